Context: an optimization exercise on an open-source flow, tuned for small area, a short achievable clock period and few clock cycles per item. The choices shown serve that exercise and are no tape-out recipe.
RTL that was checked went through simulation tests only; none was proved equivalent to the original.
Runs are listed by start time; runs that overlapped did not see each other's results, and the first one shown may already differ from the original design.
Some runs may be left out. An edit can pass the tests and still lose a function that they never use.
No functional check of the RTL was part of runs 4 to 11 and 14 to 16.
Power figures rest on the tool's default switching activity, not on a simulated workload.

==> flow/design.v <==
`timescale 1ns / 1ps
module divider#(
  parameter WIDTH    = 32,
  parameter CACHING  =  0,  
  parameter INIT_VLD =  0  
)(
  input clk, 
  input rst, 
  input start, 
  input      [WIDTH-1:0] dividend, 
  input      [WIDTH-1:0] divisor, 
  output reg [WIDTH-1:0] quotient, 
  output     [WIDTH-1:0] remainder, 
  output reg zeroErr, 
  output valid
);
  localparam IDLE = 0,
             PREP = 1,
             CALC = 2;
  reg [1:0] state;
  reg [WIDTH-1:0] dividendOp; 
  reg [WIDTH  :0] divisorOp; 
  localparam C_WIDTH = $clog2(WIDTH)+1;
  reg [C_WIDTH-1:0] shiftCounter;
  always@(posedge clk) begin
    if(state == IDLE) begin
      shiftCounter <= 0;
    end case(state)
      PREP: shiftCounter <= shiftCounter+1;
      CALC: shiftCounter <= shiftCounter-1;
    endcase
  end
  wire zeroDivide = divisor == 0;
  wire useCache;  
  wire startCalculation = !zeroDivide && start && !(CACHING && useCache);
  wire subtract  = {1'b0,dividendOp} >= divisorOp && state == CALC;
  wire stopShift = dividendOp < (divisorOp<<1);
  generate  
    if(INIT_VLD) begin
      assign valid = state == IDLE && !start;
    end else begin
      reg valid_en;
      assign valid = valid_en && !start && state == IDLE;
      always@(posedge clk) begin
        if(rst) begin
          valid_en <= 0;
        end else begin
          valid_en <= valid_en || start;
        end
      end
    end
  endgenerate
  always@(posedge clk) begin
    if(rst) begin
      zeroErr <= 0;
    end else begin
      zeroErr <= start && state == IDLE ? zeroDivide : zeroErr;
    end
  end
  always@(posedge clk) begin
    if(startCalculation) begin
      divisorOp <= divisor;
    end else case(state)
      PREP: divisorOp <= divisorOp<<1;
      CALC: divisorOp <= divisorOp>>1;
    endcase
  end
  always@(posedge clk) begin
    if(startCalculation) begin
      dividendOp <= dividend;
    end else begin
      dividendOp <= subtract ? dividendOp-divisorOp : dividendOp; 
    end
  end
  always@(posedge clk) begin
    if(state == PREP) begin
      quotient <= 0;
    end else begin
      quotient <= state == CALC ? (quotient<<1) | subtract : quotient;
    end
  end
  assign remainder = dividendOp;
  always@(posedge clk) begin
    if(rst) begin
      state <= IDLE;
    end else case(state)
      IDLE: state <=  startCalculation ? PREP : state;
      PREP: state <=         stopShift ? CALC : state;
      CALC: state <= shiftCounter == 0 ? IDLE : state;
    endcase
  end
  generate  
    if(CACHING) begin
      reg [WIDTH-1:0] dividend_cached, divisor_cached;
      assign useCache = (dividend == dividend_cached) && (divisor == divisor_cached);
      always@(posedge clk) begin
        if (rst) begin
          dividend_cached <= 0;
          divisor_cached  <= 0;
        end else begin
          dividend_cached <= startCalculation && state == IDLE ? dividend : dividend_cached;
          divisor_cached  <= startCalculation && state == IDLE ? divisor  :  divisor_cached;
        end
      end
    end
  endgenerate
endmodule
==> flow/run.sh <==
#!/bin/bash
# synth_recipe.tcl (not shown) runs the flow's synth.tcl, then flattens the netlist and writes it again
# the make line also repeats each setting of config.mk as NAME=value (left out here)
make -C /OpenROAD-flow-scripts/flow DESIGN_CONFIG=/design/flow/config.mk WORK_HOME=/design/flow/orfs CLKGATE_MAP_FILE= SYNTH_SCRIPT=/design/flow/synth_recipe.tcl finish
==> flow/config.mk <==
export PLATFORM = sky130hd
export DESIGN_NAME = divider
export DESIGN_NICKNAME = divider
export VERILOG_FILES = /design/flow/design.v
export SDC_FILE = /design/flow/constraint.sdc
export NUM_CORES = 4
export LEC_CHECK = 0
export CAP_MARGIN = 20
export CORE_MARGIN = 2
export CORE_UTILIZATION = 40
export SLEW_MARGIN = 20
==> flow/constraint.sdc <==
create_clock -name core_clock -period 5.0 [get_ports {clk}]
set_input_delay 1.0000 -clock core_clock [delete_from_list [all_inputs] [get_ports {clk}]]
set_output_delay 1.0000 -clock core_clock [all_outputs]
set_load 0.01 [all_outputs]
==> flow_metrics.tcl, run 1 <==
set metrics [dict create \
    status "complete, no violations" \
    dp_cells 1110 \
    critical_path_arrival_ns 3.44 \
    power.static_leakage_uw 0.00379 \
    seq_power_share_pct 28.3 \
    timing.final.crit_period_ns 3.39 \
    timing_worst_setup_path_type "reg -> reg" \
    placedInstanceArea_um2 8820 \
    clock_skew_ns 0.00917 \
    cp-end-kind "register" \
    initialDrtViolationCount 259 \
    final_area_um2 9140 \
    synthFlopType "edfxtp_1" \
    hold_buffers 0 \
    p_clk_share_pct 13.3 \
    final_core_utilization_pct 51.0 \
    tns_ns 0 \
    tritoncts "done" \
    globalRoute.totalOverflow 0 \
    syn_inst 774 \
    synth-seq-area-share_pct 39.2 \
    mappedNetlistArea_um2 7250 \
    fin_nets 1032 \
    initial_utilization_pct 40.5 \
    layout-drive-gt1-share_pct 4.57 \
    hold_ws_ns 0.475 \
    post_cts_buffers 0 \
    switching_share_pct 43.2 \
    core_area_um2 17900 \
    sw_pwr_uw 2320 \
    clock_tree.buffer_depth 2 \
    critPathRequiredTime_ns 5.06 \
    via_per_inst 5.36 \
    cellInternalPower_uw 3050 \
    htreeDepth 3 \
    instances_no_fill 1127 \
    ios 133 \
    drt_first_pass_iters 5 \
    max_clock_freq_ghz 0.295 \
    comb_power_share_pct 58.3 \
    maxSlewHeadroom_pct 49.9 \
    period_share_pct 67.8 \
    final.fill_count 1709 \
    detail_route.drc_violations 0 \
    cts_made_buffers 9 \
    setup-violations-final 0 \
    maximum_number_of_pins_on_one_net_before_global_route_repair 57 \
    synth-edff-count 70 \
    cellPowerDensity_nw_per_um2 588 \
    hpwlAfterDp_um 14900 \
    timing.final.hold_violations 0 \
    floorplan.die.height_um 139 \
    finalMaxSlewViolations 0 \
    globalRouteTotalUtil_pct 20.0 \
    numClockSinks 107 \
    synth-warning-count 2 \
    worst_slew_pin_slew_ns 0.751 \
    chipWidth_um 139 \
    peakVddDrop_mv 0.260 \
    post_synth_num_cell_types 63 \
    max_cap_violations 0 \
    setup.worst_path.start_class "register" \
    synth_nets 913 \
    postSynthRegisterBits 107 \
    postCtsResizedCells 0 \
    first_global_vias 5863 \
    clk_pin_slew_ns 0.08 \
    worstSkewPairLatency_ns 0.35 \
    cts_root_buf "clkbuf_16" \
    ys_async_sr_fraction_pct 0 \
    dr_total_vias 6046 \
    area_delta_synth_final_pct 25.9 \
    detailed_route_wire_length_um 19700 \
    portBuffers 132 \
    crit_path_max_fanout 21 \
    syn-mean-instance-area_um2 9.37 \
    final_antenna_diode_count 0 \
    row_count 49 \
    post_drt_wl_per_cell_um 17.4 \
    die-area_um2 19200 \
    grt_first_pass_wirelength_um 30900 \
    setup_repair_after_global_routing_missed_its_margin "false" \
    antenna_violations_before_repair 0 \
    min-delay-path-class "reg -> reg" \
    gpl.final_weighted_congestion 0.867 \
    ant_nets_after_route 0 \
]
cells in the mapped netlist (2+ instances only):
library cell | instances | area [µm²]
a211oi_2 | 3 | 37.5
dfxtp_1 | 37 | 741
buf_1 | 3 | 11.3
or3_1 | 4 | 25.0
mux2i_1 | 63 | 631
a31o_2 | 3 | 26.3
nor4_1 | 12 | 75.1
and4_1 | 3 | 26.3
nand2_1 | 43 | 161
o21ai_0 | 22 | 110
a31oi_1 | 7 | 43.8
and3_1 | 7 | 43.8
o2111ai_1 | 3 | 26.3
nand3b_1 | 2 | 15.0
ha_1 | 70 | 876
nand3_1 | 9 | 45.0
edfxtp_1 | 70 | 2100
xnor2_1 | 12 | 105
or2_2 | 4 | 25.0
o21bai_1 | 2 | 15.0
fa_1 | 2 | 40.0
o21a_1 | 2 | 15.0
nor2_1 | 105 | 394
a211o_1 | 2 | 17.5
nor3_1 | 6 | 30.0
inv_1 | 49 | 184
buf_2 | 4 | 20.0
a211oi_1 | 5 | 37.5
clkbuf_1 | 23 | 86.3
o31ai_1 | 4 | 30.0
o211ai_1 | 4 | 30.0
xor2_1 | 14 | 123
and2_1 | 7 | 43.8
nor2b_1 | 8 | 50.1
nand4_1 | 13 | 81.3
a21oi_1 | 84 | 420
nand2b_1 | 6 | 37.5
a21o_1 | 32 | 240
sequential cells by signal (all words and copies together) (netlist names):
register	count
divisorOp	33
genblk1.valid_en	1
state	2
quotient	32
shiftCounter	6
dividendOp	32
zeroErr	1
worst paths after layout:
path / startpoint / to / slack (ns) / cells past startpoint
setup / recovery: divisorOp[1] / dividendOp[18] / 1.61 / 11
hold / removal: genblk1.valid_en / genblk1.valid_en / 0.48 / 2
setup reg to reg: divisorOp[1] / dividendOp[18] / 1.61 / 11
hold reg to reg: genblk1.valid_en / genblk1.valid_en / 0.48 / 2
cell usage in the layout (no fill, tap or decap), drive strengths merged, types with 13 or more instances in the layout:
master / n
a21o: 32
a21oi: 85
clkdlybuf4s50: 132
dfxtp: 37
edfxtp: 70
ha: 70
inv: 52
mux2i: 63
nand2: 43
nand4: 13
nor2: 105
o21ai: 23
xor2: 14
per-layer routing:
metal  vias to the layer above  global-route usage (%)  part of all wire [%]
met5                         -                       0                     0
met4                         0                    5.21                   1.2
met3                        17                    3.80                   5.2
met2                       159                    31.7                    45
met1                      2816                    28.1                    49
li1                       3054                       -                     -
stage by stage:
stage	worst slack (ns)	total power (µW)
6_report	1.61	5370
2_1_floorplan	0.205	3700
3_3_place_gp	1.35	4640
5_1_grt	1.40	5790
4_1_cts	1.31	5390
3_5_place_dp	1.32	4650
power groups by stage:
| stage | registers [µW] | logic (µW) | clock network [µW] |
|---|---|---|---|
| final | 1520 | 3130 | 715 |
| after global routing | 1550 | 3470 | 760 |
| after CTS | 1530 | 3130 | 733 |
| after detailed placement | 1540 | 3110 | 0 |
| after global placement | 1540 | 3100 | 0 |
| after floorplan | 1500 | 2210 | 0 |
area by class of cell:
type                       instances  area (µm²)  share of cell area [%]
timing repair buffer             139        1390                    15.3
sequential                       107        2840                    31.1
multi-input combinational        587        4140                    45.3
clock inverter                     4        27.5                   0.301
clock buffer                      12         258                    2.82
inverter                          49         184                    2.01
tap                              229         287                    3.14
worst max-delay path, cell delays in order (launching register included):
cell and delay, ns:
edfxtp_1 0.43, inv_1 0.12, ha_1 0.31, nor2b_1 0.16, o2111ai_1 0.14, a21oi_1 0.25, o21bai_1 0.17, a31oi_2 0.41
a31o_1 0.28, a21oi_1 0.12, o21ai_4 0.45, buf_16 0.24
cell families after synthesis:
group                      synth area share, %
adders and majority gates                 12.6
AOI/OAI and AO/OA                         17.0
DFF                                       39.2
and+or+nand+nor                           15.0
muxes                                     8.85
buffers and inverters                     4.23
xor gates and xnor gates                  3.14
Testbench counts, summed over its fixed seeds: cycles 50,286, items 3,200.
==> run 2, diff against run 1 <==
==> flow/design.v (replaced) <==
`timescale 1ns / 1ps
module divider#(
  parameter WIDTH    = 32,
  parameter CACHING  =  0,
  parameter INIT_VLD =  0
)(
  input clk,
  input rst,
  input start,
  input      [WIDTH-1:0] dividend,
  input      [WIDTH-1:0] divisor,
  output reg [WIDTH-1:0] quotient,
  output     [WIDTH-1:0] remainder,
  output reg zeroErr,
  output valid
);
  reg [31:0] rem;
  reg [31:0] dsr;
  reg [4:0]  cnt;
  reg        busy;
  reg        vld;
  wire [5:0] za;
  wire [5:0] zb;
  divider_lzc32 u_lza (.x(dividend), .z(za));
  divider_lzc32 u_lzb (.x(divisor), .z(zb));
  wire [6:0] sdiff = {1'b0, zb} - {1'b0, za};    
  wire       shorter = sdiff[6];                  
  wire       zeroDivide = zb[5];
  wire       quick = shorter | zeroDivide;
  wire [4:0] s = sdiff[4:0];
  wire [32:0] diff = {1'b0, rem} - {1'b0, dsr};
  wire        ge = ~diff[32];
  wire        last = cnt == 5'd0;
  assign remainder = rem;
  assign valid = vld;
  always @(posedge clk) begin
    if (rst) begin
      busy <= 1'b0;
      vld  <= 1'b0;
    end else if (start) begin
      busy <= ~quick;
      vld  <= quick;
    end else if (busy && last) begin
      busy <= 1'b0;
      vld  <= 1'b1;
    end
  end
  always @(posedge clk) begin
    if (start) begin
      rem      <= dividend;
      quotient <= 32'd0;
      dsr      <= divisor << s;
      cnt      <= s;
      zeroErr  <= zeroDivide;
    end else begin
      if (busy) begin
        if (ge) rem <= diff[31:0];
        quotient <= {quotient[30:0], ge};
      end
      dsr <= dsr >> 1;
      cnt <= cnt - 5'd1;
    end
  end
endmodule
module divider_lzc32 (
  input  [31:0] x,
  output [5:0]  z
);
  wire [15:0] v0;
  wire [15:0] z0;
  wire [7:0]  v1;
  wire [15:0] z1;
  wire [3:0]  v2;
  wire [11:0] z2;
  wire [1:0]  v3;
  wire [7:0]  z3;
  genvar i;
  generate
    for (i = 0; i < 16; i = i + 1) begin : l0
      assign v0[i] = x[2*i+1] | x[2*i];
      assign z0[i] = ~x[2*i+1];
    end
    for (i = 0; i < 8; i = i + 1) begin : l1
      assign v1[i] = v0[2*i+1] | v0[2*i];
      assign z1[2*i+1:2*i] = v0[2*i+1] ? {1'b0, z0[2*i+1]} : {1'b1, z0[2*i]};
    end
    for (i = 0; i < 4; i = i + 1) begin : l2
      assign v2[i] = v1[2*i+1] | v1[2*i];
      assign z2[3*i+2:3*i] = v1[2*i+1] ? {1'b0, z1[4*i+3:4*i+2]} : {1'b1, z1[4*i+1:4*i]};
    end
    for (i = 0; i < 2; i = i + 1) begin : l3
      assign v3[i] = v2[2*i+1] | v2[2*i];
      assign z3[4*i+3:4*i] = v2[2*i+1] ? {1'b0, z2[6*i+5:6*i+3]} : {1'b1, z2[6*i+2:6*i]};
    end
  endgenerate
  wire [4:0] z4 = v3[1] ? {1'b0, z3[7:4]} : {1'b1, z3[3:0]};
  assign z = (v3[1] | v3[0]) ? {1'b0, z4} : 6'd32;
endmodule
==> flow_metrics.tcl, run 2 <==
set metrics [dict create \
    depth_of_the_worst_register_to_register_path 16 \
    drt_first_pass_iters 6 \
    period_share_pct 94.2 \
    min-delay-path-class "reg -> reg" \
    ios 133 \
    gpl.final_weighted_congestion 0.920 \
    final_core_utilization_pct 56.4 \
    hold_ws_ns 0.475 \
    detailed_route_wire_length_um 22600 \
    synth_top_area_share_pct 19.1 \
    timing.final.hold_violations 0 \
    syn-mean-instance-area_um2 8.82 \
    layout-drive-gt1-share_pct 17.3 \
    globalRouteTotalUtil_pct 22.9 \
    synth_top_cells_by_count "nand2_1 (84), nor2_1 (77), dfxtp_1 (71), inv_1 (63), a21oi_1 (61)" \
    cp_slowest_stage_delay_ns 0.54 \
    hold_buffers 0 \
    final_antenna_diode_count 0 \
    dr_total_vias 7207 \
    post_cts_buffers 0 \
    globalRoute.totalOverflow 0 \
    power.static_leakage_uw 0.00422 \
    numClockSinks 104 \
    crit_path_max_fanout 10 \
    peakVddDrop_mv 0.198 \
    antenna_violations_before_repair 0 \
    largestRegisters "dsr x32, quotient x32, rem x32" \
    syn_inst 846 \
    portBuffers 132 \
    worst_hold_path.endpoint "cnt[0]" \
    post_drt_wl_per_cell_um 17.2 \
    final_common_cell "clkdlybuf4s50_1" \
    max_clock_freq_ghz 0.212 \
    detail_route.drc_violations 0 \
    cp_cell_sequence "clkdlybuf4s50_1, nor4_1, o31ai_1, a21oi_1, o31ai_1, o211ai_1, inv_1, ha_1, inv_1, fa_1, xnor2_2, buf_4, mux2i_1, nor2_1, or3_1" \
    area_delta_synth_final_pct 37.2 \
    setup_repair_after_global_routing_missed_its_margin "false" \
    reg2reg_slack_ns 0.97 \
    grt_first_pass_wirelength_um 36200 \
    critPathRequiredTime_ns 5.24 \
    postCtsResizedCells 0 \
    mappedNetlistArea_um2 7460 \
    setup.worst_path.start_class "input port" \
    postSynthRegisterBits 104 \
    synth-edff-count 33 \
    timing.final.crit_period_ns 4.71 \
    worstSkewPairLatency_ns 0.36 \
    synthFlopType "dfxtp_1" \
    synth_nets 955 \
    cts_root_buf "clkbuf_16" \
    clock_tree.buffer_depth 2 \
    die-area_um2 19800 \
    crit_path_top_delay_cell "clkdlybuf4s50_1" \
    synth-warning-count 1 \
    cts_made_buffers 9 \
    hpwlAfterDp_um 18200 \
    maxSlewHeadroom_pct 34.1 \
    rr_startpoint "rem[0]" \
    core_area_um2 18100 \
    clk_pin_slew_ns 0.08 \
    path_buf_inv 4 \
    r2r_end "rem[17]" \
    worst_slew_pin_slew_ns 0.989 \
    synth-seq-area-share_pct 32.3 \
    tritoncts "done" \
    fin_nets 1191 \
    ys_async_sr_fraction_pct 0 \
    htreeDepth 3 \
    post_synth_num_cell_types 56 \
    via_per_inst 5.48 \
    min-delay-start "cnt[0]" \
    floorplan.die.height_um 141 \
    clock_skew_ns 0.00976 \
    hold_depth 1 \
    initialDrtViolationCount 316 \
    row_count 49 \
    first_global_vias 6821 \
    finalMaxSlewViolations 0 \
    maximum_number_of_pins_on_one_net_before_global_route_repair 72 \
    synthDominantAreaCellType "dfxtp_1" \
    worst_path_dominant_cell_family "buffers and inverters" \
    chipWidth_um 141 \
    max_cap_violations 0 \
    timing_worst_setup_path_type "in -> reg" \
    layout.cells.most_common_list "clkdlybuf4s50_1 (131), buf_4 (128), nand2_1 (84), nor2_1 (77), dfxtp_1 (70)" \
    initial_utilization_pct 41.1 \
    synth_area_leaders "dfxtp_1 (19%), edfxtp_1 (13%), mux4_2 (8.2%)" \
    cp-end-kind "register" \
    setup-violations-final 0 \
    critical_path_arrival_ns 4.95 \
    post-synth-top-count-cell "nand2_1" \
    ant_nets_after_route 0 \
    status "complete, no violations" \
    cellPowerDensity_nw_per_um2 445 \
]
==> run 2: changes by cell type in the layout (fill, tap and decap cells not counted), moves of 13 or more <==
cell | previous run | this run
buf_4 | 6 | 128
edfxtp_1 | 70 | 33
inv_1 | 49 | 63
o21ai_0 | 20 | 58
ha_1 | 69 | 40
nor3_1 | 6 | 21
dfxtp_1 | 37 | 70
a21oi_1 | 84 | 61
a21o_1 | 32 | 19
mux4_2 | 0 | 27
nand2_1 | 43 | 84
nor2_1 | 105 | 77
==> run 2: per-layer routing <==
layer  wire (µm)  up-vias  global-route usage [%]  part of all wire (%)
li1            -     3600                       -                     -
met1       10500     3366                    31.3                    46
met4         482        0                    7.16                   2.1
met2       10600      209                    38.7                    47
met5           0        -                       0                     0
met3        1040       32                    2.11                   4.6
==> run 2: cells by family (layout without fill, tap and decap cells) <==
| kind of cell | after synthesis | after routing | share of synthesized area [%] |
|---|---|---|---|
| simple gates | 245 | 245 | 14.8 |
| compound gates | 238 | 238 | 20.5 |
| flops | 104 | 104 | 32.3 |
| buf+inv | 101 | 342 | 5.30 |
| mux | 84 | 84 | 16.0 |
| fa+ha+maj | 42 | 42 | 7.24 |
| xor+xnor | 32 | 32 | 3.76 |
==> run 2: how the worst max path moves through the flow <==
stage,from,endpoint,slack [ns],cells after the start
after detailed placement,divisor[2],dsr[26],-0.06,22
after global routing,dividend[22],dsr[25],0.04,14
final,dividend[2],dsr[25],0.29,15
after CTS,dividend[23],dsr[28],0.28,14
after global placement,divisor[2],dsr[28],-0.03,15
after floorplan,divisor[6],dsr[18],0.46,13
==> run 2: stage by stage <==
stage                     setup WS (ns)  setup TNS, ns  instances  area (µm²)  power [µW]
after floorplan                   0.457              0        846        7460        2940
after global placement          -0.0321        -0.0949       1300        9950        3870
after detailed placement        -0.0601         -0.214       1300        9950        3880
after CTS                         0.275              0       1316       10200        4570
after global routing             0.0446              0       1316       10200        4880
final                             0.292              0       1316       10200        4560
==> run 2: report_power, final <==
| group | internal (µW) | switching (µW) | leakage [µW] |
|---|---|---|---|
| clock network | 346 | 337 | 0.000141 |
| logic | 1260 | 1350 | 0.00317 |
| registers | 1130 | 137 | 0.000912 |
| total | 2730 | 1820 | 0.00422 |
==> run 2: layout make-up <==
type | count | area, µm²
Clock buffer | 10 | 229
Clock inverter | 6 | 47.5
Fill cell | 1736 | 7910
Inverter | 64 | 240
Multi-Input combinational cell | 641 | 4690
Sequential cell | 104 | 2410
Tap cell | 229 | 287
Timing Repair Buffer | 262 | 2330
Testbench counts for the RTL of run 2, summed over its fixed seeds: cycles 24,253, items 3,200.
==> run 3, diff against run 2 <==
==> flow/flow/run.sh (new file) <==
#!/bin/bash
set -euo pipefail
bash standard.sh "BUFFER_PORTS_ARGS=-buffer_cell sky130_fd_sc_hd__buf_1" finish > make_finish.log 2>&1
==> flow/standard.sh (new file) <==
#!/bin/bash
# synth_recipe.tcl (not shown) runs the flow's synth.tcl, then flattens the netlist and writes it again
# the make line also repeats each setting of config.mk as NAME=value (left out here)
make -C /OpenROAD-flow-scripts/flow DESIGN_CONFIG=/design/flow/config.mk WORK_HOME=/design/flow/orfs CLKGATE_MAP_FILE= SYNTH_SCRIPT=/design/flow/synth_recipe.tcl "${@:-finish}"
removed: flow/run.sh
==> flow_metrics.tcl, run 3 <==
set metrics [dict create \
    dp_cells 1210 \
    detail_route.drc_violations 0 \
    first_global_vias 6516 \
    postSynthRegisterBits 104 \
    maxUsedRoutingLayer "met4" \
    largestRegisters "dsr x32, quotient x32, rem x32" \
    gpl.final_weighted_congestion 0.956 \
    globalRouteTotalUtil_pct 22.1 \
    ios 133 \
    synth_area_leaders "dfxtp_1 (19%), edfxtp_1 (13%), mux4_2 (8.2%)" \
    post_cts_buffers 0 \
    worstSkewPairLatency_ns 0.36 \
    row_count 49 \
    period_share_pct 96.5 \
    layout.cells.most_common_list "buf_1 (131), nand2_1 (84), nor2_1 (77), dfxtp_1 (70), inv_1 (63)" \
    tritoncts "done" \
    totalPowerFinal_uw 4320 \
    postCtsResizedCells 0 \
    ant_nets_after_route 0 \
    critPathRequiredTime_ns 5.29 \
    min-delay-path-class "reg -> reg" \
    cp_cell_sequence "buf_1, nor2_1, nand4_1, nor4_1, o21ai_0, a211oi_1, o311ai_0, buf_4, fa_1, buf_4, xnor2_2, buf_4, o31ai_1, o21ai_0, o21ai_0" \
    clk_pin_slew_ns 0.08 \
    timing_worst_setup_path_type "in -> reg" \
    dr_total_vias 7011 \
    final_common_cell "buf_1" \
    synthFlopType "dfxtp_1" \
    numClockSinks 104 \
    synth_top_cells_by_count "nand2_1 (84), nor2_1 (77), dfxtp_1 (71), inv_1 (63), a21oi_1 (61)" \
    synth_nets 955 \
    power.static_leakage_uw 0.00345 \
    via_per_inst 5.72 \
    detailed_route_wire_length_um 21800 \
    initialDrtViolationCount 623 \
    synth-seq-area-share_pct 32.3 \
    max_clock_freq_ghz 0.207 \
    htreeDepth 3 \
    area_delta_synth_final_pct 17.1 \
    worst_slew_pin_slew_ns 0.968 \
    timing.final.hold_violations 0 \
    post_synth_num_cell_types 56 \
    maxSlewHeadroom_pct 35.5 \
    clock_tree.buffer_depth 2 \
    met3_length_um 1290 \
    portBuffers 132 \
    syn_inst 846 \
    timing.final.crit_period_ns 4.83 \
    synth-edff-count 33 \
    max_cap_violations 0 \
    post-synth-top-count-cell "nand2_1" \
    finalMaxSlewViolations 0 \
    die-area_um2 19800 \
    clock_skew_ns 0.00673 \
    setup-violations-final 0 \
    globalRoute.totalOverflow 0 \
    cts_made_buffers 9 \
    grt_first_pass_wirelength_um 34700 \
    antenna_violations_before_repair 0 \
    crit_path_top_delay_cell "o31ai_1" \
    setup_repair_after_global_routing_missed_its_margin "false" \
    cp-end-kind "register" \
    synthDominantAreaCellType "dfxtp_1" \
    met1_routed_wirelength_after_detailed_routing_um 10200 \
    final_core_utilization_pct 48.1 \
    layout-drive-gt1-share_pct 9.73 \
    core_area_um2 18100 \
    synth_top_area_share_pct 19.1 \
    cellPowerDensity_nw_per_um2 494 \
    peakVddDrop_mv 0.176 \
    floorplan.die.height_um 141 \
    hpwlAfterDp_um 17300 \
    crit_path_max_fanout 11 \
    placedInstanceArea_um2 8430 \
    final_area_um2 8730 \
    fin_nets 1101 \
    synth-warning-count 1 \
    ys_async_sr_fraction_pct 0 \
    post_drt_wl_per_cell_um 17.7 \
    syn-mean-instance-area_um2 8.82 \
    instances_no_fill 1226 \
    mappedNetlistArea_um2 7460 \
    chipWidth_um 141 \
    setup.worst_path.start_class "input port" \
    critical_path_arrival_ns 5.12 \
    cts_root_buf "clkbuf_16" \
    tns_ns 0 \
    drt_first_pass_iters 7 \
    final_antenna_diode_count 0 \
    met2WireLength_um 9770 \
    maximum_number_of_pins_on_one_net_before_global_route_repair 74 \
    initial_utilization_pct 41.1 \
    status "complete, no violations" \
    cp_slowest_stage_delay_ns 0.65 \
    hold_buffers 0 \
]
==> run 3: worst paths after layout <==
path	from	depth (start not counted)	slack (ns)	end
hold / removal	cnt[0]	1	0.47	cnt[0]
setup / recovery	dividend[23]	15	0.17	dsr[28]
setup reg to reg	rem[0]	16	0.91	rem[15]
hold reg to reg	cnt[0]	1	0.47	cnt[0]
==> run 3: metrics by stage <==
stage | setup slack, ns | hold slack (ns)
finish | 0.174 | 0.470
global route | 0.00681 | 0.519
CTS | 0.282 | 0.475
detailed placement | -0.0714 | 0.462
global placement | -0.147 | 0.456
floorplan | 0.457 | 0.435
==> run 3: metal layers <==
metal / GRT usage [%] / vias to the layer above
met1: 31.4 / 3285
li1: - / 3420
met4: 7.68 / 0
met5: 0 / -
met3: 2.79 / 44
met2: 35.1 / 262
==> run 3: layout make-up <==
| type | count | area, µm² |
|---|---|---|
| Inverter | 64 | 240 |
| Timing Repair Buffer | 172 | 812 |
| Tap cell | 229 | 287 |
| Sequential cell | 104 | 2410 |
| Clock inverter | 7 | 81.3 |
| Fill cell | 1801 | 9410 |
| Multi-Input combinational cell | 641 | 4680 |
| Clock buffer | 9 | 225 |
==> run 3: logic make-up (layout without fill, tap and decap cells) <==
group	Yosys count	count (layout)	share of synthesized area, %
flip-flops	104	104	32.3
AND/OR/NAND/NOR	245	245	14.8
adder cells (fa/ha/maj)	42	42	7.24
buffers and inverters	101	252	5.30
AO/OA/AOI/OAI	238	238	20.5
XOR/XNOR	32	32	3.76
multiplexers	84	84	16.0
==> run 3: worst max-delay path: cells and delay by family <==
family / cells / cell delay (ns)
AO/OA/AOI/OAI: 6 / 1.84
XOR/XNOR: 1 / 0.26
AND/OR/NAND/NOR: 3 / 0.86
adder cells (fa/ha/maj): 1 / 0.43
buffers and inverters: 4 / 0.73
==> run 3: report_power, final <==
group	total (µW)	internal (µW)	switching (µW)
logic	2330	994	1330
clock network	726	359	367
registers	1260	1130	137
==> run 4, diff against run 3 <==
--- a/flow/design.v
+++ b/flow/design.v
@@ -17,6 +17,7 @@
   reg [31:0] rem;
   reg [31:0] dsr;
   reg [4:0]  cnt;
+  reg        align;
   reg        busy;
   reg        vld;
   wire [5:0] za;
@@ -27,7 +28,6 @@
   wire       shorter = sdiff[6];                  
   wire       zeroDivide = zb[5];
   wire       quick = shorter | zeroDivide;
-  wire [4:0] s = sdiff[4:0];
   wire [32:0] diff = {1'b0, rem} - {1'b0, dsr};
   wire        ge = ~diff[32];
   wire        last = cnt == 5'd0;
@@ -35,11 +35,16 @@
   assign valid = vld;
   always @(posedge clk) begin
     if (rst) begin
-      busy <= 1'b0;
-      vld  <= 1'b0;
+      align <= 1'b0;
+      busy  <= 1'b0;
+      vld   <= 1'b0;
     end else if (start) begin
-      busy <= ~quick;
-      vld  <= quick;
+      align <= ~quick;
+      busy  <= 1'b0;
+      vld   <= quick;
+    end else if (align) begin
+      align <= 1'b0;
+      busy  <= 1'b1;
     end else if (busy && last) begin
       busy <= 1'b0;
       vld  <= 1'b1;
@@ -49,9 +54,11 @@
     if (start) begin
       rem      <= dividend;
       quotient <= 32'd0;
-      dsr      <= divisor << s;
-      cnt      <= s;
+      dsr      <= divisor;
+      cnt      <= sdiff[4:0];
       zeroErr  <= zeroDivide;
+    end else if (align) begin
+      dsr      <= dsr << cnt;
     end else begin
       if (busy) begin
         if (ge) rem <= diff[31:0];
--- a/flow/config.mk
+++ b/flow/config.mk
@@ -5,7 +5,9 @@
 export SDC_FILE = /design/flow/constraint.sdc
 export NUM_CORES = 4
 export LEC_CHECK = 0
+export ABC_CLOCK_PERIOD_IN_PS = 2000
 export CAP_MARGIN = 20
 export CORE_MARGIN = 2
 export CORE_UTILIZATION = 40
+export SETUP_SLACK_MARGIN = 2.8
 export SLEW_MARGIN = 20
==> flow_metrics.tcl, run 4 <==
set metrics [dict create \
    setup-violations-final 0 \
    setup.worst_path.start_class "input port" \
    setup_repair_after_global_routing_missed_its_margin "true" \
    peakVddDrop_mv 0.238 \
    synth_area_leaders "dfxtp_1 (15%), edfxtp_1 (14%), nand2_1 (7.7%)" \
    antenna_violations_before_repair 0 \
    instances_no_fill 1514 \
    via_per_inst 5.84 \
    detailed_route_wire_length_um 30600 \
    drt_first_pass_iters 5 \
    clock_skew_ns 0.0145 \
    initial_utilization_pct 40.3 \
    htreeDepth 3 \
    floorplan.die.height_um 149 \
    synth-warning-count 1 \
    syn-mean-instance-area_um2 8.19 \
    layout-drive-gt1-share_pct 34.9 \
    syn_inst 1025 \
    power.static_leakage_uw 0.00447 \
    initialDrtViolationCount 779 \
    grt_first_pass_wirelength_um 45200 \
    detail_route.drc_violations 0 \
    tns_ns 0 \
    critPathRequiredTime_ns 5.09 \
    timing.final.crit_period_ns 3.32 \
    cp_cell_sequence "buf_6, nor2_4, o31ai_4, a211oi_2, nor3_2, nor4_2, o41ai_2, buf_4, a2111o_1, ha_1, a21o_1, a21oi_2, xor2_1, a21oi_1" \
    cellPowerDensity_nw_per_um2 414 \
    dr_total_vias 8838 \
    synth-seq-area-share_pct 29.8 \
    timing_worst_setup_path_type "in -> reg" \
    critical_path_arrival_ns 3.41 \
    maxSlewHeadroom_pct 33.9 \
    first_global_vias 8158 \
    numClockSinks 105 \
    post_synth_num_cell_types 74 \
    cts_root_buf "clkbuf_16" \
    timing.final.hold_violations 0 \
    die-area_um2 22200 \
    tritoncts "done" \
    cts_made_buffers 9 \
    area_delta_synth_final_pct 43.0 \
    layout.cells.most_common_list "nand2_1 (159), buf_1 (118), buf_4 (82), nor2_1 (72), a21oi_1 (63)" \
    placedInstanceArea_um2 9350 \
    gpl.final_weighted_congestion 0.915 \
    synth_top_area_share_pct 15.5 \
    max_cap_violations 0 \
    postSynthRegisterBits 105 \
    worstSkewPairLatency_ns 0.37 \
    ys_async_sr_fraction_pct 0 \
    final_core_utilization_pct 57.7 \
    ant_nets_after_route 0 \
    mappedNetlistArea_um2 8400 \
    clock_tree.buffer_depth 2 \
    crit_path_max_fanout 4 \
    largestRegisters "dsr x32, quotient x32, rem x32" \
    synth-edff-count 40 \
    ios 133 \
    row_count 53 \
    synthDominantAreaCellType "dfxtp_1" \
    synth_top_cells_by_count "nand2_1 (172), a21oi_1 (99), nor2_1 (87), o21ai_0 (84), dfxtp_1 (65)" \
    min-delay-path-class "reg -> reg" \
    cp_slowest_stage_delay_ns 0.36 \
    period_share_pct 66.4 \
    clk_pin_slew_ns 0.08 \
    chipWidth_um 149 \
    globalRouteTotalUtil_pct 26.2 \
    worst_slew_pin_slew_ns 0.990 \
    crit_path_top_delay_cell "a2111o_1" \
    cp-end-kind "register" \
    post-synth-top-count-cell "nand2_1" \
    globalRoute.totalOverflow 0 \
    hpwlAfterDp_um 20300 \
    final_antenna_diode_count 0 \
    synth_nets 1134 \
    dp_cells 1385 \
    portBuffers 132 \
    maximum_number_of_pins_on_one_net_before_global_route_repair 88 \
    finalMaxSlewViolations 0 \
    hold_buffers 0 \
    hold_ws_ns 0.468 \
    post_drt_wl_per_cell_um 20.2 \
    core_area_um2 20800 \
    final_common_cell "nand2_1" \
    synthFlopType "dfxtp_1" \
    fin_nets 1343 \
    final_area_um2 12000 \
    status "complete, no violations" \
    max_clock_freq_ghz 0.301 \
]
-- run 4: cell type report --
cell class,instances,area (µm²)
Inverter,58,223
Fill cell,1827,8810
Tap cell,275,344
Timing Repair Buffer,254,1750
Sequential cell,105,2580
Multi-Input combinational cell,806,6820
Clock buffer,9,225
Clock inverter,7,70.1
-- run 4: cells by family (layout without fill, tap and decap cells) --
kind of cell	Yosys count	after routing	synth area share [%]
simple gates	349	350	18.0
fa+ha+maj	42	42	6.44
xor+xnor	30	30	3.13
buf+inv	115	328	6.03
mux	66	66	12.6
flops	105	105	29.8
compound gates	318	318	24.0
-- run 4: worst max-delay path, delay by kind of cell --
kind,cells,cell delay [ns]
xor gates and xnor gates,1,0.15
buffers and inverters,2,0.27
adders and majority gates,1,0.28
AOI/OAI and AO/OA,7,1.26
and+or+nand+nor,3,0.43
-- run 4: through the flow --
step / total power [µW] / setup WS [ns]
floorplan: 2750 / 1.79
global placement: 3220 / 1.05
detailed placement: 3220 / 1.04
CTS: 4590 / 1.66
global route: 5210 / 1.60
finish: 4970 / 1.68
-- run 4: where the power goes --
part	leakage (µW)	total, µW	internal (µW)	switching (µW)
Combinational	0.00338	3070	1440	1640
Clock	0.000147	739	355	385
Sequential	0.000945	1160	1030	128
Total	0.00447	4970	2830	2150
-- run 4: per-layer routing --
metal  up-vias  global-route usage (%)  part of all wire [%]
met2       350                    43.6                    49
met3        60                    4.37                   6.3
li1       4157                       -                     -
met5         -                       0                     0
met1      4271                    34.7                    42
met4         0                    8.43                   3.1
-- run 4: path summary, 6_finish.rpt --
check / from / to / slack (ns) / depth (start not counted)
max reg2reg: rem[0] / rem[14] / 2.16 / 13
min reg2reg: quotient[31] / quotient[31] / 0.47 / 2
max: dividend[3] / cnt[3] / 1.68 / 14
min: quotient[31] / quotient[31] / 0.47 / 2
-- run 4: repair_timing --
item,in CTS,in global routing
gates resized for setup,242,135
cloned,4,1
buffers inserted,72,36
endpoints found under the setup margin,129,98
pin swaps,68,62
==> run 5, diff against run 4 <==
==> flow/config.mk (replaced) <==
export PLATFORM = sky130hd
export DESIGN_NAME = divider
export DESIGN_NICKNAME = divider
export VERILOG_FILES = /design/flow/design.v
export SDC_FILE = /design/flow/constraint.sdc
export NUM_CORES = 4
export LEC_CHECK = 0
export ABC_CLOCK_PERIOD_IN_PS = 2500
export CAP_MARGIN = 20
export CORE_MARGIN = 2
export CORE_UTILIZATION = 40
export SETUP_SLACK_MARGIN = 2.3
export SLEW_MARGIN = 20
==> flow_metrics.tcl, run 5 <==
set metrics [dict create \
    finalMaxSlewViolations 0 \
    antenna_violations_before_repair 0 \
    mappedNetlistArea_um2 8400 \
    grt_first_pass_wirelength_um 42100 \
    setup-violations-final 0 \
    layout.cells.most_common_list "nand2_1 (168), buf_1 (123), a21oi_1 (86), nor2_1 (79), o21ai_0 (75)" \
    max_cap_violations 0 \
    clock_skew_ns 0.0138 \
    core_area_um2 20800 \
    tns_ns 0 \
    ios 133 \
    place_ws_ns 1.13 \
    gpl.final_weighted_congestion 0.909 \
    tritoncts "done" \
    crit_path_max_fanout 4 \
    period_share_pct 62.8 \
    timing.final.crit_period_ns 3.14 \
    clock_tree.buffer_depth 2 \
    first_global_vias 7700 \
    fin_nets 1266 \
    cts_root_buf "clkbuf_16" \
    portBuffers 132 \
    layout-drive-gt1-share_pct 20.0 \
    worstSkewPairLatency_ns 0.36 \
    final_common_cell "nand2_1" \
    critPathRequiredTime_ns 5.09 \
    clk_pin_slew_ns 0.08 \
    hpwlAfterDp_um 20400 \
    floorplan.die.height_um 149 \
    die-area_um2 22200 \
    cp-end-kind "register" \
    final_core_utilization_pct 49.6 \
    synthDominantAreaCellType "dfxtp_1" \
    htreeDepth 3 \
    globalRoute.totalOverflow 0 \
    post-synth-top-count-cell "nand2_1" \
    syn_inst 1025 \
    setup_repair_after_global_routing_missed_its_margin "true" \
    final_antenna_diode_count 0 \
    synthFlopType "dfxtp_1" \
    largestRegisters "dsr x32, quotient x32, rem x32" \
    syn-mean-instance-area_um2 8.19 \
    area_delta_synth_final_pct 23.1 \
    ys_async_sr_fraction_pct 0 \
    cts_made_buffers 9 \
    synth-seq-area-share_pct 29.8 \
    synth_top_cells_by_count "nand2_1 (172), a21oi_1 (99), nor2_1 (87), o21ai_0 (84), dfxtp_1 (65)" \
    drt_first_pass_iters 5 \
    synth_top_area_share_pct 15.5 \
    timing.final.hold_violations 0 \
    initialDrtViolationCount 761 \
    detailed_route_wire_length_um 27700 \
    power.static_leakage_uw 0.00381 \
    synth_nets 1134 \
    post_drt_wl_per_cell_um 19.3 \
    globalRouteTotalUtil_pct 24.4 \
    maxSlewHeadroom_pct 54.3 \
    detail_route.drc_violations 0 \
    min-delay-path-class "reg -> reg" \
    status "complete, no violations" \
    timing_worst_setup_path_type "in -> reg" \
    ant_nets_after_route 0 \
    dr_total_vias 8237 \
    synth_area_leaders "dfxtp_1 (15%), edfxtp_1 (14%), nand2_1 (7.7%)" \
    synth-warning-count 1 \
    worst_slew_pin_slew_ns 0.686 \
    numClockSinks 105 \
    initial_utilization_pct 40.3 \
    chipWidth_um 149 \
    critical_path_arrival_ns 3.24 \
    postSynthRegisterBits 105 \
    post_synth_num_cell_types 74 \
    synth-edff-count 40 \
    maximum_number_of_pins_on_one_net_before_global_route_repair 78 \
    max_clock_freq_ghz 0.318 \
    cellPowerDensity_nw_per_um2 403 \
    via_per_inst 5.73 \
    setup.worst_path.start_class "input port" \
    peakVddDrop_mv 0.197 \
    row_count 53 \
    final.setup.worst_slack_ns 1.86 \
]
[run 5: path summary, 6_finish.rpt]
check,depth (start not counted),endpoint,slack (ns),startpoint
worst max-delay path,11,cnt[2],1.86,dividend[3]
worst min-delay path,2,quotient[31],0.46,quotient[31]
worst max register to register,12,rem[5],2.20,rem[0]
worst min register to register,2,quotient[31],0.46,quotient[31]
[run 5: cell families (layout without fill, tap and decap cells)]
logic type	count (synthesis)	after routing	share of synthesized area [%]
AO/OA/AOI/OAI	318	318	24.0
buffers and inverters	115	250	6.03
XOR/XNOR	30	30	3.13
multiplexers	66	66	12.6
adder cells (fa/ha/maj)	42	42	6.44
flip-flops	105	105	29.8
AND/OR/NAND/NOR	349	351	18.0
[run 5: critical path, stage by stage]
cell       delay, ns
buf_2           0.13
nor4_1          0.43
nand4_1         0.30
nor3_2          0.40
a2111oi_4       0.10
fa_2            0.38
buf_4           0.15
buf_6           0.10
xnor2_1         0.12
nand2_1         0.06
o21ai_1         0.06
[run 5: routing by layer]
metal  track usage, %  share of wire [%]
met5                0                  0
met4             6.33                1.5
met3             3.27                5.1
met2             40.9                 49
met1             33.3                 44
[run 5: power by group]
group	internal [µW]	switching (µW)
Clock	360	388
Sequential	1030	130
Combinational	968	1290
Total	2360	1810
[run 5: per-stage QoR]
step / hold slack (ns) / instances / instance area [µm²] / power (µW)
after global routing: 0.489 / 1437 / 10300 / 4430
after floorplan: 0.481 / 1025 / 8540 / 2650
final: 0.464 / 1437 / 10300 / 4170
after CTS: 0.463 / 1423 / 9890 / 3990
after detailed placement: 0.451 / 1386 / 9180 / 3120
after global placement: 0.444 / 1386 / 9180 / 3130
[run 5: timing repair]
action	CTS	global route
resized for setup	59	84
endpoints found under the setup margin	51	60
gates cloned	2	0
hold buffers	0	0
pin swaps	27	34
setup buffers	19	14
[run 5: final cells by class]
type                       instances  area, µm²
clock buffer                       9        225
timing repair buffer             176        927
multi-input combinational        807       6010
tap                              275        344
sequential                       105       2530
clock inverter                     7       81.3
inverter                          58        218
fill                            2047      10500
==> run 6, diff against run 5 <==
--- a/flow/design.v
+++ b/flow/design.v
@@ -17,6 +17,7 @@
   reg [31:0] rem;
   reg [31:0] dsr;
   reg [4:0]  cnt;
+  reg [4:0]  zbr;
   reg        align;
   reg        busy;
   reg        vld;
@@ -24,10 +25,12 @@
   wire [5:0] zb;
   divider_lzc32 u_lza (.x(dividend), .z(za));
   divider_lzc32 u_lzb (.x(divisor), .z(zb));
-  wire [6:0] sdiff = {1'b0, zb} - {1'b0, za};    
-  wire       shorter = sdiff[6];                  
-  wire       zeroDivide = zb[5];
+  wire [31:0] sa;                                 
+  divider_smear32 u_sa (.x(dividend), .s(sa));
+  wire       zeroDivide = ~|divisor;
+  wire       shorter = |(divisor & ~sa);          
   wire       quick = shorter | zeroDivide;
+  wire [4:0] s = zbr - cnt;                       
   wire [32:0] diff = {1'b0, rem} - {1'b0, dsr};
   wire        ge = ~diff[32];
   wire        last = cnt == 5'd0;
@@ -55,10 +58,12 @@
       rem      <= dividend;
       quotient <= 32'd0;
       dsr      <= divisor;
-      cnt      <= sdiff[4:0];
+      cnt      <= za[4:0];
+      zbr      <= zb[4:0];
       zeroErr  <= zeroDivide;
     end else if (align) begin
-      dsr      <= dsr << cnt;
+      dsr      <= dsr << s;
+      cnt      <= s;
     end else begin
       if (busy) begin
         if (ge) rem <= diff[31:0];
@@ -103,3 +108,14 @@
   wire [4:0] z4 = v3[1] ? {1'b0, z3[7:4]} : {1'b1, z3[3:0]};
   assign z = (v3[1] | v3[0]) ? {1'b0, z4} : 6'd32;
 endmodule
+module divider_smear32 (
+  input  [31:0] x,
+  output [31:0] s
+);
+  wire [31:0] p0 = x;
+  wire [31:0] p1 = p0 | {1'b0, p0[31:1]};
+  wire [31:0] p2 = p1 | {2'b0, p1[31:2]};
+  wire [31:0] p3 = p2 | {4'b0, p2[31:4]};
+  wire [31:0] p4 = p3 | {8'b0, p3[31:8]};
+  assign s = p4 | {16'b0, p4[31:16]};
+endmodule
==> flow_metrics.tcl, run 6 <==
set metrics [dict create \
    synth_top_cells_by_count "nand2_1 (189), a21oi_1 (106), nor2_1 (95), o21ai_0 (83), dfxtp_1 (70)" \
    ant_nets_after_route 0 \
    met3_usage_pct 3.36 \
    synth_top_area_share_pct 16.4 \
    finalMaxSlewViolations 0 \
    tritoncts "done" \
    post-synth-top-count-cell "nand2_1" \
    largestRegisters "dsr x32, quotient x32, rem x32" \
    cp-end-kind "register" \
    hold_buffers 0 \
    setup.worst_path.start_class "register" \
    cts_made_buffers 9 \
    synth_nets 1194 \
    rr_startpoint "rem[0]" \
    crit_path_max_fanout 8 \
    period_share_pct 61.1 \
    detail_route.drc_violations 0 \
    final.fill_count 1937 \
    row_count 53 \
    min-delay-start "quotient[31]" \
    portBuffers 132 \
    grt.met2_usage_pct 43.5 \
    layout-drive-gt1-share_pct 26.5 \
    clk_pin_slew_ns 0.08 \
    synth-edff-count 40 \
    synthDominantAreaCellType "dfxtp_1" \
    dr_total_vias 9250 \
    clock_tree.buffer_depth 2 \
    clock_skew_ns 0.0105 \
    postSynthRegisterBits 110 \
    first_global_vias 8608 \
    status "complete, no violations" \
    tns_ns 0 \
    critPathCapture "rem[22]" \
    grt.met1_usage_pct 40.2 \
    layout.cells.most_common_list "nand2_1 (180), buf_1 (102), a21oi_1 (90), nor2_1 (84), buf_4 (66)" \
    critPathRequiredTime_ns 5.09 \
    final_common_cell "nand2_1" \
    post_synth_num_cell_types 76 \
    setup_repair_after_global_routing_missed_its_margin "true" \
    fin_nets 1376 \
    synthFlopType "dfxtp_1" \
    via_per_inst 5.97 \
    core_area_um2 21000 \
    max_clock_freq_ghz 0.327 \
    synth_area_leaders "dfxtp_1 (16%), edfxtp_1 (14%), nand2_1 (8.3%)" \
    max_cap_violations 0 \
    hpwlAfterDp_um 22900 \
    grt_first_pass_wirelength_um 48800 \
    power.static_leakage_uw 0.00439 \
    instances_no_fill 1549 \
    maximum_number_of_pins_on_one_net_before_global_route_repair 68 \
    syn_inst 1087 \
    detailed_route_wire_length_um 32300 \
    maxSlewHeadroom_pct 37.4 \
    final_antenna_diode_count 0 \
    worstSkewPairLatency_ns 0.37 \
    mappedNetlistArea_um2 8560 \
    ios 133 \
    chipWidth_um 150 \
    floorplan.die.height_um 150 \
    timing_worst_setup_path_type "reg -> reg" \
    syn-mean-instance-area_um2 7.87 \
    initialDrtViolationCount 963 \
    worst_slew_pin_slew_ns 0.938 \
    timing.final.crit_period_ns 3.06 \
    post_drt_wl_per_cell_um 20.9 \
    cellPowerDensity_nw_per_um2 467 \
    die-area_um2 22600 \
    final_core_utilization_pct 54.2 \
    globalRouteTotalUtil_pct 28.2 \
    worstSetupStartpoint "rem[0]" \
    drt_first_pass_iters 8 \
    antenna_violations_before_repair 0 \
    synth-warning-count 1 \
    htreeDepth 3 \
    cts_root_buf "clkbuf_16" \
    initial_utilization_pct 40.7 \
    setup-violations-final 0 \
    numClockSinks 110 \
    timing.final.hold_violations 0 \
    globalRoute.totalOverflow 0 \
    reg2reg_slack_ns 1.94 \
    r2r_end "rem[22]" \
    ys_async_sr_fraction_pct 0 \
    depth_of_the_worst_register_to_register_path 14 \
    synth-seq-area-share_pct 30.4 \
    peakVddDrop_mv 0.237 \
    area_delta_synth_final_pct 33.1 \
    grt_most_used_layer "met2" \
    gpl.final_weighted_congestion 0.989 \
    dp_cells 1453 \
    critical_path_arrival_ns 3.15 \
    min-delay-path-class "reg -> reg" \
]
run 6: cell count changes after synthesis, moves of 7 or more:
cell,previous run,this run
nor2_1,87,95
nand3_1,8,18
clkbuf_1,31,41
mux2i_1,20,38
inv_1,57,65
nor3_1,23,14
mux2_2,15,5
nand2_1,172,189
a21oi_1,99,106
a311oi_1,1,10
a21o_1,18,33
run 6: how the worst min path moves through the flow:
stage	to	slack [ns]	depth (start not counted)
2_1_floorplan	quotient[31]	0.48	2
3_3_place_gp	quotient[31]	0.44	2
3_5_place_dp	quotient[31]	0.45	2
4_1_cts	quotient[31]	0.46	2
5_1_grt	quotient[29]	0.48	2
6_report	quotient[31]	0.46	2
run 6: layout make-up:
| type | instances | area, µm² | area share [%] |
|---|---|---|---|
| repair buffers | 225 | 1460 | 12.8 |
| inverters | 65 | 244 | 2.14 |
| well taps | 275 | 344 | 3.02 |
| clock inverters | 6 | 52.6 | 0.461 |
| multi-input cells | 858 | 6430 | 56.4 |
| clock buffers | 10 | 229 | 2.01 |
| flip-flops and latches | 110 | 2640 | 23.2 |
run 6: worst max-delay path: stages, from the launching register on:
cell       delay [ns]
edfxtp_1         0.36
inv_1            0.05
ha_2             0.19
fa_2             0.38
nor2b_4          0.16
o2111ai_4        0.14
a21oi_2          0.21
a211oi_4         0.06
buf_6            0.13
a221oi_4         0.28
a41oi_2          0.17
buf_4            0.19
a21oi_4          0.17
buf_12           0.15
buf_16           0.13
run 6: logic make-up after synthesis:
group | count (synthesis) | share of synthesized area (%)
adder cells (fa/ha/maj) | 40 | 6.02
AND/OR/NAND/NOR | 382 | 19.8
flip-flops | 110 | 30.4
multiplexers | 58 | 9.05
AO/OA/AOI/OAI | 340 | 25.2
XOR/XNOR | 37 | 3.87
buffers and inverters | 120 | 5.64
run 6: through the flow:
stage          area, µm²  hold slack (ns)  worst slack (ns)  total power, µW
5_1_grt            11400            0.484              1.88             5570
3_5_place_dp        9320            0.448              1.39             3450
2_1_floorplan       8620            0.481              2.03             2860
6_report           11400            0.461              1.94             5320
4_1_cts            10700            0.460              2.00             4760
3_3_place_gp        9320            0.442              1.50             3450
run 6: power breakdown:
group / internal, µW / switching [µW]
Combinational: 1530 / 1850
Clock: 349 / 388
Sequential: 1090 / 122
Total: 2960 / 2360
run 6: metal layers:
layer  share of wire (%)  vias up
li1                    -     4308
met1                  43     4401
met2                  45      476
met3                 8.5       65
met4                 3.1        0
met5                   0        -
run 6: repair_timing:
item | CTS | global route
pin swaps | 40 | 61
cloned | 3 | 0
setup buffers | 51 | 26
setup endpoints to repair | 86 | 86
resized for setup | 138 | 161
==> run 7, diff against run 6 <==
--- a/flow/design.v
+++ b/flow/design.v
@@ -31,9 +31,13 @@
   wire       shorter = |(divisor & ~sa);          
   wire       quick = shorter | zeroDivide;
   wire [4:0] s = zbr - cnt;                       
-  wire [32:0] diff = {1'b0, rem} - {1'b0, dsr};
-  wire        ge = ~diff[32];
-  wire        last = cnt == 5'd0;
+  wire [32:0] diff1 = {1'b0, rem} - {1'b0, dsr};
+  wire [32:0] diff2 = {1'b0, rem} - {2'b0, dsr[31:1]};
+  wire        ge1 = ~diff1[32];
+  wire        ge2 = ~diff2[32];
+  wire        k0 = cnt == 5'd0;
+  wire        two = ~ge1 & ~k0;
+  wire        last = k0 | (cnt == 5'd1 & ~ge1);
   assign remainder = rem;
   assign valid = vld;
   always @(posedge clk) begin
@@ -66,11 +70,22 @@
       cnt      <= s;
     end else begin
       if (busy) begin
-        if (ge) rem <= diff[31:0];
-        quotient <= {quotient[30:0], ge};
+        if (ge1)
+          rem <= diff1[31:0];
+        else if (two && ge2)
+          rem <= diff2[31:0];
+        if (two)
+          quotient <= {quotient[29:0], 1'b0, ge2};
+        else
+          quotient <= {quotient[30:0], ge1};
       end
-      dsr <= dsr >> 1;
-      cnt <= cnt - 5'd1;
+      if (two) begin
+        dsr <= dsr >> 2;
+        cnt <= cnt - 5'd2;
+      end else begin
+        dsr <= dsr >> 1;
+        cnt <= cnt - 5'd1;
+      end
     end
   end
 endmodule
==> flow_metrics.tcl, run 7 <==
set metrics [dict create \
    worstSkewPairLatency_ns 0.39 \
    final_common_cell "buf_1" \
    cts_root_buf "clkbuf_16" \
    clk_pin_slew_ns 0.10 \
    largestRegisters "dsr x32, quotient x32, rem x32" \
    chipWidth_um 171 \
    detail_route.drc_violations 0 \
    setup.worst_path.start_class "register" \
    period_share_pct 65.0 \
    r2r_end "rem[26]" \
    rr_startpoint "rem[2]" \
    tritoncts "done" \
    cts_made_buffers 9 \
    timing.final.hold_violations 0 \
    post-synth-top-count-cell "nand2_1" \
    critical_path_arrival_ns 3.36 \
    tns_ns 0 \
    finalMaxSlewViolations 0 \
    clock_skew_ns 0.0185 \
    ant_nets_after_route 0 \
    initialDrtViolationCount 1427 \
    mappedNetlistArea_um2 11100 \
    reg2reg_slack_ns 1.75 \
    setup_repair_after_global_routing_missed_its_margin "true" \
    synth_nets 1589 \
    worst_slew_pin_slew_ns 1.08 \
    via_per_inst 6.29 \
    core_area_um2 27600 \
    syn_inst 1448 \
    area_delta_synth_final_pct 36.5 \
    post_synth_num_cell_types 77 \
    portBuffers 132 \
    synth_top_cells_by_count "nand2_1 (160), a21oi_1 (151), nor2_1 (135), o21ai_0 (80), inv_1 (77)" \
    maximum_number_of_pins_on_one_net_before_global_route_repair 65 \
    syn-mean-instance-area_um2 7.67 \
    globalRoute.totalOverflow 0 \
    hpwlAfterDp_um 32200 \
    timing_worst_setup_path_type "reg -> reg" \
    htreeDepth 3 \
    synth-warning-count 1 \
    fin_nets 1766 \
    final.fill_count 2530 \
    drt_first_pass_iters 5 \
    synthFlopType "dfxtp_1" \
    synth_top_area_share_pct 12.4 \
    cp-end-kind "register" \
    post_drt_wl_per_cell_um 23.4 \
    detailed_route_wire_length_um 47000 \
    final_antenna_diode_count 0 \
    crit_path_max_fanout 4 \
    dr_total_vias 12625 \
    first_global_vias 11402 \
    worst_hold_path.endpoint "quotient[6]" \
    max_clock_freq_ghz 0.308 \
    synthDominantAreaCellType "dfxtp_1" \
    globalRouteTotalUtil_pct 30.1 \
    register_area_um2 2640 \
    hold_depth 2 \
    row_count 61 \
    min-delay-start "quotient[4]" \
    initial_utilization_pct 40.3 \
    ios 133 \
    antenna_violations_before_repair 1 \
    min-delay-path-class "reg -> reg" \
    floorplan.die.height_um 171 \
    critPathRequiredTime_ns 5.11 \
    setup-violations-final 0 \
    hold_buffers 0 \
    die-area_um2 29100 \
    numClockSinks 110 \
    max_cap_violations 0 \
    multi_input_area_um2 9580 \
    layout.cells.most_common_list "buf_1 (129), nand2_1 (127), nor2_1 (121), a21oi_1 (102), inv_1 (66)" \
    synth_area_leaders "dfxtp_1 (12%), edfxtp_1 (11%), ha_1 (8.0%)" \
    depth_of_the_worst_register_to_register_path 11 \
    ys_async_sr_fraction_pct 0 \
    synth-seq-area-share_pct 23.5 \
    gpl.final_weighted_congestion 0.972 \
    timing.final.crit_period_ns 3.25 \
    layout-drive-gt1-share_pct 28.8 \
    status "complete, no violations" \
    clock_tree.buffer_depth 2 \
    grt_first_pass_wirelength_um 66800 \
    synth-edff-count 41 \
    postSynthRegisterBits 110 \
    maxSlewHeadroom_pct 27.7 \
]
==> run 7: cell count changes after synthesis, sizes merged, moves of 25 or more <==
cell	previous run	this run
a211oi	8	36
a21oi	107	152
a311oi	10	35
ha	38	71
nand2	189	163
nor2	95	136
nor3	14	55
==> run 7: metrics by stage <==
| stage | setup WS, ns | hold WS, ns | instances | cell area, µm² | util [%] |
|---|---|---|---|---|---|
| after floorplan | 1.80 | 0.483 | 1448 | 11400 | - |
| after global placement | 1.04 | 0.486 | 1883 | 12000 | 43.4 |
| after detailed placement | 1.03 | 0.494 | 1883 | 12000 | 43.4 |
| after CTS | 1.83 | 0.499 | 1956 | 13500 | 49.0 |
| after global routing | 1.69 | 0.533 | 2008 | 15200 | 55.0 |
| final | 1.75 | 0.503 | 2008 | 15200 | 55.0 |
==> run 7: what timing repair did <==
item / CTS / global route
setup buffers: 46 / 43
pin swaps: 40 / 119
gates resized for setup: 162 / 264
endpoints found under the setup margin: 140 / 142
gates cloned: 11 / 9
==> run 7: cell type report <==
type | instances | area share [%]
Multi-Input combinational cell | 1179 | 63.1
Sequential cell | 110 | 17.4
Timing Repair Buffer | 248 | 12.2
Tap cell | 378 | 3.12
Inverter | 77 | 1.96
Clock buffer | 9 | 1.49
Clock inverter | 7 | 0.668
==> run 7: worst max-delay path by stage <==
stage / endpoint / slack (ns) / cells past startpoint / startpoint
6_report: rem[26] / 1.75 / 11 / rem[2]
5_1_grt: rem[26] / 1.69 / 13 / rem[0]
3_3_place_gp: quotient[11] / 1.04 / 11 / dsr[27]
4_1_cts: vld / 1.83 / 14 / rem[0]
3_5_place_dp: quotient[5] / 1.03 / 11 / dsr[25]
2_1_floorplan: rem[0] / 1.80 / 14 / rem[0]
==> run 7: worst max-delay path, stage by stage, from the launching register on <==
cell,delay [ns]
edfxtp_1,0.46
ha_1,0.37
and2b_1,0.19
o31a_1,0.34
buf_6,0.15
o2111a_1,0.27
o211ai_1,0.32
a31o_2,0.26
o21ai_0,0.10
a21oi_1,0.20
xor2_1,0.22
a221oi_2,0.08
==> run 7: kinds of logic (layout without fill, tap and decap cells) <==
logic type | count (synthesis) | after routing | synth area share [%]
XOR/XNOR | 58 | 58 | 4.57
AND/OR/NAND/NOR | 472 | 482 | 19.3
AO/OA/AOI/OAI | 502 | 502 | 29.9
adder cells (fa/ha/maj) | 74 | 74 | 8.53
multiplexers | 63 | 63 | 7.68
flip-flops | 110 | 110 | 23.5
buffers and inverters | 169 | 341 | 6.56
==> run 7: per-layer routing <==
metal  global-route usage, %  share of wire (%)  routed length (µm)  vias to the layer above
li1                        -                  -                   -                     5773
met1                    40.4                 42               19600                     6129
met2                    48.1                 45               21400                      623
met3                    6.13                9.1                4290                       98
met4                    10.7                3.8                1770                        2
met5                       0              0.021                  10                        -
Power of run 7 is not shown: the default activity estimate is doubtful for this run.
==> run 8, diff against run 7 <==
--- a/flow/design.v
+++ b/flow/design.v
@@ -14,78 +14,83 @@
   output reg zeroErr,
   output valid
 );
-  reg [31:0] rem;
+  reg [32:0] rem;       
   reg [31:0] dsr;
   reg [4:0]  cnt;
   reg [4:0]  zbr;
   reg        align;
   reg        busy;
+  reg        fix;
   reg        vld;
-  wire [5:0] za;
-  wire [5:0] zb;
+  wire [5:0]  za;
+  wire [5:0]  zb;
   divider_lzc32 u_lza (.x(dividend), .z(za));
   divider_lzc32 u_lzb (.x(divisor), .z(zb));
   wire [31:0] sa;                                 
   divider_smear32 u_sa (.x(dividend), .s(sa));
-  wire       zeroDivide = ~|divisor;
-  wire       shorter = |(divisor & ~sa);          
-  wire       quick = shorter | zeroDivide;
-  wire [4:0] s = zbr - cnt;                       
-  wire [32:0] diff1 = {1'b0, rem} - {1'b0, dsr};
-  wire [32:0] diff2 = {1'b0, rem} - {2'b0, dsr[31:1]};
-  wire        ge1 = ~diff1[32];
-  wire        ge2 = ~diff2[32];
-  wire        k0 = cnt == 5'd0;
-  wire        two = ~ge1 & ~k0;
-  wire        last = k0 | (cnt == 5'd1 & ~ge1);
-  assign remainder = rem;
+  wire        zeroDivide = ~|divisor;
+  wire        shorter = |(divisor & ~sa);         
+  wire        quick = shorter | zeroDivide;
+  wire [4:0]  s;
+  wire [5:0]  bw;
+  wire [31:0] sh [0:5];
+  assign bw[0] = 1'b0;
+  assign sh[0] = dsr;
+  genvar i;
+  generate
+    for (i = 0; i < 5; i = i + 1) begin : al
+      assign s[i]    = zbr[i] ^ cnt[i] ^ bw[i];
+      assign bw[i+1] = (~zbr[i] & cnt[i]) | (~(zbr[i] ^ cnt[i]) & bw[i]);
+      assign sh[i+1] = s[i] ? (sh[i] << (1 << i)) : sh[i];
+    end
+  endgenerate
+  wire        neg = rem[32];
+  wire [32:0] sum = rem + ({1'b0, dsr} ^ {33{~neg}}) + {32'd0, ~neg};
+  wire        last = cnt == 5'd0;
+  assign remainder = rem[31:0];
   assign valid = vld;
   always @(posedge clk) begin
     if (rst) begin
       align <= 1'b0;
       busy  <= 1'b0;
+      fix   <= 1'b0;
       vld   <= 1'b0;
     end else if (start) begin
       align <= ~quick;
       busy  <= 1'b0;
+      fix   <= 1'b0;
       vld   <= quick;
     end else if (align) begin
       align <= 1'b0;
       busy  <= 1'b1;
     end else if (busy && last) begin
-      busy <= 1'b0;
-      vld  <= 1'b1;
+      busy  <= 1'b0;
+      fix   <= sum[32];
+      vld   <= ~sum[32];
+    end else if (fix) begin
+      fix   <= 1'b0;
+      vld   <= 1'b1;
     end
   end
   always @(posedge clk) begin
     if (start) begin
-      rem      <= dividend;
+      rem      <= {1'b0, dividend};
       quotient <= 32'd0;
       dsr      <= divisor;
       cnt      <= za[4:0];
       zbr      <= zb[4:0];
       zeroErr  <= zeroDivide;
     end else if (align) begin
-      dsr      <= dsr << s;
+      dsr      <= sh[5];
       cnt      <= s;
     end else begin
-      if (busy) begin
-        if (ge1)
-          rem <= diff1[31:0];
-        else if (two && ge2)
-          rem <= diff2[31:0];
-        if (two)
-          quotient <= {quotient[29:0], 1'b0, ge2};
-        else
-          quotient <= {quotient[30:0], ge1};
-      end
-      if (two) begin
-        dsr <= dsr >> 2;
-        cnt <= cnt - 5'd2;
-      end else begin
+      if (busy || fix)
+        rem <= sum;
+      if (busy)
+        quotient <= {quotient[30:0], ~sum[32]};
+      if (!last)
         dsr <= dsr >> 1;
-        cnt <= cnt - 5'd1;
-      end
+      cnt <= cnt - 5'd1;
     end
   end
 endmodule
==> flow/config.mk (replaced) <==
export PLATFORM = sky130hd
export DESIGN_NAME = divider
export DESIGN_NICKNAME = divider
export VERILOG_FILES = /design/flow/design.v
export SDC_FILE = /design/flow/constraint.sdc
export NUM_CORES = 4
export LEC_CHECK = 0
export CAP_MARGIN = 20
export CORE_MARGIN = 2
export CORE_UTILIZATION = 50
export SETUP_SLACK_MARGIN = 2.5
export SLEW_MARGIN = 20
==> flow_metrics.tcl, run 8 <==
set metrics [dict create \
    postSynthRegisterBits 112 \
    timing.final.hold_violations 0 \
    timing.final.crit_period_ns 3.06 \
    timing_worst_setup_path_type "reg -> reg" \
    worstSkewPairLatency_ns 0.37 \
    chipWidth_um 139 \
    synth-seq-area-share_pct 32.4 \
    portBuffers 132 \
    gpl.final_weighted_congestion 0.934 \
    syn_inst 1080 \
    via_per_inst 6.32 \
    synthDominantAreaCellType "edfxtp_1" \
    cp_slowest_stage_delay_ns 0.59 \
    htreeDepth 3 \
    max_cap_violations 0 \
    final.setup.worst_slack_ns 1.94 \
    setup-violations-final 0 \
    detail_route.drc_violations 0 \
    globalRoute.totalOverflow 0 \
    tns_ns 0 \
    post-synth-top-count-cell "nand2_1" \
    tritoncts "done" \
    largestRegisters "rem x33, dsr x32, quotient x32" \
    period_share_pct 61.3 \
    min-delay-path-class "reg -> reg" \
    syn-mean-instance-area_um2 8.40 \
    ant_nets_after_route 0 \
    cts_made_buffers 9 \
    drt_first_pass_iters 5 \
    critPathRequiredTime_ns 5.10 \
    synth-edff-count 70 \
    power.static_leakage_uw 0.00462 \
    clk_pin_slew_ns 0.09 \
    largest_register_ff_count 33 \
    worst_path_dominant_cell_family "multiplexers" \
    initial_utilization_pct 50.7 \
    numClockSinks 112 \
    ys_async_sr_fraction_pct 0 \
    cp-end-kind "register" \
    finalMaxSlewViolations 0 \
    synthFlopType "edfxtp_1" \
    first_global_vias 8934 \
    post_synth_num_cell_types 76 \
    worst_path_most_repeated_cell "mux2_4" \
    globalRouteTotalUtil_pct 33.6 \
    max_clock_freq_ghz 0.326 \
    layout.cells.most_common_list "nand2_1 (156), buf_1 (115), a21oi_1 (94), buf_4 (88), edfxtp_1 (70)" \
    maximum_number_of_pins_on_one_net_before_global_route_repair 80 \
    synth_top_area_share_pct 23.2 \
    cellPowerDensity_nw_per_um2 561 \
    grt.met2_usage_pct 55.2 \
    grt_most_used_layer "met2" \
    hold_depth 2 \
    worst_slew_pin_slew_ns 0.868 \
    cts_root_buf "clkbuf_16" \
    cp_num_cells 11 \
    synth_top_cells_by_count "nand2_1 (166), a21oi_1 (108), o21ai_0 (89), nor2_1 (77), edfxtp_1 (70)" \
    floorplan.die.height_um 139 \
    clock_tree.buffer_depth 2 \
    die-area_um2 19200 \
    synth_nets 1185 \
    antenna_violations_before_repair 0 \
    critical_path_arrival_ns 3.16 \
    crit_path_top_delay_cell "fa_2" \
    initialDrtViolationCount 878 \
    setup.worst_path.start_class "register" \
    detailed_route_wire_length_um 33800 \
    clock_skew_ns 0.0144 \
    synth-warning-count 1 \
    ios 133 \
    peakVddDrop_mv 0.316 \
    dr_total_vias 9618 \
    depth_of_the_worst_register_to_register_path 11 \
    hpwlAfterDp_um 23000 \
    totalPowerFinal_uw 6920 \
    path_buf_inv 2 \
    core_area_um2 17900 \
    post_drt_wl_per_cell_um 22.2 \
    final_antenna_diode_count 0 \
    final_common_cell "nand2_1" \
    mappedNetlistArea_um2 9070 \
    layout-drive-gt1-share_pct 28.6 \
    maxSlewHeadroom_pct 42.1 \
    fin_nets 1393 \
    status "complete, no violations" \
    met3_usage_pct 5.52 \
    place_ws_ns 1.27 \
    grt.met1_usage_pct 45.2 \
    area_delta_synth_final_pct 36.2 \
    synth_area_leaders "edfxtp_1 (23%), dfxtp_1 (9.3%), nand2_1 (6.9%)" \
    cp_cell_sequence "inv_2, ha_4, fa_2, buf_6, mux2_4, nor2_4, a21oi_2, mux4_2, mux2_4, a211oi_2, a21oi_1" \
    setup_repair_after_global_routing_missed_its_margin "true" \
    row_count 49 \
    top_register "rem" \
    crit_path_max_fanout 4 \
    grt_first_pass_wirelength_um 50800 \
]
run 8: logic make-up after synthesis:
| logic type | after synthesis | synth area share, % |
|---|---|---|
| compound gates | 333 | 23.5 |
| buf+inv | 98 | 4.17 |
| xor+xnor | 60 | 5.79 |
| flops | 112 | 32.4 |
| fa+ha+maj | 38 | 5.57 |
| mux | 55 | 8.44 |
| simple gates | 384 | 20.1 |
run 8: worst paths after layout:
check,from,endpoint,slack (ns)
setup reg to reg,zbr[0],dsr[26],1.94
hold / removal,quotient[31],quotient[31],0.46
hold reg to reg,quotient[31],quotient[31],0.46
setup / recovery,zbr[0],dsr[26],1.94
run 8: cell type report:
type,count,area [µm²]
repair inverters,2,12.5
inverters,41,158
repair buffers,252,1640
multi-input cells,870,7020
fillers,1451,5550
clock inverters,6,60.1
clock buffers,10,229
well taps,229,287
flip-flops and latches,112,2950
run 8: routing by layer:
layer  vias to the layer above  share of wire [%]  wire length (µm)
met2                       520                 47             15800
li1                       4406                  -                 -
met3                        99                8.4              2840
met5                         -                  0                 0
met1                      4593                 41             13800
met4                         0                4.0              1340
run 8: worst min-delay path: cells and delay by family (launching register included):
family | cells | cell delay (ns)
AO/OA/AOI/OAI | 1 | 0.05
AND/OR/NAND/NOR | 1 | 0.05
flip-flops | 1 | 0.32
run 8: where the power goes:
group | internal [µW] | total (µW) | switching, µW
logic | 2240 | 4680 | 2440
clock network | 353 | 757 | 404
registers | 1240 | 1480 | 245
total | 3830 | 6920 | 3090
run 8: per-stage QoR:
stage	instance area, µm²	utilization [%]	cells	hold slack, ns
6_report	12300	69.0	1522	0.464
3_3_place_gp	9880	55.2	1394	0.444
2_1_floorplan	9340	-	1080	0.454
4_1_cts	11700	65.4	1494	0.464
5_1_grt	12300	69.0	1522	0.489
3_5_place_dp	9880	55.2	1394	0.451
run 8: repair_timing:
action | in CTS | in global routing
hold buffers | 0 | 0
pin swaps | 80 | 67
hold endpoints to repair | 0 | 0
setup buffers | 83 | 27
gates cloned | 1 | 1
endpoints found under the setup margin | 71 | 99
gates resized for setup | 180 | 101
==> run 9, diff against run 8 <==
--- a/flow/config.mk
+++ b/flow/config.mk
@@ -8,5 +8,5 @@
 export CAP_MARGIN = 20
 export CORE_MARGIN = 2
 export CORE_UTILIZATION = 50
-export SETUP_SLACK_MARGIN = 2.5
+export SETUP_SLACK_MARGIN = 1.5
 export SLEW_MARGIN = 20
==> flow_metrics.tcl, run 9 <==
set metrics [dict create \
    ant_nets_after_route 0 \
    switching_share_pct 45.5 \
    synth_top_area_share_pct 23.2 \
    globalRoute.totalOverflow 0 \
    peakVddDrop_mv 0.252 \
    post_drt_wl_per_cell_um 21.3 \
    globalRouteTotalUtil_pct 30.9 \
    cellPowerDensity_nw_per_um2 530 \
    instances_no_fill 1420 \
    p_clk_share_pct 13.5 \
    clk_pin_slew_ns 0.08 \
    initialDrtViolationCount 803 \
    final_area_um2 10200 \
    grt_first_pass_wirelength_um 47000 \
    cellInternalPower_uw 2930 \
    clock_tree.buffer_depth 2 \
    grt.met1_usage_pct 42.6 \
    min-delay-path-class "reg -> reg" \
    floorplan.die.height_um 139 \
    first_global_vias 8387 \
    status "complete, no violations" \
    max_clock_freq_ghz 0.300 \
    tns_ns 0 \
    clock_skew_ns 0.00978 \
    portBuffers 132 \
    synth-seq-area-share_pct 32.4 \
    synth_top_cells_by_count "nand2_1 (166), a21oi_1 (108), o21ai_0 (89), nor2_1 (77), edfxtp_1 (70)" \
    synth_compound_gate_area_share_pct 23.5 \
    final_core_utilization_pct 56.7 \
    worstSkewPairLatency_ns 0.37 \
    fin_nets 1291 \
    finalMaxSlewViolations 0 \
    sw_pwr_uw 2450 \
    synth_xor_area_share_pct 5.79 \
    detail_route.drc_violations 0 \
    core_area_um2 17900 \
    critPathRequiredTime_ns 5.18 \
    setup-violations-final 0 \
    initial_utilization_pct 50.7 \
    hpwlAfterDp_um 22900 \
    timing_worst_setup_path_type "reg -> reg" \
    crit_path_top_delay_cell "fa_2" \
    synth_fa_ha_area_share_pct 5.57 \
    synth-edff-count 70 \
    chipWidth_um 139 \
    ys_async_sr_fraction_pct 0 \
    synth_area_leaders "edfxtp_1 (23%), dfxtp_1 (9.3%), nand2_1 (6.9%)" \
    synthDominantAreaCellType "edfxtp_1" \
    synthSimpleGateAreaFrac_pct 20.1 \
    die-area_um2 19200 \
    critical_path_arrival_ns 3.52 \
    layout-drive-gt1-share_pct 7.72 \
    final.fill_count 1728 \
    ios 133 \
    top_register "rem" \
    power.static_leakage_uw 0.00370 \
    largestRegisters "rem x33, dsr x32, quotient x32" \
    timing.final.crit_period_ns 3.34 \
    htreeDepth 3 \
    synthFlopType "edfxtp_1" \
    drt_first_pass_iters 8 \
    comb_power_share_pct 59.2 \
    largest_register_ff_count 33 \
    setup.worst_path.start_class "register" \
    detailed_route_wire_length_um 30200 \
    synth-warning-count 1 \
    cp_cell_sequence "inv_1, ha_2, fa_2, inv_1, fa_2, clkinvlp_4, buf_4, buf_4, o21a_1, a21oi_1, a22oi_1, o21ai_0" \
    dr_total_vias 8989 \
    cp_slowest_stage_delay_ns 0.82 \
    final_antenna_diode_count 0 \
    cts_root_buf "clkbuf_16" \
    crit_path_max_fanout 20 \
    mappedNetlistArea_um2 9070 \
    post_synth_mux_area_share_pct 8.44 \
    syn-mean-instance-area_um2 8.40 \
    gpl.final_weighted_congestion 0.980 \
    syn_inst 1080 \
    setup_repair_after_global_routing_missed_its_margin "false" \
    dp_cells 1398 \
    post-synth-top-count-cell "nand2_1" \
    synth_nets 1185 \
    antenna_violations_before_repair 0 \
    met3_usage_pct 5.21 \
    postSynthRegisterBits 112 \
    seq_power_share_pct 27.4 \
    final_common_cell "nand2_1" \
    numClockSinks 112 \
    totalPowerFinal_uw 5380 \
    multi_input_area_um2 5820 \
    cts_made_buffers 9 \
    placedInstanceArea_um2 9760 \
    via_per_inst 6.33 \
    worst_path_dominant_cell_family "adder cells" \
    path_buf_inv 5 \
    area_delta_synth_final_pct 12.0 \
    main_combinational_cell_family_by_area_after_synthesis "compound AO/OA/AOI/OAI gates" \
    max_cap_violations 0 \
    tritoncts "done" \
    worst_slew_pin_slew_ns 0.984 \
    timing.final.hold_violations 0 \
    maximum_number_of_pins_on_one_net_before_global_route_repair 59 \
    post_synth_num_cell_types 76 \
    grt.met2_usage_pct 48.4 \
    cp-end-kind "register" \
    register_area_um2 2950 \
    grt_most_used_layer "met2" \
    period_share_pct 66.8 \
    layout.cells.most_common_list "nand2_1 (166), buf_1 (131), a21oi_1 (108), o21ai_0 (87), nor2_1 (77)" \
    hold_buffers 0 \
    maxSlewHeadroom_pct 33.5 \
    row_count 49 \
]
==> run 9: cell counts after synthesis <==
No cell type changed its count.
==> run 9: what timing repair did <==
item,in CTS,in global routing
pin swaps,0,2
endpoints found under the setup margin,9,27
setup buffers,0,5
resized for setup,4,11
==> run 9: per-stage QoR <==
step | hold slack [ns] | worst slack [ns]
after global routing | 0.475 | 1.50
after global placement | 0.445 | 1.47
after CTS | 0.470 | 1.54
after detailed placement | 0.458 | 1.37
after floorplan | 0.454 | 1.81
final | 0.468 | 1.66
==> run 9: cell families after synthesis <==
logic type / after synthesis
xor+xnor: 60
simple gates: 384
compound gates: 333
mux: 55
buf+inv: 98
flops: 112
fa+ha+maj: 38
==> run 9: routing by layer <==
| layer | vias to the layer above | part of all wire [%] |
|---|---|---|
| met5 | - | 0 |
| met4 | 0 | 3.7 |
| met3 | 68 | 8.6 |
| met2 | 473 | 45 |
| met1 | 4260 | 43 |
| li1 | 4188 | - |
==> run 9: worst paths after layout <==
check	startpoint	to	cells after the start	slack (ns)
max reg2reg	zbr[0]	dsr[14]	12	1.66
max	zbr[0]	dsr[14]	12	1.66
min reg2reg	quotient[31]	quotient[31]	2	0.47
min	quotient[31]	quotient[31]	2	0.47
==> run 9: tightest hold or removal path: stages, from the launching register on <==
cell and delay [ns]:
dfxtp_1 0.32, nand2_1 0.05, a21oi_1 0.05
==> run 9: power groups by stage <==
stage,clock network (µW),registers (µW),logic [µW]
6_report,724,1470,3190
3_3_place_gp,0,1490,3040
3_5_place_dp,0,1490,3040
5_1_grt,766,1490,3490
2_1_floorplan,0,1420,2310
4_1_cts,733,1470,3070
==> run 9: final cells by class <==
class / count / share of cell area (%)
multi-input combinational: 870 / 57.3
clock inverter: 6 / 0.554
clock buffer: 10 / 2.25
timing repair buffer: 152 / 6.54
inverter: 41 / 1.55
tap: 229 / 2.82
sequential: 112 / 29.0
==> run 10, diff against run 9 <==
--- a/flow/design.v
+++ b/flow/design.v
@@ -39,8 +39,9 @@
   genvar i;
   generate
     for (i = 0; i < 5; i = i + 1) begin : al
-      assign s[i]    = zbr[i] ^ cnt[i] ^ bw[i];
-      assign bw[i+1] = (~zbr[i] & cnt[i]) | (~(zbr[i] ^ cnt[i]) & bw[i]);
+      wire eq = zbr[i] ~^ cnt[i];
+      assign s[i]    = eq ? bw[i] : ~bw[i];
+      assign bw[i+1] = eq ? bw[i] : cnt[i];
       assign sh[i+1] = s[i] ? (sh[i] << (1 << i)) : sh[i];
     end
   endgenerate
@@ -74,24 +75,27 @@
   end
   always @(posedge clk) begin
     if (start) begin
-      rem      <= {1'b0, dividend};
       quotient <= 32'd0;
-      dsr      <= divisor;
       cnt      <= za[4:0];
       zbr      <= zb[4:0];
       zeroErr  <= zeroDivide;
     end else if (align) begin
-      dsr      <= sh[5];
       cnt      <= s;
     end else begin
-      if (busy || fix)
-        rem <= sum;
       if (busy)
         quotient <= {quotient[30:0], ~sum[32]};
-      if (!last)
-        dsr <= dsr >> 1;
       cnt <= cnt - 5'd1;
     end
+  end
+  always @(posedge clk) begin
+    if (start)
+      rem <= {1'b0, dividend};
+    else if (busy || fix)
+      rem <= sum;
+  end
+  always @(posedge clk) begin
+    if (!(busy && last))
+      dsr <= start ? divisor : align ? sh[5] : dsr >> 1;
   end
 endmodule
 module divider_lzc32 (
--- a/flow/config.mk
+++ b/flow/config.mk
@@ -8,5 +8,5 @@
 export CAP_MARGIN = 20
 export CORE_MARGIN = 2
 export CORE_UTILIZATION = 50
-export SETUP_SLACK_MARGIN = 1.5
+export SETUP_SLACK_MARGIN = 2.0
 export SLEW_MARGIN = 20
==> flow_metrics.tcl, run 10 <==
set metrics [dict create \
    fin_nets 1351 \
    numClockSinks 112 \
    worstSetupStartpoint "rem[32]" \
    grt_first_pass_wirelength_um 48700 \
    globalRouteTotalUtil_pct 32.2 \
    post-synth-top-count-cell "nand2_1" \
    cellPowerDensity_nw_per_um2 466 \
    layout-drive-gt1-share_pct 14.0 \
    clock_tree.buffer_depth 2 \
    via_per_inst 6.19 \
    min-delay-path-class "reg -> reg" \
    setup_repair_after_global_routing_missed_its_margin "true" \
    synthFlopType "edfxtp_1" \
    dr_total_vias 9173 \
    cp_cell_sequence "buf_4, xnor2_4, ha_4, a21oi_4, o311ai_4, a211o_1, a21o_1, a32oi_4, o31ai_2, a31oi_2, nor4b_2, a211o_1" \
    synth-warning-count 1 \
    worst_path_most_repeated_cell "a211o_1" \
    core_area_um2 17900 \
    final_common_cell "nand2_1" \
    met3_usage_pct 6.91 \
    max_cap_violations 0 \
    crit_path_top_delay_cell "dfxtp_4" \
    post_synth_num_cell_types 82 \
    layout.cells.most_common_list "nand2_1 (171), buf_1 (131), a21oi_1 (112), nor2_1 (74), edfxtp_1 (70)" \
    status "complete, no violations" \
    clock_skew_ns 0.0119 \
    hpwlAfterDp_um 23100 \
    grt.met2_usage_pct 51.5 \
    cp_slowest_stage_delay_ns 0.41 \
    portBuffers 132 \
    mappedNetlistArea_um2 9110 \
    initialDrtViolationCount 744 \
    largestRegisters "rem x33, dsr x32, quotient x32" \
    min-delay-start "quotient[10]" \
    timing_worst_setup_path_type "reg -> reg" \
    globalRoute.totalOverflow 0 \
    postSynthRegisterBits 112 \
    ios 133 \
    clk_pin_slew_ns 0.09 \
    ys_async_sr_fraction_pct 0 \
    floorplan.die.height_um 139 \
    synth-seq-area-share_pct 32.3 \
    synth_top_cells_by_count "nand2_1 (173), a21oi_1 (122), nor2_1 (76), edfxtp_1 (70), o21ai_0 (66)" \
    final_core_utilization_pct 61.1 \
    timing.final.crit_period_ns 3.20 \
    maxSlewHeadroom_pct 43.8 \
    max_clock_freq_ghz 0.312 \
    area_delta_synth_final_pct 20.0 \
    setup-violations-final 0 \
    die-area_um2 19300 \
    critPathRequiredTime_ns 5.13 \
    cts_root_buf "clkbuf_16" \
    timing.final.hold_violations 0 \
    worst_slew_pin_slew_ns 0.835 \
    antenna_violations_before_repair 0 \
    first_global_vias 8633 \
    path_buf_inv 1 \
    synthDominantAreaCellType "edfxtp_1" \
    synth_nets 1195 \
    syn-mean-instance-area_um2 8.33 \
    cp-end-kind "register" \
    setup.worst_path.start_class "register" \
    detail_route.drc_violations 0 \
    grt.met1_usage_pct 42.5 \
    tritoncts "done" \
    detailed_route_wire_length_um 32500 \
    initial_utilization_pct 50.9 \
    synth_top_area_share_pct 23.1 \
    peakVddDrop_mv 0.279 \
    critical_path_arrival_ns 3.33 \
    period_share_pct 64.0 \
    final_area_um2 10900 \
    top_register "rem" \
    synth_area_leaders "edfxtp_1 (23%), dfxtp_1 (9.2%), nand2_1 (7.1%)" \
    worst_path_dominant_cell_family "compound AO/OA/AOI/OAI gates" \
    power.static_leakage_uw 0.00408 \
    maximum_number_of_pins_on_one_net_before_global_route_repair 77 \
    gpl.final_weighted_congestion 0.952 \
    syn_inst 1093 \
    post_drt_wl_per_cell_um 21.9 \
    drt_first_pass_iters 6 \
    tns_ns 0 \
    final.fill_count 1671 \
    worstSkewPairLatency_ns 0.38 \
    placedInstanceArea_um2 9750 \
    synth-edff-count 70 \
    htreeDepth 3 \
    hold_buffers 0 \
    rr_startpoint "rem[32]" \
    largest_register_ff_count 33 \
    row_count 49 \
    finalMaxSlewViolations 0 \
    ant_nets_after_route 0 \
    grt_most_used_layer "met2" \
    crit_path_max_fanout 9 \
    chipWidth_um 139 \
    cts_made_buffers 9 \
    final_antenna_diode_count 0 \
]
run 10: changes by cell type in the layout (fill, tap and decap cells not counted), moves of 6 or more:
cell / previous run / this run
a21oi_2: 1 / 12
and3_1: 26 / 4
buf_4: 17 / 60
mux2_2: 12 / 6
mux2i_1: 27 / 58
mux4_2: 16 / 4
nand3_1: 11 / 19
o21a_1: 12 / 2
o21ai_0: 87 / 62
o21ai_1: 3 / 9
o221ai_1: 9 / 3
or4_1: 10 / 4
xnor2_1: 51 / 43
xor2_1: 8 / 18
run 10: area by class of cell:
cell class | count | area [µm²] | share of cell area, %
clock buffer | 9 | 225 | 2.06
timing repair buffer | 199 | 1060 | 9.70
sequential | 112 | 2950 | 27.0
tap | 229 | 287 | 2.62
inverter | 36 | 135 | 1.24
clock inverter | 7 | 93.8 | 0.859
multi-input combinational | 891 | 6180 | 56.6
run 10: worst register-to-register path: stages, from the launching register on:
cell and delay (ns):
dfxtp_4 0.41, buf_4 0.18, xnor2_4 0.20, ha_4 0.25
a21oi_4 0.21, o311ai_4 0.15, a211o_1 0.36, a21o_1 0.25
a32oi_4 0.32, o31ai_2 0.12, a31oi_2 0.20, nor4b_2 0.08
a211o_1 0.24
run 10: cell families after synthesis:
| kind of cell | after synthesis | share of synthesized area, % |
|---|---|---|
| AO/OA/AOI/OAI | 334 | 23.2 |
| XOR/XNOR | 73 | 7.75 |
| adder cells (fa/ha/maj) | 37 | 5.17 |
| buffers and inverters | 93 | 4.34 |
| flip-flops | 112 | 32.3 |
| multiplexers | 71 | 8.44 |
| AND/OR/NAND/NOR | 373 | 18.8 |
run 10: path summary, 6_finish.rpt:
check                 end  slack, ns  depth (start not counted)
min reg2reg  quotient[11]       0.47                          2
max               rem[29]       1.80                         12
min          quotient[11]       0.47                          2
max reg2reg       rem[29]       1.80                         12
run 10: per-layer routing:
metal  share of wire [%]  wire length (µm)
met1                  42             13600
met2                  46             14800
met3                 8.8              2840
met4                 3.8              1240
met5                   0                 0
run 10: timing repair:
action / CTS / global route
endpoints found under the setup margin: 39 / 39
gates cloned: 2 / 2
pin swaps: 18 / 36
setup buffers: 24 / 29
resized for setup: 23 / 47
run 10: through the flow:
step                setup slack (ns)  total power, µW  std cells  hold WS (ns)
floorplan                       1.97             3170       1093         0.473
global placement                1.52             3790       1410         0.449
detailed placement              1.45             3790       1410         0.458
CTS                             1.88             4790       1452         0.471
global route                    1.68             5360       1483         0.485
finish                          1.80             5090       1483         0.470
run 10: where the power goes:
group          internal (µW)  total, µW  switching (µW)
clock                    375        819             445
sequential              1160       1310             154
combinational           1240       2960            1720
==> run 11, diff against run 10 <==
==> flow/flow/run.sh (replaced) <==
#!/bin/bash
set -euo pipefail
bash standard.sh "BUFFER_PORTS_ARGS=-buffer_cell sky130_fd_sc_hd__buf_1" "ADDER_MAP_FILE=" finish > make_finish.log 2>&1
==> flow_metrics.tcl, run 11 <==
set metrics [dict create \
    max_clock_freq_ghz 0.298 \
    htreeDepth 3 \
    die-area_um2 24000 \
    syn_inst 1524 \
    via_per_inst 6.24 \
    hpwlAfterDp_um 27000 \
    post-synth-top-count-cell "nand2_1" \
    hold_buffers 0 \
    cts_root_buf "clkbuf_16" \
    clock_skew_ns 0.0147 \
    clock_tree.buffer_depth 2 \
    instances_no_fill 1961 \
    cp-end-kind "register" \
    fin_nets 1738 \
    synthDominantAreaCellType "edfxtp_1" \
    worst_slew_pin_slew_ns 0.737 \
    final_antenna_diode_count 0 \
    timing.final.crit_period_ns 3.36 \
    detailed_route_wire_length_um 39600 \
    dp_cells 1841 \
    max_cap_violations 0 \
    mappedNetlistArea_um2 11400 \
    power.static_leakage_uw 0.00493 \
    synth-edff-count 70 \
    register_area_um2 2950 \
    antenna_violations_before_repair 2 \
    tritoncts "done" \
    synth_top_cells_by_count "nand2_1 (193), a21oi_1 (169), nor2_1 (147), o21ai_0 (110), xnor2_1 (81)" \
    cp_slowest_stage_delay_ns 0.48 \
    critical_path_arrival_ns 3.49 \
    numClockSinks 112 \
    tns_ns 0 \
    initialDrtViolationCount 1419 \
    critPathRequiredTime_ns 5.14 \
    final.fill_count 2111 \
    clk_pin_slew_ns 0.09 \
    synth-seq-area-share_pct 25.8 \
    synth_area_leaders "edfxtp_1 (18%), a21oi_1 (7.4%), dfxtp_1 (7.4%)" \
    reg2reg_slack_ns 1.64 \
    hold_ws_ns 0.469 \
    worst_path_most_repeated_cell "buf_6" \
    finalMaxSlewViolations 0 \
    final_common_cell "nand2_1" \
    synth-warning-count 1 \
    initial_utilization_pct 50.6 \
    chipWidth_um 155 \
    drt_first_pass_iters 5 \
    status "complete, no violations" \
    cts_made_buffers 9 \
    post_drt_wl_per_cell_um 20.2 \
    globalRoute.totalOverflow 0 \
    ys_async_sr_fraction_pct 0 \
    period_share_pct 67.1 \
    min-delay-path-class "reg -> reg" \
    layout.cells.most_common_list "nand2_1 (191), a21oi_1 (162), nor2_1 (144), buf_1 (132), o21ai_0 (104)" \
    syn-mean-instance-area_um2 7.47 \
    core_area_um2 22500 \
    detail_route.drc_violations 0 \
    timing_worst_setup_path_type "reg -> reg" \
    peakVddDrop_mv 0.212 \
    synth_top_area_share_pct 18.5 \
    row_count 55 \
    first_global_vias 11046 \
    post_synth_num_cell_types 96 \
    timing.final.hold_violations 0 \
    globalRouteTotalUtil_pct 32.0 \
    grt_first_pass_wirelength_um 61200 \
    dr_total_vias 12246 \
    crit_path_top_delay_cell "edfxtp_1" \
    setup-violations-final 0 \
    maxSlewHeadroom_pct 50.5 \
    top_register "rem" \
    synthFlopType "edfxtp_1" \
    ant_nets_after_route 0 \
    maximum_number_of_pins_on_one_net_before_global_route_repair 62 \
    place_ws_ns 1.19 \
    largest_register_ff_count 33 \
    area_delta_synth_final_pct 19.2 \
    floorplan.die.height_um 155 \
    portBuffers 132 \
    setup_repair_after_global_routing_missed_its_margin "true" \
    cellPowerDensity_nw_per_um2 436 \
    postSynthRegisterBits 112 \
    crit_path_max_fanout 4 \
    gpl.final_weighted_congestion 0.911 \
    largestRegisters "rem x33, dsr x32, quotient x32" \
    cp_cell_sequence "buf_6, or2b_1, a21oi_2, o41ai_4, a41oi_2, and2_4, o221ai_4, a211oi_4, nor4b_4, buf_6, nand3_2, a2bb2oi_2, nor3_2, a221o_1" \
    ios 133 \
    final.setup.worst_slack_ns 1.64 \
    worstSkewPairLatency_ns 0.38 \
    synth_nets 1591 \
    multi_input_area_um2 8150 \
    layout-drive-gt1-share_pct 16.2 \
    setup.worst_path.start_class "register" \
]
-- run 11: changes by cell type in the layout (fill, tap and decap cells not counted), moves of 17 or more --
cell and delta:
nand3_1 +17, nor2_1 +70, buf_4 +38, o21ai_0 +42, nor3_1 +17, inv_1 +22, ha_1 -28, xnor2_1 +29
a21oi_1 +50, nand2_1 +20
-- run 11: worst paths after layout --
kind                      from           end  cells past startpoint
setup / recovery        dsr[0]       rem[28]                     14
hold reg to reg   quotient[31]  quotient[31]                      2
setup reg to reg        dsr[0]       rem[28]                     14
hold / removal    quotient[31]  quotient[31]                      2
-- run 11: cell type report --
cell class | count | area share [%]
multi-input combinational | 1233 | 60.1
sequential | 112 | 21.7
timing repair buffer | 253 | 11.5
tap | 285 | 2.63
inverter | 62 | 1.73
clock buffer | 9 | 1.66
clock inverter | 7 | 0.710
-- run 11: critical path: cells and delay by family (launching register included) --
family / cells / cell delay [ns]
compound gates: 7 / 1.47
buf+inv: 2 / 0.32
flops: 1 / 0.48
simple gates: 5 / 0.84
-- run 11: power by group --
part | total (µW) | internal [µW] | switching (µW)
Combinational | 3640 | 1600 | 2040
Clock | 798 | 373 | 425
Sequential | 1480 | 1170 | 308
-- run 11: kinds of logic after synthesis --
family	Yosys count	share of synthesized area, %
compound gates	466	26.5
xor+xnor	108	8.37
fa+ha+maj	19	1.71
buf+inv	180	6.91
flops	112	25.8
mux	85	7.91
simple gates	554	22.7
-- run 11: routing by layer --
layer,GRT usage (%),wire length (µm),vias to the layer above
met5,0,13,-
met4,11.2,1100,2
met3,3.65,3180,73
met2,49.3,17800,552
met1,46.5,17500,5835
li1,-,-,5784
-- run 11: stage by stage --
stage,instance area (µm²),power [µW],utilization [%]
3_5_place_dp,11900,4510,52.8
2_1_floorplan,11400,3810,-
5_1_grt,13600,6310,60.3
6_report,13600,5920,60.3
3_3_place_gp,11900,4470,52.8
4_1_cts,13100,5670,58.2
-- run 11: timing repair --
action	in CTS	in global routing
pin swaps	37	22
gates cloned	2	1
buffers inserted	69	32
gates resized for setup	68	46
endpoints found under the setup margin	58	50
==> run 12, diff against run 11 <==
--- a/flow/design.v
+++ b/flow/design.v
@@ -14,13 +14,12 @@
   output reg zeroErr,
   output valid
 );
-  reg [32:0] rem;       
+  reg [31:0] rem;
   reg [31:0] dsr;
   reg [4:0]  cnt;
   reg [4:0]  zbr;
   reg        align;
   reg        busy;
-  reg        fix;
   reg        vld;
   wire [5:0]  za;
   wire [5:0]  zb;
@@ -45,57 +44,48 @@
       assign sh[i+1] = s[i] ? (sh[i] << (1 << i)) : sh[i];
     end
   endgenerate
-  wire        neg = rem[32];
-  wire [32:0] sum = rem + ({1'b0, dsr} ^ {33{~neg}}) + {32'd0, ~neg};
+  wire [32:0] diff = {1'b0, rem} - {1'b0, dsr};
+  wire        ge = ~diff[32];
   wire        last = cnt == 5'd0;
-  assign remainder = rem[31:0];
+  assign remainder = rem;
   assign valid = vld;
   always @(posedge clk) begin
     if (rst) begin
       align <= 1'b0;
       busy  <= 1'b0;
-      fix   <= 1'b0;
       vld   <= 1'b0;
     end else if (start) begin
       align <= ~quick;
       busy  <= 1'b0;
-      fix   <= 1'b0;
       vld   <= quick;
     end else if (align) begin
       align <= 1'b0;
       busy  <= 1'b1;
     end else if (busy && last) begin
       busy  <= 1'b0;
-      fix   <= sum[32];
-      vld   <= ~sum[32];
-    end else if (fix) begin
-      fix   <= 1'b0;
       vld   <= 1'b1;
     end
   end
   always @(posedge clk) begin
+    zbr <= zb[4:0];
+    cnt <= start ? za[4:0] : align ? s : cnt - 5'd1;
+  end
+  always @(posedge clk) begin
     if (start) begin
       quotient <= 32'd0;
-      cnt      <= za[4:0];
-      zbr      <= zb[4:0];
       zeroErr  <= zeroDivide;
-    end else if (align) begin
-      cnt      <= s;
-    end else begin
-      if (busy)
-        quotient <= {quotient[30:0], ~sum[32]};
-      cnt <= cnt - 5'd1;
+    end else if (busy) begin
+      quotient <= {quotient[30:0], ge};
     end
   end
   always @(posedge clk) begin
     if (start)
-      rem <= {1'b0, dividend};
-    else if (busy || fix)
-      rem <= sum;
+      rem <= dividend;
+    else if (busy && ge)
+      rem <= diff[31:0];
   end
   always @(posedge clk) begin
-    if (!(busy && last))
-      dsr <= start ? divisor : align ? sh[5] : dsr >> 1;
+    dsr <= start ? divisor : align ? sh[5] : dsr >> 1;
   end
 endmodule
 module divider_lzc32 (
==> flow/flow/run.sh (replaced) <==
#!/bin/bash
set -euo pipefail
bash standard.sh "BUFFER_PORTS_ARGS=-buffer_cell sky130_fd_sc_hd__buf_1" finish > make_finish.log 2>&1
--- a/flow/config.mk
+++ b/flow/config.mk
@@ -7,6 +7,6 @@
 export LEC_CHECK = 0
 export CAP_MARGIN = 20
 export CORE_MARGIN = 2
-export CORE_UTILIZATION = 50
-export SETUP_SLACK_MARGIN = 2.0
+export CORE_UTILIZATION = 60
+export SETUP_SLACK_MARGIN = 1.0
 export SLEW_MARGIN = 20
==> flow_metrics.tcl, run 12 <==
set metrics [dict create \
    status "complete, no violations" \
    floorplan.die.height_um 124 \
    period_share_pct 68.0 \
    drt_first_pass_iters 6 \
    critical_path_arrival_ns 3.42 \
    synth_nets 1213 \
    initialDrtViolationCount 1467 \
    final.setup.worst_slack_ns 1.60 \
    grt_first_pass_wirelength_um 44700 \
    syn-mean-instance-area_um2 7.76 \
    detailed_route_wire_length_um 29400 \
    timing.final.hold_violations 0 \
    synth_area_leaders "dfxtp_1 (17%), edfxtp_1 (12%), mux2i_1 (7.0%)" \
    worst_path_dominant_cell_family "compound AO/OA/AOI/OAI gates" \
    chipWidth_um 124 \
    row_count 43 \
    gpl.final_weighted_congestion 1.05 \
    final_common_cell "buf_1" \
    setup_repair_after_global_routing_missed_its_margin "false" \
    hold_buffers 0 \
    synth_top_cells_by_count "nor2_1 (123), a21oi_1 (115), nand2_1 (115), o21ai_0 (76), dfxtp_1 (75)" \
    synth-warning-count 1 \
    setup-violations-final 0 \
    min-delay-path-class "reg -> reg" \
    timing.final.crit_period_ns 3.40 \
    ys_async_sr_fraction_pct 0 \
    portBuffers 132 \
    fin_nets 1308 \
    peakVddDrop_mv 0.224 \
    cp-end-kind "register" \
    final_core_utilization_pct 67.9 \
    path_buf_inv 2 \
    worst_slew_pin_slew_ns 1.04 \
    synthDominantAreaCellType "dfxtp_1" \
    synthFlopType "dfxtp_1" \
    crit_path_max_fanout 32 \
    crit_path_top_delay_cell "buf_4" \
    place_ws_ns 1.66 \
    cp_slowest_stage_delay_ns 0.41 \
    core_area_um2 13900 \
    worstSkewPairLatency_ns 0.37 \
    ant_nets_after_route 0 \
    seq_power_share_pct 27.6 \
    post_drt_wl_per_cell_um 21.1 \
    clock_tree.buffer_depth 2 \
    critPathRequiredTime_ns 5.02 \
    dr_total_vias 9118 \
    synth-edff-count 35 \
    cp_cell_sequence "inv_1, ha_1, fa_1, nor2b_1, o21ai_1, a21oi_1, nand4_1, a21oi_1, o31ai_1, a21oi_1, a211o_1, buf_4" \
    comb_power_share_pct 54.5 \
    maximum_number_of_pins_on_one_net_before_global_route_repair 67 \
    cts_made_buffers 9 \
    tns_ns 0 \
    layout.cells.most_common_list "buf_1 (131), nor2_1 (123), nand2_1 (115), a21oi_1 (115), o21ai_0 (76)" \
    post_synth_num_cell_types 79 \
    cellInternalPower_uw 2240 \
    setup.worst_path.start_class "register" \
    mappedNetlistArea_um2 8610 \
    initial_utilization_pct 61.8 \
    area_delta_synth_final_pct 9.92 \
    first_global_vias 8061 \
    switching_share_pct 46.9 \
    postSynthRegisterBits 110 \
    globalRoute.totalOverflow 0 \
    timing_worst_setup_path_type "reg -> reg" \
    postCtsResizedCells 0 \
    htreeDepth 3 \
    globalRouteTotalUtil_pct 38.7 \
    numClockSinks 110 \
    largestRegisters "dsr x32, quotient x32, rem x32" \
    maxSlewHeadroom_pct 30.8 \
    sw_pwr_uw 1970 \
    clock_skew_ns 0.0108 \
    clk_pin_slew_ns 0.08 \
    final_antenna_diode_count 0 \
    cellPowerDensity_nw_per_um2 445 \
    max_cap_violations 0 \
    layout-drive-gt1-share_pct 4.38 \
    detail_route.drc_violations 0 \
    via_per_inst 6.56 \
    finalMaxSlewViolations 0 \
    cts_root_buf "clkbuf_16" \
    ios 133 \
    synth_top_area_share_pct 17.4 \
    power.static_leakage_uw 0.00369 \
    max_clock_freq_ghz 0.294 \
    hpwlAfterDp_um 22500 \
    syn_inst 1110 \
    p_clk_share_pct 17.9 \
    post-synth-top-count-cell "nor2_1" \
    post_cts_buffers 0 \
    worst_path_most_repeated_cell "a21oi_1" \
    synth-seq-area-share_pct 29.6 \
    tritoncts "done" \
    die-area_um2 15300 \
    antenna_violations_before_repair 0 \
]
## run 12: cell count changes in the layout (fill, tap and decap cells not counted), sizes merged, moves of 31 or more
cell,change
xnor2,-61
o21ai,-31
ha,+35
edfxtp,-35
dfxtp,+33
a21oi,-58
nand2,-77
buf,-108
## run 12: final timing paths
check | depth (start not counted) | slack, ns | to | startpoint
worst max-delay path | 12 | 1.60 | rem[7] | rem[0]
worst min register to register | 2 | 0.53 | quotient[11] | quotient[11]
worst max register to register | 12 | 1.60 | rem[7] | rem[0]
worst min-delay path | 2 | 0.53 | quotient[11] | quotient[11]
## run 12: worst register-to-register path, cell delays in order (launching register included)
cell and delay, ns:
edfxtp_1 0.35, inv_1 0.05, ha_1 0.21, fa_1 0.40, nor2b_1 0.14, o21ai_1 0.09, a21oi_1 0.33, nand4_1 0.27
a21oi_1 0.35, o31ai_1 0.16, a21oi_1 0.17, a211o_1 0.11, buf_4 0.41
## run 12: routing by layer
metal  share of wire [%]  global-route usage [%]
met3                  11                    8.33
met1                  41                    55.1
met5                   0                       0
met2                  44                    57.9
met4                 3.5                    13.8
## run 12: through the flow
step	total power (µW)	hold WS [ns]	cell area [µm²]	cells
3_3_place_gp	3370	0.484	9170	1374
6_report	4210	0.527	9470	1390
5_1_grt	4450	0.545	9470	1390
4_1_cts	4120	0.529	9470	1390
3_5_place_dp	3380	0.510	9170	1374
2_1_floorplan	2790	0.500	8610	1110
## run 12: logic make-up after synthesis
family / after synthesis / synth area share [%]
XOR/XNOR: 35 / 3.82
multiplexers: 71 / 9.20
flip-flops: 110 / 29.6
buffers and inverters: 128 / 6.02
AO/OA/AOI/OAI: 352 / 25.8
adder cells (fa/ha/maj): 37 / 5.45
AND/OR/NAND/NOR: 377 / 20.1
## run 12: area by class of cell
class                           instances  area, µm²
Clock buffer                            9        225
Timing Repair Buffer                  143        582
Inverter                               69        259
Tap cell                              180        225
Multi-Input combinational cell        872       5550
Sequential cell                       110       2550
Fill cell                            1265       4470
Clock inverter                          7       72.6
## run 12: power groups by stage
stage	Clock (µW)	Sequential (µW)	Combinational (µW)
2_1_floorplan	0	1170	1620
3_3_place_gp	0	1180	2190
3_5_place_dp	0	1180	2200
4_1_cts	750	1160	2220
5_1_grt	785	1170	2490
6_report	754	1160	2290
Testbench counts for the RTL of run 12, summed over its fixed seeds: cycles 25,920, items 3,200.
==> run 13, diff against run 12 <==
--- a/flow/config.mk
+++ b/flow/config.mk
@@ -8,5 +8,5 @@
 export CAP_MARGIN = 20
 export CORE_MARGIN = 2
 export CORE_UTILIZATION = 60
-export SETUP_SLACK_MARGIN = 1.0
+export SETUP_SLACK_MARGIN = 2.0
 export SLEW_MARGIN = 20
==> flow_metrics.tcl, run 13 <==
set metrics [dict create \
    status "complete, no violations" \
    maximum_number_of_pins_on_one_net_before_global_route_repair 70 \
    seq_power_share_pct 26.4 \
    numClockSinks 110 \
    clk_pin_slew_ns 0.07 \
    multi_input_area_um2 5840 \
    mappedNetlistArea_um2 8610 \
    final_core_utilization_pct 70.8 \
    crit_path_top_delay_cell "edfxtp_1" \
    final_common_cell "buf_1" \
    synth-seq-area-share_pct 29.6 \
    chipWidth_um 124 \
    worstSkewPairLatency_ns 0.37 \
    first_global_vias 8367 \
    gpl.final_weighted_congestion 1.00 \
    cp-end-kind "register" \
    max_cap_violations 0 \
    syn_inst 1110 \
    post-synth-top-count-cell "nor2_1" \
    synth_top_area_share_pct 17.4 \
    antenna_violations_before_repair 0 \
    worst_path_most_repeated_cell "a21oi_2" \
    timing.final.crit_period_ns 3.05 \
    post_synth_num_cell_types 79 \
    worst_path_dominant_cell_family "compound AO/OA/AOI/OAI gates" \
    critical_path_arrival_ns 3.10 \
    cellPowerDensity_nw_per_um2 449 \
    via_per_inst 6.75 \
    timing.final.hold_violations 0 \
    critPathRequiredTime_ns 5.06 \
    cp_cell_sequence "inv_2, ha_4, fa_2, nor2b_2, o21ai_2, a21oi_2, nand4_1, a21oi_2, o31ai_4, a21oi_2, buf_4, a211o_4" \
    depth_of_the_worst_register_to_register_path 12 \
    ys_async_sr_fraction_pct 0 \
    postSynthRegisterBits 110 \
    layout.cells.most_common_list "buf_1 (131), nor2_1 (123), nand2_1 (115), a21oi_1 (107), o21ai_0 (73)" \
    row_count 43 \
    synthDominantAreaCellType "dfxtp_1" \
    layout-drive-gt1-share_pct 8.80 \
    cellInternalPower_uw 2340 \
    core_area_um2 13900 \
    clock_tree.buffer_depth 2 \
    globalRouteTotalUtil_pct 40.4 \
    synthFlopType "dfxtp_1" \
    ant_nets_after_route 0 \
    initial_utilization_pct 61.8 \
    synth_top_cells_by_count "nor2_1 (123), a21oi_1 (115), nand2_1 (115), o21ai_0 (76), dfxtp_1 (75)" \
    synth_nets 1213 \
    die-area_um2 15300 \
    setup-violations-final 0 \
    crit_path_max_fanout 8 \
    power.static_leakage_uw 0.00381 \
    floorplan.die.height_um 124 \
    syn-mean-instance-area_um2 7.76 \
    largestRegisters "dsr x32, quotient x32, rem x32" \
    cts_root_buf "clkbuf_16" \
    period_share_pct 60.9 \
    register_area_um2 2560 \
    dr_total_vias 9496 \
    tns_ns 0 \
    post_drt_wl_per_cell_um 22.2 \
    setup_repair_after_global_routing_missed_its_margin "true" \
    final.fill_count 1225 \
    tritoncts "done" \
    globalRoute.totalOverflow 0 \
    detail_route.drc_violations 0 \
    synth-edff-count 35 \
    peakVddDrop_mv 0.281 \
    maxSlewHeadroom_pct 23.4 \
    grt_first_pass_wirelength_um 46700 \
    fin_nets 1325 \
    detailed_route_wire_length_um 31300 \
    synth-warning-count 1 \
    min-delay-path-class "reg -> reg" \
    final_antenna_diode_count 0 \
    path_buf_inv 2 \
    hpwlAfterDp_um 22300 \
    p_clk_share_pct 16.8 \
    synth_area_leaders "dfxtp_1 (17%), edfxtp_1 (12%), mux2i_1 (7.0%)" \
    finalMaxSlewViolations 0 \
    sw_pwr_uw 2090 \
    clock_skew_ns 0.0127 \
    switching_share_pct 47.2 \
    max_clock_freq_ghz 0.328 \
    comb_power_share_pct 56.8 \
    portBuffers 132 \
    ios 133 \
    initialDrtViolationCount 1408 \
    worst_slew_pin_slew_ns 1.15 \
    cp_num_cells 12 \
    cp_slowest_stage_delay_ns 0.37 \
    hold_depth 2 \
    cts_made_buffers 9 \
    area_delta_synth_final_pct 14.5 \
    setup.worst_path.start_class "register" \
    timing_worst_setup_path_type "reg -> reg" \
    drt_first_pass_iters 6 \
    htreeDepth 3 \
]
==> run 13: cell counts after synthesis <==
Identical to the previous run, type by type.
==> run 13: path summary, 6_finish.rpt <==
| check | slack [ns] | from | to |
|---|---|---|---|
| setup / recovery | 1.95 | rem[0] | rem[0] |
| hold / removal | 0.51 | quotient[0] | quotient[0] |
| hold reg to reg | 0.51 | quotient[0] | quotient[0] |
| setup reg to reg | 1.95 | rem[0] | rem[0] |
==> run 13: what timing repair did <==
action	CTS	global route
buffers inserted	10	4
pin swaps	12	16
hold buffers	0	0
cloned	4	1
setup endpoints to repair	40	62
hold endpoints to repair	0	0
gates resized for setup	18	37
==> run 13: through the flow <==
| step | setup slack, ns | hold slack, ns | instance area (µm²) | cells | total power (µW) |
|---|---|---|---|---|---|
| final | 1.95 | 0.512 | 9860 | 1407 | 4430 |
| after floorplan | 2.11 | 0.500 | 8610 | 1110 | 2790 |
| after global placement | 1.57 | 0.473 | 9150 | 1372 | 3380 |
| after detailed placement | 1.46 | 0.499 | 9150 | 1372 | 3390 |
| after CTS | 2.00 | 0.509 | 9670 | 1402 | 4210 |
| after global routing | 1.86 | 0.531 | 9860 | 1407 | 4630 |
==> run 13: area by class of cell <==
| type | count | share of cell area [%] |
|---|---|---|
| inverters | 69 | 2.63 |
| clock inverters | 6 | 0.431 |
| flip-flops and latches | 110 | 25.9 |
| well taps | 180 | 2.28 |
| multi-input cells | 877 | 59.2 |
| repair buffers | 155 | 7.02 |
| clock buffers | 10 | 2.54 |
==> run 13: cells by family after synthesis <==
group | Yosys count | synth area share, %
compound gates | 352 | 25.8
xor+xnor | 35 | 3.82
fa+ha+maj | 37 | 5.45
buf+inv | 128 | 6.02
flops | 110 | 29.6
mux | 71 | 9.20
simple gates | 377 | 20.1
==> run 13: worst min-delay path: cells and delay by family (launching register included) <==
kind             cells  cell delay, ns
flip-flops           1            0.33
AND/OR/NAND/NOR      1            0.08
AO/OA/AOI/OAI        1            0.06
==> run 13: layer usage <==
layer  vias to the layer above  GRT usage [%]  share of wire, %
li1                       4301              -                 -
met1                      4381           56.3                40
met2                       677           60.0                42
met3                       137           8.97                13
met4                         0           17.8               5.4
met5                         -              0                 0
==> run 13: power by group through the flow <==
stage               registers, µW  clock network [µW]  logic [µW]
CTS                          1160                 738        2310
global placement             1170                   0        2200
detailed placement           1180                   0        2210
finish                       1170                 742        2510
floorplan                    1170                   0        1620
global route                 1180                 766        2680
==> run 14, diff against run 13 <==
--- a/flow/design.v
+++ b/flow/design.v
@@ -44,8 +44,9 @@
       assign sh[i+1] = s[i] ? (sh[i] << (1 << i)) : sh[i];
     end
   endgenerate
-  wire [32:0] diff = {1'b0, rem} - {1'b0, dsr};
-  wire        ge = ~diff[32];
+  wire [32:0] diff;
+  wire        ge;
+  divider_sub33 u_sub (.a({1'b0, rem}), .b({1'b0, dsr}), .d(diff), .co(ge));
   wire        last = cnt == 5'd0;
   assign remainder = rem;
   assign valid = vld;
@@ -133,3 +134,43 @@
   wire [31:0] p4 = p3 | {8'b0, p3[31:8]};
   assign s = p4 | {16'b0, p4[31:16]};
 endmodule
+module divider_sub33 (
+  input  [32:0] a,
+  input  [32:0] b,
+  output [32:0] d,
+  output        co
+);
+  wire [32:0] p = a ^ ~b;
+  wire [32:0] g = a & ~b;
+  wire [32:0] G [0:9];
+  wire [32:0] P [0:9];
+  assign G[0] = {g[32:1], g[0] | p[0]};
+  assign P[0] = {p[32:1], 1'b0};
+  genvar l, i;
+  generate
+    for (l = 0; l < 5; l = l + 1) begin : up
+      for (i = 0; i < 33; i = i + 1) begin : b
+        if (i % (2 << l) == (2 << l) - 1) begin : n
+          assign G[l+1][i] = G[l][i] | (P[l][i] & G[l][i - (1 << l)]);
+          assign P[l+1][i] = P[l][i] & P[l][i - (1 << l)];
+        end else begin : w
+          assign G[l+1][i] = G[l][i];
+          assign P[l+1][i] = P[l][i];
+        end
+      end
+    end
+    for (l = 0; l < 4; l = l + 1) begin : dn
+      for (i = 0; i < 33; i = i + 1) begin : b
+        if (i % (16 >> l) == (8 >> l) - 1 && i >= 3 * (8 >> l) - 1) begin : n
+          assign G[l+6][i] = G[l+5][i] | (P[l+5][i] & G[l+5][i - (8 >> l)]);
+          assign P[l+6][i] = P[l+5][i] & P[l+5][i - (8 >> l)];
+        end else begin : w
+          assign G[l+6][i] = G[l+5][i];
+          assign P[l+6][i] = P[l+5][i];
+        end
+      end
+    end
+  endgenerate
+  assign d  = p ^ {G[9][31:0], 1'b1};
+  assign co = G[9][32];
+endmodule
==> flow_metrics.tcl, run 14 <==
set metrics [dict create \
    tns_ns 0 \
    globalRoute.totalOverflow 0 \
    cp-end-kind "register" \
    core_area_um2 13700 \
    initialDrtViolationCount 1139 \
    cellInternalPower_uw 2380 \
    status "complete, no violations" \
    post-synth-top-count-cell "nand2_1" \
    ios 133 \
    largestRegisters "dsr x32, quotient x32, rem x32" \
    synth_nets 1140 \
    clock_skew_ns 0.0117 \
    chipWidth_um 122 \
    htreeDepth 3 \
    timing.final.hold_violations 0 \
    synth-warning-count 2 \
    synth_top_cells_by_count "nand2_1 (126), nor2_1 (118), a21oi_1 (88), dfxtp_1 (75)" \
    drt_first_pass_iters 6 \
    peakVddDrop_mv 0.268 \
    worstSkewPairLatency_ns 0.38 \
    sw_pwr_uw 1900 \
    post_synth_num_cell_types 64 \
    clock_tree.buffer_depth 2 \
    fin_nets 1262 \
    hpwlAfterDp_um 20900 \
    maximum_number_of_pins_on_one_net_before_global_route_repair 82 \
    min-delay-path-class "reg -> reg" \
    setup-violations-final 0 \
    area_delta_synth_final_pct 17.5 \
    synth_area_leaders "dfxtp_1 (18%), edfxtp_1 (13%), mux2i_1 (7.1%)" \
    post_drt_wl_per_cell_um 21.0 \
    initial_utilization_pct 60.8 \
    final_core_utilization_pct 71.5 \
    critPathRequiredTime_ns 5.13 \
    cts_root_buf "clkbuf_16" \
    syn_inst 1023 \
    setup.worst_path.start_class "register" \
    detail_route.drc_violations 0 \
    layout.cells.most_common_list "buf_1 (131), nand2_1 (125), nor2_1 (116), a21oi_1 (78)" \
    row_count 43 \
    layout-drive-gt1-share_pct 14.0 \
    cellPowerDensity_nw_per_um2 436 \
    floorplan.die.height_um 122 \
    worst_slew_pin_slew_ns 0.976 \
    cts_made_buffers 9 \
    gpl.final_weighted_congestion 0.975 \
    switching_share_pct 44.4 \
    synthFlopType "dfxtp_1" \
    period_share_pct 63.8 \
    comb_power_share_pct 53.5 \
    finalMaxSlewViolations 0 \
    max_clock_freq_ghz 0.314 \
    first_global_vias 7781 \
    crit_path_max_fanout 3 \
    numClockSinks 110 \
    timing_worst_setup_path_type "reg -> reg" \
    maxSlewHeadroom_pct 34.9 \
    mappedNetlistArea_um2 8350 \
    globalRouteTotalUtil_pct 37.1 \
    die-area_um2 14900 \
    grt_first_pass_wirelength_um 42200 \
    portBuffers 132 \
    syn-mean-instance-area_um2 8.16 \
    power.static_leakage_uw 0.00372 \
    clk_pin_slew_ns 0.09 \
    dr_total_vias 8572 \
    postSynthRegisterBits 110 \
    tritoncts "done" \
    final_antenna_diode_count 0 \
    synth_top_area_share_pct 18.0 \
    ys_async_sr_fraction_pct 0 \
    max_cap_violations 0 \
    setup_repair_after_global_routing_missed_its_margin "true" \
    synth-edff-count 35 \
    final_common_cell "buf_1" \
    timing.final.crit_period_ns 3.19 \
    p_clk_share_pct 18.0 \
    critical_path_arrival_ns 3.32 \
    final_area_um2 9810 \
    hold_buffers 0 \
    detailed_route_wire_length_um 28000 \
    seq_power_share_pct 28.5 \
    antenna_violations_before_repair 0 \
    synth-seq-area-share_pct 30.6 \
    synthDominantAreaCellType "dfxtp_1" \
    placedInstanceArea_um2 8980 \
    ant_nets_after_route 0 \
    via_per_inst 6.45 \
]
## run 14: through the flow
stage	instances	power, µW	worst slack, ns	hold WS [ns]
final	1330	4280	1.81	0.501
after global routing	1330	4530	1.72	0.529
after CTS	1316	4080	1.82	0.506
after detailed placement	1294	3220	1.52	0.485
after global placement	1294	3190	1.54	0.477
after floorplan	1023	2660	2.02	0.531
## run 14: final cells by class
type / instances / area, µm²
fillers: 1161 / 3910
repair buffers: 163 / 747
clock buffers: 9 / 225
flip-flops and latches: 110 / 2580
inverters: 68 / 256
well taps: 180 / 225
clock inverters: 7 / 88.8
multi-input cells: 793 / 5680
## run 14: cells by family after synthesis
group	synth area share [%]
AOI/OAI and AO/OA	20.2
buffers and inverters	5.53
muxes	12.3
xor gates and xnor gates	3.49
DFF	30.6
adders and majority gates	8.93
and+or+nand+nor	18.9
## run 14: power by group through the flow
| stage | Clock, µW | Sequential [µW] | Combinational, µW |
|---|---|---|---|
| after CTS | 770 | 1210 | 2090 |
| final | 769 | 1220 | 2290 |
| after floorplan | 0 | 1210 | 1460 |
| after global placement | 0 | 1220 | 1970 |
| after detailed placement | 0 | 1230 | 1990 |
| after global routing | 808 | 1230 | 2490 |
## run 14: layer usage
layer  GRT usage, %  vias up  share of wire [%]
met5              0        -                  0
li1               -     3954                  -
met1           52.2     3987                 41
met3           7.40       71                 11
met4           16.8        0                4.2
met2           55.3      560                 45
## run 14: worst max-delay path, stage by stage, from the launching register on
cell,delay [ns]
edfxtp_1,0.37
inv_1,0.05
ha_2,0.18
fa_2,0.33
nand2b_4,0.16
a21oi_4,0.17
o2111ai_4,0.15
o21ai_4,0.25
and2_4,0.21
a21oi_2,0.06
o21a_1,0.20
o21a_1,0.18
fa_2,0.35
xnor2_1,0.13
nor2_1,0.09
nor2_1,0.05
## run 14: worst paths after layout
| path | from | endpoint | slack (ns) | cells after the start |
|---|---|---|---|---|
| max | rem[0] | rem[31] | 1.81 | 15 |
| min | quotient[31] | quotient[31] | 0.50 | 2 |
| max reg2reg | rem[0] | rem[31] | 1.81 | 15 |
| min reg2reg | quotient[31] | quotient[31] | 0.50 | 2 |
## run 14: timing repair
action / CTS / global route
pin swaps: 14 / 20
resized for setup: 39 / 54
endpoints found under the setup margin: 56 / 76
setup buffers: 6 / 14
==> run 15, diff against run 14 <==
--- a/flow/design.v
+++ b/flow/design.v
@@ -44,10 +44,15 @@
       assign sh[i+1] = s[i] ? (sh[i] << (1 << i)) : sh[i];
     end
   endgenerate
-  wire [32:0] diff;
-  wire        ge;
-  divider_sub33 u_sub (.a({1'b0, rem}), .b({1'b0, dsr}), .d(diff), .co(ge));
-  wire        last = cnt == 5'd0;
+  wire [32:0] diff1;
+  wire [32:0] diff2;
+  wire        ge1;
+  wire        ge2;
+  divider_sub33 u_sub1 (.a({1'b0, rem}), .b({1'b0, dsr}), .d(diff1), .co(ge1));
+  divider_sub33 u_sub2 (.a({1'b0, rem}), .b({2'b0, dsr[31:1]}), .d(diff2), .co(ge2));
+  wire        k0 = cnt == 5'd0;
+  wire        two = ~ge1 & ~k0;
+  wire        last = k0 | (cnt == 5'd1 & ~ge1);
   assign remainder = rem;
   assign valid = vld;
   always @(posedge clk) begin
@@ -69,24 +74,26 @@
   end
   always @(posedge clk) begin
     zbr <= zb[4:0];
-    cnt <= start ? za[4:0] : align ? s : cnt - 5'd1;
+    cnt <= start ? za[4:0] : align ? s : two ? cnt - 5'd2 : cnt - 5'd1;
   end
   always @(posedge clk) begin
     if (start) begin
       quotient <= 32'd0;
       zeroErr  <= zeroDivide;
     end else if (busy) begin
-      quotient <= {quotient[30:0], ge};
+      quotient <= two ? {quotient[29:0], 1'b0, ge2} : {quotient[30:0], ge1};
     end
   end
   always @(posedge clk) begin
     if (start)
       rem <= dividend;
-    else if (busy && ge)
-      rem <= diff[31:0];
+    else if (busy && ge1)
+      rem <= diff1[31:0];
+    else if (busy && two && ge2)
+      rem <= diff2[31:0];
   end
   always @(posedge clk) begin
-    dsr <= start ? divisor : align ? sh[5] : dsr >> 1;
+    dsr <= start ? divisor : align ? sh[5] : two ? dsr >> 2 : dsr >> 1;
   end
 endmodule
 module divider_lzc32 (
==> flow_metrics.tcl, run 15 <==
set metrics [dict create \
    numClockSinks 110 \
    drt_first_pass_iters 9 \
    final_antenna_diode_count 0 \
    gpl.final_weighted_congestion 1.08 \
    multi_input_area_um2 8450 \
    worst_slew_pin_slew_ns 0.936 \
    dr_total_vias 11783 \
    largestRegisters "dsr x32, quotient x32, rem x32" \
    final.fill_count 1173 \
    timing.final.crit_period_ns 3.43 \
    synth-edff-count 36 \
    crit_path_max_fanout 7 \
    cts_root_buf "clkbuf_16" \
    depth_of_the_worst_register_to_register_path 11 \
    met3_usage_pct 9.16 \
    cp-end-kind "register" \
    grt.met1_usage_pct 59.5 \
    layout.cells.most_common_list "buf_1 (131), nor2_1 (120), nand2_1 (111), mux2i_1 (91)" \
    ios 133 \
    post-synth-top-count-cell "nor2_1" \
    final_common_cell "buf_1" \
    critical_path_arrival_ns 3.55 \
    cp_slowest_stage_delay_ns 0.61 \
    setup_repair_after_global_routing_missed_its_margin "true" \
    max_cap_violations 0 \
    period_share_pct 68.5 \
    fin_nets 1609 \
    clock_skew_ns 0.0111 \
    htreeDepth 3 \
    detailed_route_wire_length_um 41600 \
    ys_async_sr_fraction_pct 0 \
    clk_pin_slew_ns 0.08 \
    area_delta_synth_final_pct 28.1 \
    floorplan.die.height_um 138 \
    worst_path_dominant_cell_family "compound AO/OA/AOI/OAI gates" \
    setup-violations-final 0 \
    synthFlopType "dfxtp_1" \
    min-delay-start "quotient[31]" \
    place_ws_ns 1.31 \
    hpwlAfterDp_um 26800 \
    synth_area_leaders "dfxtp_1 (14%), edfxtp_1 (10%), mux2i_1 (9.3%)" \
    hold_depth 2 \
    timing_worst_setup_path_type "reg -> reg" \
    syn-mean-instance-area_um2 8.45 \
    synthDominantAreaCellType "dfxtp_1" \
    rr_startpoint "dsr[29]" \
    mappedNetlistArea_um2 10700 \
    detail_route.drc_violations 0 \
    tns_ns 0 \
    first_global_vias 10593 \
    chipWidth_um 138 \
    worstSkewPairLatency_ns 0.37 \
    final.setup.worst_slack_ns 1.57 \
    via_per_inst 7.04 \
    synth_top_area_share_pct 13.8 \
    row_count 48 \
    status "complete, no violations" \
    critPathRequiredTime_ns 5.12 \
    core_area_um2 17400 \
    postSynthRegisterBits 110 \
    synth-seq-area-share_pct 23.9 \
    worst_hold_path.endpoint "quotient[31]" \
    cp_cell_sequence "inv_1, ha_1, a21o_1, a21o_1, a21oi_2, a21oi_4, buf_12, buf_12, buf_16, buf_4, a221o_1" \
    reg2reg_slack_ns 1.57 \
    syn_inst 1269 \
    path_buf_inv 5 \
    globalRoute.totalOverflow 0 \
    max_clock_freq_ghz 0.292 \
    cts_made_buffers 9 \
    post_drt_wl_per_cell_um 24.9 \
    final_core_utilization_pct 79.2 \
    die-area_um2 19000 \
    min-delay-path-class "reg -> reg" \
    maximum_number_of_pins_on_one_net_before_global_route_repair 78 \
    crit_path_top_delay_cell "dfxtp_1" \
    register_area_um2 2600 \
    clock_tree.buffer_depth 2 \
    portBuffers 132 \
    grt_most_used_layer "met2" \
    ant_nets_after_route 0 \
    hold_buffers 0 \
    post_synth_num_cell_types 87 \
    synth-warning-count 2 \
    r2r_end "rem[25]" \
    setup.worst_path.start_class "register" \
    grt.met2_usage_pct 60.5 \
    finalMaxSlewViolations 0 \
    tritoncts "done" \
    antenna_violations_before_repair 0 \
    layout-drive-gt1-share_pct 21.1 \
    hold_ws_ns 0.509 \
    synth_nets 1434 \
    synth_top_cells_by_count "nor2_1 (124), nand2_1 (112), mux2i_1 (100), inv_1 (78), a21oi_1 (76)" \
    initial_utilization_pct 61.8 \
    initialDrtViolationCount 1656 \
    maxSlewHeadroom_pct 37.1 \
    grt_first_pass_wirelength_um 59700 \
    globalRouteTotalUtil_pct 41.4 \
    timing.final.hold_violations 0 \
]
==> run 15: cell count changes after synthesis, sizes merged, moves of 16 or more <==
cell	change
a211oi	+37
fa	+16
o311ai	+19
ha	+32
xor2	+24
mux2i	+42
xnor2	-16
a21o	+19
==> run 15: per-layer routing <==
metal,vias up,part of all wire (%)
met4,0,5.3
met2,930,42
met5,-,0
li1,5105,-
met1,5535,40
met3,213,13
==> run 15: what timing repair did <==
action / in CTS / in global routing
buffers inserted: 52 / 13
pin swaps: 42 / 29
gates cloned: 13 / 4
resized for setup: 139 / 101
setup endpoints to repair: 137 / 136
==> run 15: how the worst max path moves through the flow <==
stage | from | depth (start not counted) | endpoint
final | dsr[29] | 11 | rem[25]
after detailed placement | dsr[5] | 11 | cnt[1]
after CTS | rem[0] | 15 | rem[23]
after global placement | rem[0] | 12 | cnt[1]
after global routing | rem[0] | 17 | rem[31]
after floorplan | rem[0] | 13 | rem[0]
==> run 15: stage by stage <==
stage | cells | cell area (µm²)
6_report | 1674 | 13700
5_1_grt | 1674 | 13700
4_1_cts | 1657 | 13100
3_5_place_dp | 1576 | 11400
3_3_place_gp | 1576 | 11400
2_1_floorplan | 1269 | 10800
==> run 15: area by class of cell <==
class	instances	share of cell area (%)
multi-input cells	1010	61.5
flip-flops and latches	110	18.9
repair buffers	234	13.3
inverters	79	2.16
well taps	225	2.05
clock buffers	13	1.90
clock inverters	3	0.173
==> run 15: kinds of logic after synthesis <==
family | share of synthesized area [%]
xor+xnor | 3.61
buf+inv | 6.10
mux | 12.2
compound gates | 24.5
simple gates | 16.1
flops | 23.9
fa+ha+maj | 13.7
==> run 15: worst reg2reg max path: stages, from the launching register on <==
cell,delay [ns]
dfxtp_1,0.61
inv_1,0.14
ha_1,0.39
a21o_1,0.20
a21o_1,0.20
a21oi_2,0.60
a21oi_4,0.13
buf_12,0.18
buf_12,0.14
buf_16,0.15
buf_4,0.15
a221o_1,0.30
Power of run 15 is not shown: the default activity estimate is doubtful for this run.
==> run 16, diff against run 15 <==
--- a/flow/design.v
+++ b/flow/design.v
@@ -44,12 +44,10 @@
       assign sh[i+1] = s[i] ? (sh[i] << (1 << i)) : sh[i];
     end
   endgenerate
-  wire [32:0] diff1;
-  wire [32:0] diff2;
-  wire        ge1;
-  wire        ge2;
-  divider_sub33 u_sub1 (.a({1'b0, rem}), .b({1'b0, dsr}), .d(diff1), .co(ge1));
-  divider_sub33 u_sub2 (.a({1'b0, rem}), .b({2'b0, dsr[31:1]}), .d(diff2), .co(ge2));
+  wire [32:0] diff1 = {1'b0, rem} - {1'b0, dsr};
+  wire [32:0] diff2 = {1'b0, rem} - {2'b0, dsr[31:1]};
+  wire        ge1 = ~diff1[32];
+  wire        ge2 = ~diff2[32];
   wire        k0 = cnt == 5'd0;
   wire        two = ~ge1 & ~k0;
   wire        last = k0 | (cnt == 5'd1 & ~ge1);
@@ -141,43 +139,3 @@
   wire [31:0] p4 = p3 | {8'b0, p3[31:8]};
   assign s = p4 | {16'b0, p4[31:16]};
 endmodule
-module divider_sub33 (
-  input  [32:0] a,
-  input  [32:0] b,
-  output [32:0] d,
-  output        co
-);
-  wire [32:0] p = a ^ ~b;
-  wire [32:0] g = a & ~b;
-  wire [32:0] G [0:9];
-  wire [32:0] P [0:9];
-  assign G[0] = {g[32:1], g[0] | p[0]};
-  assign P[0] = {p[32:1], 1'b0};
-  genvar l, i;
-  generate
-    for (l = 0; l < 5; l = l + 1) begin : up
-      for (i = 0; i < 33; i = i + 1) begin : b
-        if (i % (2 << l) == (2 << l) - 1) begin : n
-          assign G[l+1][i] = G[l][i] | (P[l][i] & G[l][i - (1 << l)]);
-          assign P[l+1][i] = P[l][i] & P[l][i - (1 << l)];
-        end else begin : w
-          assign G[l+1][i] = G[l][i];
-          assign P[l+1][i] = P[l][i];
-        end
-      end
-    end
-    for (l = 0; l < 4; l = l + 1) begin : dn
-      for (i = 0; i < 33; i = i + 1) begin : b
-        if (i % (16 >> l) == (8 >> l) - 1 && i >= 3 * (8 >> l) - 1) begin : n
-          assign G[l+6][i] = G[l+5][i] | (P[l+5][i] & G[l+5][i - (8 >> l)]);
-          assign P[l+6][i] = P[l+5][i] & P[l+5][i - (8 >> l)];
-        end else begin : w
-          assign G[l+6][i] = G[l+5][i];
-          assign P[l+6][i] = P[l+5][i];
-        end
-      end
-    end
-  endgenerate
-  assign d  = p ^ {G[9][31:0], 1'b1};
-  assign co = G[9][32];
-endmodule
==> flow_metrics.tcl, run 16 <==
set metrics [dict create \
    post_drt_wl_per_cell_um 24.3 \
    synth_top_cells_by_count "nand2_1 (179), nor2_1 (146), a21oi_1 (127), mux2i_1 (92), dfxtp_1 (74)" \
    syn_inst 1430 \
    globalRoute.totalOverflow 0 \
    max_cap_violations 0 \
    area_delta_synth_final_pct 29.1 \
    cp-end-kind "register" \
    synthSimpleGateAreaFrac_pct 19.9 \
    status "complete, no violations" \
    clock_skew_ns 0.0220 \
    clk_pin_slew_ns 0.10 \
    postSynthRegisterBits 110 \
    critical_path_arrival_ns 3.40 \
    core_area_um2 18000 \
    fin_nets 1734 \
    tns_ns 0 \
    hold_buffers 0 \
    antenna_violations_before_repair 0 \
    cts_made_buffers 9 \
    ant_nets_after_route 0 \
    die-area_um2 19400 \
    setup_repair_after_global_routing_missed_its_margin "true" \
    synth-edff-count 36 \
    grt_first_pass_wirelength_um 66600 \
    largestRegisters "dsr x32, quotient x32, rem x32" \
    final_antenna_diode_count 0 \
    synth_top_area_share_pct 13.5 \
    initial_utilization_pct 61.1 \
    maximum_number_of_pins_on_one_net_before_global_route_repair 79 \
    htreeDepth 3 \
    layout.cells.most_common_list "nand2_1 (145), nor2_1 (133), buf_1 (131), a21oi_1 (103), mux2i_1 (84)" \
    synthDominantAreaCellType "dfxtp_1" \
    chipWidth_um 139 \
    drt_first_pass_iters 6 \
    mappedNetlistArea_um2 11000 \
    via_per_inst 7.01 \
    clock_tree.buffer_depth 2 \
    timing.final.hold_violations 0 \
    portBuffers 132 \
    numClockSinks 110 \
    globalRouteTotalUtil_pct 43.2 \
    reg2reg_slack_ns 1.68 \
    timing.final.crit_period_ns 3.32 \
    synth_nets 1567 \
    main_combinational_cell_family_by_area_after_synthesis "compound AO/OA/AOI/OAI gates" \
    period_share_pct 66.5 \
    max_clock_freq_ghz 0.301 \
    post_synth_num_cell_types 84 \
    tritoncts "done" \
    initialDrtViolationCount 1595 \
    syn-mean-instance-area_um2 7.67 \
    row_count 49 \
    min-delay-path-class "reg -> reg" \
    detailed_route_wire_length_um 44500 \
    synth_compound_gate_area_share_pct 28.0 \
    setup.worst_path.start_class "register" \
    post_synth_mux_area_share_pct 9.22 \
    worstSkewPairLatency_ns 0.38 \
    hpwlAfterDp_um 29100 \
    maxSlewHeadroom_pct 37.5 \
    setup-violations-final 0 \
    final.fill_count 1258 \
    gpl.final_weighted_congestion 1.02 \
    synth_area_leaders "dfxtp_1 (14%), edfxtp_1 (9.9%), mux2i_1 (8.4%)" \
    hold_ws_ns 0.488 \
    crit_path_max_fanout 8 \
    synth_fa_ha_area_share_pct 8.35 \
    synthFlopType "dfxtp_1" \
    layout-drive-gt1-share_pct 21.2 \
    cts_root_buf "clkbuf_16" \
    timing_worst_setup_path_type "reg -> reg" \
    synth-warning-count 1 \
    ys_async_sr_fraction_pct 0 \
    ios 133 \
    synth_xor_area_share_pct 5.17 \
    worst_slew_pin_slew_ns 0.938 \
    dr_total_vias 12837 \
    detail_route.drc_violations 0 \
    finalMaxSlewViolations 0 \
    final_common_cell "nand2_1" \
    first_global_vias 11960 \
    floorplan.die.height_um 139 \
    post-synth-top-count-cell "nand2_1" \
    critPathRequiredTime_ns 5.08 \
    synth-seq-area-share_pct 23.4 \
]
run 16: cell types whose count changed in the layout (fill, tap and decap cells not counted), moves of 14 or more:
cell,before,now
a21oi_1,65,103
fa_1,24,0
nand2_1,111,145
xnor2_1,2,27
nand2_2,1,29
o21ai_0,28,42
a311oi_1,5,38
a211oi_1,41,15
run 16: cells by family after synthesis:
| logic type | after synthesis |
|---|---|
| compound gates | 453 |
| xor+xnor | 63 |
| fa+ha+maj | 72 |
| buf+inv | 150 |
| flops | 110 |
| mux | 100 |
| simple gates | 482 |
run 16: routing by layer:
| metal | global-route usage, % | vias to the layer above | wire length (µm) |
|---|---|---|---|
| li1 | - | 5673 | - |
| met1 | 56.6 | 5946 | 17000 |
| met2 | 66.3 | 984 | 19000 |
| met3 | 7.81 | 234 | 5270 |
| met4 | 26.1 | 0 | 3340 |
| met5 | 0 | - | 0 |
run 16: worst paths after layout:
check	cells after the start	from	end
worst max-delay path	12	dsr[3]	rem[2]
worst min-delay path	2	quotient[31]	quotient[31]
worst max register to register	12	dsr[3]	rem[2]
worst min register to register	2	quotient[31]	quotient[31]
run 16: cell type report:
class	instances	area [µm²]	share of cell area (%)
clock buffers	9	225	1.59
clock inverters	7	98.8	0.698
inverters	74	278	1.96
multi-input cells	1178	9040	63.8
flip-flops and latches	110	2590	18.3
well taps	229	287	2.02
repair buffers	224	1650	11.6
run 16: metrics by stage:
step                      area [µm²]  setup slack [ns]  cells  utilization, %
after global routing           14200              1.54   1831            78.8
after global placement         11700              1.39   1733            64.9
after CTS                      13500              1.77   1814            75.4
after floorplan                11100              1.95   1430               -
after detailed placement       11700              1.33   1733            64.9
final                          14200              1.68   1831            78.8
run 16: worst max-delay path: stages (launching register included):
cell and delay (ns):
dfxtp_2 0.38, inv_1 0.14, ha_4 0.34, a211oi_2 0.08
o21ai_1 0.21, or3b_4 0.46, o2111ai_4 0.35, a21boi_2 0.11
nor2b_4 0.15, o41ai_4 0.19, buf_4 0.20, a31o_4 0.23
buf_12 0.16
run 16: repair_timing:
action	CTS	global route
endpoints found under the setup margin	137	137
buffers inserted	49	13
pin swaps	103	54
cloned	16	3
gates resized for setup	203	90
Power of run 16 is not shown: the default activity estimate is doubtful for this run.
==> run 17, diff against run 16 <==
--- a/flow/design.v
+++ b/flow/design.v
@@ -44,13 +44,9 @@
       assign sh[i+1] = s[i] ? (sh[i] << (1 << i)) : sh[i];
     end
   endgenerate
-  wire [32:0] diff1 = {1'b0, rem} - {1'b0, dsr};
-  wire [32:0] diff2 = {1'b0, rem} - {2'b0, dsr[31:1]};
-  wire        ge1 = ~diff1[32];
-  wire        ge2 = ~diff2[32];
-  wire        k0 = cnt == 5'd0;
-  wire        two = ~ge1 & ~k0;
-  wire        last = k0 | (cnt == 5'd1 & ~ge1);
+  wire [32:0] diff = {1'b0, rem} - {1'b0, dsr};
+  wire        ge = ~diff[32];
+  wire        last = cnt == 5'd0;
   assign remainder = rem;
   assign valid = vld;
   always @(posedge clk) begin
@@ -72,26 +68,24 @@
   end
   always @(posedge clk) begin
     zbr <= zb[4:0];
-    cnt <= start ? za[4:0] : align ? s : two ? cnt - 5'd2 : cnt - 5'd1;
+    cnt <= start ? za[4:0] : align ? s : cnt - 5'd1;
   end
   always @(posedge clk) begin
     if (start) begin
       quotient <= 32'd0;
       zeroErr  <= zeroDivide;
     end else if (busy) begin
-      quotient <= two ? {quotient[29:0], 1'b0, ge2} : {quotient[30:0], ge1};
+      quotient <= {quotient[30:0], ge};
     end
   end
   always @(posedge clk) begin
     if (start)
       rem <= dividend;
-    else if (busy && ge1)
-      rem <= diff1[31:0];
-    else if (busy && two && ge2)
-      rem <= diff2[31:0];
+    else if (busy && ge)
+      rem <= diff[31:0];
   end
   always @(posedge clk) begin
-    dsr <= start ? divisor : align ? sh[5] : two ? dsr >> 2 : dsr >> 1;
+    dsr <= start ? divisor : align ? sh[5] : dsr >> 1;
   end
 endmodule
 module divider_lzc32 (
--- a/flow/config.mk
+++ b/flow/config.mk
@@ -8,5 +8,5 @@
 export CAP_MARGIN = 20
 export CORE_MARGIN = 2
 export CORE_UTILIZATION = 60
-export SETUP_SLACK_MARGIN = 2.0
+export SETUP_SLACK_MARGIN = 2.3
 export SLEW_MARGIN = 20
==> flow_metrics.tcl, run 17 <==
set metrics [dict create \
    finalMaxSlewViolations 0 \
    worst_slew_pin_slew_ns 0.809 \
    min-delay-path-class "reg -> reg" \
    ys_async_sr_fraction_pct 0 \
    tritoncts "done" \
    critical_path_arrival_ns 3.12 \
    synth_top_cells_by_count "nor2_1 (123), a21oi_1 (115), nand2_1 (115), o21ai_0 (76), dfxtp_1 (75)" \
    period_share_pct 61.0 \
    cp-end-kind "register" \
    maximum_number_of_pins_on_one_net_before_global_route_repair 66 \
    clk_pin_slew_ns 0.08 \
    synth_nets 1213 \
    synth-edff-count 35 \
    cellInternalPower_uw 2400 \
    die-area_um2 15300 \
    max_clock_freq_ghz 0.328 \
    globalRouteTotalUtil_pct 41.6 \
    fin_nets 1329 \
    setup_repair_after_global_routing_missed_its_margin "true" \
    layout-drive-gt1-share_pct 12.3 \
    postSynthRegisterBits 110 \
    critPathRequiredTime_ns 5.07 \
    synth-warning-count 1 \
    peakVddDrop_mv 0.265 \
    synthDominantAreaCellType "dfxtp_1" \
    grt_first_pass_wirelength_um 47700 \
    ant_nets_after_route 0 \
    final_core_utilization_pct 73.2 \
    p_clk_share_pct 16.2 \
    numClockSinks 110 \
    floorplan.die.height_um 124 \
    totalPowerFinal_uw 4630 \
    clock_skew_ns 0.0104 \
    area_delta_synth_final_pct 18.5 \
    synth-seq-area-share_pct 29.6 \
    post_drt_wl_per_cell_um 22.7 \
    via_per_inst 6.79 \
    detail_route.drc_violations 0 \
    gpl.final_weighted_congestion 0.986 \
    tns_ns 0 \
    synth_area_leaders "dfxtp_1 (17%), edfxtp_1 (12%), mux2i_1 (7.0%)" \
    portBuffers 132 \
    cts_root_buf "clkbuf_16" \
    hold_ws_ns 0.521 \
    seq_power_share_pct 25.3 \
    largestRegisters "dsr x32, quotient x32, rem x32" \
    ios 133 \
    crit_path_max_fanout 8 \
    antenna_violations_before_repair 0 \
    power.static_leakage_uw 0.00388 \
    htreeDepth 3 \
    comb_power_share_pct 58.5 \
    drt_first_pass_iters 13 \
    mappedNetlistArea_um2 8610 \
    hpwlAfterDp_um 22200 \
    post-synth-top-count-cell "nor2_1" \
    dp_cells 1371 \
    timing.final.hold_violations 0 \
    status "complete, no violations" \
    initial_utilization_pct 61.8 \
    timing.final.crit_period_ns 3.05 \
    max_cap_violations 0 \
    syn_inst 1110 \
    sw_pwr_uw 2230 \
    first_global_vias 8613 \
    worstSkewPairLatency_ns 0.37 \
    initialDrtViolationCount 1486 \
    setup.worst_path.start_class "register" \
    cts_made_buffers 9 \
    syn-mean-instance-area_um2 7.76 \
    globalRoute.totalOverflow 0 \
    row_count 43 \
    dr_total_vias 9584 \
    timing_worst_setup_path_type "reg -> reg" \
    setup-violations-final 0 \
    instances_no_fill 1412 \
    detailed_route_wire_length_um 32000 \
    clock_tree.buffer_depth 2 \
    synthFlopType "dfxtp_1" \
    maxSlewHeadroom_pct 45.6 \
    final_common_cell "buf_1" \
    synth_top_area_share_pct 17.4 \
    cellPowerDensity_nw_per_um2 454 \
    post_synth_num_cell_types 79 \
    core_area_um2 13900 \
    switching_share_pct 48.1 \
    chipWidth_um 124 \
    hold_buffers 0 \
    layout.cells.most_common_list "buf_1 (128), nor2_1 (118), nand2_1 (112), a21oi_1 (105), dfxtp_1 (68)" \
]
==> run 17: changes by cell type in the layout (fill, tap and decap cells not counted), sizes merged, moves of 11 or more <==
| cell | previous run | this run |
|---|---|---|
| xor2 | 30 | 13 |
| xnor2 | 33 | 21 |
| mux2i | 92 | 60 |
| buf | 218 | 155 |
| o211ai | 19 | 8 |
| a211oi | 29 | 17 |
| nand2b | 19 | 7 |
| a311oi | 40 | 3 |
| a21oi | 128 | 115 |
| ha | 68 | 35 |
| nand2 | 187 | 116 |
| nor2 | 148 | 124 |
==> run 17: cell families (layout without fill, tap and decap cells) <==
logic type	count (synthesis)	count (layout)	share of synthesized area [%]
flip-flops	110	110	29.6
other	0	1	0
adder cells (fa/ha/maj)	37	37	5.45
AND/OR/NAND/NOR	377	378	20.1
multiplexers	71	71	9.20
buffers and inverters	128	244	6.02
XOR/XNOR	35	36	3.82
AO/OA/AOI/OAI	352	355	25.8
==> run 17: routing by layer <==
layer	vias to the layer above	share of wire (%)	track usage, %
met3	156	13	12.1
met2	699	43	61.3
met4	0	5.2	19.0
li1	4307	-	-
met5	-	0	1.39
met1	4422	39	56.2
==> run 17: worst max-delay path, stage by stage, from the launching register on <==
cell and delay [ns]:
dfxtp_1 0.39, inv_1 0.14, ha_2 0.47, nand2_1 0.09, o21bai_2 0.21, a211oi_2 0.09, a221o_1 0.39, a21oi_1 0.29
o31ai_4 0.13, a21oi_2 0.17, buf_6 0.15, a211o_4 0.20
==> run 17: power groups by stage <==
stage          Combinational, µW  Clock [µW]  Sequential, µW
3_3_place_gp                2200           0            1170
6_report                    2710         749            1170
3_5_place_dp                2200           0            1170
5_1_grt                     2870         776            1180
4_1_cts                     2380         751            1160
2_1_floorplan               1620           0            1170
==> run 17: repair_timing <==
action	4_1_cts	5_1_grt
setup buffers	12	7
gates resized for setup	55	66
pin swaps	22	19
cloned	5	0
endpoints found under the setup margin	70	86
==> run 17: cell type report <==
cell class	instances	area [µm²]
antenna	1	2.50
clock buffer	9	225
clock inverter	7	71.3
fill	1149	3730
inverter	69	263
multi-input combinational	877	6090
sequential	110	2570
tap	180	225
timing repair buffer	159	749
==> run 17: metrics by stage <==
step | setup slack (ns) | area [µm²]
6_report | 1.95 | 10200
5_1_grt | 1.85 | 10200
4_1_cts | 2.06 | 9860
3_5_place_dp | 1.74 | 9160
3_3_place_gp | 1.81 | 9160
2_1_floorplan | 2.18 | 8630
==> run 17: path summary, 6_finish.rpt <==
| kind | depth (start not counted) | slack, ns | startpoint | end |
|---|---|---|---|---|
| max | 11 | 1.95 | dsr[22] | rem[0] |
| min | 1 | 0.52 | vld | vld |
| max reg2reg | 11 | 1.95 | dsr[22] | rem[0] |
| min reg2reg | 1 | 0.52 | vld | vld |
Testbench counts for the RTL of run 17, summed over its fixed seeds: cycles 25,920, items 3,200.
==> run 18, diff against run 17 <==
--- a/flow/config.mk
+++ b/flow/config.mk
@@ -7,6 +7,6 @@
 export LEC_CHECK = 0
 export CAP_MARGIN = 20
 export CORE_MARGIN = 2
-export CORE_UTILIZATION = 60
-export SETUP_SLACK_MARGIN = 2.3
+export CORE_UTILIZATION = 65
+export SETUP_SLACK_MARGIN = 1.7
 export SLEW_MARGIN = 20
==> flow_metrics.tcl, run 18 <==
set metrics [dict create \
    status "complete, no violations" \
    critPathRequiredTime_ns 5.10 \
    grt_first_pass_wirelength_um 46000 \
    met3_usage_pct 9.00 \
    hold_ws_ns 0.525 \
    via_per_inst 6.73 \
    max_clock_freq_ghz 0.313 \
    crit_path_max_fanout 5 \
    hold_buffers 0 \
    maximum_number_of_pins_on_one_net_before_global_route_repair 76 \
    synth_top_cells_by_count "nor2_1 (123), a21oi_1 (115), nand2_1 (115), o21ai_0 (76), dfxtp_1 (75)" \
    max_cap_violations 0 \
    cts_made_buffers 9 \
    reg2reg_slack_ns 1.81 \
    die-area_um2 14200 \
    path_buf_inv 1 \
    floorplan.die.height_um 119 \
    postSynthRegisterBits 110 \
    setup-violations-final 0 \
    timing_worst_setup_path_type "reg -> reg" \
    grt.met1_usage_pct 55.4 \
    synth_nets 1213 \
    cp_cell_sequence "inv_1, ha_1, nor2b_1, o2111ai_1, a21oi_1, nor3_1, o31ai_1, a311oi_1, xor2_1, o21ai_0" \
    cts_root_buf "clkbuf_16" \
    mappedNetlistArea_um2 8610 \
    syn_inst 1110 \
    setup.worst_path.start_class "register" \
    core_area_um2 13100 \
    gpl.final_weighted_congestion 1.07 \
    first_global_vias 8584 \
    crit_path_top_delay_cell "o31ai_1" \
    synth-warning-count 1 \
    synth-seq-area-share_pct 29.6 \
    fin_nets 1307 \
    critical_path_arrival_ns 3.29 \
    grt_most_used_layer "met2" \
    post_drt_wl_per_cell_um 21.5 \
    initialDrtViolationCount 1402 \
    period_share_pct 63.8 \
    post-synth-top-count-cell "nor2_1" \
    cp_slowest_stage_delay_ns 0.66 \
    final_antenna_diode_count 0 \
    initial_utilization_pct 65.8 \
    ys_async_sr_fraction_pct 0 \
    synth_area_leaders "dfxtp_1 (17%), edfxtp_1 (12%), mux2i_1 (7.0%)" \
    min-delay-path-class "reg -> reg" \
    power.static_leakage_uw 0.00370 \
    synth_top_area_share_pct 17.4 \
    largestRegisters "dsr x32, quotient x32, rem x32" \
    timing.final.crit_period_ns 3.19 \
    place_ws_ns 1.54 \
    detail_route.drc_violations 0 \
    htreeDepth 3 \
    timing.final.hold_violations 0 \
    worstSkewPairLatency_ns 0.37 \
    layout-drive-gt1-share_pct 4.55 \
    peakVddDrop_mv 0.277 \
    portBuffers 132 \
    ios 133 \
    chipWidth_um 119 \
    worst_slew_pin_slew_ns 1.05 \
    globalRouteTotalUtil_pct 41.5 \
    ant_nets_after_route 0 \
    numClockSinks 110 \
    synthDominantAreaCellType "dfxtp_1" \
    post_synth_num_cell_types 79 \
    dr_total_vias 9322 \
    setup_repair_after_global_routing_missed_its_margin "false" \
    tritoncts "done" \
    totalPowerFinal_uw 4240 \
    cp-end-kind "register" \
    grt.met2_usage_pct 64.0 \
    clk_pin_slew_ns 0.09 \
    drt_first_pass_iters 7 \
    globalRoute.totalOverflow 0 \
    layout.cells.most_common_list "buf_1 (131), nor2_1 (123), nand2_1 (115), a21oi_1 (113), o21ai_0 (76)" \
    worst_path_dominant_cell_family "compound AO/OA/AOI/OAI gates" \
    hpwlAfterDp_um 22400 \
    maxSlewHeadroom_pct 30.3 \
    final_core_utilization_pct 72.5 \
    synthFlopType "dfxtp_1" \
    cellPowerDensity_nw_per_um2 447 \
    final.setup.worst_slack_ns 1.81 \
    clock_tree.buffer_depth 2 \
    clock_skew_ns 0.00875 \
    detailed_route_wire_length_um 29700 \
    row_count 42 \
    final_common_cell "buf_1" \
    antenna_violations_before_repair 0 \
    synth-edff-count 35 \
    tns_ns 0 \
    syn-mean-instance-area_um2 7.76 \
    finalMaxSlewViolations 0 \
    area_delta_synth_final_pct 10.2 \
]
run 18: cell count changes in the layout (fill, tap and decap cells not counted), moves of 6 or more:
| cell | delta |
|---|---|
| o21ai_0 | +12 |
| a21oi_2 | -7 |
| o21ai_1 | -8 |
| dfxtp_1 | +6 |
| ha_1 | +8 |
| ha_2 | -7 |
| buf_4 | -11 |
| a21oi_1 | +8 |
run 18: worst paths after layout:
kind | endpoint | startpoint | cells after the start
worst max register to register | rem[23] | dsr[1] | 10
worst max-delay path | rem[23] | dsr[1] | 10
worst min register to register | quotient[6] | quotient[5] | 2
worst min-delay path | quotient[6] | quotient[5] | 2
run 18: cells by family (layout without fill, tap and decap cells):
family          count (synthesis)  in the layout  synth area share [%]
flops                         110            110                  29.6
compound gates                352            352                  25.8
xor+xnor                       35             35                  3.82
fa+ha+maj                      37             37                  5.45
simple gates                  377            377                  20.1
buf+inv                       128            227                  6.02
mux                            71             71                  9.20
run 18: worst min-delay path, cell delays in order, from the launching register on:
cell and delay (ns):
dfxtp_1 0.35, mux2i_1 0.07, nor2_1 0.07
run 18: layout make-up:
cell class / instances / area [µm²]
clock inverters: 7 / 81.3
well taps: 176 / 220
flip-flops and latches: 110 / 2550
fillers: 1060 / 3600
multi-input cells: 872 / 5560
clock buffers: 9 / 225
inverters: 69 / 259
repair buffers: 142 / 587
run 18: repair_timing:
action | in CTS | in global routing
buffers inserted | 0 | 1
pin swaps | 0 | 1
gates resized for setup | 4 | 3
setup endpoints to repair | 30 | 30
run 18: routing by layer:
layer  up-vias  part of all wire [%]
met4         0                   5.1
met3       128                    13
met2       675                    44
li1       4243                     -
met5         -                     0
met1      4276                    38
run 18: report_power, final:
part | internal (µW) | switching [µW] | leakage [µW]
Clock | 361 | 397 | 0.000150
Sequential | 1060 | 101 | 0.000967
Combinational | 814 | 1510 | 0.00258
run 18: through the flow:
step | std cells | cell area [µm²]
final | 1385 | 9490
after detailed placement | 1368 | 9150
after CTS | 1384 | 9470
after floorplan | 1110 | 8610
after global routing | 1385 | 9490
after global placement | 1368 | 9150
==> run 19, diff against run 18 <==
--- a/flow/config.mk
+++ b/flow/config.mk
@@ -7,6 +7,7 @@
 export LEC_CHECK = 0
 export CAP_MARGIN = 20
 export CORE_MARGIN = 2
-export CORE_UTILIZATION = 65
-export SETUP_SLACK_MARGIN = 1.7
+export CORE_UTILIZATION = 60
+export CTS_BUF_LIST = sky130_fd_sc_hd__clkbuf_4 sky130_fd_sc_hd__clkbuf_8
+export SETUP_SLACK_MARGIN = 2.0
 export SLEW_MARGIN = 20
==> flow_metrics.tcl, run 19 <==
set metrics [dict create \
    grt_most_used_layer "met2" \
    initialDrtViolationCount 1455 \
    clk_pin_slew_ns 0.11 \
    hold_buffers 0 \
    period_share_pct 60.3 \
    post-synth-top-count-cell "nor2_1" \
    cp_slowest_stage_delay_ns 0.67 \
    floorplan.die.height_um 124 \
    chipWidth_um 124 \
    cts_made_buffers 9 \
    final_common_cell "buf_1" \
    maxSlewHeadroom_pct 42.7 \
    synthFlopType "dfxtp_1" \
    synth-edff-count 35 \
    row_count 43 \
    mappedNetlistArea_um2 8610 \
    grt.met2_usage_pct 57.9 \
    via_per_inst 6.73 \
    tns_ns 0 \
    status "complete, no violations" \
    postSynthRegisterBits 110 \
    drt_first_pass_iters 7 \
    layout.cells.most_common_list "buf_1 (131), nor2_1 (123), nand2_1 (115), a21oi_1 (109), o21ai_0 (76)" \
    synth_top_cells_by_count "nor2_1 (123), a21oi_1 (115), nand2_1 (115), o21ai_0 (76), dfxtp_1 (75)" \
    clock_tree.buffer_depth 2 \
    setup.worst_path.start_class "register" \
    met3_usage_pct 9.39 \
    critical_path_arrival_ns 3.33 \
    path_buf_inv 2 \
    first_global_vias 8298 \
    synth-seq-area-share_pct 29.6 \
    core_area_um2 13900 \
    cellPowerDensity_nw_per_um2 435 \
    ys_async_sr_fraction_pct 0 \
    setup_repair_after_global_routing_missed_its_margin "true" \
    initial_utilization_pct 61.8 \
    totalPowerFinal_uw 4250 \
    power.static_leakage_uw 0.00378 \
    timing_worst_setup_path_type "reg -> reg" \
    ant_nets_after_route 0 \
    maximum_number_of_pins_on_one_net_before_global_route_repair 70 \
    post_drt_wl_per_cell_um 21.9 \
    tritoncts "done" \
    detail_route.drc_violations 0 \
    syn-mean-instance-area_um2 7.76 \
    final_antenna_diode_count 0 \
    worstSkewPairLatency_ns 0.41 \
    detailed_route_wire_length_um 30800 \
    fin_nets 1327 \
    finalMaxSlewViolations 0 \
    antenna_violations_before_repair 0 \
    cp_cell_sequence "xnor3_4, buf_4, buf_4, mux2i_1, mux2_2, nand2_1, o21ai_0, a22oi_1, a22oi_1, o21ai_1" \
    cp-end-kind "register" \
    grt_first_pass_wirelength_um 45800 \
    area_delta_synth_final_pct 13.4 \
    synth_nets 1213 \
    worst_slew_pin_slew_ns 0.854 \
    timing.final.crit_period_ns 3.02 \
    dr_total_vias 9485 \
    post_synth_num_cell_types 79 \
    max_clock_freq_ghz 0.332 \
    worst_path_dominant_cell_family "compound AO/OA/AOI/OAI gates" \
    timing.final.hold_violations 0 \
    grt.met1_usage_pct 55.6 \
    hpwlAfterDp_um 22300 \
    layout-drive-gt1-share_pct 8.71 \
    peakVddDrop_mv 0.261 \
    synth_top_area_share_pct 17.4 \
    max_cap_violations 0 \
    cts_root_buf "clkbuf_8" \
    crit_path_max_fanout 5 \
    synthDominantAreaCellType "dfxtp_1" \
    syn_inst 1110 \
    gpl.final_weighted_congestion 1.00 \
    globalRoute.totalOverflow 0 \
    largestRegisters "dsr x32, quotient x32, rem x32" \
    htreeDepth 3 \
    min-delay-path-class "reg -> reg" \
    critPathRequiredTime_ns 5.32 \
    die-area_um2 15300 \
    globalRouteTotalUtil_pct 39.6 \
    crit_path_top_delay_cell "xnor3_4" \
    clock_skew_ns 0.0221 \
    ios 133 \
    setup-violations-final 0 \
    numClockSinks 110 \
    synth_area_leaders "dfxtp_1 (17%), edfxtp_1 (12%), mux2i_1 (7.0%)" \
    synth-warning-count 1 \
    portBuffers 132 \
]
-- run 19: logic make-up (layout without fill, tap and decap cells) --
family,count (synthesis),in the layout,synth area share [%]
and+or+nand+nor,377,378,20.1
AOI/OAI and AO/OA,352,355,25.8
buffers and inverters,128,241,6.02
DFF,110,110,29.6
muxes,71,71,9.20
adders and majority gates,37,37,5.45
xor gates and xnor gates,35,37,3.82
-- run 19: report_power, final --
part | internal, µW | leakage, µW | total [µW] | switching, µW
logic | 906 | 0.00271 | 2500 | 1600
clock network | 235 | 0.000101 | 580 | 345
registers | 1060 | 0.000967 | 1170 | 104
total | 2200 | 0.00378 | 4250 | 2050
-- run 19: area by class of cell --
cell class / count / area [µm²]
multi-input combinational: 878 / 5830
timing repair buffer: 156 / 699
clock buffer: 9 / 124
tap: 180 / 225
sequential: 110 / 2560
fill: 1260 / 4170
clock inverter: 7 / 72.6
inverter: 69 / 259
-- run 19: timing repair --
| item | 4_1_cts | 5_1_grt |
|---|---|---|
| cloned | 4 | 2 |
| endpoints found under the setup margin | 41 | 60 |
| pin swaps | 8 | 12 |
| resized for setup | 17 | 29 |
| buffers inserted | 5 | 10 |
-- run 19: final timing paths --
path               start           to  slack (ns)  cells past startpoint
max               zbr[1]      dsr[12]        1.98                     10
min          quotient[0]  quotient[0]        0.52                      2
max reg2reg       zbr[1]      dsr[12]        1.98                     10
min reg2reg  quotient[0]  quotient[0]        0.52                      2
-- run 19: routing by layer --
metal,up-vias,wire length (µm)
met4,0,1490
met3,128,3950
met5,-,0
li1,4302,-
met2,668,13200
met1,4387,12200
-- run 19: through the flow --
step / cell area, µm² / hold slack, ns / setup WS [ns] / cells / utilization (%)
5_1_grt: 9770 / 0.536 / 1.92 / 1409 / 70.1
3_5_place_dp: 9150 / 0.499 / 1.46 / 1372 / 65.7
3_3_place_gp: 9150 / 0.473 / 1.57 / 1372 / 65.7
2_1_floorplan: 8610 / 0.500 / 2.11 / 1110 / -
6_report: 9770 / 0.517 / 1.98 / 1409 / 70.1
4_1_cts: 9510 / 0.514 / 1.98 / 1397 / 68.3
-- run 19: worst register-to-register path, cell delays in order, from the launching register on --
cell,delay [ns]
dfxtp_1,0.54
xnor3_4,0.67
buf_4,0.19
buf_4,0.13
mux2i_1,0.13
mux2_2,0.29
nand2_1,0.08
o21ai_0,0.18
a22oi_1,0.45
a22oi_1,0.15
o21ai_1,0.14
==> run 20, diff against run 19 <==
--- a/flow/config.mk
+++ b/flow/config.mk
@@ -8,6 +8,6 @@
 export CAP_MARGIN = 20
 export CORE_MARGIN = 2
 export CORE_UTILIZATION = 60
-export CTS_BUF_LIST = sky130_fd_sc_hd__clkbuf_4 sky130_fd_sc_hd__clkbuf_8
+export CTS_BUF_LIST = sky130_fd_sc_hd__clkbuf_8 sky130_fd_sc_hd__clkbuf_16
 export SETUP_SLACK_MARGIN = 2.0
 export SLEW_MARGIN = 20
==> flow_metrics.tcl, run 20 <==
set metrics [dict create \
    tns_ns 0 \
    min-delay-path-class "reg -> reg" \
    ios 133 \
    floorplan.die.height_um 124 \
    synth_area_leaders "dfxtp_1 (17%), edfxtp_1 (12%), mux2i_1 (7.0%)" \
    worst_slew_pin_slew_ns 1.15 \
    clock_skew_ns 0.0127 \
    via_per_inst 6.75 \
    timing.final.crit_period_ns 3.05 \
    status "complete, no violations" \
    critPathRequiredTime_ns 5.06 \
    worstSetupStartpoint "rem[0]" \
    critical_path_arrival_ns 3.10 \
    detailed_route_wire_length_um 31300 \
    final_antenna_diode_count 0 \
    post_drt_wl_per_cell_um 22.2 \
    max_clock_freq_ghz 0.328 \
    maxSlewHeadroom_pct 23.4 \
    cts_made_buffers 9 \
    core_area_um2 13900 \
    layout-drive-gt1-share_pct 8.80 \
    instances_no_fill 1407 \
    gpl.final_weighted_congestion 1.00 \
    worstSkewPairLatency_ns 0.37 \
    crit_path_max_fanout 8 \
    clk_pin_slew_ns 0.07 \
    setup-violations-final 0 \
    die-area_um2 15300 \
    synth_top_area_share_pct 17.4 \
    final_area_um2 9860 \
    timing.final.hold_violations 0 \
    cellPowerDensity_nw_per_um2 449 \
    power.static_leakage_uw 0.00381 \
    cp-end-kind "register" \
    final_common_cell "buf_1" \
    timing_worst_setup_path_type "reg -> reg" \
    largestRegisters "dsr x32, quotient x32, rem x32" \
    post-synth-top-count-cell "nor2_1" \
    numClockSinks 110 \
    max_cap_violations 0 \
    period_share_pct 60.9 \
    chipWidth_um 124 \
    syn-mean-instance-area_um2 7.76 \
    hpwlAfterDp_um 22300 \
    peakVddDrop_mv 0.281 \
    htreeDepth 3 \
    globalRoute.totalOverflow 0 \
    synth-seq-area-share_pct 29.6 \
    portBuffers 132 \
    dp_cells 1372 \
    cts_root_buf "clkbuf_16" \
    synth_top_cells_by_count "nor2_1 (123), a21oi_1 (115), nand2_1 (115), o21ai_0 (76), dfxtp_1 (75)" \
    min-delay-start "quotient[0]" \
    ys_async_sr_fraction_pct 0 \
    row_count 43 \
    initial_utilization_pct 61.8 \
    mappedNetlistArea_um2 8610 \
    detail_route.drc_violations 0 \
    fin_nets 1325 \
    setup_repair_after_global_routing_missed_its_margin "true" \
    synth-warning-count 1 \
    post_synth_num_cell_types 79 \
    layout.cells.most_common_list "buf_1 (131), nor2_1 (123), nand2_1 (115), a21oi_1 (107), o21ai_0 (73)" \
    postSynthRegisterBits 110 \
    maximum_number_of_pins_on_one_net_before_global_route_repair 70 \
    syn_inst 1110 \
    antenna_violations_before_repair 0 \
    clock_tree.buffer_depth 2 \
    tritoncts "done" \
    first_global_vias 8367 \
    initialDrtViolationCount 1408 \
    rr_startpoint "rem[0]" \
    synthFlopType "dfxtp_1" \
    synth_nets 1213 \
    ant_nets_after_route 0 \
    grt_first_pass_wirelength_um 46700 \
    globalRouteTotalUtil_pct 40.4 \
    setup.worst_path.start_class "register" \
    synth-edff-count 35 \
    dr_total_vias 9496 \
    placedInstanceArea_um2 9150 \
    drt_first_pass_iters 6 \
    synthDominantAreaCellType "dfxtp_1" \
    finalMaxSlewViolations 0 \
    area_delta_synth_final_pct 14.5 \
]
-- run 20: cell counts after synthesis --
Identical to the previous run, type by type.
-- run 20: cells by family after synthesis --
logic type / share of synthesized area, %
buf+inv: 6.02
flops: 29.6
simple gates: 20.1
xor+xnor: 3.82
mux: 9.20
fa+ha+maj: 5.45
compound gates: 25.8
-- run 20: cell type report --
cell class	count	area (µm²)
clock buffer	10	250
clock inverter	6	42.5
fill	1225	4070
inverter	69	259
multi-input combinational	877	5840
sequential	110	2560
tap	180	225
timing repair buffer	155	692
-- run 20: path summary, 6_finish.rpt --
path | end | slack, ns | cells after the start
worst max-delay path | rem[0] | 1.95 | 12
worst min-delay path | quotient[0] | 0.51 | 2
worst max register to register | rem[0] | 1.95 | 12
worst min register to register | quotient[0] | 0.51 | 2
-- run 20: per-stage QoR --
| step | utilization [%] | hold WS (ns) | worst slack (ns) | power, µW |
|---|---|---|---|---|
| CTS | 69.4 | 0.509 | 2.00 | 4210 |
| global route | 70.8 | 0.531 | 1.86 | 4630 |
| global placement | 65.7 | 0.473 | 1.57 | 3380 |
| finish | 70.8 | 0.512 | 1.95 | 4430 |
| detailed placement | 65.7 | 0.499 | 1.46 | 3390 |
| floorplan | - | 0.500 | 2.11 | 2790 |
-- run 20: timing repair --
item	in CTS	in global routing
resized for setup	18	37
pin swaps	12	16
hold buffers	0	0
buffers inserted	10	4
cloned	4	1
endpoints found under the setup margin	40	62
-- run 20: critical path, stage by stage (launching register included) --
cell,delay [ns]
edfxtp_1,0.37
inv_2,0.06
ha_4,0.16
fa_2,0.35
nor2b_2,0.13
o21ai_2,0.08
a21oi_2,0.23
nand4_1,0.27
a21oi_2,0.32
o31ai_4,0.12
a21oi_2,0.30
buf_4,0.18
a211o_4,0.20
-- run 20: power by group --
part           internal [µW]  leakage, µW  total [µW]  switching [µW]
logic                    903      0.00270        2510            1610
registers               1060     0.000967        1170             108
clock network            372     0.000146         742             370
total                   2340      0.00381        4430            2090
-- run 20: metal layers --
| metal | track usage (%) | vias up | part of all wire (%) |
|---|---|---|---|
| met4 | 17.8 | 0 | 5.4 |
| met3 | 8.97 | 137 | 13 |
| met2 | 60.0 | 677 | 42 |
| li1 | - | 4301 | - |
| met5 | 0 | - | 0 |
| met1 | 56.3 | 4381 | 40 |
==> run 21, diff against run 20 <==
--- a/flow/config.mk
+++ b/flow/config.mk
@@ -8,6 +8,7 @@
 export CAP_MARGIN = 20
 export CORE_MARGIN = 2
 export CORE_UTILIZATION = 60
-export CTS_BUF_LIST = sky130_fd_sc_hd__clkbuf_8 sky130_fd_sc_hd__clkbuf_16
+export CTS_BUF_LIST = sky130_fd_sc_hd__clkbuf_8
+export CTS_CLUSTER_SIZE = 10
 export SETUP_SLACK_MARGIN = 2.0
 export SLEW_MARGIN = 20
==> flow_metrics.tcl, run 21 <==
set metrics [dict create \
    status "complete, no violations" \
    synth_top_area_share_pct 17.4 \
    worstSetupStartpoint "zbr[1]" \
    hold_ws_ns 0.517 \
    tns_ns 0 \
    syn_inst 1110 \
    power.static_leakage_uw 0.00378 \
    worstSkewPairLatency_ns 0.41 \
    die-area_um2 15300 \
    numClockSinks 110 \
    ant_nets_after_route 0 \
    min-delay-path-class "reg -> reg" \
    clock_skew_ns 0.0221 \
    cts_root_buf "clkbuf_8" \
    synth-warning-count 1 \
    via_per_inst 6.73 \
    synth-edff-count 35 \
    worst_slew_pin_slew_ns 0.854 \
    hpwlAfterDp_um 22300 \
    clock_tree.buffer_depth 2 \
    maximum_number_of_pins_on_one_net_before_global_route_repair 70 \
    cellPowerDensity_nw_per_um2 435 \
    clk_pin_slew_ns 0.11 \
    synth_compound_gate_area_share_pct 25.8 \
    crit_path_max_fanout 5 \
    synth-seq-area-share_pct 29.6 \
    ys_async_sr_fraction_pct 0 \
    final.setup.worst_slack_ns 1.98 \
    initialDrtViolationCount 1455 \
    grt_first_pass_wirelength_um 45800 \
    largestRegisters "dsr x32, quotient x32, rem x32" \
    synthSimpleGateAreaFrac_pct 20.1 \
    htreeDepth 3 \
    final_antenna_diode_count 0 \
    globalRouteTotalUtil_pct 39.6 \
    drt_first_pass_iters 7 \
    antenna_violations_before_repair 0 \
    synth_area_leaders "dfxtp_1 (17%), edfxtp_1 (12%), mux2i_1 (7.0%)" \
    ios 133 \
    post_synth_mux_area_share_pct 9.20 \
    final.fill_count 1260 \
    critical_path_arrival_ns 3.33 \
    timing.final.hold_violations 0 \
    setup_repair_after_global_routing_missed_its_margin "true" \
    syn-mean-instance-area_um2 7.76 \
    timing_worst_setup_path_type "reg -> reg" \
    dr_total_vias 9485 \
    place_ws_ns 1.46 \
    detail_route.drc_violations 0 \
    placedInstanceArea_um2 9150 \
    rr_startpoint "zbr[1]" \
    area_delta_synth_final_pct 13.4 \
    finalMaxSlewViolations 0 \
    layout-drive-gt1-share_pct 8.71 \
    post-synth-top-count-cell "nor2_1" \
    min-delay-start "quotient[0]" \
    setup.worst_path.start_class "register" \
    setup-violations-final 0 \
    synth_xor_area_share_pct 3.82 \
    maxSlewHeadroom_pct 42.7 \
    floorplan.die.height_um 124 \
    cts_made_buffers 9 \
    max_clock_freq_ghz 0.332 \
    period_share_pct 60.3 \
    critPathRequiredTime_ns 5.32 \
    synthFlopType "dfxtp_1" \
    initial_utilization_pct 61.8 \
    peakVddDrop_mv 0.261 \
    detailed_route_wire_length_um 30800 \
    max_cap_violations 0 \
    postSynthRegisterBits 110 \
    globalRoute.totalOverflow 0 \
    synth_nets 1213 \
    tritoncts "done" \
    final_core_utilization_pct 70.1 \
    chipWidth_um 124 \
    portBuffers 132 \
    synth_fa_ha_area_share_pct 5.45 \
    gpl.final_weighted_congestion 1.00 \
    final_common_cell "buf_1" \
    synth_top_cells_by_count "nor2_1 (123), a21oi_1 (115), nand2_1 (115), o21ai_0 (76), dfxtp_1 (75)" \
    main_combinational_cell_family_by_area_after_synthesis "compound AO/OA/AOI/OAI gates" \
    row_count 43 \
    synthDominantAreaCellType "dfxtp_1" \
    post_drt_wl_per_cell_um 21.9 \
    post_synth_num_cell_types 79 \
    core_area_um2 13900 \
    mappedNetlistArea_um2 8610 \
    fin_nets 1327 \
    layout.cells.most_common_list "buf_1 (131), nor2_1 (123), nand2_1 (115), a21oi_1 (109), o21ai_0 (76)" \
    final_area_um2 9770 \
    cp-end-kind "register" \
    first_global_vias 8298 \
    timing.final.crit_period_ns 3.02 \
]
-- run 21: stage by stage --
step                cells  total power, µW
floorplan            1110             2790
global placement     1372             3380
detailed placement   1372             3390
CTS                  1397             4010
global route         1409             4470
finish               1409             4250
-- run 21: critical path: stages, from the launching register on --
cell and delay [ns]:
dfxtp_1 0.54, xnor3_4 0.67, buf_4 0.19, buf_4 0.13, mux2i_1 0.13, mux2_2 0.29, nand2_1 0.08, o21ai_0 0.18
a22oi_1 0.44, a22oi_1 0.15, o21ai_1 0.14
-- run 21: cells by family after synthesis --
logic type / after synthesis
xor gates and xnor gates: 35
AOI/OAI and AO/OA: 352
buffers and inverters: 128
muxes: 71
DFF: 110
and+or+nand+nor: 377
adders and majority gates: 37
-- run 21: layer usage --
layer / vias to the layer above / wire [µm] / track usage, % / part of all wire (%)
met5: - / 0 / 0 / 0
met3: 128 / 3950 / 9.39 / 13
met2: 668 / 13200 / 57.9 / 43
li1: 4302 / - / - / -
met4: 0 / 1490 / 17.1 / 4.8
met1: 4387 / 12200 / 55.6 / 40
-- run 21: final cells by class --
cell class	instances	area [µm²]	share of cell area, %
multi-input combinational	878	5830	59.7
sequential	110	2560	26.2
inverter	69	259	2.65
clock inverter	7	72.6	0.743
clock buffer	9	124	1.27
timing repair buffer	156	699	7.16
tap	180	225	2.31
-- run 21: what timing repair did --
action                     in CTS  in global routing
setup endpoints to repair      41                 60
gates resized for setup        17                 29
pin swaps                       8                 12
cloned                          4                  2
buffers inserted                5                 10
hold buffers                    0                  0
-- run 21: report_power, final --
part,switching (µW),internal (µW)
clock network,345,235
logic,1600,906
registers,104,1060
total,2050,2200
-- run 21: worst paths after layout --
path                                     to  slack, ns  depth (start not counted)
worst max-delay path                dsr[12]       1.98                         10
worst min-delay path            quotient[0]       0.52                          2
worst max register to register      dsr[12]       1.98                         10
worst min register to register  quotient[0]       0.52                          2
==> run 22, diff against run 21 <==
--- a/flow/config.mk
+++ b/flow/config.mk
@@ -8,7 +8,7 @@
 export CAP_MARGIN = 20
 export CORE_MARGIN = 2
 export CORE_UTILIZATION = 60
-export CTS_BUF_LIST = sky130_fd_sc_hd__clkbuf_8
-export CTS_CLUSTER_SIZE = 10
+export CTS_BUF_LIST = sky130_fd_sc_hd__clkbuf_4 sky130_fd_sc_hd__clkbuf_8
+export CTS_CLUSTER_SIZE = 8
 export SETUP_SLACK_MARGIN = 2.0
 export SLEW_MARGIN = 20
==> flow_metrics.tcl, run 22 <==
set metrics [dict create \
    status "complete, no violations" \
    cts_made_buffers 9 \
    multi_input_area_um2 5830 \
    worstSkewPairLatency_ns 0.41 \
    syn_inst 1110 \
    post-synth-top-count-cell "nor2_1" \
    depth_of_the_worst_register_to_register_path 10 \
    crit_path_top_delay_cell "xnor3_4" \
    initialDrtViolationCount 1455 \
    period_share_pct 60.3 \
    layout-drive-gt1-share_pct 8.71 \
    synth_area_leaders "dfxtp_1 (17%), edfxtp_1 (12%), mux2i_1 (7.0%)" \
    row_count 43 \
    timing_worst_setup_path_type "reg -> reg" \
    mappedNetlistArea_um2 8610 \
    place_ws_ns 1.46 \
    switching_share_pct 48.2 \
    ios 133 \
    clk_pin_slew_ns 0.11 \
    synth_top_area_share_pct 17.4 \
    portBuffers 132 \
    clock_skew_ns 0.0221 \
    tns_ns 0 \
    ant_nets_after_route 0 \
    hold_buffers 0 \
    numClockSinks 110 \
    detail_route.drc_violations 0 \
    maximum_number_of_pins_on_one_net_before_global_route_repair 70 \
    first_global_vias 8298 \
    setup_repair_after_global_routing_missed_its_margin "true" \
    peakVddDrop_mv 0.261 \
    timing.final.crit_period_ns 3.02 \
    reg2reg_slack_ns 1.98 \
    drt_first_pass_iters 7 \
    synthDominantAreaCellType "dfxtp_1" \
    tritoncts "done" \
    syn-mean-instance-area_um2 7.76 \
    synth_top_cells_by_count "nor2_1 (123), a21oi_1 (115), nand2_1 (115), o21ai_0 (76), dfxtp_1 (75)" \
    synth-warning-count 1 \
    synth-edff-count 35 \
    postSynthRegisterBits 110 \
    totalPowerFinal_uw 4250 \
    cellPowerDensity_nw_per_um2 435 \
    post_drt_wl_per_cell_um 21.9 \
    sw_pwr_uw 2050 \
    max_cap_violations 0 \
    chipWidth_um 124 \
    comb_power_share_pct 58.9 \
    final_antenna_diode_count 0 \
    ys_async_sr_fraction_pct 0 \
    synthFlopType "dfxtp_1" \
    critPathCapture "dsr[12]" \
    register_area_um2 2560 \
    critPathRequiredTime_ns 5.32 \
    detailed_route_wire_length_um 30800 \
    via_per_inst 6.73 \
    core_area_um2 13900 \
    max_clock_freq_ghz 0.332 \
    maxSlewHeadroom_pct 42.7 \
    layout.cells.most_common_list "buf_1 (131), nor2_1 (123), nand2_1 (115), a21oi_1 (109), o21ai_0 (76)" \
    cellInternalPower_uw 2200 \
    gpl.final_weighted_congestion 1.00 \
    rr_startpoint "zbr[1]" \
    floorplan.die.height_um 124 \
    area_delta_synth_final_pct 13.4 \
    globalRoute.totalOverflow 0 \
    dr_total_vias 9485 \
    power.static_leakage_uw 0.00378 \
    cts_root_buf "clkbuf_8" \
    antenna_violations_before_repair 0 \
    min-delay-path-class "reg -> reg" \
    cp-end-kind "register" \
    seq_power_share_pct 27.5 \
    grt_first_pass_wirelength_um 45800 \
    crit_path_max_fanout 5 \
    timing.final.hold_violations 0 \
    globalRouteTotalUtil_pct 39.6 \
    dp_cells 1372 \
    hold_ws_ns 0.517 \
    setup.worst_path.start_class "register" \
    p_clk_share_pct 13.6 \
    synth_nets 1213 \
    setup-violations-final 0 \
    critical_path_arrival_ns 3.33 \
    cp_slowest_stage_delay_ns 0.67 \
    die-area_um2 15300 \
    htreeDepth 3 \
    clock_tree.buffer_depth 2 \
    post_synth_num_cell_types 79 \
    final_common_cell "buf_1" \
    final.setup.worst_slack_ns 1.98 \
    synth-seq-area-share_pct 29.6 \
    largestRegisters "dsr x32, quotient x32, rem x32" \
    initial_utilization_pct 61.8 \
    hpwlAfterDp_um 22300 \
    worstSetupStartpoint "zbr[1]" \
    final.fill_count 1260 \
    worst_slew_pin_slew_ns 0.854 \
    fin_nets 1327 \
    cp_cell_sequence "xnor3_4, buf_4, buf_4, mux2i_1, mux2_2, nand2_1, o21ai_0, a22oi_1, a22oi_1, o21ai_1" \
    r2r_end "dsr[12]" \
    instances_no_fill 1409 \
    finalMaxSlewViolations 0 \
]
-- run 22: cell counts after synthesis --
No cell type changed its count.
-- run 22: layout make-up --
class | count | share of cell area (%)
Inverter | 69 | 2.65
Sequential cell | 110 | 26.2
Multi-Input combinational cell | 878 | 59.7
Tap cell | 180 | 2.31
Clock inverter | 7 | 0.743
Clock buffer | 9 | 1.27
Timing Repair Buffer | 156 | 7.16
-- run 22: layer usage --
| metal | vias up | part of all wire [%] | global-route usage [%] |
|---|---|---|---|
| met1 | 4387 | 40 | 55.6 |
| met2 | 668 | 43 | 57.9 |
| met3 | 128 | 13 | 9.39 |
| li1 | 4302 | - | - |
| met5 | - | 0 | 0 |
| met4 | 0 | 4.8 | 17.1 |
-- run 22: kinds of logic after synthesis --
group	count (synthesis)	share of synthesized area, %
adder cells (fa/ha/maj)	37	5.45
AND/OR/NAND/NOR	377	20.1
multiplexers	71	9.20
AO/OA/AOI/OAI	352	25.8
flip-flops	110	29.6
buffers and inverters	128	6.02
XOR/XNOR	35	3.82
-- run 22: power by group through the flow --
stage / sequential [µW] / combinational (µW) / clock (µW)
6_report: 1170 / 2500 / 580
5_1_grt: 1180 / 2690 / 604
2_1_floorplan: 1170 / 1620 / 0
4_1_cts: 1160 / 2280 / 576
3_3_place_gp: 1170 / 2200 / 0
3_5_place_dp: 1180 / 2210 / 0
-- run 22: how the worst min path moves through the flow --
stage | startpoint | to | slack [ns] | depth (start not counted)
final | quotient[0] | quotient[0] | 0.52 | 2
after global routing | quotient[0] | quotient[0] | 0.54 | 2
after CTS | quotient[0] | quotient[0] | 0.51 | 2
after detailed placement | quotient[0] | quotient[0] | 0.50 | 2
after global placement | quotient[31] | quotient[31] | 0.47 | 2
after floorplan | dsr[21] | dsr[20] | 0.50 | 2
-- run 22: stage by stage --
| step | instance area [µm²] | utilization [%] |
|---|---|---|
| 2_1_floorplan | 8610 | - |
| 3_3_place_gp | 9150 | 65.7 |
| 3_5_place_dp | 9150 | 65.7 |
| 4_1_cts | 9510 | 68.3 |
| 5_1_grt | 9770 | 70.1 |
| 6_report | 9770 | 70.1 |
-- run 22: worst max-delay path, delay by kind of cell (launching register included) --
family          cells  cell delay (ns)
simple gates        1             0.08
buf+inv             2             0.32
compound gates      4             0.91
flops               1             0.54
mux                 2             0.42
xor+xnor            1             0.67
-- run 22: repair_timing --
item | 4_1_cts | 5_1_grt
buffers inserted | 5 | 10
resized for setup | 17 | 29
endpoints found under the setup margin | 41 | 60
pin swaps | 8 | 12
gates cloned | 4 | 2

[separate check: timing with driven ports]
How much do the figures lean on ideal ports? The routed layouts below were timed once more, with nothing changed but the port constraints. Step 1 (the two cells are an assumption about what drives the block):
set clk [get_ports {clk}]
set_driving_cell -lib_cell sky130_fd_sc_hd__clkbuf_16 $clk
set_driving_cell -lib_cell sky130_fd_sc_hd__buf_2 [delete_from_list [all_inputs] $clk]
Step 2 also shifts input and output timing later by t, the mid clock arrival at the registers, as if the neighbouring blocks saw the same clock. a / b / c = no drivers / after step 1 / after step 2; a / b = the first two.
run | t, ns | slack for setup (ns) | clock arrival spread, ns | slew at the worst register clock pin (ns) | worst slew at a driven data input, ns
run 1 | 0.390 | 1.612 / 1.612 / 1.319 | 0.009 / 0.009 | 0.08 / 0.08 | 0.06
run 2 | 0.394 | 0.292 / 0.300 / -0.094 | 0.011 / 0.010 | 0.08 / 0.08 | 0.04
run 3 | 0.401 | 0.174 / 0.194 / -0.207 | 0.008 / 0.008 | 0.08 / 0.08 | 0.06
run 4 | 0.404 | 1.680 / 1.686 / 1.282 | 0.014 / 0.014 | 0.09 / 0.09 | 0.06
run 5 | 0.400 | 1.859 / 1.870 / 1.470 | 0.014 / 0.014 | 0.08 / 0.08 | 0.07
run 6 | 0.412 | 1.943 / 1.943 / 1.721 | 0.010 / 0.010 | 0.08 / 0.08 | 0.06
run 7 | 0.430 | 1.748 / 1.748 / 1.495 | 0.018 / 0.019 | 0.10 / 0.10 | 0.08
run 8 | 0.409 | 1.935 / 1.935 / 1.935 | 0.014 / 0.014 | 0.09 / 0.09 | 0.06
run 9 | 0.407 | 1.662 / 1.662 / 1.615 | 0.009 / 0.010 | 0.08 / 0.08 | 0.05
run 10 | 0.421 | 1.800 / 1.800 / 1.631 | 0.013 / 0.013 | 0.10 / 0.10 | 0.05
run 11 | 0.417 | 1.643 / 1.643 / 1.643 | 0.014 / 0.015 | 0.09 / 0.09 | 0.04
run 12 | 0.413 | 1.598 / 1.598 / 1.598 | 0.011 / 0.011 | 0.09 / 0.09 | 0.06
run 13 | 0.406 | 1.954 / 1.954 / 1.747 | 0.013 / 0.013 | 0.08 / 0.08 | 0.06
run 14 | 0.411 | 1.810 / 1.810 / 1.792 | 0.011 / 0.012 | 0.09 / 0.09 | 0.04
run 15 | 0.413 | 1.573 / 1.573 / 1.480 | 0.011 / 0.011 | 0.08 / 0.08 | 0.06
run 16 | 0.417 | 1.676 / 1.676 / 1.584 | 0.022 / 0.022 | 0.10 / 0.10 | 0.07
run 17 | 0.410 | 1.950 / 1.950 / 1.950 | 0.010 / 0.010 | 0.08 / 0.08 | 0.06
run 18 | 0.409 | 1.808 / 1.808 / 1.771 | 0.009 / 0.009 | 0.09 / 0.09 | 0.06
run 19 | 0.438 | 1.984 / 1.984 / 1.762 | 0.022 / 0.023 | 0.13 / 0.13 | 0.07
run 20 | 0.406 | 1.954 / 1.954 / 1.747 | 0.013 / 0.013 | 0.08 / 0.08 | 0.06
run 21 | 0.438 | 1.984 / 1.984 / 1.762 | 0.022 / 0.023 | 0.13 / 0.13 | 0.07
run 22 | 0.438 | 1.984 / 1.984 / 1.762 | 0.022 / 0.023 | 0.13 / 0.13 | 0.07
Met with ideal ports but missed after step 2: setup timing in run 2 and run 3. The setup slack of run 4, which loses most, moves by +0.006 ns with the drivers and by -0.398 ns with both steps.
